What follows belongs to an exercise in optimizing a design on an open flow for small area; a production flow would make more cautious choices. Function was checked by simulation only, so behaviour that the tests miss may differ from the original. Runs are listed by start time; runs that overlapped did not see each other's results, and the first one shown may already differ from the original design. Some runs may be left out. An edit can pass the tests and still lose a function that they never use. Power figures rest on the tool's default switching activity, not on a simulated workload.

## design/flow/config.mk

```make
export PLATFORM = sky130hd
export DESIGN_NAME = PolarisCPU
export DESIGN_NICKNAME = PolarisCPU
export VERILOG_FILES = /design/flow/design.v
export SDC_FILE = /design/flow/constraint.sdc
export NUM_CORES = 4
export LEC_CHECK = 0
export CAP_MARGIN = 20
export CORE_MARGIN = 2
export CORE_UTILIZATION = 40
export SLEW_MARGIN = 20
```

## design/flow/run.sh

```bash
#!/bin/bash
# synth_recipe.tcl (not shown) runs the flow's synth.tcl, then flattens the netlist and writes it again
# the make line also repeats each setting of config.mk as NAME=value (left out here)
make -C /OpenROAD-flow-scripts/flow DESIGN_CONFIG=/design/flow/config.mk WORK_HOME=/design/flow/orfs CLKGATE_MAP_FILE= SYNTH_SCRIPT=/design/flow/synth_recipe.tcl finish
```

## design/flow/design.v

```verilog
`timescale 1ns / 1ps
module PolarisCPU(
	output			fence_o,
	output			trap_o,
	output	[3:0]		cause_o,
	output	[63:0]		mepc_o,
	output			mpie_o,
	output			mie_o,
	input			irq_i,
	input			iack_i,
	input	[31:0]		idat_i,
	output	[63:0]		iadr_o,
	output			istb_o,
	input			dack_i,
	input	[63:0]		ddat_i,
	output	[63:0]		ddat_o,
	output	[63:0]		dadr_o,
	output			dwe_o,
	output			dcyc_o,
	output			dstb_o,
	output	[1:0]		dsiz_o,
	output			dsigned_o,
	output	[11:0]		cadr_o,
	output			coe_o,
	output			cwe_o,
	input			cvalid_i,
	output	[63:0]		cdat_o,
	input	[63:0]		cdat_i,
	input			clk_i,
	input			reset_i
);
	wire		pc_mbvec, pc_pcPlus4;
	wire		ft0_o;
	wire		iadr_pc;
	wire		ir_idat;
	reg		ft0;
	reg		rst;
	reg	[63:0]	pc, ia;
	wire	[63:0]	pc_mux, ia_mux;
	reg	[31:0]	ir;
	wire	[31:0]	ir_mux;
	reg		xt0, xt1, xt2, xt3, xt4;
	wire		xt0_o, xt1_o, xt2_o, xt3_o, xt4_o;
	wire	[4:0]	ra_mux;
	wire		ra_ir1, ra_ir2, ra_ird;
	wire		rdat_alu, rdat_pc;
	wire	[63:0]	rdat_i, rdat_o;
	wire		rwe_o;
	reg	[63:0]	alua, alub;
	wire	[63:0]	alua_mux, alub_mux;
	wire		alua_rdat, alua_0, alua_ia;
	wire		alub_rdat, alub_imm12i, alub_imm12s, alub_imm20u, alub_imm20uj;
	wire	[63:0]	imm12i, imm12s, imm12sb;
	wire		pc_alu;
	wire		cflag_i;
	wire		sum_en;
	wire		and_en;
	wire		xor_en;
	wire		invB_en;
	wire		lsh_en;
	wire		rsh_en;
	wire		ltu_en, lts_en;
	wire	[63:0]	aluResult, aluXResult;
	wire		cflag_o;
	wire		vflag_o;
	wire		zflag_o;
	wire	[3:0]	rmask_i;
	wire		sx32_en;
	wire		alua_alua;
	wire		alub_alub;
	wire	[63:0]	imm20u, imm20uj;
	wire		ia_pc;
	wire		dadr_alu;
	wire		dcyc_1;
	wire		dstb_1;
	wire		dsiz_fn3;
	wire		rdat_ddat;
	wire		ddat_rdat;
	wire	[7:0]	ccr_mux;
	reg	[7:0]	ccr;
	wire		ccr_alu;
	wire		alub_imm12sb;
	reg		trap;
	wire		mcause_2, mcause_3, mcause_11;
	wire		pc_mtvec;
	reg	[63:0]	mepc;
	wire	[63:0]	mepc_mux;
	wire		mepc_ia;
	wire		pc_mepc;
	wire		mie, mpie;
	wire		mie_0, mie_mpie;
	wire		mpie_mie, mpie_1;
	wire		rdat_cdat, cdat_rdat;
	wire		coe_1, cwe_1;
	wire		cdat_imm5;
	wire		cdat_alu;
	wire		alub_imm5;
	wire		alua_cdat;
	wire		icvalid_i;
	wire	[63:0]	icdat_i;
	wire	[63:0]	mtvec_i;
	wire		take_irq;
	wire		mepc_pc;
	wire		mcause_irq_o;
	wire		cvalid = icvalid_i | cvalid_i;
	wire	[63:0]	ucdat_i = icdat_i | cdat_i;
	wire rdNotZero = |ir[11:7];
	wire r1NotZero = |ir[19:15];
	wire [63:0] imm5 = {59'b0, ir[19:15]};
	assign coe_o = coe_1 & rdNotZero;
	assign cwe_o = cwe_1 & r1NotZero;
	assign cadr_o = ir[31:20];
	assign cdat_o = (cdat_rdat ? rdat_o : 0) |
			(cdat_alu ? aluXResult : 0) |
			(cdat_imm5 ? imm5 : 0);
	wire ltFlag = aluXResult[63] ^ vflag_o;
	assign ccr_mux = ccr_alu ? {cflag_o, ~cflag_o, ~ltFlag, ltFlag, 2'b00, ~zflag_o, zflag_o} : ccr;
	assign dsigned_o = dsiz_fn3 & ~ir[14];
	assign dsiz_o = dsiz_fn3 ? ir[13:12] : 2'b00;
	assign dcyc_o = dcyc_1;
	assign dstb_o = dstb_1;
	assign dadr_o = (dadr_alu ? aluXResult : 64'd0);
	assign ddat_o = (ddat_rdat ? rdat_o : 0);
	assign aluXResult = (sx32_en ? {{32{aluResult[31]}}, aluResult[31:0]} : aluResult);
	assign imm12i = {{52{ir[31]}}, ir[31:20]};
	assign imm12s = {{52{ir[31]}}, ir[31:25], ir[11:7]};
	assign imm12sb = {{51{ir[31]}}, ir[31], ir[7], ir[30:25], ir[11:8], 1'b0};
	assign imm20u = {{32{ir[31]}}, ir[31:12], 12'd0};
	assign imm20uj = {{43{ir[31]}}, ir[31], ir[19:12], ir[20], ir[30:21], 1'b0};
	assign alua_alua = ~|{alua_rdat, alua_0, alua_ia, alua_cdat};
	assign alub_alub = ~|{alub_rdat, alub_imm12i, alub_imm12s, alub_imm12sb, alub_imm20u, alub_imm20uj, alub_imm5};
	assign alua_mux =	 
			(alua_ia ? ia : 0) |
			(alua_rdat ? rdat_o : 0) |
			(alua_cdat ? ucdat_i : 0) |
			(alua_alua ? alua : 0);
	assign alub_mux =
			(alub_rdat ? rdat_o : 0) |
			(alub_imm12i ? imm12i : 0) |
			(alub_imm12s ? imm12s : 0) |
			(alub_imm12sb ? imm12sb : 0) |
			(alub_imm20u ? imm20u : 0) |
			(alub_imm20uj ? imm20uj : 0) |
			(alub_imm5 ? imm5 : 0) |
			(alub_alub ? alub : 0);
	assign rdat_i = (rdat_alu ? aluXResult : 0) |
			(rdat_ddat ? ddat_i : 0) |
			(rdat_cdat ? ucdat_i : 0) |
			(rdat_pc ? pc : 0);
	assign ra_mux = (ra_ir1 ? ir[19:15] : 0) |
			(ra_ir2 ? ir[24:20] : 0) |
			(ra_ird ? ir[11:7] : 0);	 
	wire pc_pc    = ~|{pc_mbvec,pc_pcPlus4,pc_alu,pc_mtvec,pc_mepc};
	assign pc_mux = (pc_mbvec ? 64'hFFFF_FFFF_FFFF_FF00 : 64'h0) |
			(pc_pcPlus4 ? pc + 4 : 64'h0) |
			(pc_alu ? aluXResult : 64'h0) |
			(pc_mtvec ? mtvec_i : 64'h0) |
			(pc_mepc ? mepc_o : 64'h0) |
			(pc_pc ? pc : 64'h0);	 
	wire ia_ia    = ~ia_pc;
        assign ia_mux = (ia_pc ? pc : 0) |
			(ia_ia ? ia : 0);
	assign iadr_o = iadr_pc ? pc : 0;
	wire ir_ir    = ~ir_idat;
	assign ir_mux = (ir_idat ? idat_i : 0) |
			(ir_ir ? ir : 0);	 
	always @(posedge clk_i) begin
		rst <= reset_i;
		pc <= pc_mux;
		ia <= ia_mux;
		ft0 <= ft0_o;
		xt0 <= xt0_o;
		xt1 <= xt1_o;
		xt2 <= xt2_o;
		xt3 <= xt3_o;
		xt4 <= xt4_o;
		ir <= ir_mux;
		alua <= alua_mux;
		alub <= alub_mux;
		ccr <= ccr_mux;
		trap <= trap_o;
	end
	Sequencer s(
		.xt0_o(xt0_o),
		.xt1_o(xt1_o),
		.xt2_o(xt2_o),
		.xt3_o(xt3_o),
		.xt0(xt0),
		.xt1(xt1),
		.xt2(xt2),
		.xt3(xt3),
		.ft0(ft0),
		.istb_o(istb_o),
		.iadr_pc(iadr_pc),
		.iack_i(iack_i),
		.pc_mbvec(pc_mbvec),
		.pc_pcPlus4(pc_pcPlus4),
		.ir_idat(ir_idat),
		.ir(ir),
		.ft0_o(ft0_o),
		.rdat_pc(rdat_pc),
		.sum_en(sum_en),
		.pc_alu(pc_alu),
		.ra_ir1(ra_ir1),
		.ra_ir2(ra_ir2),
		.ra_ird(ra_ird),
		.alua_rdat(alua_rdat),
		.alub_rdat(alub_rdat),
		.alub_imm12i(alub_imm12i),
		.rwe_o(rwe_o),
		.rdat_alu(rdat_alu),
		.and_en(and_en),
		.xor_en(xor_en),
		.invB_en(invB_en),
		.lsh_en(lsh_en),
		.rsh_en(rsh_en),
		.cflag_i(cflag_i),
		.sx32_en(sx32_en),
		.alua_0(alua_0),
		.alub_imm20u(alub_imm20u),
		.ia_pc(ia_pc),
		.alua_ia(alua_ia),
		.dadr_alu(dadr_alu),
		.dcyc_1(dcyc_1),
		.dstb_1(dstb_1),
		.dsiz_fn3(dsiz_fn3),
		.rdat_ddat(rdat_ddat),
		.dack_i(dack_i),
		.ddat_rdat(ddat_rdat),
		.alub_imm12s(alub_imm12s),
		.dwe_o(dwe_o),
		.alub_imm20uj(alub_imm20uj),
		.ccr_alu(ccr_alu),
		.alub_imm12sb(alub_imm12sb),
		.xt4_o(xt4_o),
		.xt4(xt4),
		.ccr(ccr),
		.fence_o(fence_o),
		.trap_o(trap_o),
		.trap(trap),
		.mcause_2(mcause_2),
		.mcause_3(mcause_3),
		.mcause_11(mcause_11),
		.pc_mtvec(pc_mtvec),
		.mepc_ia(mepc_ia),
		.pc_mepc(pc_mepc),
		.mpie_mie(mpie_mie),
		.mpie_1(mpie_1),
		.mie_mpie(mie_mpie),
		.mie_0(mie_0),
		.csrok_i(cvalid),
		.rdat_cdat(rdat_cdat),
		.coe_o(coe_1),
		.cdat_rdat(cdat_rdat),
		.cwe_o(cwe_1),
		.cdat_imm5(cdat_imm5),
		.cdat_alu(cdat_alu),
		.alub_imm5(alub_imm5),
		.alua_cdat(alua_cdat),
		.take_irq(take_irq),
		.mepc_pc(mepc_pc),
		.mcause_irq_o(mcause_irq_o),
		.ltu_en(ltu_en),
		.lts_en(lts_en),
		.rst(rst)
	);
	xrs xrs(
		.clk_i(clk_i),
		.ra_i(ra_mux),
		.rdat_i(rdat_i),
		.rdat_o(rdat_o),
		.rmask_i({4{rwe_o}})
	);
	alu alu(
		.inA_i(alua),
		.inB_i(alub),
		.cflag_i(cflag_i),
		.sum_en_i(sum_en),
		.and_en_i(and_en),
		.xor_en_i(xor_en),
		.invB_en_i(invB_en),
		.lsh_en_i(lsh_en),
		.rsh_en_i(rsh_en),
		.ltu_en_i(ltu_en),
		.lts_en_i(lts_en),
		.out_o(aluResult),
		.cflag_o(cflag_o),
		.vflag_o(vflag_o),
		.zflag_o(zflag_o)
	);
	CSRs csrs(
		.cadr_i(cadr_o),
		.cvalid_o(icvalid_i),
		.cdat_o(icdat_i),
		.cdat_i(cdat_o),
		.coe_i(coe_o),
		.cwe_i(cwe_o),
		.mie_0(mie_0),
		.mie_mpie(mie_mpie),
		.mpie_mie(mpie_mie),
		.mpie_1(mpie_1),
		.mtvec_o(mtvec_i),
		.mepc_o(mepc_o),
		.mie_o(mie_o),
		.mpie_o(mpie_o),
		.ft0_i(ft0),
		.tick_i(1'b0),	 
		.mcause_2(mcause_2),
		.mcause_3(mcause_3),
		.mcause_11(mcause_11),
		.mepc_ia(mepc_ia),
		.mepc_pc(mepc_pc),
		.ia_i(ia),
		.pc_i(pc),
		.cause_o(cause_o),
		.irq_i(irq_i),
		.take_irq_o(take_irq),
		.mcause_irq_i(mcause_irq_o),
		.reset_i(reset_i),
		.clk_i(clk_i)
	);
endmodule
module CSRs(
	input	[11:0]	cadr_i,
	output		cvalid_o,
	output	[63:0]	cdat_o,
	input	[63:0]	cdat_i,
	input		coe_i,
	input		cwe_i,
	input		mie_0,
	input		mie_mpie,
	input		mpie_mie,
	input		mpie_1,
	output	[63:0]	mtvec_o,
	output	[63:0]	mepc_o,
	output	[3:0]	cause_o,
	input	[63:0]	ia_i,
	input	[63:0]	pc_i,
	output		mie_o,
	output		mpie_o,
	input		ft0_i,
	input		tick_i,
	input		mcause_2,
	input		mcause_3,
	input		mcause_11,
	input		mcause_irq_i,
	input		mepc_ia,
	input		mepc_pc,
	input		irq_i,
	output		take_irq_o,
	input		reset_i,
	input		clk_i
);
	reg		mpie, mie;
	reg	[63:0]	mtvec;
	reg	[63:0]	mscratch;
	reg	[63:0]	mepc;
	reg	[4:0]	mcause;		 
	reg	[63:0]	mbadaddr;
	reg	[63:0]	mcycle;
	reg	[63:0]	mtime;
	reg	[63:0]	minstret;
	reg		irqEn;
	wire		mpie_mux, mie_mux;
	wire	[63:0]	mtvec_mux;
	wire	[63:0]	mscratch_mux;
	wire	[63:0]	mepc_mux;
	wire	[4:0]	mcause_mux;
	wire	[63:0]	mbadaddr_mux;
	wire	[63:0]	mcycle_mux;
	wire	[63:0]	mtime_mux;
	wire	[63:0]	minstret_mux;
	assign mtvec_o = mtvec;
	assign mepc_o = mepc;
	wire		csrv_misa = (cadr_i == 12'hF10);
	wire		csrv_mvendorid = (cadr_i == 12'hF11);
	wire		csrv_marchid = (cadr_i == 12'hF12);
	wire		csrv_mimpid = (cadr_i == 12'hF13);
	wire		csrv_mhartid = (cadr_i == 12'hF14);
	wire		csrv_mstatus = (cadr_i == 12'h300);
	wire		csrv_medeleg = (cadr_i == 12'h302);
	wire		csrv_mideleg = (cadr_i == 12'h303);
	wire		csrv_mie = (cadr_i == 12'h304);
	wire		csrv_mtvec = (cadr_i == 12'h305);
	wire		csrv_mscratch = (cadr_i == 12'h340);
	wire		csrv_mepc = (cadr_i == 12'h341);
	wire		csrv_mcause = (cadr_i == 12'h342);
	wire		csrv_mbadaddr = (cadr_i == 12'h343);
	wire		csrv_mip = (cadr_i == 12'h344);
	wire		csrv_mcycle = (cadr_i == 12'hF00);
	wire		csrv_mtime = (cadr_i == 12'hF01);
	wire		csrv_minstret = (cadr_i == 12'hF02);
	assign cvalid_o = |{
		csrv_misa, csrv_mvendorid, csrv_marchid,
		csrv_mimpid, csrv_mhartid, csrv_mstatus,
		csrv_medeleg, csrv_mideleg, csrv_mie,
		csrv_mtvec, csrv_mscratch, csrv_mepc,
		csrv_mcause, csrv_mbadaddr, csrv_mip,
		csrv_mcycle, csrv_mtime, csrv_minstret
	};
	wire	[63:0]	csrd_misa = {2'b10, 36'd0, 26'b00000001000000000100000000};
	wire	[63:0]	csrd_mvendorid = 64'd0;
	wire	[63:0]	csrd_marchid = 64'd0;
	wire	[63:0]	csrd_mimpid = 64'h1161008010000000;
	wire	[63:0]	csrd_mhartid = 64'd0;
	wire	[63:0]	csrd_mstatus = {
		1'b0,		 
		34'd0,		 
		5'b00000,	 
		4'b0000,	 
		3'b000,		 
		2'b00,		 
		2'b00,		 
		2'b11,		 
		2'b10,		 
		1'b1,		 
		mpie, 3'b000,
		mie, 3'b000
	};
	wire	[63:0]	csrd_medeleg = 64'd0;
	wire	[63:0]	csrd_mideleg = 64'd0;
	wire	[63:0]	csrd_mie = {
		52'd0,
		irqEn,
		11'd0
	};
	wire	[63:0]	csrd_mtvec = mtvec;
	wire	[63:0]	csrd_mscratch = mscratch;
	wire	[63:0]	csrd_mepc = mepc;
	wire	[63:0]	csrd_mcause = {
		mcause[4],
		59'd0,		 
		mcause[3:0]
	};
	wire	[63:0]	csrd_mbadaddr = mbadaddr;
	wire	[63:0]	csrd_mip = {
		52'd0,
		irq_i,
		11'd0
	};
	wire	[63:0]	csrd_mcycle = mcycle;
	wire	[63:0]	csrd_mtime = mtime;
	wire	[63:0]	csrd_minstret = minstret;
	assign take_irq_o = mie & irqEn & irq_i;
	assign cdat_o =
		(csrv_misa ? csrd_misa : 0) |
		(csrv_mvendorid ? csrd_mvendorid : 0) |
		(csrv_marchid ? csrd_marchid : 0) |
		(csrv_mimpid ? csrd_mimpid : 0) |
		(csrv_mhartid ? csrd_mhartid : 0) |
		(csrv_mstatus ? csrd_mstatus : 0) |
		(csrv_medeleg ? csrd_medeleg : 0) |
		(csrv_mideleg ? csrd_mideleg : 0) |
		(csrv_mie ? csrd_mie : 0) |
		(csrv_mtvec ? csrd_mtvec : 0) |
		(csrv_mscratch ? csrd_mscratch : 0) |
		(csrv_mepc ? csrd_mepc : 0) |
		(csrv_mcause ? csrd_mcause : 0) |
		(csrv_mbadaddr ? csrd_mbadaddr : 0) |
		(csrv_mip ? csrd_mip : 0) |
		(csrv_mcycle ? csrd_mcycle : 0) |
		(csrv_mtime ? csrd_mtime : 0) |
		(csrv_minstret ? csrd_minstret : 0);
	wire irqEn_cdat = csrv_mie & cwe_i;
	wire irqEn_irqEn = ~|{irqEn_cdat, reset_i};
	wire irqEn_mux =
			(irqEn_cdat ? cdat_i[11] : 0) |
			(irqEn_irqEn ? irqEn : 0);
	wire mstatus_we = csrv_mstatus & cwe_i;
	wire mie_mie = ~|{mie_0, mie_mpie, mstatus_we};
	assign mie_mux =
			(mie_0 ? 0 : 0) |
			(mie_mpie ? mpie : 0) |
			(mstatus_we ? cdat_i[3] : 0) |
			(mie_mie ? mie : 0);
	wire mpie_mpie = ~|{mpie_mie, mpie_1, mstatus_we};
	assign mpie_mux =
			(mpie_mie ? mie : 0) |
			(mpie_1 ? 1 : 0) |
			(mstatus_we ? cdat_i[7] : 0) |
			(mpie_mpie ? mpie : 0);
	assign mie_o = mie;
	assign mpie_o = mpie;
	wire mtvec_we = csrv_mtvec & cwe_i;
	wire mtvec_mtvec = ~|{mtvec_we, reset_i};
	assign mtvec_mux =
			(mtvec_we ? cdat_i : 0) |
			(reset_i ? 64'hFFFF_FFFF_FFFF_FE00 : 0) |
			(mtvec_mtvec ? mtvec : 0);
	wire mscratch_we = csrv_mscratch & cwe_i;
	assign mscratch_mux = (mscratch_we ? cdat_i : mscratch);
	wire mepc_we = csrv_mepc & cwe_i;
	wire mepc_mepc = ~|{mepc_we, mepc_ia, mepc_pc};
	assign mepc_mux =
			(mepc_we ? cdat_i : 0) |
			(mepc_ia ? ia_i : 0) |
			(mepc_pc ? pc_i : 0) |
			(mepc_mepc ? mepc : 0);
	wire mcause_we = csrv_mcause & cwe_i;
	wire mcause_mcause = ~|{mcause_2, mcause_3, mcause_11, mcause_we};
	assign cause_o = mcause_mux[3:0];
	assign mcause_mux =
			(mcause_we ? {cdat_i[63], cdat_i[3:0]} : 0) |
			(mcause_2 ? {mcause_irq_i, 4'd2} : 0) |
			(mcause_3 ? {mcause_irq_i, 4'd3} : 0) |
			(mcause_11 ? {mcause_irq_i, 4'd11} : 0) |
			(mcause_mcause ? mcause : 0);
	wire mbadaddr_we = csrv_mbadaddr & cwe_i;
	assign mbadaddr_mux = (mbadaddr_we ? cdat_i : mbadaddr);
	assign mcycle_mux = (~reset_i ? mcycle + 1 : 0);
	assign minstret_mux =
			(~reset_i & ft0_i ? minstret + 1 : 0) |
			(~reset_i & ~ft0_i ? minstret : 0);
	assign mtime_mux =
			(~reset_i & tick_i ? mtime + 1 : 0) |
			(~reset_i & ~tick_i ? mtime : 0);
	always @(posedge clk_i) begin
		mie <= mie_mux;
		mpie <= mpie_mux;
		mtvec <= mtvec_mux;
		mscratch <= mscratch_mux;
		mepc <= mepc_mux;
		mcause <= mcause_mux;
		mbadaddr <= mbadaddr_mux;
		mcycle <= mcycle_mux;
		minstret <= minstret_mux;
		mtime <= mtime_mux;
		irqEn <= irqEn_mux;
	end
endmodule
module Sequencer(
	input 	take_irq,
	input 	csrok_i,
	input 	trap,
	input [7:0]	ccr,
	input 	xt4,
	input 	xt3,
	input 	xt2,
	input 	xt1,
	input 	xt0,
	input [31:0]	ir,
	input 	dack_i,
	input 	iack_i,
	input 	ft0,
	input 	rst,
	output 	mcause_irq_o,
	output 	mepc_pc,
	output 	alub_imm5,
	output 	alua_cdat,
	output 	cdat_alu,
	output 	cdat_imm5,
	output 	cwe_o,
	output 	cdat_rdat,
	output 	coe_o,
	output 	rdat_cdat,
	output 	mpie_1,
	output 	mie_mpie,
	output 	pc_mepc,
	output 	mcause_2,
	output 	mcause_3,
	output 	mcause_11,
	output 	mie_0,
	output 	mpie_mie,
	output 	pc_mtvec,
	output 	mepc_ia,
	output 	trap_o,
	output 	fence_o,
	output 	xt4_o,
	output 	alub_imm12sb,
	output 	ccr_alu,
	output 	dwe_o,
	output 	ddat_rdat,
	output 	rdat_ddat,
	output 	dsiz_fn3,
	output 	dstb_1,
	output 	dcyc_1,
	output 	dadr_alu,
	output 	ia_pc,
	output 	sx32_en,
	output 	pc_alu,
	output 	xt3_o,
	output 	and_en,
	output 	rsh_en,
	output 	xor_en,
	output 	ltu_en,
	output 	lts_en,
	output 	invB_en,
	output 	cflag_i,
	output 	lsh_en,
	output 	sum_en,
	output 	alub_imm20uj,
	output 	alub_imm20u,
	output 	alub_imm12s,
	output 	alub_imm12i,
	output 	alub_rdat,
	output 	alua_ia,
	output 	alua_0,
	output 	alua_rdat,
	output 	rwe_o,
	output 	rdat_pc,
	output 	rdat_alu,
	output 	ra_ird,
	output 	ra_ir2,
	output 	ra_ir1,
	output 	xt2_o,
	output 	xt1_o,
	output 	xt0_o,
	output 	ir_idat,
	output 	pc_pcPlus4,
	output 	istb_o,
	output 	iadr_pc,
	output 	pc_mbvec,
	output 	ft0_o
);
wire  isCsrRcI;
wire  isCsrRc;
wire  isCsrRsI;
wire  isCsrRs;
wire  isCsrRwI;
wire  isCsrRw;
wire  isMRet;
wire  isEBreak;
wire  isECall;
wire  isFence;
wire  isBr;
wire  isJal;
wire  isStore;
wire  isLoad;
wire  isLuiAuipc;
wire  useAlu2;
wire  useAlu;
wire  fn3_is_111;
wire  fn3_is_110;
wire  fn3_is_101;
wire  fn3_is_100;
wire  fn3_is_011;
wire  fn3_is_010;
wire  fn3_is_001;
wire  fn3_is_000;
wire  isJalr;
wire  isOpR;
wire  isOpI;
wire R1391 = (|rst) ; 
wire R1392 = ~(|rst) & (|ft0) & ~(|take_irq) & ~(|trap_o) ; 
wire R1393 = ~(|rst) & (|ft0) & ~(|take_irq) & ~(|trap_o) & ~(|iack_i) ; 
wire R1394 = ~(|rst) & (|ft0) & ~(|take_irq) & ~(|trap_o) & (|iack_i) ; 
wire R1395 = ~(|rst) & ~(|take_irq) & (|trap) ; 
wire R1396 = ~(|rst) & (|ft0) & (|take_irq) ; 
wire R1397 = ~(|rst) & ~(|trap) & ~(|ft0) & ~(|xt0) & ~(|xt1) & ~(|xt2) & ~(|xt3) & ~(|xt4) ; 
wire R1398 = ( ir[14:12] == 3'b000 ) ; 
wire R1399 = ( ir[14:12] == 3'b001 ) ; 
wire R1400 = ( ir[14:12] == 3'b010 ) ; 
wire R1401 = ( ir[14:12] == 3'b011 ) ; 
wire R1402 = ( ir[14:12] == 3'b100 ) ; 
wire R1403 = ( ir[14:12] == 3'b101 ) ; 
wire R1404 = ( ir[14:12] == 3'b110 ) ; 
wire R1405 = ( ir[14:12] == 3'b111 ) ; 
wire R1406 = ( ir[6:4] == 3'b001 ) & ( ir[2:0] == 3'b011 ) ; 
wire R1407 = ( ir[6:4] == 3'b011 ) & ( ir[2:0] == 3'b011 ) ; 
wire R1408 = ~(|rst) & (|xt0) & (|isOpI) ; 
wire R1409 = ~(|rst) & (|xt1) & (|isOpI) ; 
wire R1410 = ~(|rst) & (|xt2) & (|isOpI) ; 
wire R1411 = (|useAlu) & (|fn3_is_000) ; 
wire R1412 = (|useAlu) & (|fn3_is_001) ; 
wire R1413 = (|useAlu) & (|fn3_is_010) ; 
wire R1414 = (|useAlu) & (|fn3_is_011) ; 
wire R1415 = (|useAlu) & (|fn3_is_100) ; 
wire R1416 = (|useAlu) & (|fn3_is_101) & ~(|ir[30]) ; 
wire R1417 = (|useAlu) & (|fn3_is_101) & (|ir[30]) ; 
wire R1418 = (|useAlu) & (|fn3_is_110) ; 
wire R1419 = (|useAlu) & (|fn3_is_111) ; 
wire R1420 = (|useAlu) & (|ir[3]) ; 
wire R1421 = ~(|rst) & (|xt0) & (|isOpR) ; 
wire R1422 = ~(|rst) & (|xt1) & (|isOpR) ; 
wire R1423 = ~(|rst) & (|xt2) & (|isOpR) ; 
wire R1424 = ~(|rst) & (|xt3) & (|isOpR) ; 
wire R1425 = (|useAlu2) & (|fn3_is_000) & ~(|ir[30]) ; 
wire R1426 = (|useAlu2) & (|fn3_is_000) & (|ir[30]) ; 
wire R1427 = (|useAlu2) & (|fn3_is_001) ; 
wire R1428 = (|useAlu2) & (|fn3_is_010) ; 
wire R1429 = (|useAlu2) & (|fn3_is_011) ; 
wire R1430 = (|useAlu2) & (|fn3_is_100) ; 
wire R1431 = (|useAlu2) & (|fn3_is_101) & ~(|ir[30]) ; 
wire R1432 = (|useAlu2) & (|fn3_is_101) & (|ir[30]) ; 
wire R1433 = (|useAlu2) & (|fn3_is_110) ; 
wire R1434 = (|useAlu2) & (|fn3_is_111) ; 
wire R1435 = (|useAlu2) & (|ir[3]) ; 
wire R1436 = ( ir[6:0] == 7'b1100111 ) ; 
wire R1437 = ( ir[6:0] == 7'b1101111 ) ; 
wire R1438 = ~(|rst) & (|xt0) & (|isJalr) ; 
wire R1439 = ~(|rst) & (|xt1) & (|isJalr) ; 
wire R1440 = ~(|rst) & (|xt2) & (|isJalr) ; 
wire R1441 = ~(|rst) & (|xt3) & (|isJalr) ; 
wire R1442 = ~(|rst) & (|xt0) & (|isJal) ; 
wire R1443 = ~(|rst) & (|xt1) & (|isJal) ; 
wire R1444 = ~(|rst) & (|xt2) & (|isJal) ; 
wire R1445 = ~(|ir[6]) & ( ir[4:0] == 5'b10111 ) ; 
wire R1446 = ~(|rst) & (|xt0) & (|isLuiAuipc) ; 
wire R1447 = ~(|rst) & (|xt0) & (|isLuiAuipc) & (|ir[5]) ; 
wire R1448 = ~(|rst) & (|xt0) & (|isLuiAuipc) & ~(|ir[5]) ; 
wire R1449 = ~(|rst) & (|xt1) & (|isLuiAuipc) ; 
wire R1450 = ( ir[6:0] == 7'b0000011 ) ; 
wire R1451 = ( ir[6:0] == 7'b0100011 ) ; 
wire R1452 = ~(|rst) & (|xt0) & (|isLoad) ; 
wire R1453 = ~(|rst) & (|xt1) & (|isLoad) ; 
wire R1454 = ~(|rst) & (|xt2) & (|isLoad) & ~(|dack_i) ; 
wire R1455 = ~(|rst) & (|xt2) & (|isLoad) & (|dack_i) ; 
wire R1456 = ~(|rst) & (|xt0) & (|isStore) ; 
wire R1457 = ~(|rst) & (|xt1) & (|isStore) ; 
wire R1458 = ~(|rst) & (|xt2) & (|isStore) & ~(|dack_i) ; 
wire R1459 = ~(|rst) & (|xt2) & (|isStore) & (|dack_i) ; 
wire R1460 = ( ir[6:0] == 7'b1100011 ) ; 
wire R1461 = ~(|rst) & (|xt0) & (|isBr) ; 
wire R1462 = ~(|rst) & (|xt1) & (|isBr) ; 
wire R1463 = ~(|rst) & (|xt2) & (|isBr) ; 
wire R1464 = ~(|rst) & (|xt3) & (|isBr) ; 
wire R1465 = ~(|rst) & (|xt4) & (|isBr) ; 
wire R1466 = (|isBr) & (|xt4) & (|fn3_is_000) & (|ccr[0]) ; 
wire R1467 = (|isBr) & (|xt4) & (|fn3_is_001) & (|ccr[1]) ; 
wire R1468 = (|isBr) & (|xt4) & (|fn3_is_100) & (|ccr[4]) ; 
wire R1469 = (|isBr) & (|xt4) & (|fn3_is_101) & (|ccr[5]) ; 
wire R1470 = (|isBr) & (|xt4) & (|fn3_is_110) & (|ccr[6]) ; 
wire R1471 = (|isBr) & (|xt4) & (|fn3_is_111) & (|ccr[7]) ; 
wire R1472 = ( ir[31:28] == 4'b0000 ) & ( ir[19:0] == 20'h0000F ) ; 
wire R1473 = ( ir[31:0] == 32'h0000100F ) ; 
wire R1474 = ~(|rst) & (|isFence) & (|xt0) ; 
wire R1475 = ~(|rst) & (|isFence) & (|xt1) ; 
wire R1476 = ~(|rst) & (|isFence) & (|xt2) ; 
wire R1477 = ~(|rst) & (|isFence) & (|xt3) ; 
wire R1478 = ( ir[31:0] == 32'b0000_0000_0000_00000_000_00000_1110011 ) ; 
wire R1479 = ( ir[31:0] == 32'b0000_0000_0001_00000_000_00000_1110011 ) ; 
wire R1480 = ~(|rst) & (|isECall) & (|xt0) ; 
wire R1481 = ~(|rst) & (|isEBreak) & (|xt0) ; 
wire R1482 = ( ir[31:0] == 32'b0011_0000_0010_00000_000_00000_1110011 ) ; 
wire R1483 = ~(|rst) & (|isMRet) & (|xt0) ; 
wire R1484 = ( ir[6:0] == 7'b1110011 ) & (|fn3_is_001) ; 
wire R1485 = ( ir[6:0] == 7'b1110011 ) & (|fn3_is_010) ; 
wire R1486 = ( ir[6:0] == 7'b1110011 ) & (|fn3_is_011) ; 
wire R1487 = ( ir[6:0] == 7'b1110011 ) & (|fn3_is_101) ; 
wire R1488 = ( ir[6:0] == 7'b1110011 ) & (|fn3_is_110) ; 
wire R1489 = ( ir[6:0] == 7'b1110011 ) & (|fn3_is_111) ; 
wire R1490 = ~(|rst) & (|isCsrRw) & (|xt0) & (|csrok_i) ; 
wire R1491 = ~(|rst) & (|isCsrRw) & (|xt1) ; 
wire R1492 = ~(|rst) & (|isCsrRwI) & (|xt0) & (|csrok_i) ; 
wire R1493 = ~(|rst) & (|isCsrRwI) & (|xt1) ; 
wire R1494 = ~(|rst) & (|isCsrRs) & (|xt0) & (|csrok_i) ; 
wire R1495 = ~(|rst) & (|isCsrRs) & (|xt1) ; 
wire R1496 = ~(|rst) & (|isCsrRs) & (|xt2) ; 
wire R1497 = ~(|rst) & (|isCsrRsI) & (|xt0) & (|csrok_i) ; 
wire R1498 = ~(|rst) & (|isCsrRsI) & (|xt1) ; 
wire R1499 = ~(|rst) & (|isCsrRsI) & (|xt2) ; 
wire R1500 = ~(|rst) & (|isCsrRc) & (|xt0) & (|csrok_i) ; 
wire R1501 = ~(|rst) & (|isCsrRc) & (|xt1) ; 
wire R1502 = ~(|rst) & (|isCsrRc) & (|xt2) ; 
wire R1503 = ~(|rst) & (|isCsrRcI) & (|xt0) & (|csrok_i) ; 
wire R1504 = ~(|rst) & (|isCsrRcI) & (|xt1) ; 
wire R1505 = ~(|rst) & (|isCsrRcI) & (|xt2) ; 
wire  out1506 = R1391 ? 1 : 0 ; 
wire  out1507 = R1391 ? 1 : 0 ; 
wire  out1508 = R1391 ? 1 : 0 ; 
wire  out1509 = R1391 ? 1 : 0 ; 
wire  out1510 = R1392 ? 1 : 0 ; 
wire  out1511 = R1392 ? 1 : 0 ; 
wire  out1512 = R1393 ? 1 : 0 ; 
wire  out1513 = R1394 ? 1 : 0 ; 
wire  out1514 = R1394 ? 1 : 0 ; 
wire  out1515 = R1394 ? 1 : 0 ; 
wire  out1516 = R1394 ? 1 : 0 ; 
wire  out1517 = R1395 ? 1 : 0 ; 
wire  out1518 = R1395 ? 1 : 0 ; 
wire  out1519 = R1395 ? 1 : 0 ; 
wire  out1520 = R1395 ? 1 : 0 ; 
wire  out1521 = R1395 ? 1 : 0 ; 
wire  out1522 = R1396 ? 1 : 0 ; 
wire  out1523 = R1396 ? 1 : 0 ; 
wire  out1524 = R1396 ? 1 : 0 ; 
wire  out1525 = R1396 ? 1 : 0 ; 
wire  out1526 = R1396 ? 1 : 0 ; 
wire  out1527 = R1396 ? 1 : 0 ; 
wire  out1528 = R1396 ? 1 : 0 ; 
wire  out1529 = R1397 ? 1 : 0 ; 
wire  out1530 = R1397 ? 1 : 0 ; 
wire  out1531 = R1398 ? 1 : 0 ; 
wire  out1532 = R1399 ? 1 : 0 ; 
wire  out1533 = R1400 ? 1 : 0 ; 
wire  out1534 = R1401 ? 1 : 0 ; 
wire  out1535 = R1402 ? 1 : 0 ; 
wire  out1536 = R1403 ? 1 : 0 ; 
wire  out1537 = R1404 ? 1 : 0 ; 
wire  out1538 = R1405 ? 1 : 0 ; 
wire  out1539 = R1406 ? 1 : 0 ; 
wire  out1540 = R1407 ? 1 : 0 ; 
wire  out1541 = R1408 ? 1 : 0 ; 
wire  out1542 = R1408 ? 1 : 0 ; 
wire  out1543 = R1409 ? 1 : 0 ; 
wire  out1544 = R1409 ? 1 : 0 ; 
wire  out1545 = R1409 ? 1 : 0 ; 
wire  out1546 = R1410 ? 1 : 0 ; 
wire  out1547 = R1410 ? 1 : 0 ; 
wire  out1548 = R1410 ? 1 : 0 ; 
wire  out1549 = R1410 ? 1 : 0 ; 
wire  out1550 = R1410 ? 1 : 0 ; 
wire  out1551 = R1411 ? 1 : 0 ; 
wire  out1552 = R1412 ? 1 : 0 ; 
wire  out1553 = R1413 ? 1 : 0 ; 
wire  out1554 = R1413 ? 1 : 0 ; 
wire  out1555 = R1413 ? 1 : 0 ; 
wire  out1556 = R1414 ? 1 : 0 ; 
wire  out1557 = R1414 ? 1 : 0 ; 
wire  out1558 = R1414 ? 1 : 0 ; 
wire  out1559 = R1415 ? 1 : 0 ; 
wire  out1560 = R1416 ? 1 : 0 ; 
wire  out1561 = R1417 ? 1 : 0 ; 
wire  out1562 = R1417 ? 1 : 0 ; 
wire  out1563 = R1418 ? 1 : 0 ; 
wire  out1564 = R1418 ? 1 : 0 ; 
wire  out1565 = R1419 ? 1 : 0 ; 
wire  out1566 = R1420 ? 1 : 0 ; 
wire  out1567 = R1421 ? 1 : 0 ; 
wire  out1568 = R1421 ? 1 : 0 ; 
wire  out1569 = R1422 ? 1 : 0 ; 
wire  out1570 = R1422 ? 1 : 0 ; 
wire  out1571 = R1422 ? 1 : 0 ; 
wire  out1572 = R1423 ? 1 : 0 ; 
wire  out1573 = R1423 ? 1 : 0 ; 
wire  out1574 = R1424 ? 1 : 0 ; 
wire  out1575 = R1424 ? 1 : 0 ; 
wire  out1576 = R1424 ? 1 : 0 ; 
wire  out1577 = R1424 ? 1 : 0 ; 
wire  out1578 = R1424 ? 1 : 0 ; 
wire  out1579 = R1425 ? 1 : 0 ; 
wire  out1580 = R1426 ? 1 : 0 ; 
wire  out1581 = R1426 ? 1 : 0 ; 
wire  out1582 = R1426 ? 1 : 0 ; 
wire  out1583 = R1427 ? 1 : 0 ; 
wire  out1584 = R1428 ? 1 : 0 ; 
wire  out1585 = R1428 ? 1 : 0 ; 
wire  out1586 = R1428 ? 1 : 0 ; 
wire  out1587 = R1429 ? 1 : 0 ; 
wire  out1588 = R1429 ? 1 : 0 ; 
wire  out1589 = R1429 ? 1 : 0 ; 
wire  out1590 = R1430 ? 1 : 0 ; 
wire  out1591 = R1431 ? 1 : 0 ; 
wire  out1592 = R1432 ? 1 : 0 ; 
wire  out1593 = R1432 ? 1 : 0 ; 
wire  out1594 = R1433 ? 1 : 0 ; 
wire  out1595 = R1433 ? 1 : 0 ; 
wire  out1596 = R1434 ? 1 : 0 ; 
wire  out1597 = R1435 ? 1 : 0 ; 
wire  out1598 = R1436 ? 1 : 0 ; 
wire  out1599 = R1437 ? 1 : 0 ; 
wire  out1600 = R1438 ? 1 : 0 ; 
wire  out1601 = R1438 ? 1 : 0 ; 
wire  out1602 = R1438 ? 1 : 0 ; 
wire  out1603 = R1438 ? 1 : 0 ; 
wire  out1604 = R1439 ? 1 : 0 ; 
wire  out1605 = R1439 ? 1 : 0 ; 
wire  out1606 = R1440 ? 1 : 0 ; 
wire  out1607 = R1440 ? 1 : 0 ; 
wire  out1608 = R1440 ? 1 : 0 ; 
wire  out1609 = R1441 ? 1 : 0 ; 
wire  out1610 = R1441 ? 1 : 0 ; 
wire  out1611 = R1441 ? 1 : 0 ; 
wire  out1612 = R1442 ? 1 : 0 ; 
wire  out1613 = R1442 ? 1 : 0 ; 
wire  out1614 = R1442 ? 1 : 0 ; 
wire  out1615 = R1442 ? 1 : 0 ; 
wire  out1616 = R1443 ? 1 : 0 ; 
wire  out1617 = R1443 ? 1 : 0 ; 
wire  out1618 = R1443 ? 1 : 0 ; 
wire  out1619 = R1444 ? 1 : 0 ; 
wire  out1620 = R1444 ? 1 : 0 ; 
wire  out1621 = R1444 ? 1 : 0 ; 
wire  out1622 = R1445 ? 1 : 0 ; 
wire  out1623 = R1446 ? 1 : 0 ; 
wire  out1624 = R1446 ? 1 : 0 ; 
wire  out1625 = R1447 ? 1 : 0 ; 
wire  out1626 = R1448 ? 1 : 0 ; 
wire  out1627 = R1449 ? 1 : 0 ; 
wire  out1628 = R1449 ? 1 : 0 ; 
wire  out1629 = R1449 ? 1 : 0 ; 
wire  out1630 = R1449 ? 1 : 0 ; 
wire  out1631 = R1449 ? 1 : 0 ; 
wire  out1632 = R1450 ? 1 : 0 ; 
wire  out1633 = R1451 ? 1 : 0 ; 
wire  out1634 = R1452 ? 1 : 0 ; 
wire  out1635 = R1452 ? 1 : 0 ; 
wire  out1636 = R1453 ? 1 : 0 ; 
wire  out1637 = R1453 ? 1 : 0 ; 
wire  out1638 = R1453 ? 1 : 0 ; 
wire  out1639 = R1454 ? 1 : 0 ; 
wire  out1640 = R1454 ? 1 : 0 ; 
wire  out1641 = R1454 ? 1 : 0 ; 
wire  out1642 = R1454 ? 1 : 0 ; 
wire  out1643 = R1454 ? 1 : 0 ; 
wire  out1644 = R1454 ? 1 : 0 ; 
wire  out1645 = R1455 ? 1 : 0 ; 
wire  out1646 = R1455 ? 1 : 0 ; 
wire  out1647 = R1455 ? 1 : 0 ; 
wire  out1648 = R1455 ? 1 : 0 ; 
wire  out1649 = R1455 ? 1 : 0 ; 
wire  out1650 = R1455 ? 1 : 0 ; 
wire  out1651 = R1455 ? 1 : 0 ; 
wire  out1652 = R1455 ? 1 : 0 ; 
wire  out1653 = R1455 ? 1 : 0 ; 
wire  out1654 = R1456 ? 1 : 0 ; 
wire  out1655 = R1456 ? 1 : 0 ; 
wire  out1656 = R1457 ? 1 : 0 ; 
wire  out1657 = R1457 ? 1 : 0 ; 
wire  out1658 = R1457 ? 1 : 0 ; 
wire  out1659 = R1457 ? 1 : 0 ; 
wire  out1660 = R1458 ? 1 : 0 ; 
wire  out1661 = R1458 ? 1 : 0 ; 
wire  out1662 = R1458 ? 1 : 0 ; 
wire  out1663 = R1458 ? 1 : 0 ; 
wire  out1664 = R1458 ? 1 : 0 ; 
wire  out1665 = R1458 ? 1 : 0 ; 
wire  out1666 = R1458 ? 1 : 0 ; 
wire  out1667 = R1458 ? 1 : 0 ; 
wire  out1668 = R1458 ? 1 : 0 ; 
wire  out1669 = R1459 ? 1 : 0 ; 
wire  out1670 = R1459 ? 1 : 0 ; 
wire  out1671 = R1459 ? 1 : 0 ; 
wire  out1672 = R1459 ? 1 : 0 ; 
wire  out1673 = R1459 ? 1 : 0 ; 
wire  out1674 = R1459 ? 1 : 0 ; 
wire  out1675 = R1459 ? 1 : 0 ; 
wire  out1676 = R1459 ? 1 : 0 ; 
wire  out1677 = R1460 ? 1 : 0 ; 
wire  out1678 = R1461 ? 1 : 0 ; 
wire  out1679 = R1461 ? 1 : 0 ; 
wire  out1680 = R1462 ? 1 : 0 ; 
wire  out1681 = R1462 ? 1 : 0 ; 
wire  out1682 = R1462 ? 1 : 0 ; 
wire  out1683 = R1463 ? 1 : 0 ; 
wire  out1684 = R1463 ? 1 : 0 ; 
wire  out1685 = R1464 ? 1 : 0 ; 
wire  out1686 = R1464 ? 1 : 0 ; 
wire  out1687 = R1464 ? 1 : 0 ; 
wire  out1688 = R1464 ? 1 : 0 ; 
wire  out1689 = R1464 ? 1 : 0 ; 
wire  out1690 = R1464 ? 1 : 0 ; 
wire  out1691 = R1464 ? 1 : 0 ; 
wire  out1692 = R1465 ? 1 : 0 ; 
wire  out1693 = R1465 ? 1 : 0 ; 
wire  out1694 = R1466 ? 1 : 0 ; 
wire  out1695 = R1467 ? 1 : 0 ; 
wire  out1696 = R1468 ? 1 : 0 ; 
wire  out1697 = R1469 ? 1 : 0 ; 
wire  out1698 = R1470 ? 1 : 0 ; 
wire  out1699 = R1471 ? 1 : 0 ; 
wire  out1700 = R1472 ? 1 : 0 ; 
wire  out1701 = R1473 ? 1 : 0 ; 
wire  out1702 = R1474 ? 1 : 0 ; 
wire  out1703 = R1474 ? 1 : 0 ; 
wire  out1704 = R1475 ? 1 : 0 ; 
wire  out1705 = R1475 ? 1 : 0 ; 
wire  out1706 = R1476 ? 1 : 0 ; 
wire  out1707 = R1476 ? 1 : 0 ; 
wire  out1708 = R1477 ? 1 : 0 ; 
wire  out1709 = R1477 ? 1 : 0 ; 
wire  out1710 = R1478 ? 1 : 0 ; 
wire  out1711 = R1479 ? 1 : 0 ; 
wire  out1712 = R1480 ? 1 : 0 ; 
wire  out1713 = R1480 ? 1 : 0 ; 
wire  out1714 = R1481 ? 1 : 0 ; 
wire  out1715 = R1481 ? 1 : 0 ; 
wire  out1716 = R1482 ? 1 : 0 ; 
wire  out1717 = R1483 ? 1 : 0 ; 
wire  out1718 = R1483 ? 1 : 0 ; 
wire  out1719 = R1483 ? 1 : 0 ; 
wire  out1720 = R1483 ? 1 : 0 ; 
wire  out1721 = R1484 ? 1 : 0 ; 
wire  out1722 = R1485 ? 1 : 0 ; 
wire  out1723 = R1486 ? 1 : 0 ; 
wire  out1724 = R1487 ? 1 : 0 ; 
wire  out1725 = R1488 ? 1 : 0 ; 
wire  out1726 = R1489 ? 1 : 0 ; 
wire  out1727 = R1490 ? 1 : 0 ; 
wire  out1728 = R1490 ? 1 : 0 ; 
wire  out1729 = R1491 ? 1 : 0 ; 
wire  out1730 = R1491 ? 1 : 0 ; 
wire  out1731 = R1491 ? 1 : 0 ; 
wire  out1732 = R1491 ? 1 : 0 ; 
wire  out1733 = R1491 ? 1 : 0 ; 
wire  out1734 = R1491 ? 1 : 0 ; 
wire  out1735 = R1491 ? 1 : 0 ; 
wire  out1736 = R1492 ? 1 : 0 ; 
wire  out1737 = R1493 ? 1 : 0 ; 
wire  out1738 = R1493 ? 1 : 0 ; 
wire  out1739 = R1493 ? 1 : 0 ; 
wire  out1740 = R1493 ? 1 : 0 ; 
wire  out1741 = R1493 ? 1 : 0 ; 
wire  out1742 = R1493 ? 1 : 0 ; 
wire  out1743 = R1493 ? 1 : 0 ; 
wire  out1744 = R1494 ? 1 : 0 ; 
wire  out1745 = R1494 ? 1 : 0 ; 
wire  out1746 = R1495 ? 1 : 0 ; 
wire  out1747 = R1495 ? 1 : 0 ; 
wire  out1748 = R1495 ? 1 : 0 ; 
wire  out1749 = R1495 ? 1 : 0 ; 
wire  out1750 = R1495 ? 1 : 0 ; 
wire  out1751 = R1495 ? 1 : 0 ; 
wire  out1752 = R1495 ? 1 : 0 ; 
wire  out1753 = R1496 ? 1 : 0 ; 
wire  out1754 = R1496 ? 1 : 0 ; 
wire  out1755 = R1496 ? 1 : 0 ; 
wire  out1756 = R1496 ? 1 : 0 ; 
wire  out1757 = R1496 ? 1 : 0 ; 
wire  out1758 = R1497 ? 1 : 0 ; 
wire  out1759 = R1498 ? 1 : 0 ; 
wire  out1760 = R1498 ? 1 : 0 ; 
wire  out1761 = R1498 ? 1 : 0 ; 
wire  out1762 = R1498 ? 1 : 0 ; 
wire  out1763 = R1498 ? 1 : 0 ; 
wire  out1764 = R1498 ? 1 : 0 ; 
wire  out1765 = R1498 ? 1 : 0 ; 
wire  out1766 = R1499 ? 1 : 0 ; 
wire  out1767 = R1499 ? 1 : 0 ; 
wire  out1768 = R1499 ? 1 : 0 ; 
wire  out1769 = R1499 ? 1 : 0 ; 
wire  out1770 = R1499 ? 1 : 0 ; 
wire  out1771 = R1500 ? 1 : 0 ; 
wire  out1772 = R1500 ? 1 : 0 ; 
wire  out1773 = R1501 ? 1 : 0 ; 
wire  out1774 = R1501 ? 1 : 0 ; 
wire  out1775 = R1501 ? 1 : 0 ; 
wire  out1776 = R1501 ? 1 : 0 ; 
wire  out1777 = R1501 ? 1 : 0 ; 
wire  out1778 = R1501 ? 1 : 0 ; 
wire  out1779 = R1501 ? 1 : 0 ; 
wire  out1780 = R1502 ? 1 : 0 ; 
wire  out1781 = R1502 ? 1 : 0 ; 
wire  out1782 = R1502 ? 1 : 0 ; 
wire  out1783 = R1502 ? 1 : 0 ; 
wire  out1784 = R1502 ? 1 : 0 ; 
wire  out1785 = R1503 ? 1 : 0 ; 
wire  out1786 = R1504 ? 1 : 0 ; 
wire  out1787 = R1504 ? 1 : 0 ; 
wire  out1788 = R1504 ? 1 : 0 ; 
wire  out1789 = R1504 ? 1 : 0 ; 
wire  out1790 = R1504 ? 1 : 0 ; 
wire  out1791 = R1504 ? 1 : 0 ; 
wire  out1792 = R1504 ? 1 : 0 ; 
wire  out1793 = R1505 ? 1 : 0 ; 
wire  out1794 = R1505 ? 1 : 0 ; 
wire  out1795 = R1505 ? 1 : 0 ; 
wire  out1796 = R1505 ? 1 : 0 ; 
wire  out1797 = R1505 ? 1 : 0 ; 
assign dsiz_fn3 = out1673|out1665|out1649|out1644;
assign isBr = out1677;
assign isFence = out1701|out1700;
assign isLoad = out1632;
assign invB_en = out1794|out1781|out1687|out1588|out1585|out1582|out1557|out1554;
assign ia_pc = out1514;
assign cflag_i = out1688|out1593|out1587|out1584|out1581|out1562|out1556|out1553;
assign and_en = out1793|out1780|out1766|out1753|out1596|out1594|out1565|out1563;
assign isJalr = out1598;
assign isCsrRs = out1722;
assign alua_ia = out1690|out1626|out1617;
assign isLuiAuipc = out1622;
assign fn3_is_000 = out1531;
assign isCsrRw = out1721;
assign coe_o = out1789|out1776|out1762|out1749|out1739|out1731;
assign mepc_ia = out1517;
assign fn3_is_001 = out1532;
assign fn3_is_010 = out1533;
assign fn3_is_100 = out1535;
assign fn3_is_011 = out1534;
assign fn3_is_101 = out1536;
assign fn3_is_110 = out1537;
assign fence_o = out1709|out1707|out1705|out1703;
assign fn3_is_111 = out1538;
assign iadr_pc = out1510;
assign useAlu = out1549;
assign ra_ird = out1787|out1774|out1760|out1747|out1737|out1729|out1650|out1627|out1613|out1601|out1574|out1546;
assign cwe_o = out1796|out1783|out1769|out1756|out1742|out1734;
assign dwe_o = out1675|out1668;
assign alua_cdat = out1791|out1778|out1764|out1751;
assign mepc_pc = out1522;
assign pc_mepc = out1718;
assign pc_alu = out1699|out1698|out1697|out1696|out1695|out1694|out1620|out1610;
assign dadr_alu = out1670|out1662|out1646|out1641;
assign ccr_alu = out1689;
assign cdat_alu = out1795|out1782|out1768|out1755;
assign pc_mbvec = out1507;
assign mcause_11 = out1713|out1526;
assign ir_idat = out1515;
assign lsh_en = out1583|out1552;
assign rdat_pc = out1614|out1602;
assign rdat_cdat = out1788|out1775|out1761|out1748|out1738|out1730;
assign cdat_rdat = out1733;
assign rdat_ddat = out1652;
assign ddat_rdat = out1674|out1666;
assign mpie_mie = out1524|out1519;
assign mie_mpie = out1719;
assign rsh_en = out1592|out1591|out1561|out1560;
assign istb_o = out1511;
assign rwe_o = out1790|out1777|out1763|out1750|out1740|out1732|out1651|out1629|out1615|out1603|out1576|out1548;
assign alua_rdat = out1682|out1657|out1637|out1607|out1570|out1544;
assign alub_imm12i = out1638|out1608|out1545;
assign sx32_en = out1597|out1566;
assign alub_rdat = out1779|out1752|out1684|out1573;
assign rdat_alu = out1628|out1575|out1547;
assign trap_o = out1714|out1712|out1529;
assign lts_en = out1586|out1555;
assign isStore = out1633;
assign sum_en = out1693|out1686|out1669|out1661|out1645|out1640|out1630|out1621|out1611|out1580|out1579|out1551;
assign ltu_en = out1589|out1558;
assign pc_mtvec = out1523|out1518;
assign alub_imm12sb = out1691;
assign xor_en = out1767|out1754|out1595|out1590|out1564|out1559;
assign alub_imm12s = out1658;
assign alub_imm20u = out1624;
assign mie_0 = out1525|out1520|out1508;
assign alub_imm20uj = out1618;
assign alua_0 = out1625;
assign dcyc_1 = out1671|out1663|out1647|out1642;
assign isECall = out1710;
assign isCsrRcI = out1726;
assign mpie_1 = out1720|out1509;
assign mcause_irq_o = out1527;
assign ft0_o = out1797|out1784|out1770|out1757|out1743|out1735|out1717|out1708|out1692|out1676|out1653|out1631|out1619|out1609|out1578|out1550|out1528|out1521|out1512|out1506;
assign useAlu2 = out1577;
assign dstb_1 = out1672|out1664|out1648|out1643;
assign ra_ir1 = out1772|out1745|out1728|out1679|out1655|out1635|out1605|out1568|out1542;
assign isEBreak = out1711;
assign ra_ir2 = out1681|out1667|out1659|out1571;
assign mcause_2 = out1530;
assign cdat_imm5 = out1741;
assign isOpI = out1539;
assign mcause_3 = out1715;
assign isCsrRsI = out1725;
assign pc_pcPlus4 = out1513;
assign xt0_o = out1516;
assign isCsrRwI = out1724;
assign xt1_o = out1785|out1771|out1758|out1744|out1736|out1727|out1702|out1678|out1654|out1634|out1623|out1612|out1600|out1567|out1541;
assign alub_imm5 = out1792|out1765;
assign xt2_o = out1786|out1773|out1759|out1746|out1704|out1680|out1660|out1656|out1639|out1636|out1616|out1604|out1569|out1543;
assign isOpR = out1540;
assign xt3_o = out1706|out1683|out1606|out1572;
assign xt4_o = out1685;
assign isMRet = out1716;
assign isCsrRc = out1723;
assign isJal = out1599;
endmodule
`timescale 1ns / 1ps
module alu(
	input	[63:0]	inA_i,
	input	[63:0]	inB_i,
	input		cflag_i,
	input		sum_en_i,
	input		and_en_i,
	input		xor_en_i,
	input		invB_en_i,
	input		lsh_en_i,
	input		rsh_en_i,
	input		ltu_en_i,	 
	input		lts_en_i,	 
	output	[63:0]	out_o,
	output		cflag_o,
	output		vflag_o,
	output		zflag_o
);
	wire [63:0] b = inB_i ^ ({64{invB_en_i}});
	wire [63:0] sumL = inA_i[62:0] + b[62:0] + {62'b0, cflag_i};
	wire c62 = sumL[63];
	wire [64:63] sumH = inA_i[63] + b[63] + c62;
	wire [63:0] rawSums = {sumH[63], sumL[62:0]};
	wire [63:0] sums = sum_en_i ? rawSums : 64'd0;
	assign zflag_o = ~(|out_o);
	assign vflag_o = sumH[64] ^ sumL[63];
	assign cflag_o = sumH[64];
	wire [63:0] ands = and_en_i ? (inA_i & b) : 64'd0;
	wire [63:0] xors = xor_en_i ? (inA_i ^ b) : 64'd0;
	wire [63:0] lsh32 = inB_i[5] ? {inA_i[31:0], 32'd0} : inA_i;
	wire [63:0] lsh16 = inB_i[4] ? {lsh32[47:0], 16'd0} : lsh32;
	wire [63:0] lsh8  = inB_i[3] ? {lsh16[55:0], 8'd0} : lsh16;
	wire [63:0] lsh4  = inB_i[2] ? {lsh8[59:0], 4'd0} : lsh8;
	wire [63:0] lsh2  = inB_i[1] ? {lsh4[61:0], 2'd0} : lsh4;
	wire [63:0] lsh1  = inB_i[0] ? {lsh2[62:0], 1'd0} : lsh2;
	wire [63:0] lshs = lsh_en_i ? lsh1 : 0;
	wire [63:32] sx5 = cflag_i ? {32{inA_i[63]}} : 0;
	wire [63:0] rsh32 = inB_i[5] ? {sx5, inA_i[63:32]} : inA_i;
	wire [63:48] sx4 = cflag_i ? {16{rsh32[63]}} : 0;
	wire [63:0] rsh16 = inB_i[4] ? {sx4, rsh32[63:16]} : rsh32;
	wire [63:56] sx3 = cflag_i ? {8{rsh16[63]}} : 0;
	wire [63:0] rsh8  = inB_i[3] ? {sx3, rsh16[63:8]} : rsh16;
	wire [63:60] sx2 = cflag_i ? {4{rsh8[63]}} : 0;
	wire [63:0] rsh4  = inB_i[2] ? {sx2, rsh8[63:4]} : rsh8;
	wire [63:62] sx1 = cflag_i ? {2{rsh4[63]}} : 0;
	wire [63:0] rsh2  = inB_i[1] ? {sx1, rsh4[63:2]} : rsh4;
	wire sx0 = cflag_i & rsh2[63];
	wire [63:0] rsh1  = inB_i[0] ? {sx0, rsh2[63:1]} : rsh2;
	wire [63:0] rshs = rsh_en_i ? rsh1 : 0;
	wire isLTS = lts_en_i ? {63'd0, rawSums[63] ^ vflag_o} : 0;
	wire isLTU = ltu_en_i ? {63'd0, ~cflag_o} : 0;
	assign out_o = sums | ands | xors | lshs | rshs | isLTS | isLTU;
endmodule
`timescale 1ns / 1ps
module xrs(
	input		clk_i,
	input	[4:0]	ra_i,
	input	[63:0]	rdat_i,
	output	[63:0]	rdat_o,
	input	[3:0]	rmask_i
);
	wire [63:0] q;
	reg [4:0] addr;
	always @(posedge clk_i) addr <= ra_i;
	assign rdat_o = (|addr) ? q : 0;
	ram column3(
		.din(rdat_i[63:48]),
		.addr(ra_i),
		.write_en(rmask_i[3]),
		.clk(clk_i),
		.dout(q[63:48])
	);
	ram column2(
		.din(rdat_i[47:32]),
		.addr(ra_i),
		.write_en(rmask_i[2]),
		.clk(clk_i),
		.dout(q[47:32])
	);
	ram column1(
		.din(rdat_i[31:16]),
		.addr(ra_i),
		.write_en(rmask_i[1]),
		.clk(clk_i),
		.dout(q[31:16])
	);
	ram column0(
		.din(rdat_i[15:0]),
		.addr(ra_i),
		.write_en(rmask_i[0]),
		.clk(clk_i),
		.dout(q[15:0])
	);
endmodule
module ram (din, addr, write_en, clk, dout);
	parameter addr_width = 5;
	parameter data_width = 16;
	input [addr_width-1:0] addr;
	input [data_width-1:0] din;
	input write_en, clk;
	output [data_width-1:0] dout;
	reg [data_width-1:0] dout;  
	reg [data_width-1:0] mem [(1<<addr_width)-1:0];
	always @(posedge clk)
	begin
		if (write_en) mem[(addr)] <= din;
		dout = mem[addr];  
	end
endmodule
```

## design/flow/constraint.sdc

```tcl
create_clock -name core_clock -period 15.0 [get_ports {clk_i}]
set_input_delay 3.0000 -clock core_clock [delete_from_list [all_inputs] [get_ports {clk_i}]]
set_output_delay 3.0000 -clock core_clock [all_outputs]
set_load 0.01 [all_outputs]
```

==> flow_metrics.tcl, run 1 <==
set metrics [dict create \
    status "finished clean" \
    synthAdderAreaFrac_pct 0.718 \
    initial_core_util_pct 40.1 \
    via_count 104000 \
    ys_seq_area_share_pct 61.0 \
    p_leak_nw 44.4 \
    post-cts-setup-buffer-count 0 \
    htreeDepth 5 \
    hold_depth 2 \
    required_ps 12000 \
    io_pins 515 \
    dpl_cell_area_um2 142000 \
    ctsHoldBuffers 0 \
    tightest_slew_ps 1390 \
    drt_iter0_drc 18200 \
    synth_xor_area_share_pct 1.33 \
    hold_start "alub[45]" \
    fp.coreArea_um2 323000 \
    relSlewSlack_pct 6.72 \
    clk_path_buf_depth 4 \
    synth-seq-cells 2811 \
    whs_endpoint "alub[45]" \
    fill_cells 28500 \
    rows 209 \
    dp.final_hpwl_um 515000 \
    final_area_um2 152000 \
    synth_top_family_by_area "compound AO/OA/AOI/OAI gates" \
    cts_tree "done" \
    dp.cells 14100 \
    cts_resized 0 \
    synthCells 9586 \
    grt-ovfl-total 0 \
    synth-async-reset-ratio_pct 0 \
    cts.clk_slew.worst_paths_ps 60 \
    fin_skew_ps 69.9 \
    grt_max_degree 127 \
    die_w_um 573 \
    fin_crit_ps 13720 \
    muxShareOfSynthArea_pct 11.9 \
    numPortBuffers 514 \
    synth_compound_area_share_pct 12.9 \
    clock-sinks 2811 \
    dieArea_um2 329000 \
    cp_slowest_stage_delay_ps 790 \
    synth_edf_count 2278 \
    area_delta_synth_final_pct 17.3 \
    ir_worst_vdd_mv 0.119 \
    yosysWarnings 4 \
    drv_slew 0 \
    drv_cap 0 \
    reg2reg_depth 31 \
    min_path_type "reg -> reg" \
    routed_wl_um 729000 \
    ant_nets 0 \
    rsz0062_at_grt "false" \
    cts_made_buffers 305 \
    final_nets 10400 \
    drtPass1Iterations 9 \
    first_global_vias 96200 \
    die_h_um 573 \
    cp-end-kind "primary output" \
    drcViolationCount 0 \
    critical_path.max_fanout 55 \
    total_power_mw 17.1 \
    max_freq_mhz 72.9 \
    clk_latency_ps 980 \
    critPathMostFrequentCell "buf_4" \
    cts-root-buf "clkbuf_16" \
    period_share_pct 91.4 \
    regArea_um2 79100 \
    cp-start-kind "flip-flop" \
    gp_congestion 1.10 \
    power_density_nw_per_um2 112 \
    drive_gt1_share_pct 18.1 \
    critical_path_arrival_ps 10720 \
    synth_flop_cell "edfxtp_1" \
    tns_ps 0 \
    ff2ff_setup_slack_ps 4150 \
    hold_violations 0 \
    yosysUniqueCellTypes 119 \
    path_class "reg -> out" \
    grt_pass1_wl_um 949000 \
    wire_per_inst_um 49.3 \
    layoutNonFillerInstCount 14800 \
    track_usage_pct 43.2 \
    synthSimpleGateAreaFrac_pct 9.01 \
    regToRegEndpoint "ccr[1]" \
    syn_area_per_cell_um2 13.5 \
    cp_slowest_cell "edfxtp_1" \
    netlist_area_um2 130000 \
    setup_viol 0 \
    antenna_found_initial 119 \
    viasPerCell 7.03 \
    synth_nets 9824 \
    multi_input_area_um2 47700 \
]
## worst max-delay path by stage
stage                         start          to  depth (start not counted)
after floorplan           flip-flop  cause_o[0]                         34
after global placement    flip-flop  cause_o[0]                         34
after detailed placement  flip-flop  cause_o[0]                         32
after CTS                 flip-flop  cause_o[0]                         32
after global routing      flip-flop  cause_o[0]                         34
final                     flip-flop  cause_o[0]                         32
## stage by stage
stage	hold WS (ps)	utilization, %	worst slack [ps]
2_1_floorplan	406	-	5560
3_3_place_gp	478	43.8	2330
3_5_place_dp	477	43.8	2690
4_1_cts	494	46.9	1620
5_1_grt	506	47.0	1200
6_report	493	47.0	1280
## synth_stat cells, types with 185 or more instances
cell type / instances / area share, %
a22oi_1: 409 / 2.4
nor2_1: 648 / 1.9
mux4_2: 564 / 9.8
nand4_1: 194 / 0.94
mux2i_1: 185 / 1.4
clkbuf_1: 493 / 1.4
dfxtp_1: 533 / 8.2
edfxtp_1: 2278 / 53
o21ai_0: 440 / 1.7
nand3_1: 291 / 1.1
a21oi_1: 296 / 1.1
nand2_1: 771 / 2.2
## cells by family (layout without fill, tap and decap cells)
group	Yosys count	after routing
AND/OR/NAND/NOR	2471	2471
other	0	96
adder cells (fa/ha/maj)	72	72
flip-flops	2811	2811
AO/OA/AOI/OAI	2307	2307
XOR/XNOR	197	197
multiplexers	822	822
buffers and inverters	906	1684
## flip-flops by register name, summed over array words and instances (netlist names), 64 cells and up, named ones only
signal / count
pc: 64
csrs.mscratch: 64
xrs.column2.mem: 512
csrs.mbadaddr: 64
csrs.mcycle: 64
csrs.mepc: 64
alub: 64
alua: 64
csrs.minstret: 64
xrs.column0.mem: 512
xrs.column1.mem: 512
csrs.mtvec: 64
xrs.column3.mem: 512
## cells in the final DEF (no fill, tap or decap), types with 43 or more instances in the layout
master,instances
edfxtp_1,2278
nand2_1,758
nor2_1,598
mux4_2,564
dfxtp_1,520
clkdlybuf4s50_1,513
buf_4,487
a22oi_1,409
o21ai_0,367
clkbuf_16,310
nand3_1,290
a21oi_1,289
nand4_1,194
mux2i_1,185
a221oi_1,150
a221o_1,120
o211ai_1,108
nor3_1,105
xnor2_1,101
inv_1,98
a222oi_1,97
diode_2,96
xor2_1,96
and2_1,95
o22ai_1,81
a32o_1,76
clkbuf_1,70
and3_1,68
ha_1,68
mux2_2,65
a21o_1,47
a31oi_1,45
or3_1,45
nor2_4,45
clkinv_1,44
a211oi_1,43
clkinv_2,43
## report_power, final
part	switching, mW	internal, mW
logic	0.552	0.304
clock network	3.31	4.31
registers	0.220	8.41
total	4.08	13.0
## final cells by class
type	count	share of cell area, %
inverters	109	0.280
clock inverters	139	0.994
diodes	96	0.158
well taps	4325	3.56
flip-flops and latches	2811	52.0
repair buffers	1026	6.10
clock buffers	410	5.54
multi-input cells	5869	31.4
## routing by layer
metal,wire [µm],part of all wire [%],GRT usage [%]
met2,313000,43,63.1
met5,311,0.043,0
met4,64900,8.9,31.9
met1,274000,38,55.8
met3,77700,11,10.9
## critical path, delay by kind of cell, from the launching register on
family | cells | cell delay [ps]
AOI/OAI and AO/OA | 12 | 3360
buffers and inverters | 7 | 2230
and+or+nand+nor | 9 | 1840
adders and majority gates | 2 | 950
DFF | 1 | 790
muxes | 1 | 170
xor gates and xnor gates | 1 | 110
==> run 2, diff against run 1 <==
==> design/flow/design.v (replaced) <==
`timescale 1ns / 1ps
module PolarisCPU(
	output			fence_o,
	output			trap_o,
	output	[3:0]		cause_o,
	output	[63:0]		mepc_o,
	output			mpie_o,
	output			mie_o,
	input			irq_i,
	input			iack_i,
	input	[31:0]		idat_i,
	output	[63:0]		iadr_o,
	output			istb_o,
	input			dack_i,
	input	[63:0]		ddat_i,
	output	[63:0]		ddat_o,
	output	[63:0]		dadr_o,
	output			dwe_o,
	output			dcyc_o,
	output			dstb_o,
	output	[1:0]		dsiz_o,
	output			dsigned_o,
	output	[11:0]		cadr_o,
	output			coe_o,
	output			cwe_o,
	input			cvalid_i,
	output	[63:0]		cdat_o,
	input	[63:0]		cdat_i,
	input			clk_i,
	input			reset_i
);
	wire		pc_mbvec, pc_pcPlus4;
	wire		ft0_o;
	wire		iadr_pc;
	wire		ir_idat;
	reg		ft0;
	reg		rst;
	reg	[63:0]	pc;
	wire	[63:0]	ia;
	wire	[63:0]	pc_mux;
	reg	[31:0]	ir;
	wire	[31:0]	ir_mux;
	reg		xt0, xt1, xt2, xt3, xt4;
	wire		xt0_o, xt1_o, xt2_o, xt3_o, xt4_o;
	wire	[4:0]	ra_mux;
	wire		ra_ir1, ra_ir2, ra_ird;
	wire		rdat_alu, rdat_pc;
	wire	[63:0]	rdat_i, rdat_o;
	wire		rwe_o;
	reg	[63:0]	alua, alub;
	wire	[63:0]	alua_mux, alub_mux;
	wire		alua_rdat, alua_0, alua_ia;
	wire		alub_rdat, alub_imm12i, alub_imm12s, alub_imm20u, alub_imm20uj;
	wire	[63:0]	imm12i, imm12s, imm12sb;
	wire		pc_alu;
	wire		cflag_i;
	wire		sum_en;
	wire		and_en;
	wire		xor_en;
	wire		invB_en;
	wire		lsh_en;
	wire		rsh_en;
	wire		ltu_en, lts_en;
	wire	[63:0]	aluResult, aluXResult;
	wire		cflag_o;
	wire		vflag_o;
	wire		zflag_o;
	wire	[3:0]	rmask_i;
	wire		sx32_en;
	wire		alua_alua;
	wire		alub_alub;
	wire	[63:0]	imm20u, imm20uj;
	wire		ia_pc;
	wire		dadr_alu;
	wire		dcyc_1;
	wire		dstb_1;
	wire		dsiz_fn3;
	wire		rdat_ddat;
	wire		ddat_rdat;
	wire	[7:0]	ccr;
	wire		ccr_alu;
	wire		alub_imm12sb;
	reg		trap;
	wire		mcause_2, mcause_3, mcause_11;
	wire		pc_mtvec;
	wire		mepc_ia;
	wire		pc_mepc;
	wire		mie, mpie;
	wire		mie_0, mie_mpie;
	wire		mpie_mie, mpie_1;
	wire		rdat_cdat, cdat_rdat;
	wire		coe_1, cwe_1;
	wire		cdat_imm5;
	wire		cdat_alu;
	wire		alub_imm5;
	wire		alua_cdat;
	wire		icvalid_i;
	wire	[63:0]	icdat_i;
	wire	[63:0]	mtvec_i;
	wire		take_irq;
	wire		mepc_pc;
	wire		mcause_irq_o;
	wire		cvalid = icvalid_i | cvalid_i;
	wire	[63:0]	ucdat_i = icdat_i | cdat_i;
	wire rdNotZero = |ir[11:7];
	wire r1NotZero = |ir[19:15];
	wire [63:0] imm5 = {59'b0, ir[19:15]};
	assign coe_o = coe_1 & rdNotZero;
	assign cwe_o = cwe_1 & r1NotZero;
	assign cadr_o = ir[31:20];
	assign cdat_o = (cdat_rdat ? rdat_o : 0) |
			(cdat_alu ? aluXResult : 0) |
			(cdat_imm5 ? imm5 : 0);
	wire ltFlag = aluXResult[63] ^ vflag_o;
	reg	[2:0]	flags;	
	always @(posedge clk_i) if (ccr_alu) flags <= {cflag_o, ltFlag, zflag_o};
	assign ccr = {flags[2], ~flags[2], ~flags[1], flags[1], 2'b00, ~flags[0], flags[0]};
	assign dsigned_o = dsiz_fn3 & ~ir[14];
	assign dsiz_o = dsiz_fn3 ? ir[13:12] : 2'b00;
	assign dcyc_o = dcyc_1;
	assign dstb_o = dstb_1;
	assign dadr_o = (dadr_alu ? aluXResult : 64'd0);
	assign ddat_o = (ddat_rdat ? rdat_o : 0);
	assign aluXResult = (sx32_en ? {{32{aluResult[31]}}, aluResult[31:0]} : aluResult);
	assign imm12i = {{52{ir[31]}}, ir[31:20]};
	assign imm12s = {{52{ir[31]}}, ir[31:25], ir[11:7]};
	assign imm12sb = {{51{ir[31]}}, ir[31], ir[7], ir[30:25], ir[11:8], 1'b0};
	assign imm20u = {{32{ir[31]}}, ir[31:12], 12'd0};
	assign imm20uj = {{43{ir[31]}}, ir[31], ir[19:12], ir[20], ir[30:21], 1'b0};
	assign alua_alua = ~|{alua_rdat, alua_0, alua_ia, alua_cdat};
	assign alub_alub = ~|{alub_rdat, alub_imm12i, alub_imm12s, alub_imm12sb, alub_imm20u, alub_imm20uj, alub_imm5};
	assign alua_mux =	
			(alua_ia ? ia : 0) |
			(alua_rdat ? rdat_o : 0) |
			(alua_cdat ? ucdat_i : 0) |
			(alua_alua ? alua : 0);
	assign alub_mux =
			(alub_rdat ? rdat_o : 0) |
			(alub_imm12i ? imm12i : 0) |
			(alub_imm12s ? imm12s : 0) |
			(alub_imm12sb ? imm12sb : 0) |
			(alub_imm20u ? imm20u : 0) |
			(alub_imm20uj ? imm20uj : 0) |
			(alub_imm5 ? imm5 : 0) |
			(alub_alub ? alub : 0);
	assign rdat_i = (rdat_alu ? aluXResult : 0) |
			(rdat_ddat ? ddat_i : 0) |
			(rdat_cdat ? ucdat_i : 0) |
			(rdat_pc ? pc : 0);
	assign ra_mux = (ra_ir1 ? ir[19:15] : 0) |
			(ra_ir2 ? ir[24:20] : 0) |
			(ra_ird ? ir[11:7] : 0);	
	wire [64:2] pc_c;
	assign pc_c[2] = 1'b1;
	genvar k;
	generate
		for (k = 2; k < 64; k = k + 1) begin : pcinc
			assign pc_c[k+1] = pc_c[k] & pc[k];
		end
	endgenerate
	wire [63:0] pc_plus4 = {pc[63:2] ^ pc_c[63:2], pc[1:0]};
	wire pc_pc    = ~|{pc_mbvec,pc_pcPlus4,pc_alu,pc_mtvec,pc_mepc};
	assign pc_mux = (pc_mbvec ? 64'hFFFF_FFFF_FFFF_FF00 : 64'h0) |
			(pc_pcPlus4 ? pc_plus4 : 64'h0) |
			(pc_alu ? aluXResult : 64'h0) |
			(pc_mtvec ? mtvec_i : 64'h0) |
			(pc_mepc ? mepc_o : 64'h0) |
			(pc_pc ? pc : 64'h0);	
	wire [64:2] pc_b;
	assign pc_b[2] = 1'b1;
	generate
		for (k = 2; k < 64; k = k + 1) begin : iadec
			assign pc_b[k+1] = pc_b[k] & ~pc[k];
		end
	endgenerate
	assign ia = {pc[63:2] ^ pc_b[63:2], pc[1:0]};
	assign iadr_o = iadr_pc ? pc : 0;
	wire ir_ir    = ~ir_idat;
	generate
		for (k = 0; k < 32; k = k + 1) begin : irm
			ao22 u(.a1(idat_i[k]), .a2(ir_idat), .b1(ir[k]), .b2(ir_ir), .x(ir_mux[k]));
		end
	endgenerate
	always @(posedge clk_i) begin
		rst <= reset_i;
		pc <= pc_mux;
		ft0 <= ft0_o;
		xt0 <= xt0_o;
		xt1 <= xt1_o;
		xt2 <= xt2_o;
		xt3 <= xt3_o;
		xt4 <= xt4_o;
		ir <= ir_mux;
		alua <= alua_mux;
		alub <= alub_mux;
		trap <= trap_o;
	end
wire  s_isCsrRcI;
wire  s_isCsrRc;
wire  s_isCsrRsI;
wire  s_isCsrRs;
wire  s_isCsrRwI;
wire  s_isCsrRw;
wire  s_isMRet;
wire  s_isEBreak;
wire  s_isECall;
wire  s_isFence;
wire  s_isBr;
wire  s_isJal;
wire  s_isStore;
wire  s_isLoad;
wire  s_isLuiAuipc;
wire  s_useAlu2;
wire  s_useAlu;
wire  s_fn3_is_111;
wire  s_fn3_is_110;
wire  s_fn3_is_101;
wire  s_fn3_is_100;
wire  s_fn3_is_011;
wire  s_fn3_is_010;
wire  s_fn3_is_001;
wire  s_fn3_is_000;
wire  s_isJalr;
wire  s_isOpR;
wire  s_isOpI;
wire s_R1391 = (|rst) ; 
wire s_R1392 = ~(|rst) & (|ft0) & ~(|take_irq) & ~(|trap_o) ; 
wire s_R1393 = ~(|rst) & (|ft0) & ~(|take_irq) & ~(|trap_o) & ~(|iack_i) ; 
wire s_R1394 = ~(|rst) & (|ft0) & ~(|take_irq) & ~(|trap_o) & (|iack_i) ; 
wire s_R1395 = ~(|rst) & ~(|take_irq) & (|trap) ; 
wire s_R1396 = ~(|rst) & (|ft0) & (|take_irq) ; 
wire s_R1397 = ~(|rst) & ~(|trap) & ~(|ft0) & ~(|xt0) & ~(|xt1) & ~(|xt2) & ~(|xt3) & ~(|xt4) ; 
wire s_R1398 = ( ir[14:12] == 3'b000 ) ; 
wire s_R1399 = ( ir[14:12] == 3'b001 ) ; 
wire s_R1400 = ( ir[14:12] == 3'b010 ) ; 
wire s_R1401 = ( ir[14:12] == 3'b011 ) ; 
wire s_R1402 = ( ir[14:12] == 3'b100 ) ; 
wire s_R1403 = ( ir[14:12] == 3'b101 ) ; 
wire s_R1404 = ( ir[14:12] == 3'b110 ) ; 
wire s_R1405 = ( ir[14:12] == 3'b111 ) ; 
wire s_R1406 = ( ir[6:4] == 3'b001 ) & ( ir[2:0] == 3'b011 ) ; 
wire s_R1407 = ( ir[6:4] == 3'b011 ) & ( ir[2:0] == 3'b011 ) ; 
wire s_R1408 = ~(|rst) & (|xt0) & (|s_isOpI) ; 
wire s_R1409 = ~(|rst) & (|xt1) & (|s_isOpI) ; 
wire s_R1410 = ~(|rst) & (|xt2) & (|s_isOpI) ; 
wire s_R1411 = (|s_useAlu) & (|s_fn3_is_000) ; 
wire s_R1412 = (|s_useAlu) & (|s_fn3_is_001) ; 
wire s_R1413 = (|s_useAlu) & (|s_fn3_is_010) ; 
wire s_R1414 = (|s_useAlu) & (|s_fn3_is_011) ; 
wire s_R1415 = (|s_useAlu) & (|s_fn3_is_100) ; 
wire s_R1416 = (|s_useAlu) & (|s_fn3_is_101) & ~(|ir[30]) ; 
wire s_R1417 = (|s_useAlu) & (|s_fn3_is_101) & (|ir[30]) ; 
wire s_R1418 = (|s_useAlu) & (|s_fn3_is_110) ; 
wire s_R1419 = (|s_useAlu) & (|s_fn3_is_111) ; 
wire s_R1420 = (|s_useAlu) & (|ir[3]) ; 
wire s_R1421 = ~(|rst) & (|xt0) & (|s_isOpR) ; 
wire s_R1422 = ~(|rst) & (|xt1) & (|s_isOpR) ; 
wire s_R1423 = ~(|rst) & (|xt2) & (|s_isOpR) ; 
wire s_R1424 = ~(|rst) & (|xt3) & (|s_isOpR) ; 
wire s_R1425 = (|s_useAlu2) & (|s_fn3_is_000) & ~(|ir[30]) ; 
wire s_R1426 = (|s_useAlu2) & (|s_fn3_is_000) & (|ir[30]) ; 
wire s_R1427 = (|s_useAlu2) & (|s_fn3_is_001) ; 
wire s_R1428 = (|s_useAlu2) & (|s_fn3_is_010) ; 
wire s_R1429 = (|s_useAlu2) & (|s_fn3_is_011) ; 
wire s_R1430 = (|s_useAlu2) & (|s_fn3_is_100) ; 
wire s_R1431 = (|s_useAlu2) & (|s_fn3_is_101) & ~(|ir[30]) ; 
wire s_R1432 = (|s_useAlu2) & (|s_fn3_is_101) & (|ir[30]) ; 
wire s_R1433 = (|s_useAlu2) & (|s_fn3_is_110) ; 
wire s_R1434 = (|s_useAlu2) & (|s_fn3_is_111) ; 
wire s_R1435 = (|s_useAlu2) & (|ir[3]) ; 
wire s_R1436 = ( ir[6:0] == 7'b1100111 ) ; 
wire s_R1437 = ( ir[6:0] == 7'b1101111 ) ; 
wire s_R1438 = ~(|rst) & (|xt0) & (|s_isJalr) ; 
wire s_R1439 = ~(|rst) & (|xt1) & (|s_isJalr) ; 
wire s_R1440 = ~(|rst) & (|xt2) & (|s_isJalr) ; 
wire s_R1441 = ~(|rst) & (|xt3) & (|s_isJalr) ; 
wire s_R1442 = ~(|rst) & (|xt0) & (|s_isJal) ; 
wire s_R1443 = ~(|rst) & (|xt1) & (|s_isJal) ; 
wire s_R1444 = ~(|rst) & (|xt2) & (|s_isJal) ; 
wire s_R1445 = ~(|ir[6]) & ( ir[4:0] == 5'b10111 ) ; 
wire s_R1446 = ~(|rst) & (|xt0) & (|s_isLuiAuipc) ; 
wire s_R1447 = ~(|rst) & (|xt0) & (|s_isLuiAuipc) & (|ir[5]) ; 
wire s_R1448 = ~(|rst) & (|xt0) & (|s_isLuiAuipc) & ~(|ir[5]) ; 
wire s_R1449 = ~(|rst) & (|xt1) & (|s_isLuiAuipc) ; 
wire s_R1450 = ( ir[6:0] == 7'b0000011 ) ; 
wire s_R1451 = ( ir[6:0] == 7'b0100011 ) ; 
wire s_R1452 = ~(|rst) & (|xt0) & (|s_isLoad) ; 
wire s_R1453 = ~(|rst) & (|xt1) & (|s_isLoad) ; 
wire s_R1454 = ~(|rst) & (|xt2) & (|s_isLoad) & ~(|dack_i) ; 
wire s_R1455 = ~(|rst) & (|xt2) & (|s_isLoad) & (|dack_i) ; 
wire s_R1456 = ~(|rst) & (|xt0) & (|s_isStore) ; 
wire s_R1457 = ~(|rst) & (|xt1) & (|s_isStore) ; 
wire s_R1458 = ~(|rst) & (|xt2) & (|s_isStore) & ~(|dack_i) ; 
wire s_R1459 = ~(|rst) & (|xt2) & (|s_isStore) & (|dack_i) ; 
wire s_R1460 = ( ir[6:0] == 7'b1100011 ) ; 
wire s_R1461 = ~(|rst) & (|xt0) & (|s_isBr) ; 
wire s_R1462 = ~(|rst) & (|xt1) & (|s_isBr) ; 
wire s_R1463 = ~(|rst) & (|xt2) & (|s_isBr) ; 
wire s_R1464 = ~(|rst) & (|xt3) & (|s_isBr) ; 
wire s_R1465 = ~(|rst) & (|xt4) & (|s_isBr) ; 
wire s_R1466 = (|s_isBr) & (|xt4) & (|s_fn3_is_000) & (|ccr[0]) ; 
wire s_R1467 = (|s_isBr) & (|xt4) & (|s_fn3_is_001) & (|ccr[1]) ; 
wire s_R1468 = (|s_isBr) & (|xt4) & (|s_fn3_is_100) & (|ccr[4]) ; 
wire s_R1469 = (|s_isBr) & (|xt4) & (|s_fn3_is_101) & (|ccr[5]) ; 
wire s_R1470 = (|s_isBr) & (|xt4) & (|s_fn3_is_110) & (|ccr[6]) ; 
wire s_R1471 = (|s_isBr) & (|xt4) & (|s_fn3_is_111) & (|ccr[7]) ; 
wire s_R1472 = ( ir[31:28] == 4'b0000 ) & ( ir[19:0] == 20'h0000F ) ; 
wire s_R1473 = ( ir[31:0] == 32'h0000100F ) ; 
wire s_R1474 = ~(|rst) & (|s_isFence) & (|xt0) ; 
wire s_R1475 = ~(|rst) & (|s_isFence) & (|xt1) ; 
wire s_R1476 = ~(|rst) & (|s_isFence) & (|xt2) ; 
wire s_R1477 = ~(|rst) & (|s_isFence) & (|xt3) ; 
wire s_R1478 = ( ir[31:0] == 32'b0000_0000_0000_00000_000_00000_1110011 ) ; 
wire s_R1479 = ( ir[31:0] == 32'b0000_0000_0001_00000_000_00000_1110011 ) ; 
wire s_R1480 = ~(|rst) & (|s_isECall) & (|xt0) ; 
wire s_R1481 = ~(|rst) & (|s_isEBreak) & (|xt0) ; 
wire s_R1482 = ( ir[31:0] == 32'b0011_0000_0010_00000_000_00000_1110011 ) ; 
wire s_R1483 = ~(|rst) & (|s_isMRet) & (|xt0) ; 
wire s_R1484 = ( ir[6:0] == 7'b1110011 ) & (|s_fn3_is_001) ; 
wire s_R1485 = ( ir[6:0] == 7'b1110011 ) & (|s_fn3_is_010) ; 
wire s_R1486 = ( ir[6:0] == 7'b1110011 ) & (|s_fn3_is_011) ; 
wire s_R1487 = ( ir[6:0] == 7'b1110011 ) & (|s_fn3_is_101) ; 
wire s_R1488 = ( ir[6:0] == 7'b1110011 ) & (|s_fn3_is_110) ; 
wire s_R1489 = ( ir[6:0] == 7'b1110011 ) & (|s_fn3_is_111) ; 
wire s_R1490 = ~(|rst) & (|s_isCsrRw) & (|xt0) & (|cvalid) ; 
wire s_R1491 = ~(|rst) & (|s_isCsrRw) & (|xt1) ; 
wire s_R1492 = ~(|rst) & (|s_isCsrRwI) & (|xt0) & (|cvalid) ; 
wire s_R1493 = ~(|rst) & (|s_isCsrRwI) & (|xt1) ; 
wire s_R1494 = ~(|rst) & (|s_isCsrRs) & (|xt0) & (|cvalid) ; 
wire s_R1495 = ~(|rst) & (|s_isCsrRs) & (|xt1) ; 
wire s_R1496 = ~(|rst) & (|s_isCsrRs) & (|xt2) ; 
wire s_R1497 = ~(|rst) & (|s_isCsrRsI) & (|xt0) & (|cvalid) ; 
wire s_R1498 = ~(|rst) & (|s_isCsrRsI) & (|xt1) ; 
wire s_R1499 = ~(|rst) & (|s_isCsrRsI) & (|xt2) ; 
wire s_R1500 = ~(|rst) & (|s_isCsrRc) & (|xt0) & (|cvalid) ; 
wire s_R1501 = ~(|rst) & (|s_isCsrRc) & (|xt1) ; 
wire s_R1502 = ~(|rst) & (|s_isCsrRc) & (|xt2) ; 
wire s_R1503 = ~(|rst) & (|s_isCsrRcI) & (|xt0) & (|cvalid) ; 
wire s_R1504 = ~(|rst) & (|s_isCsrRcI) & (|xt1) ; 
wire s_R1505 = ~(|rst) & (|s_isCsrRcI) & (|xt2) ; 
wire  s_out1506 = s_R1391 ? 1 : 0 ; 
wire  s_out1507 = s_R1391 ? 1 : 0 ; 
wire  s_out1508 = s_R1391 ? 1 : 0 ; 
wire  s_out1509 = s_R1391 ? 1 : 0 ; 
wire  s_out1510 = s_R1392 ? 1 : 0 ; 
wire  s_out1511 = s_R1392 ? 1 : 0 ; 
wire  s_out1512 = s_R1393 ? 1 : 0 ; 
wire  s_out1513 = s_R1394 ? 1 : 0 ; 
wire  s_out1514 = s_R1394 ? 1 : 0 ; 
wire  s_out1515 = s_R1394 ? 1 : 0 ; 
wire  s_out1516 = s_R1394 ? 1 : 0 ; 
wire  s_out1517 = s_R1395 ? 1 : 0 ; 
wire  s_out1518 = s_R1395 ? 1 : 0 ; 
wire  s_out1519 = s_R1395 ? 1 : 0 ; 
wire  s_out1520 = s_R1395 ? 1 : 0 ; 
wire  s_out1521 = s_R1395 ? 1 : 0 ; 
wire  s_out1522 = s_R1396 ? 1 : 0 ; 
wire  s_out1523 = s_R1396 ? 1 : 0 ; 
wire  s_out1524 = s_R1396 ? 1 : 0 ; 
wire  s_out1525 = s_R1396 ? 1 : 0 ; 
wire  s_out1526 = s_R1396 ? 1 : 0 ; 
wire  s_out1527 = s_R1396 ? 1 : 0 ; 
wire  s_out1528 = s_R1396 ? 1 : 0 ; 
wire  s_out1529 = s_R1397 ? 1 : 0 ; 
wire  s_out1530 = s_R1397 ? 1 : 0 ; 
wire  s_out1531 = s_R1398 ? 1 : 0 ; 
wire  s_out1532 = s_R1399 ? 1 : 0 ; 
wire  s_out1533 = s_R1400 ? 1 : 0 ; 
wire  s_out1534 = s_R1401 ? 1 : 0 ; 
wire  s_out1535 = s_R1402 ? 1 : 0 ; 
wire  s_out1536 = s_R1403 ? 1 : 0 ; 
wire  s_out1537 = s_R1404 ? 1 : 0 ; 
wire  s_out1538 = s_R1405 ? 1 : 0 ; 
wire  s_out1539 = s_R1406 ? 1 : 0 ; 
wire  s_out1540 = s_R1407 ? 1 : 0 ; 
wire  s_out1541 = s_R1408 ? 1 : 0 ; 
wire  s_out1542 = s_R1408 ? 1 : 0 ; 
wire  s_out1543 = s_R1409 ? 1 : 0 ; 
wire  s_out1544 = s_R1409 ? 1 : 0 ; 
wire  s_out1545 = s_R1409 ? 1 : 0 ; 
wire  s_out1546 = s_R1410 ? 1 : 0 ; 
wire  s_out1547 = s_R1410 ? 1 : 0 ; 
wire  s_out1548 = s_R1410 ? 1 : 0 ; 
wire  s_out1549 = s_R1410 ? 1 : 0 ; 
wire  s_out1550 = s_R1410 ? 1 : 0 ; 
wire  s_out1551 = s_R1411 ? 1 : 0 ; 
wire  s_out1552 = s_R1412 ? 1 : 0 ; 
wire  s_out1553 = s_R1413 ? 1 : 0 ; 
wire  s_out1554 = s_R1413 ? 1 : 0 ; 
wire  s_out1555 = s_R1413 ? 1 : 0 ; 
wire  s_out1556 = s_R1414 ? 1 : 0 ; 
wire  s_out1557 = s_R1414 ? 1 : 0 ; 
wire  s_out1558 = s_R1414 ? 1 : 0 ; 
wire  s_out1559 = s_R1415 ? 1 : 0 ; 
wire  s_out1560 = s_R1416 ? 1 : 0 ; 
wire  s_out1561 = s_R1417 ? 1 : 0 ; 
wire  s_out1562 = s_R1417 ? 1 : 0 ; 
wire  s_out1563 = s_R1418 ? 1 : 0 ; 
wire  s_out1564 = s_R1418 ? 1 : 0 ; 
wire  s_out1565 = s_R1419 ? 1 : 0 ; 
wire  s_out1566 = s_R1420 ? 1 : 0 ; 
wire  s_out1567 = s_R1421 ? 1 : 0 ; 
wire  s_out1568 = s_R1421 ? 1 : 0 ; 
wire  s_out1569 = s_R1422 ? 1 : 0 ; 
wire  s_out1570 = s_R1422 ? 1 : 0 ; 
wire  s_out1571 = s_R1422 ? 1 : 0 ; 
wire  s_out1572 = s_R1423 ? 1 : 0 ; 
wire  s_out1573 = s_R1423 ? 1 : 0 ; 
wire  s_out1574 = s_R1424 ? 1 : 0 ; 
wire  s_out1575 = s_R1424 ? 1 : 0 ; 
wire  s_out1576 = s_R1424 ? 1 : 0 ; 
wire  s_out1577 = s_R1424 ? 1 : 0 ; 
wire  s_out1578 = s_R1424 ? 1 : 0 ; 
wire  s_out1579 = s_R1425 ? 1 : 0 ; 
wire  s_out1580 = s_R1426 ? 1 : 0 ; 
wire  s_out1581 = s_R1426 ? 1 : 0 ; 
wire  s_out1582 = s_R1426 ? 1 : 0 ; 
wire  s_out1583 = s_R1427 ? 1 : 0 ; 
wire  s_out1584 = s_R1428 ? 1 : 0 ; 
wire  s_out1585 = s_R1428 ? 1 : 0 ; 
wire  s_out1586 = s_R1428 ? 1 : 0 ; 
wire  s_out1587 = s_R1429 ? 1 : 0 ; 
wire  s_out1588 = s_R1429 ? 1 : 0 ; 
wire  s_out1589 = s_R1429 ? 1 : 0 ; 
wire  s_out1590 = s_R1430 ? 1 : 0 ; 
wire  s_out1591 = s_R1431 ? 1 : 0 ; 
wire  s_out1592 = s_R1432 ? 1 : 0 ; 
wire  s_out1593 = s_R1432 ? 1 : 0 ; 
wire  s_out1594 = s_R1433 ? 1 : 0 ; 
wire  s_out1595 = s_R1433 ? 1 : 0 ; 
wire  s_out1596 = s_R1434 ? 1 : 0 ; 
wire  s_out1597 = s_R1435 ? 1 : 0 ; 
wire  s_out1598 = s_R1436 ? 1 : 0 ; 
wire  s_out1599 = s_R1437 ? 1 : 0 ; 
wire  s_out1600 = s_R1438 ? 1 : 0 ; 
wire  s_out1601 = s_R1438 ? 1 : 0 ; 
wire  s_out1602 = s_R1438 ? 1 : 0 ; 
wire  s_out1603 = s_R1438 ? 1 : 0 ; 
wire  s_out1604 = s_R1439 ? 1 : 0 ; 
wire  s_out1605 = s_R1439 ? 1 : 0 ; 
wire  s_out1606 = s_R1440 ? 1 : 0 ; 
wire  s_out1607 = s_R1440 ? 1 : 0 ; 
wire  s_out1608 = s_R1440 ? 1 : 0 ; 
wire  s_out1609 = s_R1441 ? 1 : 0 ; 
wire  s_out1610 = s_R1441 ? 1 : 0 ; 
wire  s_out1611 = s_R1441 ? 1 : 0 ; 
wire  s_out1612 = s_R1442 ? 1 : 0 ; 
wire  s_out1613 = s_R1442 ? 1 : 0 ; 
wire  s_out1614 = s_R1442 ? 1 : 0 ; 
wire  s_out1615 = s_R1442 ? 1 : 0 ; 
wire  s_out1616 = s_R1443 ? 1 : 0 ; 
wire  s_out1617 = s_R1443 ? 1 : 0 ; 
wire  s_out1618 = s_R1443 ? 1 : 0 ; 
wire  s_out1619 = s_R1444 ? 1 : 0 ; 
wire  s_out1620 = s_R1444 ? 1 : 0 ; 
wire  s_out1621 = s_R1444 ? 1 : 0 ; 
wire  s_out1622 = s_R1445 ? 1 : 0 ; 
wire  s_out1623 = s_R1446 ? 1 : 0 ; 
wire  s_out1624 = s_R1446 ? 1 : 0 ; 
wire  s_out1625 = s_R1447 ? 1 : 0 ; 
wire  s_out1626 = s_R1448 ? 1 : 0 ; 
wire  s_out1627 = s_R1449 ? 1 : 0 ; 
wire  s_out1628 = s_R1449 ? 1 : 0 ; 
wire  s_out1629 = s_R1449 ? 1 : 0 ; 
wire  s_out1630 = s_R1449 ? 1 : 0 ; 
wire  s_out1631 = s_R1449 ? 1 : 0 ; 
wire  s_out1632 = s_R1450 ? 1 : 0 ; 
wire  s_out1633 = s_R1451 ? 1 : 0 ; 
wire  s_out1634 = s_R1452 ? 1 : 0 ; 
wire  s_out1635 = s_R1452 ? 1 : 0 ; 
wire  s_out1636 = s_R1453 ? 1 : 0 ; 
wire  s_out1637 = s_R1453 ? 1 : 0 ; 
wire  s_out1638 = s_R1453 ? 1 : 0 ; 
wire  s_out1639 = s_R1454 ? 1 : 0 ; 
wire  s_out1640 = s_R1454 ? 1 : 0 ; 
wire  s_out1641 = s_R1454 ? 1 : 0 ; 
wire  s_out1642 = s_R1454 ? 1 : 0 ; 
wire  s_out1643 = s_R1454 ? 1 : 0 ; 
wire  s_out1644 = s_R1454 ? 1 : 0 ; 
wire  s_out1645 = s_R1455 ? 1 : 0 ; 
wire  s_out1646 = s_R1455 ? 1 : 0 ; 
wire  s_out1647 = s_R1455 ? 1 : 0 ; 
wire  s_out1648 = s_R1455 ? 1 : 0 ; 
wire  s_out1649 = s_R1455 ? 1 : 0 ; 
wire  s_out1650 = s_R1455 ? 1 : 0 ; 
wire  s_out1651 = s_R1455 ? 1 : 0 ; 
wire  s_out1652 = s_R1455 ? 1 : 0 ; 
wire  s_out1653 = s_R1455 ? 1 : 0 ; 
wire  s_out1654 = s_R1456 ? 1 : 0 ; 
wire  s_out1655 = s_R1456 ? 1 : 0 ; 
wire  s_out1656 = s_R1457 ? 1 : 0 ; 
wire  s_out1657 = s_R1457 ? 1 : 0 ; 
wire  s_out1658 = s_R1457 ? 1 : 0 ; 
wire  s_out1659 = s_R1457 ? 1 : 0 ; 
wire  s_out1660 = s_R1458 ? 1 : 0 ; 
wire  s_out1661 = s_R1458 ? 1 : 0 ; 
wire  s_out1662 = s_R1458 ? 1 : 0 ; 
wire  s_out1663 = s_R1458 ? 1 : 0 ; 
wire  s_out1664 = s_R1458 ? 1 : 0 ; 
wire  s_out1665 = s_R1458 ? 1 : 0 ; 
wire  s_out1666 = s_R1458 ? 1 : 0 ; 
wire  s_out1667 = s_R1458 ? 1 : 0 ; 
wire  s_out1668 = s_R1458 ? 1 : 0 ; 
wire  s_out1669 = s_R1459 ? 1 : 0 ; 
wire  s_out1670 = s_R1459 ? 1 : 0 ; 
wire  s_out1671 = s_R1459 ? 1 : 0 ; 
wire  s_out1672 = s_R1459 ? 1 : 0 ; 
wire  s_out1673 = s_R1459 ? 1 : 0 ; 
wire  s_out1674 = s_R1459 ? 1 : 0 ; 
wire  s_out1675 = s_R1459 ? 1 : 0 ; 
wire  s_out1676 = s_R1459 ? 1 : 0 ; 
wire  s_out1677 = s_R1460 ? 1 : 0 ; 
wire  s_out1678 = s_R1461 ? 1 : 0 ; 
wire  s_out1679 = s_R1461 ? 1 : 0 ; 
wire  s_out1680 = s_R1462 ? 1 : 0 ; 
wire  s_out1681 = s_R1462 ? 1 : 0 ; 
wire  s_out1682 = s_R1462 ? 1 : 0 ; 
wire  s_out1683 = s_R1463 ? 1 : 0 ; 
wire  s_out1684 = s_R1463 ? 1 : 0 ; 
wire  s_out1685 = s_R1464 ? 1 : 0 ; 
wire  s_out1686 = s_R1464 ? 1 : 0 ; 
wire  s_out1687 = s_R1464 ? 1 : 0 ; 
wire  s_out1688 = s_R1464 ? 1 : 0 ; 
wire  s_out1689 = s_R1464 ? 1 : 0 ; 
wire  s_out1690 = s_R1464 ? 1 : 0 ; 
wire  s_out1691 = s_R1464 ? 1 : 0 ; 
wire  s_out1692 = s_R1465 ? 1 : 0 ; 
wire  s_out1693 = s_R1465 ? 1 : 0 ; 
wire  s_out1694 = s_R1466 ? 1 : 0 ; 
wire  s_out1695 = s_R1467 ? 1 : 0 ; 
wire  s_out1696 = s_R1468 ? 1 : 0 ; 
wire  s_out1697 = s_R1469 ? 1 : 0 ; 
wire  s_out1698 = s_R1470 ? 1 : 0 ; 
wire  s_out1699 = s_R1471 ? 1 : 0 ; 
wire  s_out1700 = s_R1472 ? 1 : 0 ; 
wire  s_out1701 = s_R1473 ? 1 : 0 ; 
wire  s_out1702 = s_R1474 ? 1 : 0 ; 
wire  s_out1703 = s_R1474 ? 1 : 0 ; 
wire  s_out1704 = s_R1475 ? 1 : 0 ; 
wire  s_out1705 = s_R1475 ? 1 : 0 ; 
wire  s_out1706 = s_R1476 ? 1 : 0 ; 
wire  s_out1707 = s_R1476 ? 1 : 0 ; 
wire  s_out1708 = s_R1477 ? 1 : 0 ; 
wire  s_out1709 = s_R1477 ? 1 : 0 ; 
wire  s_out1710 = s_R1478 ? 1 : 0 ; 
wire  s_out1711 = s_R1479 ? 1 : 0 ; 
wire  s_out1712 = s_R1480 ? 1 : 0 ; 
wire  s_out1713 = s_R1480 ? 1 : 0 ; 
wire  s_out1714 = s_R1481 ? 1 : 0 ; 
wire  s_out1715 = s_R1481 ? 1 : 0 ; 
wire  s_out1716 = s_R1482 ? 1 : 0 ; 
wire  s_out1717 = s_R1483 ? 1 : 0 ; 
wire  s_out1718 = s_R1483 ? 1 : 0 ; 
wire  s_out1719 = s_R1483 ? 1 : 0 ; 
wire  s_out1720 = s_R1483 ? 1 : 0 ; 
wire  s_out1721 = s_R1484 ? 1 : 0 ; 
wire  s_out1722 = s_R1485 ? 1 : 0 ; 
wire  s_out1723 = s_R1486 ? 1 : 0 ; 
wire  s_out1724 = s_R1487 ? 1 : 0 ; 
wire  s_out1725 = s_R1488 ? 1 : 0 ; 
wire  s_out1726 = s_R1489 ? 1 : 0 ; 
wire  s_out1727 = s_R1490 ? 1 : 0 ; 
wire  s_out1728 = s_R1490 ? 1 : 0 ; 
wire  s_out1729 = s_R1491 ? 1 : 0 ; 
wire  s_out1730 = s_R1491 ? 1 : 0 ; 
wire  s_out1731 = s_R1491 ? 1 : 0 ; 
wire  s_out1732 = s_R1491 ? 1 : 0 ; 
wire  s_out1733 = s_R1491 ? 1 : 0 ; 
wire  s_out1734 = s_R1491 ? 1 : 0 ; 
wire  s_out1735 = s_R1491 ? 1 : 0 ; 
wire  s_out1736 = s_R1492 ? 1 : 0 ; 
wire  s_out1737 = s_R1493 ? 1 : 0 ; 
wire  s_out1738 = s_R1493 ? 1 : 0 ; 
wire  s_out1739 = s_R1493 ? 1 : 0 ; 
wire  s_out1740 = s_R1493 ? 1 : 0 ; 
wire  s_out1741 = s_R1493 ? 1 : 0 ; 
wire  s_out1742 = s_R1493 ? 1 : 0 ; 
wire  s_out1743 = s_R1493 ? 1 : 0 ; 
wire  s_out1744 = s_R1494 ? 1 : 0 ; 
wire  s_out1745 = s_R1494 ? 1 : 0 ; 
wire  s_out1746 = s_R1495 ? 1 : 0 ; 
wire  s_out1747 = s_R1495 ? 1 : 0 ; 
wire  s_out1748 = s_R1495 ? 1 : 0 ; 
wire  s_out1749 = s_R1495 ? 1 : 0 ; 
wire  s_out1750 = s_R1495 ? 1 : 0 ; 
wire  s_out1751 = s_R1495 ? 1 : 0 ; 
wire  s_out1752 = s_R1495 ? 1 : 0 ; 
wire  s_out1753 = s_R1496 ? 1 : 0 ; 
wire  s_out1754 = s_R1496 ? 1 : 0 ; 
wire  s_out1755 = s_R1496 ? 1 : 0 ; 
wire  s_out1756 = s_R1496 ? 1 : 0 ; 
wire  s_out1757 = s_R1496 ? 1 : 0 ; 
wire  s_out1758 = s_R1497 ? 1 : 0 ; 
wire  s_out1759 = s_R1498 ? 1 : 0 ; 
wire  s_out1760 = s_R1498 ? 1 : 0 ; 
wire  s_out1761 = s_R1498 ? 1 : 0 ; 
wire  s_out1762 = s_R1498 ? 1 : 0 ; 
wire  s_out1763 = s_R1498 ? 1 : 0 ; 
wire  s_out1764 = s_R1498 ? 1 : 0 ; 
wire  s_out1765 = s_R1498 ? 1 : 0 ; 
wire  s_out1766 = s_R1499 ? 1 : 0 ; 
wire  s_out1767 = s_R1499 ? 1 : 0 ; 
wire  s_out1768 = s_R1499 ? 1 : 0 ; 
wire  s_out1769 = s_R1499 ? 1 : 0 ; 
wire  s_out1770 = s_R1499 ? 1 : 0 ; 
wire  s_out1771 = s_R1500 ? 1 : 0 ; 
wire  s_out1772 = s_R1500 ? 1 : 0 ; 
wire  s_out1773 = s_R1501 ? 1 : 0 ; 
wire  s_out1774 = s_R1501 ? 1 : 0 ; 
wire  s_out1775 = s_R1501 ? 1 : 0 ; 
wire  s_out1776 = s_R1501 ? 1 : 0 ; 
wire  s_out1777 = s_R1501 ? 1 : 0 ; 
wire  s_out1778 = s_R1501 ? 1 : 0 ; 
wire  s_out1779 = s_R1501 ? 1 : 0 ; 
wire  s_out1780 = s_R1502 ? 1 : 0 ; 
wire  s_out1781 = s_R1502 ? 1 : 0 ; 
wire  s_out1782 = s_R1502 ? 1 : 0 ; 
wire  s_out1783 = s_R1502 ? 1 : 0 ; 
wire  s_out1784 = s_R1502 ? 1 : 0 ; 
wire  s_out1785 = s_R1503 ? 1 : 0 ; 
wire  s_out1786 = s_R1504 ? 1 : 0 ; 
wire  s_out1787 = s_R1504 ? 1 : 0 ; 
wire  s_out1788 = s_R1504 ? 1 : 0 ; 
wire  s_out1789 = s_R1504 ? 1 : 0 ; 
wire  s_out1790 = s_R1504 ? 1 : 0 ; 
wire  s_out1791 = s_R1504 ? 1 : 0 ; 
wire  s_out1792 = s_R1504 ? 1 : 0 ; 
wire  s_out1793 = s_R1505 ? 1 : 0 ; 
wire  s_out1794 = s_R1505 ? 1 : 0 ; 
wire  s_out1795 = s_R1505 ? 1 : 0 ; 
wire  s_out1796 = s_R1505 ? 1 : 0 ; 
wire  s_out1797 = s_R1505 ? 1 : 0 ; 
assign dsiz_fn3 = s_out1673|s_out1665|s_out1649|s_out1644;
assign s_isBr = s_out1677;
assign s_isFence = s_out1701|s_out1700;
assign s_isLoad = s_out1632;
assign invB_en = s_out1794|s_out1781|s_out1687|s_out1588|s_out1585|s_out1582|s_out1557|s_out1554;
assign ia_pc = s_out1514;
assign cflag_i = s_out1688|s_out1593|s_out1587|s_out1584|s_out1581|s_out1562|s_out1556|s_out1553;
assign and_en = s_out1793|s_out1780|s_out1766|s_out1753|s_out1596|s_out1594|s_out1565|s_out1563;
assign s_isJalr = s_out1598;
assign s_isCsrRs = s_out1722;
assign alua_ia = s_out1690|s_out1626|s_out1617;
assign s_isLuiAuipc = s_out1622;
assign s_fn3_is_000 = s_out1531;
assign s_isCsrRw = s_out1721;
assign coe_1 = s_out1789|s_out1776|s_out1762|s_out1749|s_out1739|s_out1731;
assign mepc_ia = s_out1517;
assign s_fn3_is_001 = s_out1532;
assign s_fn3_is_010 = s_out1533;
assign s_fn3_is_100 = s_out1535;
assign s_fn3_is_011 = s_out1534;
assign s_fn3_is_101 = s_out1536;
assign s_fn3_is_110 = s_out1537;
assign fence_o = s_out1709|s_out1707|s_out1705|s_out1703;
assign s_fn3_is_111 = s_out1538;
assign iadr_pc = s_out1510;
assign s_useAlu = s_out1549;
assign ra_ird = s_out1787|s_out1774|s_out1760|s_out1747|s_out1737|s_out1729|s_out1650|s_out1627|s_out1613|s_out1601|s_out1574|s_out1546;
assign cwe_1 = s_out1796|s_out1783|s_out1769|s_out1756|s_out1742|s_out1734;
assign dwe_o = s_out1675|s_out1668;
assign alua_cdat = s_out1791|s_out1778|s_out1764|s_out1751;
assign mepc_pc = s_out1522;
assign pc_mepc = s_out1718;
assign pc_alu = s_out1699|s_out1698|s_out1697|s_out1696|s_out1695|s_out1694|s_out1620|s_out1610;
assign dadr_alu = s_out1670|s_out1662|s_out1646|s_out1641;
assign ccr_alu = s_out1689;
assign cdat_alu = s_out1795|s_out1782|s_out1768|s_out1755;
assign pc_mbvec = s_out1507;
assign mcause_11 = s_out1713|s_out1526;
assign ir_idat = s_out1515;
assign lsh_en = s_out1583|s_out1552;
assign rdat_pc = s_out1614|s_out1602;
assign rdat_cdat = s_out1788|s_out1775|s_out1761|s_out1748|s_out1738|s_out1730;
assign cdat_rdat = s_out1733;
assign rdat_ddat = s_out1652;
assign ddat_rdat = s_out1674|s_out1666;
assign mpie_mie = s_out1524|s_out1519;
assign mie_mpie = s_out1719;
assign rsh_en = s_out1592|s_out1591|s_out1561|s_out1560;
assign istb_o = s_out1511;
assign rwe_o = s_out1790|s_out1777|s_out1763|s_out1750|s_out1740|s_out1732|s_out1651|s_out1629|s_out1615|s_out1603|s_out1576|s_out1548;
assign alua_rdat = s_out1682|s_out1657|s_out1637|s_out1607|s_out1570|s_out1544;
assign alub_imm12i = s_out1638|s_out1608|s_out1545;
assign sx32_en = s_out1597|s_out1566;
assign alub_rdat = s_out1779|s_out1752|s_out1684|s_out1573;
assign rdat_alu = s_out1628|s_out1575|s_out1547;
assign trap_o = s_out1714|s_out1712|s_out1529;
assign lts_en = s_out1586|s_out1555;
assign s_isStore = s_out1633;
assign sum_en = s_out1693|s_out1686|s_out1669|s_out1661|s_out1645|s_out1640|s_out1630|s_out1621|s_out1611|s_out1580|s_out1579|s_out1551;
assign ltu_en = s_out1589|s_out1558;
assign pc_mtvec = s_out1523|s_out1518;
assign alub_imm12sb = s_out1691;
assign xor_en = s_out1767|s_out1754|s_out1595|s_out1590|s_out1564|s_out1559;
assign alub_imm12s = s_out1658;
assign alub_imm20u = s_out1624;
assign mie_0 = s_out1525|s_out1520|s_out1508;
assign alub_imm20uj = s_out1618;
assign alua_0 = s_out1625;
assign dcyc_1 = s_out1671|s_out1663|s_out1647|s_out1642;
assign s_isECall = s_out1710;
assign s_isCsrRcI = s_out1726;
assign mpie_1 = s_out1720|s_out1509;
assign mcause_irq_o = s_out1527;
assign ft0_o = s_out1797|s_out1784|s_out1770|s_out1757|s_out1743|s_out1735|s_out1717|s_out1708|s_out1692|s_out1676|s_out1653|s_out1631|s_out1619|s_out1609|s_out1578|s_out1550|s_out1528|s_out1521|s_out1512|s_out1506;
assign s_useAlu2 = s_out1577;
assign dstb_1 = s_out1672|s_out1664|s_out1648|s_out1643;
assign ra_ir1 = s_out1772|s_out1745|s_out1728|s_out1679|s_out1655|s_out1635|s_out1605|s_out1568|s_out1542;
assign s_isEBreak = s_out1711;
assign ra_ir2 = s_out1681|s_out1667|s_out1659|s_out1571;
assign mcause_2 = s_out1530;
assign cdat_imm5 = s_out1741;
assign s_isOpI = s_out1539;
assign mcause_3 = s_out1715;
assign s_isCsrRsI = s_out1725;
assign pc_pcPlus4 = s_out1513;
assign xt0_o = s_out1516;
assign s_isCsrRwI = s_out1724;
assign xt1_o = s_out1785|s_out1771|s_out1758|s_out1744|s_out1736|s_out1727|s_out1702|s_out1678|s_out1654|s_out1634|s_out1623|s_out1612|s_out1600|s_out1567|s_out1541;
assign alub_imm5 = s_out1792|s_out1765;
assign xt2_o = s_out1786|s_out1773|s_out1759|s_out1746|s_out1704|s_out1680|s_out1660|s_out1656|s_out1639|s_out1636|s_out1616|s_out1604|s_out1569|s_out1543;
assign s_isOpR = s_out1540;
assign xt3_o = s_out1706|s_out1683|s_out1606|s_out1572;
assign xt4_o = s_out1685;
assign s_isMRet = s_out1716;
assign s_isCsrRc = s_out1723;
assign s_isJal = s_out1599;
	reg [4:0] xrs_addr;
	always @(posedge clk_i) xrs_addr <= ra_mux;
	wire [63:0] xrs_q [1:31];
	wire [31:1] xrs_sel;
	genvar xrs_i, xrs_j;
	generate
		for (xrs_i = 1; xrs_i < 32; xrs_i = xrs_i + 1) begin : xrs_g
			wire xrs_wr = rwe_o && (ra_mux == xrs_i);
			wire xrs_hold = ~xrs_wr;
			wire [63:0] xrs_d;
			reg [63:0] xrs_r;
			for (xrs_j = 0; xrs_j < 64; xrs_j = xrs_j + 1) begin : xrs_b
				ao22 xrs_u(.a1(rdat_i[xrs_j]), .a2(xrs_wr), .b1(xrs_r[xrs_j]), .b2(xrs_hold), .x(xrs_d[xrs_j]));
			end
			always @(posedge clk_i) xrs_r <= xrs_d;
			assign xrs_q[xrs_i] = xrs_r;
			assign xrs_sel[xrs_i] = (xrs_addr == xrs_i);
		end
	endgenerate
	wire [63:0] xrs_t [0:10];
	generate
		for (xrs_i = 0; xrs_i < 10; xrs_i = xrs_i + 1) begin : xrs_m
			for (xrs_j = 0; xrs_j < 64; xrs_j = xrs_j + 1) begin : xrs_b
				aoi222 xrs_u(
					.a(xrs_q[3*xrs_i+1][xrs_j]), .sa(xrs_sel[3*xrs_i+1]),
					.b(xrs_q[3*xrs_i+2][xrs_j]), .sb(xrs_sel[3*xrs_i+2]),
					.c(xrs_q[3*xrs_i+3][xrs_j]), .sc(xrs_sel[3*xrs_i+3]),
					.y(xrs_t[xrs_i][xrs_j]));
			end
		end
	endgenerate
	assign xrs_t[10] = ~(xrs_q[31] & {64{xrs_sel[31]}});
	assign rdat_o = ~(xrs_t[0] & xrs_t[1] & xrs_t[2] & xrs_t[3] & xrs_t[4] & xrs_t[5] &
			  xrs_t[6] & xrs_t[7] & xrs_t[8] & xrs_t[9] & xrs_t[10]);
	wire [63:0] alu_b = alub ^ ({64{invB_en}});
	wire [63:0] alu_p = alua ^ alu_b;
	wire [63:0] alu_g = alua & alu_b;
	wire [64:0] alu_c;
	assign alu_c[0] = cflag_i;
	genvar alu_k;
	generate
		for (alu_k = 0; alu_k < 16; alu_k = alu_k + 1) begin : alu_blk
			wire [3:0] alu_pp = alu_p[4*alu_k+3:4*alu_k];
			wire [3:0] alu_gg = alu_g[4*alu_k+3:4*alu_k];
			wire alu_P = &alu_pp;
			wire alu_G = alu_gg[3] | (alu_pp[3] & (alu_gg[2] | (alu_pp[2] & (alu_gg[1] | (alu_pp[1] & alu_gg[0])))));
			assign alu_c[4*alu_k+1] = alu_gg[0] | (alu_pp[0] & alu_c[4*alu_k]);
			assign alu_c[4*alu_k+2] = alu_gg[1] | (alu_pp[1] & alu_c[4*alu_k+1]);
			assign alu_c[4*alu_k+3] = alu_gg[2] | (alu_pp[2] & alu_c[4*alu_k+2]);
			assign alu_c[4*alu_k+4] = alu_G | (alu_P & alu_c[4*alu_k]);
		end
	endgenerate
	wire [63:0] alu_rawSums = alu_p ^ alu_c[63:0];
	assign cflag_o = alu_c[64];
	assign vflag_o = alu_c[64] ^ alu_c[63];
	assign zflag_o = ~(|aluResult);
	wire [63:0] alu_sums = sum_en ? alu_rawSums : 64'd0;
	wire [63:0] alu_ands = and_en ? (alua & alu_b) : 64'd0;
	wire [63:0] alu_xors = xor_en ? alu_p : 64'd0;
	wire [63:0] alu_revA;
	generate
		for (alu_k = 0; alu_k < 64; alu_k = alu_k + 1) begin : alu_ra
			assign alu_revA[alu_k] = alua[63-alu_k];
		end
	endgenerate
	wire alu_fill = cflag_i & alua[63];
	wire alu_nfill = ~alu_fill;
	wire [63:0] alu_nin, alu_s32, alu_n16, alu_s8, alu_n4, alu_s2, alu_s1;
	generate
		for (alu_k = 0; alu_k < 64; alu_k = alu_k + 1) begin : alu_sh
			mux2i alu_m0(.a0(alua[alu_k]), .a1(alu_revA[alu_k]), .s(lsh_en), .y(alu_nin[alu_k]));
			mux2i alu_m5(.a0(alu_nin[alu_k]), .a1(alu_k < 32 ? alu_nin[alu_k+32] : alu_nfill), .s(alub[5]), .y(alu_s32[alu_k]));
			mux2i alu_m4(.a0(alu_s32[alu_k]), .a1(alu_k < 48 ? alu_s32[alu_k+16] : alu_fill), .s(alub[4]), .y(alu_n16[alu_k]));
			mux2i alu_m3(.a0(alu_n16[alu_k]), .a1(alu_k < 56 ? alu_n16[alu_k+8] : alu_nfill), .s(alub[3]), .y(alu_s8[alu_k]));
			mux2i alu_m2(.a0(alu_s8[alu_k]), .a1(alu_k < 60 ? alu_s8[alu_k+4] : alu_fill), .s(alub[2]), .y(alu_n4[alu_k]));
			mux2i alu_m1(.a0(alu_n4[alu_k]), .a1(alu_k < 62 ? alu_n4[alu_k+2] : alu_nfill), .s(alub[1]), .y(alu_s2[alu_k]));
		end
	endgenerate
	assign alu_s1 = alub[0] ? {alu_fill, alu_s2[63:1]} : alu_s2;
	wire [63:0] alu_revS;
	generate
		for (alu_k = 0; alu_k < 64; alu_k = alu_k + 1) begin : alu_rs
			assign alu_revS[alu_k] = alu_s1[63-alu_k];
		end
	endgenerate
	wire [63:0] alu_shifts = (lsh_en ? alu_revS : 64'd0) | (rsh_en ? alu_s1 : 64'd0);
	wire alu_isLTS = lts_en & (alu_rawSums[63] ^ vflag_o);
	wire alu_isLTU = ltu_en & ~cflag_o;
	assign aluResult = alu_sums | alu_ands | alu_xors | alu_shifts | {63'd0, alu_isLTS | alu_isLTU};
	reg		csrs_mpie, csrs_mie;
	reg	[63:0]	csrs_mtvec;
	reg	[63:0]	csrs_mscratch;
	reg	[63:0]	csrs_mepc;
	reg	[4:0]	csrs_mcause;		
	reg	[63:0]	csrs_mbadaddr;
	reg	[63:0]	csrs_mcycle;
	reg	[63:0]	csrs_minstret;
	reg		csrs_irqEn;
	wire		csrs_mpie_mux, csrs_mie_mux;
	wire	[63:0]	csrs_mtvec_mux;
	wire	[63:0]	csrs_mscratch_mux;
	wire	[63:0]	csrs_mepc_mux;
	wire	[4:0]	csrs_mcause_mux;
	wire	[63:0]	csrs_mbadaddr_mux;
	wire	[63:0]	csrs_mcycle_mux;
	wire	[63:0]	csrs_minstret_mux;
	assign mtvec_i = csrs_mtvec;
	assign mepc_o = csrs_mepc;
	wire		csrs_csrv_misa = (cadr_o == 12'hF10);
	wire		csrs_csrv_mvendorid = (cadr_o == 12'hF11);
	wire		csrs_csrv_marchid = (cadr_o == 12'hF12);
	wire		csrs_csrv_mimpid = (cadr_o == 12'hF13);
	wire		csrs_csrv_mhartid = (cadr_o == 12'hF14);
	wire		csrs_csrv_mstatus = (cadr_o == 12'h300);
	wire		csrs_csrv_medeleg = (cadr_o == 12'h302);
	wire		csrs_csrv_mideleg = (cadr_o == 12'h303);
	wire		csrs_csrv_mie = (cadr_o == 12'h304);
	wire		csrs_csrv_mtvec = (cadr_o == 12'h305);
	wire		csrs_csrv_mscratch = (cadr_o == 12'h340);
	wire		csrs_csrv_mepc = (cadr_o == 12'h341);
	wire		csrs_csrv_mcause = (cadr_o == 12'h342);
	wire		csrs_csrv_mbadaddr = (cadr_o == 12'h343);
	wire		csrs_csrv_mip = (cadr_o == 12'h344);
	wire		csrs_csrv_mcycle = (cadr_o == 12'hF00);
	wire		csrs_csrv_mtime = (cadr_o == 12'hF01);
	wire		csrs_csrv_minstret = (cadr_o == 12'hF02);
	assign icvalid_i = |{
		csrs_csrv_misa, csrs_csrv_mvendorid, csrs_csrv_marchid,
		csrs_csrv_mimpid, csrs_csrv_mhartid, csrs_csrv_mstatus,
		csrs_csrv_medeleg, csrs_csrv_mideleg, csrs_csrv_mie,
		csrs_csrv_mtvec, csrs_csrv_mscratch, csrs_csrv_mepc,
		csrs_csrv_mcause, csrs_csrv_mbadaddr, csrs_csrv_mip,
		csrs_csrv_mcycle, csrs_csrv_mtime, csrs_csrv_minstret
	};
	wire	[63:0]	csrs_csrd_misa = {2'b10, 36'd0, 26'b00000001000000000100000000};
	wire	[63:0]	csrs_csrd_mvendorid = 64'd0;
	wire	[63:0]	csrs_csrd_marchid = 64'd0;
	wire	[63:0]	csrs_csrd_mimpid = 64'h1161008010000000;
	wire	[63:0]	csrs_csrd_mhartid = 64'd0;
	wire	[63:0]	csrs_csrd_mstatus = {
		1'b0,		
		34'd0,		
		5'b00000,	
		4'b0000,	
		3'b000,		
		2'b00,		
		2'b00,		
		2'b11,		
		2'b10,		
		1'b1,		
		csrs_mpie, 3'b000,
		csrs_mie, 3'b000
	};
	wire	[63:0]	csrs_csrd_medeleg = 64'd0;
	wire	[63:0]	csrs_csrd_mideleg = 64'd0;
	wire	[63:0]	csrs_csrd_mie = {
		52'd0,
		csrs_irqEn,
		11'd0
	};
	wire	[63:0]	csrs_csrd_mtvec = csrs_mtvec;
	wire	[63:0]	csrs_csrd_mscratch = csrs_mscratch;
	wire	[63:0]	csrs_csrd_mepc = csrs_mepc;
	wire	[63:0]	csrs_csrd_mcause = {
		csrs_mcause[4],
		59'd0,		
		csrs_mcause[3:0]
	};
	wire	[63:0]	csrs_csrd_mbadaddr = csrs_mbadaddr;
	wire	[63:0]	csrs_csrd_mip = {
		52'd0,
		irq_i,
		11'd0
	};
	wire	[63:0]	csrs_csrd_mcycle = csrs_mcycle;
	wire	[63:0]	csrs_csrd_mtime = 64'd0;
	wire	[63:0]	csrs_csrd_minstret = csrs_minstret;
	assign take_irq = csrs_mie & csrs_irqEn & irq_i;
	assign icdat_i =
		(csrs_csrv_misa ? csrs_csrd_misa : 0) |
		(csrs_csrv_mvendorid ? csrs_csrd_mvendorid : 0) |
		(csrs_csrv_marchid ? csrs_csrd_marchid : 0) |
		(csrs_csrv_mimpid ? csrs_csrd_mimpid : 0) |
		(csrs_csrv_mhartid ? csrs_csrd_mhartid : 0) |
		(csrs_csrv_mstatus ? csrs_csrd_mstatus : 0) |
		(csrs_csrv_medeleg ? csrs_csrd_medeleg : 0) |
		(csrs_csrv_mideleg ? csrs_csrd_mideleg : 0) |
		(csrs_csrv_mie ? csrs_csrd_mie : 0) |
		(csrs_csrv_mtvec ? csrs_csrd_mtvec : 0) |
		(csrs_csrv_mscratch ? csrs_csrd_mscratch : 0) |
		(csrs_csrv_mepc ? csrs_csrd_mepc : 0) |
		(csrs_csrv_mcause ? csrs_csrd_mcause : 0) |
		(csrs_csrv_mbadaddr ? csrs_csrd_mbadaddr : 0) |
		(csrs_csrv_mip ? csrs_csrd_mip : 0) |
		(csrs_csrv_mcycle ? csrs_csrd_mcycle : 0) |
		(csrs_csrv_mtime ? csrs_csrd_mtime : 0) |
		(csrs_csrv_minstret ? csrs_csrd_minstret : 0);
	wire csrs_irqEn_cdat = csrs_csrv_mie & cwe_o;
	wire csrs_irqEn_irqEn = ~|{csrs_irqEn_cdat, reset_i};
	wire csrs_irqEn_mux =
			(csrs_irqEn_cdat ? cdat_o[11] : 0) |
			(csrs_irqEn_irqEn ? csrs_irqEn : 0);
	wire csrs_mstatus_we = csrs_csrv_mstatus & cwe_o;
	wire csrs_mie_mie = ~|{mie_0, mie_mpie, csrs_mstatus_we};
	assign csrs_mie_mux =
			(mie_0 ? 0 : 0) |
			(mie_mpie ? csrs_mpie : 0) |
			(csrs_mstatus_we ? cdat_o[3] : 0) |
			(csrs_mie_mie ? csrs_mie : 0);
	wire csrs_mpie_mpie = ~|{mpie_mie, mpie_1, csrs_mstatus_we};
	assign csrs_mpie_mux =
			(mpie_mie ? csrs_mie : 0) |
			(mpie_1 ? 1 : 0) |
			(csrs_mstatus_we ? cdat_o[7] : 0) |
			(csrs_mpie_mpie ? csrs_mpie : 0);
	assign mie_o = csrs_mie;
	assign mpie_o = csrs_mpie;
	wire csrs_mtvec_we = csrs_csrv_mtvec & cwe_o;
	wire csrs_mtvec_mtvec = ~|{csrs_mtvec_we, reset_i};
	assign csrs_mtvec_mux =
			(csrs_mtvec_we ? cdat_o : 0) |
			(reset_i ? 64'hFFFF_FFFF_FFFF_FE00 : 0) |
			(csrs_mtvec_mtvec ? csrs_mtvec : 0);
	wire csrs_mscratch_we = csrs_csrv_mscratch & cwe_o;
	wire csrs_mepc_we = csrs_csrv_mepc & cwe_o;
	wire csrs_mepc_mepc = ~|{csrs_mepc_we, mepc_ia, mepc_pc};
	assign csrs_mepc_mux =
			(csrs_mepc_we ? cdat_o : 0) |
			(mepc_ia ? ia : 0) |
			(mepc_pc ? pc : 0) |
			(csrs_mepc_mepc ? csrs_mepc : 0);
	wire csrs_mcause_we = csrs_csrv_mcause & cwe_o;
	wire csrs_mcause_mcause = ~|{mcause_2, mcause_3, mcause_11, csrs_mcause_we};
	assign cause_o = csrs_mcause_mux[3:0];
	assign csrs_mcause_mux =
			(csrs_mcause_we ? {cdat_o[63], cdat_o[3:0]} : 0) |
			(mcause_2 ? {mcause_irq_o, 4'd2} : 0) |
			(mcause_3 ? {mcause_irq_o, 4'd3} : 0) |
			(mcause_11 ? {mcause_irq_o, 4'd11} : 0) |
			(csrs_mcause_mcause ? csrs_mcause : 0);
	wire csrs_mbadaddr_we = csrs_csrv_mbadaddr & cwe_o;
	wire csrs_mscratch_keep = ~csrs_mscratch_we;
	wire csrs_mbadaddr_keep = ~csrs_mbadaddr_we;
	genvar csrs_j;
	generate
		for (csrs_j = 0; csrs_j < 64; csrs_j = csrs_j + 1) begin : csrs_hm
			ao22 csrs_s(.a1(cdat_o[csrs_j]), .a2(csrs_mscratch_we), .b1(csrs_mscratch[csrs_j]), .b2(csrs_mscratch_keep), .x(csrs_mscratch_mux[csrs_j]));
			ao22 csrs_b(.a1(cdat_o[csrs_j]), .a2(csrs_mbadaddr_we), .b1(csrs_mbadaddr[csrs_j]), .b2(csrs_mbadaddr_keep), .x(csrs_mbadaddr_mux[csrs_j]));
		end
	endgenerate
	wire	[64:0]	csrs_mcycle_c, csrs_minstret_c;
	assign csrs_mcycle_c[0] = 1'b1;
	assign csrs_minstret_c[0] = ft0;
	genvar csrs_k;
	generate
		for (csrs_k = 0; csrs_k < 64; csrs_k = csrs_k + 1) begin : csrs_inc
			assign csrs_mcycle_c[csrs_k+1] = csrs_mcycle_c[csrs_k] & csrs_mcycle[csrs_k];
			assign csrs_minstret_c[csrs_k+1] = csrs_minstret_c[csrs_k] & csrs_minstret[csrs_k];
		end
	endgenerate
	assign csrs_mcycle_mux = ~reset_i ? (csrs_mcycle ^ csrs_mcycle_c[63:0]) : 64'd0;
	assign csrs_minstret_mux = ~reset_i ? (csrs_minstret ^ csrs_minstret_c[63:0]) : 64'd0;
	always @(posedge clk_i) begin
		csrs_mie <= csrs_mie_mux;
		csrs_mpie <= csrs_mpie_mux;
		csrs_mtvec <= csrs_mtvec_mux;
		csrs_mscratch <= csrs_mscratch_mux;
		csrs_mepc <= csrs_mepc_mux;
		csrs_mcause <= csrs_mcause_mux;
		csrs_mbadaddr <= csrs_mbadaddr_mux;
		csrs_mcycle <= csrs_mcycle_mux;
		csrs_minstret <= csrs_minstret_mux;
		csrs_irqEn <= csrs_irqEn_mux;
	end
endmodule
module mux2i(
	input	a0, a1, s,
	output	y
);
	assign y = ~(s ? a1 : a0);
endmodule
module aoi222(
	input	a, sa, b, sb, c, sc,
	output	y
);
	assign y = ~((a & sa) | (b & sb) | (c & sc));
endmodule
module ao22(
	input	a1, a2, b1, b2,
	output	x
);
	assign x = (a1 & a2) | (b1 & b2);
endmodule
==> design/flow/flow/run.sh (new file) <==
#!/bin/bash
# Layout flow: the standard ORFS flow (standard.sh) with two changes:
#  - the port buffers are buf_1 cells instead of the flow's default choice;
#  - clock tree synthesis clusters up to 30 sinks under each clkbuf_16 and
#    adds no dummy loads.
# Synthesis is the standard one, run on its own first.
# Each step's full output goes to a log file here; ORFS's own per-stage logs
# are under orfs/logs/.
set -euo pipefail
bash standard.sh synth > flow_synth.log 2>&1
bash standard.sh \
	BUFFER_PORTS_ARGS="-buffer_cell sky130_fd_sc_hd__buf_1" \
	CTS_ARGS="-sink_clustering_enable -repair_clock_nets -dont_use_dummy_load -buf_list sky130_fd_sc_hd__clkbuf_16 -sink_clustering_size 30 -sink_clustering_max_diameter 60" \
	finish > flow_finish.log 2>&1
==> design/flow/standard.sh (new file) <==
#!/bin/bash
# synth_recipe.tcl (not shown) runs the flow's synth.tcl, then flattens the netlist and writes it again
# the make line also repeats each setting of config.mk as NAME=value (left out here)
make -C /OpenROAD-flow-scripts/flow DESIGN_CONFIG=/design/flow/config.mk WORK_HOME=/design/flow/orfs CLKGATE_MAP_FILE= SYNTH_SCRIPT=/design/flow/synth_recipe.tcl "${@:-finish}"
--- a/design/flow/config.mk
+++ b/design/flow/config.mk
@@ -7,5 +7,6 @@
 export LEC_CHECK = 0
 export CAP_MARGIN = 20
 export CORE_MARGIN = 2
-export CORE_UTILIZATION = 40
+export CORE_UTILIZATION = 50
 export SLEW_MARGIN = 20
+export SYNTH_HIERARCHICAL = 1
removed: design/flow/run.sh
==> flow_metrics.tcl, run 2 <==
set metrics [dict create \
    status "finished clean" \
    wire_per_inst_um 40.6 \
    cp-start-kind "flip-flop" \
    cts.clk_slew.worst_paths_ps 70 \
    grt-ovfl-total 0 \
    path_buf_inv 4 \
    initial_core_util_pct 50.4 \
    critical_path.max_fanout 37 \
    grt_max_degree 76 \
    die_w_um 467 \
    drtPass1Iterations 14 \
    fin_skew_ps 119 \
    cp-end-kind "primary output" \
    synth_edf_count 3 \
    ir_worst_vdd_mv 0.124 \
    ys_seq_area_share_pct 49.0 \
    track_usage_pct 46.4 \
    rows 169 \
    yosysMostFrequentCell "dfxtp_1" \
    synth_nets 10200 \
    critPathTopFamily "compound AO/OA/AOI/OAI gates" \
    cts_resized 0 \
    drcViolationCount 0 \
    required_ps 12000 \
    ctsHoldBuffers 0 \
    fin_crit_ps 13160 \
    path_class "reg -> out" \
    largest_reg_flops 1984 \
    setup_viol 0 \
    cts_made_buffers 171 \
    gp_congestion 1.01 \
    syn_area_per_cell_um2 11.1 \
    tightest_slew_ps 1330 \
    first_global_vias 97100 \
    die_h_um 467 \
    min_path_type "reg -> reg" \
    clk_path_buf_depth 3 \
    grt_pass1_wl_um 738000 \
    final_area_um2 120000 \
    drive_gt1_share_pct 8.02 \
    layout_setup_ws_ps 1840 \
    period_share_pct 87.8 \
    drv_cap 0 \
    htreeDepth 4 \
    timing.rr.start "pc[2]" \
    top_register "xrs_g.xrs_r" \
    synth-async-reset-ratio_pct 0 \
    layoutNonFillerInstCount 13200 \
    cp_slowest_stage_delay_ps 980 \
    cts_tree "done" \
    layout_common_cells "dfxtp_1, a22o_1, a222oi_1" \
    relSlewSlack_pct 11.1 \
    critical_path_arrival_ps 10160 \
    cts-root-buf "clkbuf_16" \
    viasPerCell 7.87 \
    io_pins 515 \
    regToRegEndpoint "alua[63]" \
    synthCells 9634 \
    synth_flop_cell "dfxtp_1" \
    dp.final_hpwl_um 340000 \
    hold_violations 0 \
    cp.depth 29 \
    ant_nets 0 \
    max_freq_mhz 76.0 \
    fp.coreArea_um2 213000 \
    tns_ps 0 \
    netlist.top_cell.by_area "dfxtp_1" \
    ff2ff_setup_slack_ps 2090 \
    synth.top_cell.area_share_pct 48.9 \
    dieArea_um2 218000 \
    netlist_area_um2 107000 \
    drv_slew 0 \
    reg2reg_depth 64 \
    fill_cells 18200 \
    dp.cells 13000 \
    critPathCapture "cdat_o[59]" \
    post-cts-setup-buffer-count 0 \
    clock-sinks 2616 \
    clk_latency_ps 900 \
    yosysWarnings 7 \
    rsz0062_at_grt "false" \
    synth-seq-cells 2616 \
    numPortBuffers 514 \
    final_nets 10900 \
    routed_wl_um 534000 \
    final_common_cell "dfxtp_1" \
    p_leak_nw 45.9 \
    power_density_nw_per_um2 103 \
    synth_commonest_cells "dfxtp_1, a22o_1, a222oi_1" \
    dpl_cell_area_um2 115000 \
    synth_area_leaders "dfxtp_1, a22o_1, a222oi_1" \
    via_count 104000 \
    dp_slack_ps 2350 \
    hold_start "csrs_mcycle[0]" \
    drt_iter0_drc 20500 \
    area_delta_synth_final_pct 12.1 \
    cp_slowest_cell "dfxtp_1" \
    yosysUniqueCellTypes 84 \
    cp-startpoint "ir[5]" \
    antenna_found_initial 34 \
]
[run 2: changes by cell type in the layout (fill, tap and decap cells not counted), moves of 345 or more]
cell and change:
clkdlybuf4s50_1 -513, nor2_1 -345, dfxtp_1 +2086, buf_1 +513
mux4_2 -564, edfxtp_1 -2275, a22o_1 +2144, a222oi_1 +635
[run 2: final cells by class]
class,count,area [µm²],share of cell area (%)
inverters,153,581,0.484
clock buffers,171,4280,3.57
diodes,14,35.0,0.0292
flip-flops and latches,2616,52400,43.7
repair buffers,880,4820,4.02
well taps,2821,3530,2.94
multi-input cells,6511,54300,45.2
[run 2: modules after synthesis (local to each module, per instance)]
module	cells inside	flip-flops and latches
ao22	1	0
PolarisCPU	6466	2616
aoi222	1	0
mux2i	1	0
[run 2: how the worst min path moves through the flow]
stage / depth (start not counted) / slack [ps] / to
after global routing: 1 / 480 / xrs_g[29].xrs_r[31]
after detailed placement: 1 / 430 / csrs_mcycle[0]
after CTS: 1 / 440 / csrs_mcycle[0]
after global placement: 1 / 420 / csrs_mcycle[0]
final: 1 / 460 / csrs_mcycle[0]
after floorplan: 1 / 400 / csrs_mcycle[0]
[run 2: where the power goes]
part,switching [mW],internal [mW]
sequential,0.199,7.04
clock,2.41,2.01
combinational,0.448,0.218
[run 2: logic make-up (layout without fill, tap and decap cells)]
family	after synthesis	after routing	synth area share, %
buffers and inverters	507	1204	1.86
AOI/OAI and AO/OA	4220	4220	33.4
and+or+nand+nor	1405	1405	6.35
adders and majority gates	357	357	4.51
xor gates and xnor gates	74	74	0.606
muxes	455	455	4.26
other	0	14	0
DFF	2616	2616	49.0
[run 2: stage by stage]
step / hold WS (ps) / power [mW] / utilization, %
finish: 458 / 12.3 / 56.4
CTS: 444 / 12.3 / 56.3
floorplan: 402 / 7.65 / -
global route: 479 / 12.6 / 56.4
global placement: 420 / 8.01 / 54.3
detailed placement: 431 / 8.02 / 54.3
[run 2: routing by layer]
layer / wire length (µm) / GRT usage (%) / vias to the layer above
met1: 205000 / 61.4 / 51600
met3: 73100 / 14.8 / 1771
met2: 218000 / 65.4 / 8927
li1: - / - / 41300
met4: 38300 / 28.6 / 22
met5: 341 / 0.549 / -
[run 2: worst register-to-register path, delay by kind of cell, from the launching register on]
kind	cells	cell delay (ps)
compound gates	2	390
fa+ha+maj	60	11660
xor+xnor	1	150
flops	1	490
buf+inv	1	80
==> run 3, diff against run 2 <==
--- a/design/flow/config.mk
+++ b/design/flow/config.mk
@@ -7,6 +7,6 @@
 export LEC_CHECK = 0
 export CAP_MARGIN = 20
 export CORE_MARGIN = 2
-export CORE_UTILIZATION = 50
+export CORE_UTILIZATION = 40
 export SLEW_MARGIN = 20
 export SYNTH_HIERARCHICAL = 1
==> flow_metrics.tcl, run 3 <==
set metrics [dict create \
    synth_top_family_by_area "compound AO/OA/AOI/OAI gates" \
    synth-async-reset-ratio_pct 0 \
    die_w_um 521 \
    fin_skew_ps 135 \
    io_pins 515 \
    rsz0062_at_grt "false" \
    dieArea_um2 272000 \
    muxShareOfSynthArea_pct 4.26 \
    yosysWarnings 7 \
    clk_latency_ps 900 \
    fp.coreArea_um2 266000 \
    p_leak_nw 46.2 \
    ir_worst_vdd_mv 0.128 \
    synth_edf_count 3 \
    hold_violations 0 \
    grt-ovfl-total 0 \
    synth_flop_cell "dfxtp_1" \
    final_nets 10900 \
    cts_tree "done" \
    relSlewSlack_pct 12.6 \
    setup_viol 0 \
    drv_cap 0 \
    comb_power_share_pct 6.0 \
    netlist_area_um2 107000 \
    drive_gt1_share_pct 8.37 \
    total_power_mw 12.5 \
    numPortBuffers 514 \
    drtPass1Iterations 13 \
    cts.clk_slew.worst_paths_ps 80 \
    tightest_slew_ps 1310 \
    tns_ps 0 \
    p_int_mw 9.38 \
    largest_reg_flops 1984 \
    wire_per_inst_um 39.9 \
    first_global_vias 97500 \
    die_h_um 521 \
    cts_made_buffers 180 \
    synthCells 9634 \
    routed_wl_um 556000 \
    p_switching_mw 3.15 \
    drv_slew 0 \
    p_seq_share_pct 57.6 \
    htreeDepth 4 \
    critical_path_arrival_ps 10350 \
    ys_seq_area_share_pct 49.0 \
    netlist.top_cell.by_area "dfxtp_1" \
    yosysUniqueCellTypes 84 \
    synth_compound_area_share_pct 33.4 \
    top_register "xrs_g.xrs_r" \
    clockPowerShare_pct 36.4 \
    critical_path.max_fanout 37 \
    clk_path_buf_depth 3 \
    path_class "reg -> out" \
    track_usage_pct 38.6 \
    via_count 104000 \
    viasPerCell 7.49 \
    drcViolationCount 0 \
    period_share_pct 89.0 \
    grt_pass1_wl_um 762000 \
    yosysMostFrequentCell "dfxtp_1" \
    dp_slack_ps 2340 \
    final_common_cell "dfxtp_1" \
    synth_commonest_cells "dfxtp_1, a22o_1, a222oi_1" \
    swShare_pct 25.1 \
    cts_resized 0 \
    clock-sinks 2616 \
    ant_nets 0 \
    cp-start-kind "flip-flop" \
    post-cts-setup-buffer-count 0 \
    gp_congestion 1.04 \
    dp.final_hpwl_um 363000 \
    drt_iter0_drc 22000 \
    syn_area_per_cell_um2 11.1 \
    hold_ws_ps 451 \
    grt_max_degree 77 \
    min_path_type "reg -> reg" \
    cts-root-buf "clkbuf_16" \
    cp-end-kind "primary output" \
    reg2reg_depth 64 \
    synth-seq-cells 2616 \
    synthSimpleGateAreaFrac_pct 6.35 \
    status "finished clean" \
    hold_depth 1 \
    ctsHoldBuffers 0 \
    finish.utilization_pct 45.6 \
    required_ps 12000 \
    synth_area_leaders "dfxtp_1, a22o_1, a222oi_1" \
    area_delta_synth_final_pct 13.3 \
    initial_core_util_pct 40.3 \
    rows 189 \
    synth.top_cell.area_share_pct 48.9 \
    fin_crit_ps 13350 \
    synth_xor_area_share_pct 0.606 \
    layout_setup_ws_ps 1650 \
    synthAdderAreaFrac_pct 4.51 \
    layout_common_cells "dfxtp_1, a22o_1, a222oi_1" \
    power_density_nw_per_um2 103 \
    antenna_found_initial 39 \
    max_freq_mhz 74.9 \
    synth_nets 10200 \
]
run 3: cell counts after synthesis:
No cell type changed its count.
run 3: per-module statistics from Yosys, one instance, submodules excluded:
module,times used,cells
mux2i,384,1
PolarisCPU,1,6466
aoi222,640,1
ao22,2144,1
run 3: final timing paths:
kind / startpoint / end / slack, ps
setup / recovery: ir[5] / cdat_o[47] / 1650
hold / removal: csrs_mcycle[0] / csrs_mcycle[0] / 450
setup reg to reg: pc[2] / alua[63] / 2080
hold reg to reg: csrs_mcycle[0] / csrs_mcycle[0] / 450
run 3: power groups by stage:
stage | clock, mW | sequential, mW | combinational [mW]
5_1_grt | 4.80 | 7.22 | 0.774
3_3_place_gp | 0 | 7.37 | 0.708
2_1_floorplan | 0 | 7.31 | 0.332
3_5_place_dp | 0 | 7.37 | 0.711
6_report | 4.56 | 7.22 | 0.751
4_1_cts | 4.55 | 7.21 | 0.713
run 3: metal layers:
| metal | part of all wire [%] | vias up | GRT usage, % |
|---|---|---|---|
| met5 | 0.033 | - | 0.140 |
| met4 | 6.4 | 16 | 21.4 |
| met1 | 39 | 52100 | 51.5 |
| met2 | 41 | 9160 | 54.2 |
| met3 | 14 | 1651 | 13.2 |
| li1 | - | 41400 | - |
run 3: logic make-up after synthesis:
kind of cell    Yosys count
mux                     455
flops                  2616
xor+xnor                 74
simple gates           1405
buf+inv                 507
fa+ha+maj               357
compound gates         4220
run 3: stage by stage:
stage	instances	instance area, µm²
floorplan	9634	107000
global placement	13700	117000
detailed placement	13700	117000
CTS	13900	121000
global route	13900	121000
finish	13900	121000
run 3: worst max-delay path, stage by stage, from the launching register on:
cell,delay [ps]
dfxtp_1,890
mux2i_1,430
nor3_4,80
a221oi_4,260
buf_4,660
xnor2_1,190
ha_1,390
a21oi_1,160
o21ai_0,130
a221oi_1,430
nand2_1,110
a21oi_1,960
nor2_1,120
nor2_1,390
o21ai_0,210
fa_1,450
fa_1,450
fa_1,440
o211a_1,230
o21ai_0,990
o21ai_0,570
o22a_1,430
inv_1,140
buf_1,300
run 3: area by class of cell:
class	instances	area (µm²)
multi-input combinational	6511	54300
sequential	2616	52400
inverter	153	578
clock buffer	180	4500
tap	3533	4420
timing repair buffer	911	4960
antenna	27	67.6
fill	24400	144000
==> run 4, diff against run 3 <==
--- a/design/flow/design.v
+++ b/design/flow/design.v
@@ -35,9 +35,10 @@
 	wire		ir_idat;
 	reg		ft0;
 	reg		rst;
-	reg	[63:0]	pc;
-	wire	[63:0]	ia;
-	wire	[63:0]	pc_mux;
+	reg	[63:0]	ia;
+	reg		pcf;
+	wire	[63:0]	pc;
+	wire	[63:0]	ia_mux;
 	reg	[31:0]	ir;
 	wire	[31:0]	ir_mux;
 	reg		xt0, xt1, xt2, xt3, xt4;
@@ -150,30 +151,31 @@
 	assign ra_mux = (ra_ir1 ? ir[19:15] : 0) |
 			(ra_ir2 ? ir[24:20] : 0) |
 			(ra_ird ? ir[11:7] : 0);	
-	wire [64:2] pc_c;
-	assign pc_c[2] = 1'b1;
+	wire [63:2] pc_c;
+	wire [8:0] pc_bc;
+	assign pc_bc[0] = pcf;
 	genvar k;
 	generate
+		for (k = 0; k < 8; k = k + 1) begin : pcblk
+			localparam LO = 2 + 8 * k;
+			localparam HI = (k == 7) ? 63 : LO + 7;
+			assign pc_c[LO] = pc_bc[k];
+			assign pc_bc[k+1] = pc_bc[k] & (&ia[HI:LO]);
+		end
 		for (k = 2; k < 64; k = k + 1) begin : pcinc
-			assign pc_c[k+1] = pc_c[k] & pc[k];
+			if (((k - 2) % 8) != 7 && k != 63)
+				assign pc_c[k+1] = pc_c[k] & ia[k];
 		end
 	endgenerate
-	wire [63:0] pc_plus4 = {pc[63:2] ^ pc_c[63:2], pc[1:0]};
-	wire pc_pc    = ~|{pc_mbvec,pc_pcPlus4,pc_alu,pc_mtvec,pc_mepc};
-	assign pc_mux = (pc_mbvec ? 64'hFFFF_FFFF_FFFF_FF00 : 64'h0) |
-			(pc_pcPlus4 ? pc_plus4 : 64'h0) |
+	assign pc = {ia[63:2] ^ pc_c[63:2], ia[1:0]};
+	wire ia_ia    = ~|{pc_mbvec,pc_pcPlus4,pc_alu,pc_mtvec,pc_mepc};
+	assign ia_mux = (pc_mbvec ? 64'hFFFF_FFFF_FFFF_FF00 : 64'h0) |
+			(pc_pcPlus4 ? pc : 64'h0) |
 			(pc_alu ? aluXResult : 64'h0) |
 			(pc_mtvec ? mtvec_i : 64'h0) |
 			(pc_mepc ? mepc_o : 64'h0) |
-			(pc_pc ? pc : 64'h0);	
-	wire [64:2] pc_b;
-	assign pc_b[2] = 1'b1;
-	generate
-		for (k = 2; k < 64; k = k + 1) begin : iadec
-			assign pc_b[k+1] = pc_b[k] & ~pc[k];
-		end
-	endgenerate
-	assign ia = {pc[63:2] ^ pc_b[63:2], pc[1:0]};
+			(ia_ia ? ia : 64'h0);	
+	wire pcf_mux = pc_pcPlus4 | (ia_ia & pcf);
 	assign iadr_o = iadr_pc ? pc : 0;
 	wire ir_ir    = ~ir_idat;
 	generate
@@ -183,7 +185,8 @@
 	endgenerate
 	always @(posedge clk_i) begin
 		rst <= reset_i;
-		pc <= pc_mux;
+		ia <= ia_mux;
+		pcf <= pcf_mux;
 		ft0 <= ft0_o;
 		xt0 <= xt0_o;
 		xt1 <= xt1_o;
--- a/design/flow/config.mk
+++ b/design/flow/config.mk
@@ -7,6 +7,6 @@
 export LEC_CHECK = 0
 export CAP_MARGIN = 20
 export CORE_MARGIN = 2
-export CORE_UTILIZATION = 40
+export CORE_UTILIZATION = 50
 export SLEW_MARGIN = 20
 export SYNTH_HIERARCHICAL = 1
==> flow_metrics.tcl, run 4 <==
set metrics [dict create \
    status "finished clean" \
    power_density_nw_per_um2 106 \
    clock-sinks 2617 \
    cp-start-kind "flip-flop" \
    grt-ovfl-total 0 \
    ys_seq_area_share_pct 48.9 \
    path_class "reg -> out" \
    ant_nets 0 \
    cts.clk_slew.worst_paths_ps 80 \
    htreeDepth 4 \
    cp-startpoint "ir[3]" \
    final_nets 10800 \
    reg2reg_depth 64 \
    hold_violations 0 \
    antenna_found_initial 63 \
    comb_power_share_pct 8.4 \
    die_w_um 467 \
    synth_flop_cell "dfxtp_1" \
    first_global_vias 100000 \
    viasPerCell 8.22 \
    critical_path_arrival_ps 10170 \
    die_h_um 467 \
    numPortBuffers 514 \
    yosysWarnings 7 \
    synth-async-reset-ratio_pct 0 \
    cp.depth 26 \
    finish.utilization_pct 56.5 \
    critical_path.max_fanout 29 \
    required_ps 12000 \
    clk_path_buf_depth 3 \
    setup_viol 0 \
    synth_nets 10100 \
    synth-seq-cells 2617 \
    routed_wl_um 593000 \
    layout_common_cells "dfxtp_1, a22o_1, a222oi_1" \
    cts_tree "done" \
    via_count 109000 \
    cts_made_buffers 170 \
    yosysMostFrequentCell "dfxtp_1" \
    track_usage_pct 51.6 \
    regToRegEndpoint "csrs_minstret[62]" \
    rows 169 \
    p_leak_nw 45.9 \
    grt_max_degree 78 \
    dp.cells 13000 \
    synth_edf_count 3 \
    drcViolationCount 0 \
    critPathTopFamily "compound AO/OA/AOI/OAI gates" \
    period_share_pct 87.8 \
    synth_commonest_cells "dfxtp_1, a22o_1, a222oi_1" \
    rsz0062_at_grt "false" \
    cts-root-buf "clkbuf_16" \
    cp_slowest_stage_delay_ps 950 \
    critPathCapture "cdat_o[59]" \
    dp.final_hpwl_um 376000 \
    fin_skew_ps 123 \
    largest_reg_flops 1984 \
    netlist_area_um2 107000 \
    relSlewSlack_pct 7.94 \
    cts_resized 0 \
    p_int_mw 9.41 \
    tightest_slew_ps 1380 \
    netlist.top_cell.by_area "dfxtp_1" \
    syn_area_per_cell_um2 11.1 \
    critPathMostFrequentCell "fa_1" \
    swShare_pct 26.1 \
    io_pins 515 \
    drive_gt1_share_pct 8.48 \
    min_path_type "reg -> reg" \
    yosysUniqueCellTypes 95 \
    fin_crit_ps 13170 \
    drv_slew 0 \
    layoutNonFillerInstCount 13300 \
    synth.top_cell.area_share_pct 48.8 \
    drtPass1Iterations 15 \
    clk_latency_ps 910 \
    ir_worst_vdd_mv 0.136 \
    area_delta_synth_final_pct 12.0 \
    synthCells 9665 \
    ff2ff_setup_slack_ps 2170 \
    post-cts-setup-buffer-count 0 \
    grt_pass1_wl_um 805000 \
    clockPowerShare_pct 34.7 \
    dieArea_um2 218000 \
    final_common_cell "dfxtp_1" \
    path_buf_inv 3 \
    cp-end-kind "primary output" \
    ctsHoldBuffers 0 \
    wire_per_inst_um 44.8 \
    timing.rr.start "ft0" \
    p_seq_share_pct 56.9 \
    max_freq_mhz 75.9 \
    gp_congestion 1.09 \
    initial_core_util_pct 50.4 \
    tns_ps 0 \
    fp.coreArea_um2 213000 \
    drt_iter0_drc 26300 \
    p_switching_mw 3.33 \
    cp_slowest_cell "a2111o_2" \
    drv_cap 0 \
    synth_area_leaders "dfxtp_1, a22o_1, a222oi_1" \
    top_register "xrs_g.xrs_r" \
]
==> run 4: cell types whose count changed after synthesis, sizes merged, moves of 37 or more <==
cell    change
a222oi     +60
xor2       +64
a221oi     -42
ha         -66
nand3      +98
o22ai      -98
a21oi      +48
xnor2      -58
buf        +51
inv        -76
a31oi      -37
==> run 4: cell type report <==
cell class                 count  area, µm²
timing repair buffer         923       5130
sequential                  2617      52400
tap                         2821       3530
antenna                       47        118
fill                       18300      92500
inverter                      79        302
multi-input combinational   6599      54300
clock buffer                 170       4250
==> run 4: metal layers <==
metal	track usage, %	wire length, µm	vias to the layer above	share of wire (%)
met4	35.1	49200	36	8.3
li1	-	-	41600	-
met1	65.8	215000	53300	36
met5	1.47	824	-	0.14
met2	69.5	231000	11400	39
met3	22.2	96900	2591	16
==> run 4: metrics by stage <==
step	power [mW]	area (µm²)	worst slack (ps)	hold slack [ps]
floorplan	7.88	107000	3560	402
global placement	8.39	116000	2310	422
detailed placement	8.39	116000	2340	424
CTS	12.6	120000	2290	442
global route	13.0	120000	1650	475
finish	12.7	120000	1830	448
==> run 4: Yosys stat by module, one instance, submodules excluded <==
module	cell area (µm²)	cells	flops+latches
PolarisCPU	78100	6497	2617
aoi222	10.0	1	0
mux2i	10.0	1	0
ao22	8.76	1	0
==> run 4: worst reg2reg max path: cells and delay by family, from the launching register on <==
| family | cells | cell delay (ps) |
|---|---|---|
| simple gates | 1 | 130 |
| flops | 1 | 340 |
| fa+ha+maj | 63 | 12250 |
==> run 4: kinds of logic (layout without fill, tap and decap cells) <==
group,after synthesis,in the layout,synth area share [%]
AO/OA/AOI/OAI,4138,4138,33.0
XOR/XNOR,80,80,0.654
buffers and inverters,449,1172,1.73
AND/OR/NAND/NOR,1639,1639,7.70
flip-flops,2617,2617,48.9
adder cells (fa/ha/maj),291,291,3.73
other,0,47,0
multiplexers,451,451,4.23
==> run 4: power by group through the flow <==
| stage | clock [mW] | sequential [mW] | combinational (mW) |
|---|---|---|---|
| 5_1_grt | 4.61 | 7.24 | 1.11 |
| 3_3_place_gp | 0 | 7.38 | 1.01 |
| 4_1_cts | 4.37 | 7.23 | 1.01 |
| 6_report | 4.42 | 7.25 | 1.07 |
| 3_5_place_dp | 0 | 7.39 | 1.01 |
| 2_1_floorplan | 0 | 7.33 | 0.553 |
==> run 4: worst min-delay path by stage <==
| stage | start | end | slack (ps) | depth (start not counted) |
|---|---|---|---|---|
| 5_1_grt | csrs_mcycle[0] | csrs_mcycle[0] | 480 | 1 |
| 3_5_place_dp | csrs_mcycle[0] | csrs_mcycle[0] | 420 | 1 |
| 3_3_place_gp | csrs_mcycle[0] | csrs_mcycle[0] | 420 | 1 |
| 6_report | csrs_mcycle[0] | csrs_mcycle[0] | 450 | 1 |
| 4_1_cts | csrs_mcycle[0] | csrs_mcycle[0] | 440 | 1 |
| 2_1_floorplan | csrs_mcycle[0] | csrs_mcycle[0] | 400 | 1 |

-- separate check: timing with driven ports --
No port has a modelled driver above. Below, the same layouts with a new extraction and two added sets of constraints. Step 1 assumes that a clkbuf_16 drives the clock port and a buf_2 every other input. Step 2, shift: input delay + t, output delay - t, t = (earliest + latest rising clock arrival at the registers) / 2. This alone moves slack from input paths to output paths. Three values: ideal ports, drivers, drivers and shift; two values: the first two.
run | shift t [ns] | slack for setup (ns) | worst hold slack (ns) | latest minus earliest clock arrival (ns)
run 1 | 1.042 | 1.284 / 1.184 / 2.226 | 0.493 / 0.493 / 0.493 | 0.070 / 0.070
run 2 | 0.930 | 1.835 / 1.736 / 2.089 | 0.458 / 0.458 / 0.458 | 0.131 / 0.132
run 3 | 0.947 | 1.653 / 1.539 / 2.084 | 0.451 / 0.451 / 0.451 | 0.135 / 0.135
run 4 | 0.947 | 1.829 / 1.733 / 2.174 | 0.448 / 0.448 / 0.448 | 0.123 / 0.123
After both steps setup and hold are still met in every run listed.
